Context: an optimization exercise on an open-source flow, tuned for small area. The choices shown serve that exercise and are no tape-out recipe.
At most, simulation tests tie the RTL to the original design; equivalence was not proved.
Order is by start time. A run may have started before the one above it ended, and the first run may already hold edits.
Not every run is shown, and edits may drop behaviour that the tests do not exercise.
The RTL of runs 6 to 9, 17 and 18 was laid out without a check of its function.

[run.sh]
#!/bin/bash
# synth_recipe.tcl (not shown) runs the flow's synth.tcl, then flattens the netlist and writes it again
# the make line also repeats each setting of config.mk as NAME=value (left out here)
make -C /OpenROAD-flow-scripts/flow DESIGN_CONFIG=/design/flow/config.mk WORK_HOME=/design/flow/orfs CLKGATE_MAP_FILE= SYNTH_SCRIPT=/design/flow/synth_recipe.tcl finish
[config.mk]
export PLATFORM = sky130hd
export DESIGN_NAME = UartLink
export DESIGN_NICKNAME = UartLink
export VERILOG_FILES = /design/flow/design.v
export SDC_FILE = /design/flow/constraint.sdc
export NUM_CORES = 4
export LEC_CHECK = 0
export CAP_MARGIN = 20
export CORE_MARGIN = 2
export CORE_UTILIZATION = 40
export SLEW_MARGIN = 20
[constraint.sdc]
create_clock -name core_clock -period 10.0 [get_ports {clock}]
set_input_delay 2.0000 -clock core_clock [delete_from_list [all_inputs] [get_ports {clock}]]
set_output_delay 2.0000 -clock core_clock [all_outputs]
set_load 0.01 [all_outputs]
[design.v]
`timescale 1ns / 1ps
module ControlModule(
    input logic clock, reset, RX_i,
    output logic done,
    output logic [7:0] UART_DATA
    );
    logic [7:0] o_data;
    logic bit_in;
    logic [13:0] clk_counter; 
    logic counter_en, counter_clear; 
    counters SAMPLE_CLK_COUNTER(clock, reset, counter_en, counter_clear, clk_counter);  
    logic [13:0] bit_counter; 
    logic bit_en, bit_clear; 
    counters BIT_COUNTER(clock, reset, bit_en, bit_clear, bit_counter);  
    logic [7:0] data_buf;
    logic [7:0] sreg;
    logic clear_sreg;
    logic RX_1,RX;
    always_ff @(posedge clock, posedge reset) begin
        if (reset) begin
            RX<=1;
            RX_1<=1;
        end
        else begin
            RX<=RX_1;
            RX_1<=RX_i;
        end
    end
    assign bit_in=RX;
    assign UART_DATA=sreg;
    enum logic [2:0] {IDLE, START_B, DATA, END_B, CLEANUP} state, nextState;
        always_ff @(posedge clock or posedge reset) begin 
             if(reset) begin
                 state <= IDLE;
                 sreg  <= 8'd0;
             end else begin
                 state <= nextState;
                 if (clear_sreg==1'b1)
                    sreg<= 8'd0;
                 else
                    sreg  <= sreg | data_buf;
             end
         end 
         always_comb begin
             counter_clear = 1;  
             counter_en = 0;     
             bit_en = 0;   
             bit_clear = 1;
             data_buf=8'd0;
             clear_sreg=1'b0;
             done=0;
             nextState=state;
             case (state)
                 IDLE: begin
                     done = 0;
                     counter_clear = 0; 
                     counter_en = 0;     
                     bit_en = 0; 
                     bit_clear = 1; 
                     clear_sreg=1'b1;
                     if (bit_in == 0) begin
                         nextState = START_B;
                         counter_clear=1;
                     end 
                     else begin 
                         nextState = IDLE; 
                         counter_en = 1; 
                     end 
                 end 
                 START_B: begin 
                     counter_en = 1;  
                     counter_clear = 0; 
                     if (clk_counter == 14'd434)
                     begin
                         if (bit_in == 0) begin  
                              nextState = DATA; 
                         end 
                         else     
                             nextState = START_B;  
                     end 
                     else 
                     begin
                         counter_en = 1; 
                         counter_clear = 0;
                         nextState = START_B;  
                     end 
                 end 
                 DATA: begin 
                     counter_en = 1; 
                     counter_clear = 0; 
                     bit_clear = 0; 
                     bit_en = 0;
                    if (clk_counter == 14'd434) begin
                         bit_en=1;
                         data_buf[bit_counter] = bit_in;
                     end
                     else if (clk_counter == 14'd868) 
                     begin
                         counter_clear = 1;
                        if (bit_counter <= 7) 
                            nextState = DATA;
                        else
                            nextState=END_B;           
                     end 
                     else 
                         nextState = DATA; 
                 end 
                 END_B: begin
                     counter_en = 1; 
                     counter_clear = 0; 
                     if (clk_counter < 14'd868)
                     begin
                         counter_en = 1;
                         nextState = END_B;   
                     end  
                     else 
                     begin
                         counter_en = 0; 
                         counter_clear = 1;  
                         done = 1; 
                         nextState = CLEANUP; 
                     end 
                 end 
                 CLEANUP: begin 
                     done = 0; 
                     nextState = IDLE; 
                 end 
             endcase
         end 
endmodule
module counters(
   input  logic clock,
   input  logic reset,
   input  logic clock_en, clear,
   output logic[13:0] count);
   always_ff @(posedge clock or posedge reset) begin : proc_count
      if(reset) begin
         count <= 0;
      end 
      else begin
         if(clear) begin
            count <= 0;
         end
         else if(clock_en) begin
            count <= count + 1;
         end
      end
   end
endmodule: counters
`timescale 1ns / 1ps
module UARTTOMEM(
    input logic clock, reset, UART_DONE, DONE_TRANSMITTING,
    input logic [7:0] UART_DATA,
    output logic DONE_WRITING,
    output logic [191:0] dataToA,
    output logic [10:0] addrA,
    output logic weA
    );
    localparam logic [10:0] ROUND_PACKETS = 11'd8;  
    logic [5:0] writePos;
    logic clearWritePos, incWritePos, clearAddrACount, incAddrACount;
    VarCount #(.WIDTH(6), .INC_AMT(1)) posCounter (clock ,reset, incWritePos, clearWritePos, writePos);
    VarCount #(.WIDTH(11), .INC_AMT(1)) addrCounter (clock, reset, incAddrACount, clearAddrACount, addrA);
    enum logic [1:0] {INIT,WRITING, DONE} currentState, nextState;
    logic [191:0] fullPackReg;
    logic shiftFullPack;
    assign dataToA={UART_DATA,fullPackReg[191:8]};
    always_ff @(posedge clock, posedge reset) begin
        if (reset) begin
            currentState <= INIT;
            fullPackReg  <= 192'd0;
        end
        else begin
            currentState <= nextState;
            if (shiftFullPack)
                fullPackReg<=dataToA;
        end
    end
    always_comb begin
        incWritePos=1'b0;
        incAddrACount=1'b0;
        clearWritePos=1'b0;
        clearAddrACount=1'b0;
        weA=1'd0;
        DONE_WRITING=1'b0;
        shiftFullPack=1'b0;
        nextState=currentState;
        unique case(currentState)
            INIT: begin
                clearWritePos=1'b1;
                clearAddrACount=1'b1;
                nextState=WRITING;
            end
            WRITING: begin
                nextState=WRITING;
                if (UART_DONE) begin
                    incWritePos=1'b1;
                    shiftFullPack=1'b1;
                    if (writePos==6'd23) begin
                        clearWritePos=1'b1;
                        incAddrACount=1'b1;
                        weA=1'b1;
                    end
                end
                if (addrA>=ROUND_PACKETS) begin
                    nextState=DONE;
                    clearAddrACount=1'b1;
                    clearWritePos=1'b1;
                    DONE_WRITING=1'b1;
                end
            end
            DONE: begin
                nextState=DONE;
                if (DONE_TRANSMITTING)
                    nextState=INIT;
            end
        endcase
    end
endmodule
module VarCount #(parameter WIDTH=10, parameter DEFAULT_VAL=0, parameter INC_AMT=1)(
   input  logic clock,
   input  logic reset,
   input  logic clock_en, clear,
   output logic [WIDTH-1:0] count);
   always_ff @(posedge clock or posedge reset) begin : proc_count
      if(reset) begin
         count <= DEFAULT_VAL;
      end 
      else begin
         if(clear) begin
            count <= {WIDTH{1'b0}};
         end
         else if(clock_en) begin
            count <= count + INC_AMT;
         end
      end
   end
endmodule: VarCount
`timescale 1ns / 1ps
module MEMTOUART(
    input logic clock, reset, ROUND_DONE,
    input logic UART_DONE,
    input logic [191:0] dataFromMEM,
    output logic UART_START,
    output logic [7:0] dataToUART,
    output logic [10:0] addrtoMEM,
    output logic memSel,
    output logic DONE_TRANSMITTING
    );
    localparam logic [10:0] ROUND_PACKETS = 11'd8;  
    logic [5:0] writePos;
    logic clearWritePos, incWritePos, clearAddrACount, incAddrACount;
    VarCount #(.WIDTH(6), .INC_AMT(1)) posCounter (clock ,reset, incWritePos, clearWritePos, writePos);
    VarCount #(.WIDTH(11), .INC_AMT(1)) addrCounter (clock, reset, incAddrACount, clearAddrACount, addrtoMEM);
    enum logic [2:0] {INIT,WRITING, HOLD, HOLD1,HOLD2} currentState, nextState;
    logic [191:0] fullPackReg;
    logic shiftFullPack; 
    logic readReg;
    assign dataToUART=fullPackReg[7:0];
    always_ff @(posedge clock, posedge reset) begin
        if (reset) begin
            currentState <= INIT;
            fullPackReg  <= 192'd0;
        end
        else begin
            currentState <= nextState;
            if (shiftFullPack)
                fullPackReg<={8'd0, fullPackReg[191:8]};
            else if (readReg)
                fullPackReg<=dataFromMEM;
        end
    end
    always_comb begin
        incWritePos=1'b0;
        incAddrACount=1'b0;
        clearWritePos=1'b0;
        clearAddrACount=1'b0;
        shiftFullPack=1'b0;
        memSel=1'b0;
        readReg=1'b0;
        UART_START=1'b0;
        DONE_TRANSMITTING=0;
        nextState=currentState;
        unique case(currentState)
            INIT: begin
                clearWritePos=1'b1;
                clearAddrACount=1'b1;
                nextState=INIT;
                if (ROUND_DONE) begin
                    nextState=HOLD;
                    memSel=1'b1;
                end
            end
            HOLD: begin
                memSel=1'b1;
                nextState=HOLD1;
            end
            HOLD1: begin
                memSel=1'b1;
                nextState=HOLD2;
                readReg=1'b1;
            end
            HOLD2: begin
                memSel=1'b1;
                UART_START=1'b1;
                nextState=WRITING;
                shiftFullPack=1'b1;
                incAddrACount=1'b1;
            end
            WRITING: begin
                nextState=WRITING;
                memSel=1'b1;
                if (UART_DONE) begin
                    incWritePos=1'b1;
                    if (writePos!=6'd23) begin
                        shiftFullPack=1'b1;
                        UART_START=1'b1;
                    end
                    if (writePos==6'd23) begin
                        clearWritePos=1'b1;
                        nextState=HOLD;
                        if (addrtoMEM>=ROUND_PACKETS) begin
                            nextState=INIT;
                            DONE_TRANSMITTING=1;
                            clearAddrACount=1'b1;
                            clearWritePos=1'b1;
                        end
                    end
                end
            end
        endcase
    end
endmodule
`timescale 1ns / 1ps
module ControlTransmiter 
	(input logic clk, rst, rdy_in, 
		input logic [7:0] data_in,
		output logic active_o, 
		output logic bit_o,
		output logic done_o); 
    logic [18:0] clk_counter; 
    logic counter_en, counter_clear; 
    counterd SAMPLE_CLK_COUNTER(clk, rst, counter_en, counter_clear, clk_counter);  
    logic [18:0] bit_counter; 
    logic bit_en, bit_clear; 
    counterd BIT_COUNTER(clk, rst, bit_en, bit_clear, bit_counter);  
    logic [7:0] data_buf; 
    logic active_out, bit_out, done; 
    logic reg_en, reg_clear; 
    registerd #(8) STORE_DATA(clk, reg_en, rst, reg_clear, data_in, data_buf);
    enum logic [2:0] {IDLE, START_B, DATA, END_B, CLEANUP} state, nextState;
		always_ff @(posedge clk or posedge  rst) begin 
		 	if(rst) begin
		 		state <= IDLE;
		 	end else begin
		 		state <= nextState;
		 	end
		 end 
		 always_comb begin
 			counter_clear = 0; 
 			counter_en = 0; 	
 			bit_en = 0; 
 			bit_clear = 0; 
 			active_out = 0;
      reg_en=0;
      reg_clear=0;
            done=0;
            bit_out=1;
            nextState=state;
		 	case (state)
		 		IDLE: begin
		 			bit_out = 1; 
		 			done = 0;
		 			counter_en = 0; 	
		 			bit_en = 0; 
		 			bit_clear = 1; 
		 			if (rdy_in) begin
		 				active_out = 1; 
		 				reg_en = 1;     
		 				nextState = START_B; 
		 			end 
		 	        else 
		 	        	nextState = IDLE; 
		 		end 
		 		START_B: begin 
		 			bit_out = 0; 
		 			counter_en = 1; 
		 			if (clk_counter < 19'd868)
		 			begin
		 				nextState = START_B;  
		 			end 
		 			else 
		 			begin
		 				counter_en = 0; 
		 				counter_clear = 1;
		 				nextState = DATA;  
		 			end 
		 		end 
		 		DATA: begin 
		 		    bit_out = data_buf[bit_counter];
		 			counter_en = 1;
		 			counter_clear = 0; 
		 			bit_clear = 0; 
		 			bit_en = 0;  
					if (clk_counter == 19'd868)
		 			begin			
		 				bit_en = 1; 
		 				counter_clear = 1; 
						if (bit_counter < 7) 
							nextState = DATA;  
						else
							nextState = END_B;    		 			 
		 			end 
		 			else 
		 				nextState = DATA; 
		 		end 
		 		END_B: begin
		 			bit_out = 1;
		 			counter_en = 1; 
		 			if (clk_counter < 19'd868)
		 			begin
 		 				nextState = END_B;   
		 			end  
		 			else 
		 			begin
		 				counter_en = 0; 
		 				counter_clear = 1;  
		 				nextState = CLEANUP; 
		 				active_out = 0; 
		 			end 
		 		end 
		 		CLEANUP: begin 
		 			bit_out = 1; 
		 			done = 1; 
		 			nextState = IDLE; 
          if (rdy_in) begin
            reg_en=1'b1;
            nextState=START_B;
            counter_clear=1;
            bit_clear=1;
          end
		 		end 
		 	endcase
		 end 
		 assign bit_o = bit_out; 
		 assign done_o = done; 
		 assign active_o = active_out; 
endmodule: ControlTransmiter  
module registerd
   #(parameter                      WIDTH=0,
     parameter logic [WIDTH-1:0]    RESET_VAL='b0)
    (input  logic               clk, en, rst, clear,
     input  logic [WIDTH-1:0]   D,
     output logic [WIDTH-1:0]   Q);
     always_ff @(posedge clk, posedge  rst) begin
         if (rst)
             Q <= RESET_VAL;
         else if (clear)
             Q <= RESET_VAL;
         else if (en)
             Q <= D;
     end
endmodule:registerd
module counterd(
   input  logic clock,
   input  logic reset,
   input  logic clock_en, clear,
   output logic[18:0] count);
   always_ff @(posedge clock or posedge reset) begin : proc_count
      if(reset) begin
         count <= 0;
      end 
      else begin
         if(clear) begin
            count <= 0;
         end
         else if(clock_en) begin
            count <= count + 1;
         end
      end
   end
endmodule: counterd
`timescale 1ns / 1ps
module UartLink(
    input  logic         clock,
    input  logic         reset,
    input  logic         RX,
    input  logic         ROUND_DONE,
    input  logic [191:0] dataFromMEM,
    output logic         TX,
    output logic         DONE_WRITING,
    output logic [191:0] dataToA,
    output logic [10:0]  addrA,
    output logic         weA,
    output logic [10:0]  addrtoMEM,
    output logic         memSel,
    output logic         DONE_TRANSMITTING
    );
    logic       UART_DONE;
    logic [7:0] UART_DATA;
    logic       TX_START, TX_DONE, TX_ACTIVE;
    logic [7:0] TX_DATA;
    ControlModule CM(clock, reset, RX, UART_DONE, UART_DATA);
    UARTTOMEM UM(clock, reset, UART_DONE, DONE_TRANSMITTING,
                 UART_DATA, DONE_WRITING, dataToA, addrA, weA);
    MEMTOUART MU(clock, reset, ROUND_DONE, TX_DONE, dataFromMEM,
                 TX_START, TX_DATA, addrtoMEM, memSel, DONE_TRANSMITTING);
    ControlTransmiter CT(clock, reset, TX_START, TX_DATA, TX_ACTIVE, TX, TX_DONE);
endmodule
==> results of run 1 <==
## state kept, by name (all words and copies together) (netlist names)
signal                       flops
CM.BIT_COUNTER.count            14
CM.RX                            1
CM.RX_1                          1
CM.SAMPLE_CLK_COUNTER.count     14
CM.sreg                          8
CM.state                         3
CT.BIT_COUNTER.count            19
CT.SAMPLE_CLK_COUNTER.count     19
CT.STORE_DATA.Q                  8
CT.state                         3
MU.addrCounter.count            11
MU.currentState                  3
MU.fullPackReg                 192
MU.posCounter.count              6
UM.addrCounter.count            11
UM.currentState                  2
UM.fullPackReg                 184
UM.posCounter.count              6
## how the worst max path moves through the flow
stage	startpoint	endpoint	cells after the start
CTS	CT.state[1]	DONE_TRANSMITTING	4
floorplan	reset	CM.BIT_COUNTER.count[0]	1
global route	CT.state[2]	DONE_TRANSMITTING	4
detailed placement	ROUND_DONE	memSel	3
global placement	ROUND_DONE	memSel	3
finish	CT.state[1]	DONE_TRANSMITTING	4
## logic make-up after synthesis
family | after synthesis | synth area share
compound gates | 152 | 0.04219
flops | 505 | 0.5402
xor+xnor | 54 | 0.02021
mux | 393 | 0.1894
fa+ha+maj | 17 | 0.009090
simple gates | 907 | 0.1682
buf+inv | 158 | 0.03075
## layer usage
layer | vias up | wire length (µm) | global-route usage
met5 | - | 0 | 0
met4 | 0 | 1900 | 0.06756
met3 | 115 | 2619 | 0.03405
met2 | 358 | 29630 | 0.3316
met1 | 8289 | 25990 | 0.2602
li1 | 8204 | - | -
## worst max-delay path, delay by kind of cell (launching register included)
family	cells	cell delay (ns)
simple gates	3	1.61
flops	1	0.46
buf+inv	1	0.67
## through the flow
stage	hold WS, ns	setup slack [ns]	instance area, µm²
after detailed placement	0.3490	4.876	28150
after CTS	0.3574	4.606	30100
after global placement	0.3474	4.873	28140
final	0.3563	4.665	30110
after floorplan	0.3452	1.147	23400
after global routing	0.3580	4.536	30100
## cell type report
| cell class | count | share of cell area |
|---|---|---|
| Antenna cell | 4 | 0.0003325 |
| Clock buffer | 81 | 0.05469 |
| Clock inverter | 19 | 0.01002 |
| Inverter | 43 | 0.005486 |
| Multi-Input combinational cell | 1523 | 0.3351 |
| Sequential cell | 505 | 0.4198 |
| Tap cell | 765 | 0.03179 |
| Timing Repair Buffer | 428 | 0.1428 |
## Yosys cell counts (5+ instances only)
cell type  number  share of area
xnor2_1        30          0.011
nor2b_1         8         0.0021
a211oi_1       19         0.0061
mux2_2        370           0.18
a2111oi_0       5         0.0019
clkbuf_1       66          0.011
buf_2          35         0.0075
or4_1          18         0.0058
nand2_1       629           0.10
nand4_1        28         0.0075
inv_1          43         0.0069
buf_6          11         0.0053
o31ai_1        15         0.0048
nand3_1        34         0.0073
dfrtp_1       503           0.54
a31oi_1         5         0.0013
ha_1           17         0.0091
or3_1          22         0.0059
nor2_1         76          0.012
mux2i_1        13         0.0056
xor2_1         24         0.0090
mux2_1          8         0.0039
a21oi_1        38         0.0081
nor4_1         18         0.0048
o21ai_0        36         0.0077
and3_1          9         0.0024
nor3_1         28         0.0060
## layout by cell type, fill, tap and decap left out, types with 15 or more instances in the layout
| master | count |
|---|---|
| or4_1 | 18 |
| nor4_1 | 18 |
| o31ai_1 | 15 |
| xnor2_1 | 30 |
| mux2_2 | 370 |
| nand4_1 | 28 |
| clkbuf_16 | 57 |
| nor2_1 | 76 |
| inv_1 | 42 |
| nand3_1 | 34 |
| ha_1 | 17 |
| or3_1 | 22 |
| nand2_1 | 629 |
| o21ai_0 | 36 |
| dfrtp_1 | 503 |
| clkdlybuf4s50_1 | 414 |
| nor3_1 | 27 |
| a211oi_1 | 19 |
| a21oi_1 | 36 |
| xor2_1 | 24 |
==> impl_metrics.csv, run 1 <==
group,metric,value,unit
setup_path,critPathSlowestCell,"clkdlybuf4s50_1",
layout,drive_gt1_frac,0.1908,
setup_path,regToRegSetupSlack,5.99,ns
timing,worst_slew_pin_slew,1.034,ns
logic_synthesis,avgSynthCellArea,10.70,µm²
global_route,grt_overflow,0,
floorplanning,die_h,245.9,µm
global_route,first_global_vias,17380,
logic_synthesis,ys_ff_latch,505,
timing,slew_viol_final,0,
route,drc,0,
setup_path,slowest_delay,0.67,ns
floorplanning,die-area,0.06045,mm²
clock_tree,clkSinkCount,505,
clock_tree,cts_hold_buf,0,
layout,fin_util,0.5208,
timing,slew_headroom,0.2912,
floorplanning,die_w,245.9,µm
floorplanning,initial_utilization,0.4048,
timing,setup_viol,0,
place,io_buffers,414,
clock_tree,cts_resized,0,
clock_tree,clock_path_buffers,3,
route,via_count,16966,
setup_path,arrival,3.33,ns
timing,rsz0062_at_grt,"no",
floorplanning,rows,88,
timing,fin_crit_sh,0.5335,
route,ant_nets,0,
timing,fin_crit,5.335,ns
timing,setup_tns,0,ns
setup_path,worst-path-max-fanout,8,
setup_path,worst-setup-path-type,"reg2out",
clock_tree,cts_setup_buffers,0,
clock_tree,htreeDepth,2,
floorplanning,coreArea,0.05781,mm²
layout,fillCellCount,5174,
clock_tree,cts_buffers,56,
logic_synthesis,ys_async_sr_fraction,1.000,
hold_path,min_to,"CM.RX",
logic_synthesis,netlist-cell-type-count,69,
logic_synthesis,synth_warnings,9,
place,dp.cells,3264,
global_route,grt_pass1_wl,96260,µm
timing,hold_viol_final,0,
route,drt_iter0_drc,1066,
status,status,"no timing/DRC/antenna violations",
setup_path,endpoint_kind,"output port",
layout,layout.cells.non_filler,3368,
global_route,grt_max_degree,164,
setup_path,worstRegToRegCells,7,
global_route,antenna_found_initial,7,
route,avgViaCountPerCell,5.037,
route,routed_wl,60130,µm
hold_path,hp-class,"reg2reg",
floorplanning,ios,415,
layout,multiInputGateArea,0.01009,mm²
hold_path,hold_start,"CM.RX_1",
setup_path,start_kind,"register",
layout,regArea,0.01264,mm²
logic_synthesis,synth_cells,2186,
clock_tree,cts_root_buffer,"clkbuf_16",
setup_path,path_cells,"or3b_2, or3_1, nor3b_2, clkdlybuf4s50_1",
timing,finClkSkew,0.02047,ns
layout,syn_to_final_growth,28.67,%
flow_run,maxCapViolCount,0,
hold_path,min_path_cells,0,
logic_synthesis,synth_ff_type,"dfrtp_1",
timing,max_freq,187.5,MHz
global_route,grt.total_usage,0.1983,
clock_tree,path_clk_slew,0.06,ns
clock_tree,clock_latency,0.60,ns
setup_path,r2r_start,"MU.posCounter.count[0]",
place,dp_hpwl,40840,µm
route,drt_pre_antenna_iters,5,
logic_synthesis,synth_area,0.02340,mm²
setup_path,crit_required,8.00,ns
clock_tree,cts_tree,"built",
setup_path,worstReg2RegEnd,"MU.fullPackReg[34]",
place,gp_congestion,0.8308,
logic_synthesis,yosysSeqAreaShare,0.5402,
route,routedWlPerCell,17.85,µm
logic_synthesis,synth_enable_flop_cells,0,
layout,fin_nets,2770,
Power of run 1 is not shown: the default activity estimate is doubtful for this run.
==> inputs of run 2 (changes only) <==
==> design.v (replaced) <==
`timescale 1ns / 1ps
module UartLink(
    input  logic         clock,
    input  logic         reset,
    input  logic         RX,
    input  logic         ROUND_DONE,
    input  logic [191:0] dataFromMEM,
    output logic         TX,
    output logic         DONE_WRITING,
    output logic [191:0] dataToA,
    output logic [10:0]  addrA,
    output logic         weA,
    output logic [10:0]  addrtoMEM,
    output logic         memSel,
    output logic         DONE_TRANSMITTING
    );
    localparam logic [1:0] IDLE = 2'd0, START = 2'd1, DATA = 2'd2, STOP = 2'd3;
    logic [191:0] ring;
    logic [7:0]   ph;       
    logic [7:0]   idx;      
    logic [9:0]   timer;    
    logic [2:0]   pkt;      
    logic [1:0]   cs;       
    logic         txm;      
    logic         waitm;    
    logic         txq, dtq;
    wire tc  = txm ? (timer == 10'd868) : (timer == 10'd867);
    wire win = (timer[9:8] == 2'b01) && !(timer[7] & timer[6]);
    wire m   = !txm && win && (ph == idx);
    wire ins = m && (cs == DATA);
    assign weA = m && (cs == STOP) && (idx == 8'd0);
    assign DONE_WRITING = weA && (pkt == 3'd7);
    wire [7:0] txbyte = dataFromMEM[{idx[7:3], 3'b000} +: 8];
    wire       txbit  = txbyte[idx[2:0]];
    always_ff @(posedge clock)
        ring <= {ins ? RX : ring[0], ring[191:1]};
    always_ff @(posedge clock or posedge reset) begin
        if (reset) begin
            ph    <= 8'd0;
            idx   <= 8'd0;
            timer <= 10'd0;
            pkt   <= 3'd0;
            cs    <= IDLE;
            txm   <= 1'b0;
            waitm <= 1'b0;
            txq   <= 1'b1;
            dtq   <= 1'b0;
        end else begin
            ph  <= (ph == 8'd191) ? 8'd0 : ph + 8'd1;
            dtq <= txm && (cs == IDLE);
            txq <= !(txm && (cs == START || (cs == DATA && !txbit)));
            if (cs == IDLE || tc) timer <= 10'd0;
            else                  timer <= timer + 10'd1;
            case (cs)
                IDLE: begin
                    if (txm)
                        txm <= 1'b0;
                    else if (waitm) begin
                        if (ROUND_DONE) begin
                            waitm <= 1'b0;
                            txm   <= 1'b1;
                            cs    <= START;
                        end
                    end else if (!RX)
                        cs <= START;
                end
                START: if (tc) cs <= DATA;
                DATA: if (tc) begin
                    idx <= (idx == 8'd191) ? 8'd0 : idx + 8'd1;
                    if (idx[2:0] == 3'd7) cs <= STOP;
                end
                STOP: if (tc) begin
                    cs <= IDLE;
                    if (txm) begin
                        if (idx == 8'd0) pkt <= pkt + 3'd1;
                        if (!(idx == 8'd0 && pkt == 3'd7)) cs <= START;
                    end
                end
            endcase
            if (weA) begin
                pkt <= pkt + 3'd1;
                if (pkt == 3'd7) begin
                    waitm <= 1'b1;
                    cs    <= IDLE;
                end
            end
        end
    end
    assign dataToA           = ring;
    assign addrA             = {8'd0, pkt};
    assign addrtoMEM         = {8'd0, pkt};
    assign memSel            = txm;
    assign TX                = txq;
    assign DONE_TRANSMITTING = dtq;
endmodule
==> run 2 against run 1 <==
Net effect: first-iteration DRC count is 82% lower; worst hold slack worse by 0.0098 ns; via count is 64% lower; wire length is 59% lower; cell count is 63% lower; synthesized cell count is 74% lower; clock skew hardly changed; critical path depth is 1 higher; die area is 66% lower.
==> impl_metrics.csv, run 2 <==
group,metric,value,unit
logic_synthesis,ys_ff_latch,227,
setup_path,cpMostUsedCell,"and3_1",
layout,fin_nets,1175,
route,avgViaCountPerCell,4.847,
setup_path,critPathSlowestCell,"dfrtp_1",
timing,worst_slew_pin_slew,0.8669,ns
floorplanning,initial_utilization,0.4102,
timing,setup_viol,0,
route,drt_iter0_drc,191,
floorplanning,die_w,143.0,µm
logic_synthesis,ys_top_cells_by_area,"dfxtp_1, dfrtp_1, mux4_2",
clock_tree,clkSinkCount,227,
setup_path,arrival,3.11,ns
floorplanning,ios,415,
clock_tree,cts_buffers,22,
logic_synthesis,synth_enable_flop_cells,0,
timing,fin_crit,5.111,ns
route,routedWlPerCell,19.81,µm
route,routed_wl,24690,µm
layout,layout_common_cells,"clkdlybuf4s50_1, dfxtp_1, nor2_1, dfrtp_1, mux2i_1",
place,gp_congestion,0.9601,
setup_path,worstRegToRegCells,7,
floorplanning,die_h,143.0,µm
hold_path,hp-class,"reg2reg",
setup_path,slowest_delay,0.68,ns
global_route,antenna_found_initial,0,
clock_tree,cts_hold_buf,0,
clock_tree,cts_resized,0,
route,ant_nets,0,
clock_tree,clock_path_buffers,3,
floorplanning,rows,50,
route,via_count,6039,
logic_synthesis,avgSynthCellArea,13.39,µm²
hold_path,min_path_cells,0,
layout,drive_gt1_frac,0.07606,
logic_synthesis,synth_ff_type,"dfxtp_1",
global_route,grt_overflow,0,
logic_synthesis,synth_top_area_frac,0.4976,
global_route,grt.total_usage,0.2348,
logic_synthesis,synth.top_cells.by_count,"dfxtp_1, dfrtp_1, nor2_1",
timing,slew_viol_final,0,
logic_synthesis,yosysSeqAreaShare,0.6111,
clock_tree,path_clk_slew,0.06,ns
logic_synthesis,synth_cells,577,
setup_path,worst-path-max-fanout,25,
status,status,"no timing/DRC/antenna violations",
hold_path,hold_start,"ring[79]",
logic_synthesis,yosysMostFrequentCell,"dfxtp_1",
timing,finClkSkew,0.02070,ns
route,drt_pre_antenna_iters,4,
setup_path,worst-setup-path-type,"reg2out",
layout,layout_commonest_cell,"clkdlybuf4s50_1",
layout,antenna_cells,0,
timing,setup_tns,0,ns
hold_path,min_to,"ring[78]",
layout,largest_reg_flops,192,
logic_synthesis,synth_warnings,1,
route,drc,0,
logic_synthesis,yosys.area.top_type,"dfxtp_1",
logic_synthesis,netlist-cell-type-count,62,
clock_tree,cts_setup_buffers,0,
setup_path,worstReg2RegEnd,"txq",
timing,max_freq,195.7,MHz
logic_synthesis,ys_async_sr_fraction,0.1542,
timing,fin_crit_sh,0.5111,
clock_tree,cts_root_buffer,"clkbuf_16",
place,place_ws,5.396,ns
timing,rsz0062_at_grt,"no",
setup_path,crit_family,"simple AND/OR/NAND/NOR gates",
global_route,first_global_vias,6522,
timing,slew_headroom,0.4215,
setup_path,crit_required,8.00,ns
global_route,grt_max_degree,54,
setup_path,start_kind,"register",
layout,syn_to_final_growth,61.79,%
layout,top_regs,"ring (192), timer (10)",
logic_synthesis,synth_area,0.007725,mm²
global_route,grt_pass1_wl,36950,µm
setup_path,path_cells,"or3_2, and4bb_2, and3_1, and3_1, clkdlybuf4s50_1",
layout,fillCellCount,1409,
setup_path,r2r_start,"idx[3]",
clock_tree,cts_tree,"built",
timing,hold_viol_final,0,
clock_tree,clock_latency,0.50,ns
setup_path,endpoint_kind,"output port",
flow_run,maxCapViolCount,0,
place,io_buffers,398,
layout,top_register,"ring",
clock_tree,htreeDepth,1,
place,dp_hpwl,19160,µm
setup_path,regToRegSetupSlack,7.17,ns
floorplanning,coreArea,0.01883,mm²
timing,setup_slack,4.889,ns
floorplanning,die-area,0.02044,mm²
setup_path,worst-path-buf-inv,1,
==> run 2: worst max path at each step <==
stage	startpoint	endpoint	slack [ns]	cells past startpoint
final	idx[6]	DONE_WRITING	4.89	5
after global routing	idx[6]	DONE_WRITING	4.75	5
after CTS	idx[6]	DONE_WRITING	4.89	5
after detailed placement	idx[6]	DONE_WRITING	5.40	5
after global placement	idx[6]	DONE_WRITING	5.48	5
after floorplan	idx[3]	DONE_WRITING	6.31	5
==> run 2: through the flow <==
stage	hold WS [ns]	instance area, µm²	utilization	std cells
2_1_floorplan	0.3817	7781	-	592
6_report	0.3464	12500	0.6637	1246
3_5_place_dp	0.3355	11780	0.6256	1208
4_1_cts	0.3473	12500	0.6637	1246
3_3_place_gp	0.3353	11780	0.6256	1208
5_1_grt	0.3470	12500	0.6637	1246
==> run 2: area by class of cell <==
| type | instances | area [µm²] | share of cell area |
|---|---|---|---|
| clock inverters | 7 | 92.59 | 0.007408 |
| repair buffers | 402 | 4014 | 0.3212 |
| inverters | 8 | 30.03 | 0.002403 |
| well taps | 260 | 325.3 | 0.02603 |
| flip-flops and latches | 227 | 4723 | 0.3779 |
| clock buffers | 31 | 624.3 | 0.04996 |
| multi-input cells | 311 | 2689 | 0.2151 |
==> run 2: cell families after synthesis <==
logic type / share of synthesized area
flip-flops: 0.6111
AND/OR/NAND/NOR: 0.09314
multiplexers: 0.1552
AO/OA/AOI/OAI: 0.05345
buffers and inverters: 0.04811
XOR/XNOR: 0.02721
adder cells (fa/ha/maj): 0.01134
other: 0.0004854
==> run 2: per-layer routing <==
metal	track usage	up-vias	part of all wire	routed length [µm]
met5	0	-	0	0
met4	0.06462	0	0.024	601
met3	0.07646	39	0.086	2115
met2	0.4034	247	0.49	12150
met1	0.2827	2913	0.40	9822
li1	-	2840	-	-
Power of run 2 is not shown: the default activity estimate is doubtful for this run.
==> inputs of run 3 (changes only) <==
==> flow/run.sh (new file) <==
#!/bin/bash
# Standard ORFS layout (standard.sh), with the port buffers that
# buffer_ports inserts made from the smallest buffer cell.
set -o pipefail
bash standard.sh 'BUFFER_PORTS_ARGS=-buffer_cell sky130_fd_sc_hd__buf_1' finish > flow.log 2>&1
==> standard.sh (new file) <==
#!/bin/bash
# synth_recipe.tcl (not shown) runs the flow's synth.tcl, then flattens the netlist and writes it again
# the make line also repeats each setting of config.mk as NAME=value (left out here)
make -C /OpenROAD-flow-scripts/flow DESIGN_CONFIG=/design/flow/config.mk WORK_HOME=/design/flow/orfs CLKGATE_MAP_FILE= SYNTH_SCRIPT=/design/flow/synth_recipe.tcl "${@:-finish}"
--- a/config.mk
+++ b/config.mk
@@ -5,7 +5,9 @@
 export SDC_FILE = /design/flow/constraint.sdc
 export NUM_CORES = 4
 export LEC_CHECK = 0
+export ABC_AREA = 1
 export CAP_MARGIN = 20
 export CORE_MARGIN = 2
 export CORE_UTILIZATION = 40
+export CTS_BUF_LIST = sky130_fd_sc_hd__clkbuf_2 sky130_fd_sc_hd__clkbuf_4
 export SLEW_MARGIN = 20
removed: run.sh
==> run 3 against run 2 <==
Net effect: still clean on timing, DRC and antenna; register-to-register slack lost 0.06 ns; global-route usage shrank 1.6 points; wire length shrank 0.85%; cell count grew 40%; worst hold slack lost 0.035 ns; sequential cell count is the same; synthesized cell count grew 75%; first-iteration DRC count grew 35%; via count grew 29%; critical path type unchanged; highest routed layer unchanged.
==> impl_metrics.csv, run 3 <==
group,metric,value,unit
route,ant_nets,0,
clock_tree,path_clk_slew,0.07,ns
route,routedWlPerCell,14.08,µm
logic_synthesis,yosysMostFrequentCell,"nand2_1",
floorplanning,initial_utilization,0.4082,
place,gp_congestion,0.9003,
timing,setup_tns,0,ns
status,status,"no timing/DRC/antenna violations",
clock_tree,clock_latency,0.64,ns
setup_path,arrival,3.26,ns
floorplanning,rows,52,
logic_synthesis,synth_fa_ha_area_frac,0.01060,
logic_synthesis,ys_async_sr_fraction,0.1542,
logic_synthesis,netlist-cell-type-count,36,
layout,fin_area,0.01057,mm²
setup_path,worstReg2RegEnd,"txq",
logic_synthesis,synth_cells,1008,
logic_synthesis,synth_area,0.008259,mm²
timing,finClkSkew,0.05495,ns
place,io_buffers,398,
floorplanning,coreArea,0.02023,mm²
floorplanning,die-area,0.02181,mm²
timing,slew_viol_final,0,
logic_synthesis,synth_warnings,1,
place,placed_cell_area,0.009802,mm²
hold_path,hp-class,"reg2reg",
clock_tree,cts_setup_buffers,0,
route,via_count,7765,
layout,largest_reg_flops,192,
timing,fin_crit_sh,0.5265,
layout,top_register,"ring",
place,dp_hpwl,18320,µm
flow_run,maxCapViolCount,0,
setup_path,endpoint_kind,"output port",
logic_synthesis,synth_enable_flop_cells,0,
logic_synthesis,synth-compound-area-share,0.04621,
timing,fin_crit,5.265,ns
global_route,antenna_found_initial,1,
route,drc,0,
logic_synthesis,synth.top_cells.by_count,"nand2_1, dfxtp_1, inv_1",
timing,setup_viol,0,
timing,worst_slew_pin_slew,1.049,ns
floorplanning,die_w,147.7,µm
layout,layout_common_cells,"buf_1, nand2_1, dfxtp_1",
setup_path,worst-path-max-fanout,23,
layout,drive_gt1_frac,0.08174,
logic_synthesis,yosysSeqAreaShare,0.5716,
logic_synthesis,yosys.area.top_type,"dfxtp_1",
floorplanning,die_h,147.7,µm
layout,syn_to_final_growth,27.97,%
hold_path,min_to,"ring[170]",
logic_synthesis,synth_ff_type,"dfxtp_1",
setup_path,worst-setup-path-type,"reg2out",
clock_tree,cts_root_buffer,"clkbuf_4",
floorplanning,ios,415,
global_route,grt_pass1_wl,38250,µm
global_route,grt.total_usage,0.2186,
timing,max_freq,189.9,MHz
logic_synthesis,synth_xor_area_frac,0.006363,
setup_path,start_kind,"register",
layout,layout_commonest_cell,"buf_1",
clock_tree,htreeDepth,2,
route,avgViaCountPerCell,4.465,
layout,fillCellCount,2076,
global_route,first_global_vias,7652,
timing,rsz0062_at_grt,"no",
clock_tree,cts_buffers,54,
logic_synthesis,synth_top_area_frac,0.4654,
layout,fin_nets,1627,
logic_synthesis,synth-simple-area-share,0.2606,
logic_synthesis,ys_top_cells_by_area,"dfxtp_1, nand2_1, dfrtp_1",
logic_synthesis,synth_top_family_by_area,"simple AND/OR/NAND/NOR gates",
timing,hold_viol_final,0,
timing,slew_headroom,0.3007,
setup_path,regToRegSetupSlack,7.11,ns
clock_tree,cts_resized,0,
clock_tree,cts_tree,"built",
global_route,grt_overflow,0,
route,drt_iter0_drc,258,
logic_synthesis,avgSynthCellArea,8.194,µm²
hold_path,min_path_cells,0,
logic_synthesis,synthMuxAreaShare,0,
clock_tree,cts_hold_buf,0,
route,routed_wl,24480,µm
setup_path,r2r_start,"idx[3]",
layout,top_regs,"ring (192), timer (10)",
setup_path,worstRegToRegCells,13,
logic_synthesis,ys_ff_latch,227,
clock_tree,clkSinkCount,227,
setup_path,crit_required,8.00,ns
hold_path,hold_start,"ring[171]",
clock_tree,clock_path_buffers,3,
global_route,grt_max_degree,107,
route,drt_pre_antenna_iters,5,
run 3: cell count changes in the layout (fill, tap and decap cells not counted), moves of 22 or more:
cell             change
clkdlybuf4s50_1    -398
nor2_1              +61
nand3_1             +88
nand2_1            +265
clkbuf_16           -22
o21ai_0             +24
mux2i_1             -29
clkbuf_4            +86
inv_1              +113
buf_1              +398
run 3: how the worst max path moves through the flow:
stage	to	startpoint
3_5_place_dp	DONE_WRITING	idx[5]
4_1_cts	DONE_WRITING	idx[5]
3_3_place_gp	DONE_WRITING	idx[5]
2_1_floorplan	DONE_WRITING	idx[3]
5_1_grt	DONE_WRITING	idx[5]
6_report	DONE_WRITING	idx[5]
run 3: area by class of cell:
type / instances / area, µm² / area share
antenna: 1 / 2.502 / 0.0002368
clock buffer: 86 / 645.6 / 0.06109
clock inverter: 14 / 118.9 / 0.01125
inverter: 129 / 484.2 / 0.04581
multi-input combinational: 610 / 2734 / 0.2587
sequential: 227 / 4722 / 0.4468
tap: 270 / 337.8 / 0.03196
timing repair buffer: 402 / 1524 / 0.1442
run 3: kinds of logic after synthesis:
logic type	after synthesis
simple gates	515
flops	227
buf+inv	186
compound gates	66
fa+ha+maj	7
xor+xnor	6
other cells	1
run 3: critical path, stage by stage, from the launching register on:
cell      delay (ns)
dfrtp_1         0.75
inv_1           0.54
a211oi_1        0.33
nand2_1         0.07
nor3_1          0.35
nand3_2         0.19
inv_2           0.11
nand2_2         0.08
inv_1           0.06
buf_1           0.15
run 3: metrics by stage:
step | std cells | util | hold WS (ns) | worst slack, ns
finish | 1739 | 0.5223 | 0.3110 | 4.735
global route | 1739 | 0.5223 | 0.3035 | 4.370
CTS | 1738 | 0.5222 | 0.3011 | 4.638
detailed placement | 1638 | 0.4844 | 0.3344 | 5.373
global placement | 1638 | 0.4844 | 0.3298 | 5.487
floorplan | 1023 | - | 0.3817 | 6.497
run 3: routing by layer:
metal,part of all wire,GRT usage,wire [µm],up-vias
met5,0,0,0,-
met4,0.025,0.07788,615,0
met3,0.085,0.06975,2083,49
met2,0.48,0.3721,11730,309
met1,0.41,0.2602,10050,3461
li1,-,-,-,3946
Power of run 3 is not shown: the default activity estimate is doubtful for this run.
==> inputs of run 4 (changes only) <==
--- a/design.v
+++ b/design.v
@@ -23,8 +23,8 @@
     logic [1:0]   cs;       
     logic         txm;      
     logic         waitm;    
-    logic         txq, dtq;
-    wire tc  = txm ? (timer == 10'd868) : (timer == 10'd867);
+    logic         txq;
+    wire tc  = timer[9] & timer[8] & timer[6] & timer[5] & timer[2];
     wire win = (timer[9:8] == 2'b01) && !(timer[7] & timer[6]);
     wire m   = !txm && win && (ph == idx);
     wire ins = m && (cs == DATA);
@@ -32,29 +32,29 @@
     assign DONE_WRITING = weA && (pkt == 3'd7);
     wire [7:0] txbyte = dataFromMEM[{idx[7:3], 3'b000} +: 8];
     wire       txbit  = txbyte[idx[2:0]];
+    assign DONE_TRANSMITTING = txm && (cs == IDLE) && timer[0];
     always_ff @(posedge clock)
         ring <= {ins ? RX : ring[0], ring[191:1]};
+    always_ff @(posedge clock)
+        if ((cs == IDLE && !txm) || tc) timer <= 10'd0;
+        else                            timer <= timer + 10'd1;
     always_ff @(posedge clock or posedge reset) begin
         if (reset) begin
             ph    <= 8'd0;
             idx   <= 8'd0;
-            timer <= 10'd0;
             pkt   <= 3'd0;
             cs    <= IDLE;
             txm   <= 1'b0;
             waitm <= 1'b0;
             txq   <= 1'b1;
-            dtq   <= 1'b0;
         end else begin
-            ph  <= (ph == 8'd191) ? 8'd0 : ph + 8'd1;
-            dtq <= txm && (cs == IDLE);
+            ph  <= (ph[7] & (&ph[5:0])) ? 8'd0 : ph + 8'd1;
             txq <= !(txm && (cs == START || (cs == DATA && !txbit)));
-            if (cs == IDLE || tc) timer <= 10'd0;
-            else                  timer <= timer + 10'd1;
             case (cs)
                 IDLE: begin
-                    if (txm)
-                        txm <= 1'b0;
+                    if (txm) begin
+                        if (timer[0]) txm <= 1'b0;
+                    end
                     else if (waitm) begin
                         if (ROUND_DONE) begin
                             waitm <= 1'b0;
@@ -66,7 +66,7 @@
                 end
                 START: if (tc) cs <= DATA;
                 DATA: if (tc) begin
-                    idx <= (idx == 8'd191) ? 8'd0 : idx + 8'd1;
+                    idx <= (idx[7] & (&idx[5:0])) ? 8'd0 : idx + 8'd1;
                     if (idx[2:0] == 3'd7) cs <= STOP;
                 end
                 STOP: if (tc) begin
@@ -87,9 +87,8 @@
         end
     end
     assign dataToA           = ring;
-    assign addrA             = {8'd0, pkt};
-    assign addrtoMEM         = {8'd0, pkt};
+    assign addrA             = {{8{txm}}, pkt};
+    assign addrtoMEM         = {{8{waitm}}, pkt};
     assign memSel            = txm;
     assign TX                = txq;
-    assign DONE_TRANSMITTING = dtq;
 endmodule
==> flow/run.sh (replaced) <==
#!/bin/bash
# Standard ORFS layout (standard.sh) with two changes:
#  - buffer_ports makes every port buffer from the smallest buffer cell;
#  - CTS uses small clock buffers, larger sink clusters and no dummy loads.
set -o pipefail
bash standard.sh \
  'BUFFER_PORTS_ARGS=-buffer_cell sky130_fd_sc_hd__buf_1' \
  'CTS_ARGS=-sink_clustering_enable -repair_clock_nets -dont_use_dummy_load -buf_list {sky130_fd_sc_hd__clkbuf_4 sky130_fd_sc_hd__clkbuf_8} -sink_clustering_size 14 -sink_clustering_max_diameter 50' \
  finish > flow.log 2>&1
==> config.mk (replaced) <==
export PLATFORM = sky130hd
export DESIGN_NAME = UartLink
export DESIGN_NICKNAME = UartLink
export VERILOG_FILES = /design/flow/design.v
export SDC_FILE = /design/flow/constraint.sdc
export NUM_CORES = 4
export LEC_CHECK = 0
export CAP_MARGIN = 20
export CORE_MARGIN = 2
export CORE_UTILIZATION = 25
export SLEW_MARGIN = 20
==> run 4 against run 3 <==
Net effect: still clean; synthesized area down 10%; utilization down 20 points; synthesized cell count down 45%; critical path depth down 4; non-clock buffer count up 17; global-route usage down 9.7 points; clock skew up 0.0061 ns; worst hold slack worse by 0.0085 ns; via count down 26%; first-iteration DRC count down 9.3%; cell count down 23%; critical path type unchanged; highest routed layer unchanged.
==> impl_metrics.csv, run 4 <==
group,metric,value,unit
logic_synthesis,yosysMostFrequentCell,"dfxtp_1",
clock_tree,cts_setup_buffers,0,
place,dp_hpwl,16150,µm
global_route,antenna_found_initial,0,
clock_tree,clock_path_buffers,3,
timing,fin_crit,4.629,ns
floorplanning,initial_utilization,0.2519,
timing,setup_viol,0,
route,routed_wl,20780,µm
route,drt_iter0_drc,234,
timing,max_freq,216.0,MHz
floorplanning,coreArea,0.02940,mm²
clock_tree,cts_hold_buf,0,
setup_path,arrival,2.63,ns
layout,fin_area,0.009575,mm²
logic_synthesis,yosysSeqAreaShare,0.6272,
setup_path,endpoint_kind,"output port",
setup_path,worst-path-max-fanout,19,
setup_path,crit_required,8.00,ns
timing,slew_headroom,0.3891,
clock_tree,cts_resized,0,
clock_tree,cts_root_buffer,"clkbuf_8",
layout,layout_common_cells,"buf_1, dfxtp_1, mux4_2",
floorplanning,rows,63,
flow_run,maxCapViolCount,0,
route,via_count,5756,
layout,top_register,"ring",
layout,fin_nets,1153,
setup_path,worstRegToRegCells,6,
clock_tree,htreeDepth,1,
logic_synthesis,synth_top_area_frac,0.5459,
clock_tree,cts_buffers,25,
logic_synthesis,synth_warnings,1,
global_route,grt.total_usage,0.1220,
global_route,met3_usage,0.03768,
status,status,"no timing/DRC/antenna violations",
setup_path,regToRegSetupSlack,6.64,ns
timing,setup_tns,0,ns
timing,whs,0.3024,ns
logic_synthesis,synth_area,0.007407,mm²
logic_synthesis,avgSynthCellArea,13.44,µm²
setup_path,worst-setup-path-type,"reg2out",
floorplanning,die_w,176.1,µm
route,avgViaCountPerCell,4.302,
route,drt_pre_antenna_iters,4,
hold_path,hp-class,"reg2reg",
timing,finClkSkew,0.06101,ns
logic_synthesis,ys_ff_latch,226,
timing,fin_crit_sh,0.4629,
setup_path,r2r_start,"idx[3]",
logic_synthesis,synth_cells,551,
floorplanning,die_h,176.1,µm
logic_synthesis,synth_enable_flop_cells,0,
logic_synthesis,synth_ff_type,"dfxtp_1",
layout,antenna_cells,0,
place,gp_congestion,0.7515,
timing,slew_viol_final,0,
logic_synthesis,yosys.area.top_type,"dfxtp_1",
clock_tree,clkSinkCount,226,
floorplanning,die-area,0.03102,mm²
timing,rsz0062_at_grt,"no",
setup_path,start_kind,"register",
logic_synthesis,synth.top_cells.by_count,"dfxtp_1, mux4_2, nand2_1",
timing,worst_slew_pin_slew,0.9143,ns
layout,fin_util,0.3257,
clock_tree,clock_latency,0.56,ns
logic_synthesis,ys_top_cells_by_area,"dfxtp_1, mux4_2, dfrtp_1",
logic_synthesis,netlist-cell-type-count,51,
place,placed_cell_area,0.009204,mm²
timing,hold_viol_final,0,
global_route,grt_max_degree,46,
layout,drive_gt1_frac,0.08650,
global_route,grt_overflow,0,
global_route,first_global_vias,5701,
clock_tree,cts_tree,"built",
layout,largest_reg_flops,192,
global_route,grtUsageMet1,0.1522,
route,routedWlPerCell,15.53,µm
layout,top_regs,"ring (192), timer (10)",
clock_tree,path_clk_slew,0.08,ns
layout,syn_to_final_growth,29.27,%
place,io_buffers,414,
route,ant_nets,0,
setup_path,critPathCapture,"DONE_WRITING",
global_route,grt_use_met2,0.2049,
global_route,grt_pass1_wl,30050,µm
route,drc,0,
setup_path,critPathLaunch,"idx[0]",
layout,layout_commonest_cell,"buf_1",
logic_synthesis,ys_async_sr_fraction,0.1062,
global_route,top_usage_layer,"met2",
floorplanning,ios,415,
setup_path,worstReg2RegEnd,"txq",
-- run 4: cell types whose count changed in the layout (fill, tap and decap cells not counted), sizes merged, moves of 44 or more --
cell | before | now
clkbuf | 86 | 25
inv | 130 | 7
mux4 | 0 | 44
nand3 | 104 | 21
nor2 | 95 | 27
nand2 | 294 | 32
-- run 4: worst max-delay path, stage by stage (launching register included) --
cell,delay (ns)
dfrtp_1,0.77
xnor2_1,0.20
nand4_1,0.14
a2111oi_2,0.56
and3_1,0.29
buf_1,0.18
-- run 4: kinds of logic after synthesis --
| family | after synthesis | synth area share |
|---|---|---|
| mux | 64 | 0.1627 |
| simple gates | 126 | 0.08379 |
| buf+inv | 55 | 0.04172 |
| compound gates | 49 | 0.04442 |
| fa+ha+maj | 7 | 0.01182 |
| flops | 226 | 0.6272 |
| xor+xnor | 24 | 0.02838 |
-- run 4: cell type report --
| class | instances | area [µm²] |
|---|---|---|
| Multi-Input combinational cell | 270 | 2452 |
| Clock buffer | 25 | 344.1 |
| Sequential cell | 226 | 4649 |
| Tap cell | 390 | 488.0 |
| Fill cell | 3020 | 19830 |
| Inverter | 8 | 30.03 |
| Timing Repair Buffer | 419 | 1612 |
-- run 4: how the worst min path moves through the flow --
stage,from,end,cells after the start
2_1_floorplan,ring[1],ring[0],0
3_5_place_dp,ring[128],ring[127],0
6_report,ring[9],ring[8],0
3_3_place_gp,ring[32],ring[31],0
5_1_grt,ring[9],ring[8],0
4_1_cts,ring[9],ring[8],0
-- run 4: per-layer routing --
| layer | vias to the layer above | part of all wire |
|---|---|---|
| met1 | 2719 | 0.41 |
| met3 | 26 | 0.097 |
| li1 | 2721 | - |
| met5 | - | 0 |
| met2 | 290 | 0.47 |
| met4 | 0 | 0.020 |
-- run 4: per-stage QoR --
step | worst slack (ns) | std cells
finish | 5.371 | 1338
global route | 5.125 | 1338
CTS | 5.322 | 1337
detailed placement | 5.861 | 1312
global placement | 5.902 | 1312
floorplan | 6.183 | 551
Power of run 4 is not shown: the default activity estimate is doubtful for this run.
==> inputs of run 5 (changes only) <==
==> flow/run.sh (replaced) <==
#!/bin/bash
# Standard ORFS layout (standard.sh) with two changes:
#  - buffer_ports makes every port buffer from the smallest buffer cell;
#  - CTS uses small clock buffers, larger sink clusters and no dummy loads.
set -o pipefail
bash standard.sh \
  'BUFFER_PORTS_ARGS=-buffer_cell sky130_fd_sc_hd__buf_1' \
  'CTS_ARGS=-sink_clustering_enable -repair_clock_nets -dont_use_dummy_load -buf_list {sky130_fd_sc_hd__clkbuf_4 sky130_fd_sc_hd__clkbuf_8} -sink_clustering_size 20 -sink_clustering_max_diameter 60' \
  finish > flow.log 2>&1
==> run 5 against run 4 <==
Net effect: synthesized cell count did not move; critical path depth is the same; non-clock buffer count stayed put; critical path type unchanged.
==> impl_metrics.csv, run 5 <==
group,metric,value,unit
status,status,"no timing/DRC/antenna violations",
route,drc,0,
floorplanning,coreArea,0.02940,mm²
route,avgViaCountPerCell,4.252,
clock_tree,cts_buffers,19,
logic_synthesis,ys_ff_latch,226,
global_route,grt_pass1_wl,29770,µm
layout,top_register,"ring",
logic_synthesis,netlist-cell-type-count,51,
logic_synthesis,synth_area,0.007407,mm²
global_route,first_global_vias,5596,
timing,rsz0062_at_grt,"no",
setup_path,path_cells,"xnor2_1, nand4_1, a2111oi_2, and3_1, buf_1",
logic_synthesis,avgSynthCellArea,13.44,µm²
place,placed_cell_area,0.009204,mm²
global_route,grt.total_usage,0.1212,
timing,setup_viol,0,
setup_path,crit_required,8.00,ns
logic_synthesis,synth_warnings,1,
layout,fillCellCount,3032,
setup_path,critPathSlowestCell,"dfrtp_1",
setup_path,worst-setup-path-type,"reg2out",
logic_synthesis,synth_cells,551,
flow_run,maxCapViolCount,0,
setup_path,worst-path-max-fanout,19,
clock_tree,clkSinkCount,226,
floorplanning,die_h,176.1,µm
timing,finClkSkew,0.05706,ns
floorplanning,die_w,176.1,µm
layout,multiInputGateArea,0.002452,mm²
layout,layout_common_cells,"buf_1, dfxtp_1, mux4_2",
logic_synthesis,synth_top_area_frac,0.5459,
setup_path,endpoint_kind,"output port",
timing,fin_crit_sh,0.4587,
place,dp.cells,1312,
timing,slew_headroom,0.3977,
logic_synthesis,ys_top_cells_by_area,"dfxtp_1, mux4_2, dfrtp_1",
route,via_count,5663,
layout,layout_commonest_cell,"buf_1",
clock_tree,cts_root_buffer,"clkbuf_8",
logic_synthesis,synth.top_cells.by_count,"dfxtp_1, mux4_2, nand2_1",
logic_synthesis,synth_enable_flop_cells,0,
timing,slew_viol_final,0,
route,routed_wl,20690,µm
timing,max_freq,218.0,MHz
hold_path,hp-class,"reg2reg",
floorplanning,ios,415,
route,routedWlPerCell,15.53,µm
layout,antenna_cells,0,
layout,regArea,0.004649,mm²
place,dp_hpwl,16150,µm
logic_synthesis,yosysSeqAreaShare,0.6272,
timing,fin_crit,4.587,ns
timing,worst_slew_pin_slew,0.9016,ns
floorplanning,initial_utilization,0.2519,
clock_tree,path_clk_slew,0.11,ns
logic_synthesis,yosys.area.top_type,"dfxtp_1",
logic_synthesis,synth_ff_type,"dfxtp_1",
layout,fin_nets,1147,
route,drt_iter0_drc,248,
layout,largest_reg_flops,192,
route,ant_nets,0,
clock_tree,cts_setup_buffers,0,
logic_synthesis,yosysMostFrequentCell,"dfxtp_1",
setup_path,arrival,2.59,ns
clock_tree,cts_resized,0,
place,gp_congestion,0.7515,
setup_path,start_kind,"register",
route,drt_pre_antenna_iters,4,
layout,fin_util,0.3229,
global_route,grt_max_degree,46,
floorplanning,rows,63,
layout,top_regs,"ring (192), timer (10)",
global_route,grt_overflow,0,
logic_synthesis,ys_async_sr_fraction,0.1062,
timing,setup_tns,0,ns
layout,syn_to_final_growth,28.16,%
global_route,antenna_found_initial,0,
clock_tree,cts_hold_buf,0,
layout,layout.cells.non_filler,1332,
layout,fin_area,0.009493,mm²
setup_path,slowest_delay,0.77,ns
clock_tree,clock_path_buffers,3,
clock_tree,htreeDepth,1,
timing,hold_viol_final,0,
clock_tree,clock_latency,0.51,ns
place,io_buffers,414,
floorplanning,die-area,0.03102,mm²
layout,drive_gt1_frac,0.08068,
clock_tree,cts_tree,"built",
-- run 5: kinds of logic after synthesis --
logic type / Yosys count / share of synthesized area
buf+inv: 55 / 0.04172
mux: 64 / 0.1627
simple gates: 126 / 0.08379
xor+xnor: 24 / 0.02838
compound gates: 49 / 0.04442
flops: 226 / 0.6272
fa+ha+maj: 7 / 0.01182
-- run 5: stage by stage --
stage | hold WS, ns | setup WS (ns)
finish | 0.3136 | 5.413
CTS | 0.3114 | 5.360
global route | 0.3114 | 5.160
floorplan | 0.3817 | 6.183
detailed placement | 0.3341 | 5.861
global placement | 0.3339 | 5.902
-- run 5: worst max-delay path: cells and delay by family, from the launching register on --
family / cells / cell delay, ns
flip-flops: 1 / 0.77
AO/OA/AOI/OAI: 1 / 0.56
AND/OR/NAND/NOR: 2 / 0.43
XOR/XNOR: 1 / 0.20
buffers and inverters: 1 / 0.18
-- run 5: area by class of cell --
type / instances / share of cell area
clock buffer: 19 / 0.02755
inverter: 8 / 0.003163
multi-input combinational: 270 / 0.2583
sequential: 226 / 0.4898
tap: 390 / 0.05140
timing repair buffer: 419 / 0.1698
-- run 5: per-layer routing --
layer  share of wire  wire [µm]  vias up  track usage
li1                -          -     2707            -
met1            0.41       8527     2639       0.1512
met2            0.47       9758      292       0.2051
met3           0.096       1990       25      0.03575
met4           0.020        413        0      0.03099
met5               0          0        -            0
-- run 5: path summary, 6_finish.rpt --
kind                                end  slack, ns  startpoint  cells after the start
setup / recovery           DONE_WRITING       5.41      idx[0]                      5
hold / removal                 ring[51]       0.31    ring[52]                      0
setup reg to reg                    txq       6.63      idx[3]                      6
hold reg to reg                ring[51]       0.31    ring[52]                      0
max in group asynchronous           txq       8.08       reset                      3
min in group asynchronous         waitm       1.43       reset                      2
Power of run 5 is not shown: the default activity estimate is doubtful for this run.
==> inputs of run 6 (changes only) <==
--- a/design.v
+++ b/design.v
@@ -16,7 +16,7 @@
     );
     localparam logic [1:0] IDLE = 2'd0, START = 2'd1, DATA = 2'd2, STOP = 2'd3;
     logic [191:0] ring;
-    logic [7:0]   ph;       
+    logic [7:0]   c;        
     logic [7:0]   idx;      
     logic [9:0]   timer;    
     logic [2:0]   pkt;      
@@ -26,7 +26,8 @@
     logic         txq;
     wire tc  = timer[9] & timer[8] & timer[6] & timer[5] & timer[2];
     wire win = (timer[9:8] == 2'b01) && !(timer[7] & timer[6]);
-    wire m   = !txm && win && (ph == idx);
+    wire cz  = (c == 8'd0);
+    wire m   = !txm && win && cz;
     wire ins = m && (cs == DATA);
     assign weA = m && (cs == STOP) && (idx == 8'd0);
     assign DONE_WRITING = weA && (pkt == 3'd7);
@@ -40,7 +41,7 @@
         else                            timer <= timer + 10'd1;
     always_ff @(posedge clock or posedge reset) begin
         if (reset) begin
-            ph    <= 8'd0;
+            c     <= 8'd0;
             idx   <= 8'd0;
             pkt   <= 3'd0;
             cs    <= IDLE;
@@ -48,7 +49,7 @@
             waitm <= 1'b0;
             txq   <= 1'b1;
         end else begin
-            ph  <= (ph[7] & (&ph[5:0])) ? 8'd0 : ph + 8'd1;
+            if (!(cs == DATA && tc)) c <= cz ? 8'd191 : c - 8'd1;
             txq <= !(txm && (cs == START || (cs == DATA && !txbit)));
             case (cs)
                 IDLE: begin
==> flow/run.sh (replaced) <==
#!/bin/bash
# The standard layout (standard.sh, ORFS) with these changes:
#  - synthesis is the standard flow's (synth_recipe.tcl) except that ABC maps the logic
#    with flow/abc_area.script, an area-oriented script;
#  - buffer_ports makes every port buffer from the smallest buffer cell;
#  - CTS uses small clock buffers, larger sink clusters and no dummy loads.
# Each tool's output is in flow.log and in ORFS's logs under orfs/logs.
set -o pipefail
here=$(pwd)
{
  head -n 1 synth_recipe.tcl
  cat <<EOT
proc abc {args} {
  set i [lsearch -exact \$args -script]
  if {\$i >= 0} { lset args [expr {\$i + 1}] $here/flow/abc_area.script }
  yosys abc {*}\$args
}
EOT
  tail -n +2 synth_recipe.tcl
} > my_synth.tcl
bash standard.sh \
  "SYNTH_SCRIPT=$here/my_synth.tcl" \
  'BUFFER_PORTS_ARGS=-buffer_cell sky130_fd_sc_hd__buf_1' \
  'CTS_ARGS=-sink_clustering_enable -repair_clock_nets -dont_use_dummy_load -buf_list {sky130_fd_sc_hd__clkbuf_4 sky130_fd_sc_hd__clkbuf_8} -sink_clustering_size 20 -sink_clustering_max_diameter 60' \
  finish > flow.log 2>&1
==> flow/abc_area.script (new file) <==
strash
dc2
dch -f
&get -n
&nf -p -a
&put
&get -n
&st
&dch -f
&nf -p -a
&put
topo
stime -c
==> run 6 against run 5 <==
Net effect: first-iteration DRC count fell by 29%; worst hold slack improved by 0.0093 ns; sequential cell count is the same; non-clock buffer count fell by 1; critical endpoint unchanged; global-route usage is 2.2 points higher; count of clock-buffer cells in the layout shrank 2; wire length grew 11%; sequential share of layout area is 1.9 points higher; highest routed layer unchanged; register-to-register slack got worse by 0.30 ns; cell count grew 0.98%; worst setup slack got worse by 0.077 ns.
==> impl_metrics.csv, run 6 <==
group,metric,value,unit
clock_tree,cts_tree,"built",
logic_synthesis,ys_top_cells_by_area,"dfxtp_1, dfrtp_1, mux4_2",
timing,slew_headroom,0.3126,
route,routedWlPerCell,17.11,µm
layout,largest_reg_flops,192,
clock_tree,cts_root_buffer,"clkbuf_8",
setup_path,slowest_delay,0.75,ns
place,dp.cells,1327,
logic_synthesis,yosysSeqAreaShare,0.6664,
clock_tree,path_clk_slew,0.11,ns
clock_tree,cts_resized,0,
clock_tree,cts_setup_buffers,0,
floorplanning,die_w,171.0,µm
layout,layout_common_cells,"buf_1, dfxtp_1, nor2_1",
place,io_buffers,414,
setup_path,endpoint_kind,"output port",
clock_tree,htreeDepth,1,
global_route,grt_overflow,0,
flow_run,maxCapViolCount,0,
timing,finClkSkew,0.07671,ns
timing,worst_slew_pin_slew,1.031,ns
logic_synthesis,ys_async_sr_fraction,0.1062,
layout,top_register,"ring",
setup_path,arrival,2.66,ns
clock_tree,cts_buffers,17,
logic_synthesis,synth_cells,551,
logic_synthesis,synth_top_area_frac,0.5800,
floorplanning,coreArea,0.02763,mm²
route,via_count,5911,
timing,hold_viol_final,0,
global_route,grt.total_usage,0.1428,
place,placed_cell_area,0.008880,mm²
timing,rsz0062_at_grt,"no",
setup_path,path_cells,"or2_0, nor2_1, nand4_1, nor3_1, and2_0, buf_1",
route,drc,0,
logic_synthesis,yosysMostFrequentCell,"dfxtp_1",
setup_path,worst-setup-path-type,"reg2out",
timing,fin_crit_sh,0.4664,
clock_tree,clock_latency,0.51,ns
logic_synthesis,synth_warnings,1,
floorplanning,die-area,0.02924,mm²
clock_tree,cts_hold_buf,0,
layout,layout.cells.non_filler,1345,
place,gp_congestion,0.7723,
global_route,grt_max_degree,45,
logic_synthesis,synth_enable_flop_cells,0,
layout,layout_commonest_cell,"buf_1",
setup_path,worst-path-buf-inv,1,
global_route,grt_pass1_wl,31660,µm
layout,fin_nets,1172,
logic_synthesis,yosys.area.top_type,"dfxtp_1",
floorplanning,ios,415,
route,drt_iter0_drc,175,
global_route,first_global_vias,5637,
timing,slew_viol_final,0,
status,status,"no timing/DRC/antenna violations",
hold_path,hp-class,"reg2reg",
logic_synthesis,synth_ff_type,"dfxtp_1",
route,avgViaCountPerCell,4.395,
timing,max_freq,214.4,MHz
clock_tree,clock_path_buffers,3,
place,dp_hpwl,17780,µm
layout,top_regs,"ring (192), timer (10)",
floorplanning,rows,61,
route,ant_nets,0,
setup_path,crit_family,"simple AND/OR/NAND/NOR gates",
setup_path,start_kind,"register",
timing,fin_crit,4.664,ns
clock_tree,clkSinkCount,226,
setup_path,crit_required,8.00,ns
setup_path,worst-path-max-fanout,42,
timing,setup_viol,0,
setup_path,critPathSlowestCell,"dfrtp_2",
floorplanning,initial_utilization,0.2523,
floorplanning,die_h,171.0,µm
layout,drive_gt1_frac,0.04240,
layout,fin_area,0.009141,mm²
layout,antenna_cells,0,
logic_synthesis,synth.top_cells.by_count,"dfxtp_1, nor2_1, o21ai_0",
route,drt_pre_antenna_iters,4,
logic_synthesis,ys_ff_latch,226,
logic_synthesis,synth_area,0.006972,mm²
logic_synthesis,avgSynthCellArea,12.65,µm²
layout,syn_to_final_growth,31.12,%
logic_synthesis,netlist-cell-type-count,47,
route,routed_wl,23020,µm
global_route,antenna_found_initial,1,
timing,setup_tns,0,ns
## run 6: worst paths after layout
path | end | start | cells past startpoint | slack [ns]
min in group asynchronous | waitm | reset | 2 | 1.42
setup / recovery | DONE_WRITING | idx[3] | 6 | 5.34
max in group asynchronous | txq | reset | 3 | 8.12
setup reg to reg | txq | idx[3] | 8 | 6.33
hold reg to reg | ring[146] | ring[147] | 0 | 0.32
hold / removal | ring[146] | ring[147] | 0 | 0.32
## run 6: logic make-up after synthesis
kind of cell	after synthesis	synth area share
buffers and inverters	27	0.02477
AND/OR/NAND/NOR	134	0.09512
AO/OA/AOI/OAI	115	0.1093
XOR/XNOR	9	0.01131
flip-flops	226	0.6664
multiplexers	33	0.08058
adder cells (fa/ha/maj)	7	0.01256
## run 6: worst reg2reg max path, cell delays in order, from the launching register on
cell     delay (ns)
dfrtp_2        1.02
nand2_1        0.75
o21ai_0        0.44
nor3_1         0.11
o32a_1         0.35
mux4_2         0.47
o211a_1        0.23
nor3_1         0.16
o21ai_0        0.09
## run 6: metal layers
metal	up-vias	GRT usage	wire length (µm)	share of wire
li1	2828	-	-	-
met1	2707	0.1580	8616	0.37
met2	337	0.2537	11190	0.49
met3	39	0.04210	2343	0.10
met4	0	0.06153	865	0.038
met5	-	0	0	0
## run 6: cell type report
cell class | instances | area [µm²]
multi-input combinational | 298 | 2153
timing repair buffer | 418 | 1604
tap | 378 | 473.0
inverter | 8 | 30.03
sequential | 226 | 4647
clock buffer | 17 | 234.0
fill | 2892 | 18490
## run 6: metrics by stage
stage,hold slack [ns],setup WS (ns),util
2_1_floorplan,0.3817,5.387,-
3_3_place_gp,0.3331,5.783,0.3214
3_5_place_dp,0.3334,5.754,0.3214
4_1_cts,0.3293,5.264,0.3299
5_1_grt,0.3341,5.084,0.3309
6_report,0.3228,5.336,0.3309
Power of run 6 is not shown: the default activity estimate is doubtful for this run.
==> inputs of run 7 (changes only) <==
--- a/flow/run.sh
+++ b/flow/run.sh
@@ -21,5 +21,5 @@
 bash standard.sh \
   "SYNTH_SCRIPT=$here/my_synth.tcl" \
   'BUFFER_PORTS_ARGS=-buffer_cell sky130_fd_sc_hd__buf_1' \
-  'CTS_ARGS=-sink_clustering_enable -repair_clock_nets -dont_use_dummy_load -buf_list {sky130_fd_sc_hd__clkbuf_4 sky130_fd_sc_hd__clkbuf_8} -sink_clustering_size 20 -sink_clustering_max_diameter 60' \
+  'CTS_ARGS=-sink_clustering_enable -repair_clock_nets -dont_use_dummy_load -buf_list {sky130_fd_sc_hd__clkbuf_2 sky130_fd_sc_hd__clkbuf_4} -sink_clustering_size 10 -sink_clustering_max_diameter 35' \
   finish > flow.log 2>&1
==> run 7 against run 6 <==
Net effect: non-clock buffer count did not move; design area barely moved; worst setup slack got worse by 0.12 ns; worst hold slack got worse by 0.058 ns; die area did not move.
==> impl_metrics.csv, run 7 <==
group,metric,value,unit
status,status,"no timing/DRC/antenna violations",
setup_path,worstRegToRegCells,8,
logic_synthesis,ys_async_sr_fraction,0.1062,
layout,syn_to_final_growth,31.07,%
route,drt_iter0_drc,173,
layout,fin_nets,1185,
clock_tree,cts_root_buffer,"clkbuf_4",
layout,regArea,0.004647,mm²
setup_path,regToRegSetupSlack,6.39,ns
logic_synthesis,synth_top_area_frac,0.5800,
timing,setup_viol,0,
clock_tree,cts_buffers,30,
floorplanning,rows,61,
logic_synthesis,yosysSeqAreaShare,0.6664,
hold_path,min_to,"ring[140]",
route,ant_nets,0,
timing,hold_viol_final,0,
route,routed_wl,23200,µm
clock_tree,cts_hold_buf,0,
setup_path,worst-path-buf-inv,1,
setup_path,worstReg2RegEnd,"txq",
place,dp_hpwl,17780,µm
layout,layout_common_cells,"buf_1, dfxtp_1, nor2_1",
hold_path,min_path_cells,0,
global_route,grt_overflow,0,
logic_synthesis,yosys.area.top_type,"dfxtp_1",
logic_synthesis,synth_ff_type,"dfxtp_1",
clock_tree,htreeDepth,1,
route,drt_pre_antenna_iters,5,
setup_path,worst-setup-path-type,"reg2out",
floorplanning,die_h,171.0,µm
layout,fillCellCount,2894,
layout,largest_reg_flops,192,
global_route,grt.total_usage,0.1434,
layout,top_regs,"ring (192), timer (10)",
flow_run,maxCapViolCount,0,
place,io_buffers,414,
logic_synthesis,synth_cells,551,
setup_path,crit_required,8.00,ns
setup_path,critPathSlowestCell,"dfrtp_2",
global_route,antenna_found_initial,2,
logic_synthesis,yosysMostFrequentCell,"dfxtp_1",
clock_tree,cts_resized,0,
logic_synthesis,avgSynthCellArea,12.65,µm²
logic_synthesis,ys_top_cells_by_area,"dfxtp_1, dfrtp_1, mux4_2",
route,avgViaCountPerCell,4.425,
hold_path,hp-class,"reg2reg",
layout,top_register,"ring",
clock_tree,cts_tree,"built",
setup_path,start_kind,"register",
route,routedWlPerCell,17.06,µm
layout,drive_gt1_frac,0.05510,
floorplanning,die_w,171.0,µm
setup_path,crit_family,"simple AND/OR/NAND/NOR gates",
global_route,first_global_vias,5759,
clock_tree,clkSinkCount,226,
timing,rsz0062_at_grt,"no",
timing,setup_tns,0,ns
logic_synthesis,synth_enable_flop_cells,0,
timing,finClkSkew,0.1586,ns
logic_synthesis,ys_ff_latch,226,
setup_path,path_cells,"or2_0, nor2_1, nand4_1, nor3_1, and2_0, buf_1",
clock_tree,clock_latency,0.68,ns
floorplanning,initial_utilization,0.2523,
floorplanning,ios,415,
logic_synthesis,synth_warnings,1,
clock_tree,cts_setup_buffers,0,
timing,worst_slew_pin_slew,1.038,ns
clock_tree,path_clk_slew,0.10,ns
timing,max_freq,209.2,MHz
route,via_count,6018,
floorplanning,coreArea,0.02763,mm²
global_route,grt_pass1_wl,31900,µm
setup_path,worst-path-max-fanout,42,
logic_synthesis,synth_area,0.006972,mm²
logic_synthesis,synth.top_cells.by_count,"dfxtp_1, nor2_1, o21ai_0",
setup_path,endpoint_kind,"output port",
layout,multiInputGateArea,0.002153,mm²
timing,fin_crit,4.781,ns
logic_synthesis,netlist-cell-type-count,47,
global_route,grt_max_degree,45,
route,drc,0,
setup_path,arrival,2.78,ns
timing,slew_viol_final,0,
layout,layout_commonest_cell,"buf_1",
timing,slew_headroom,0.3080,
place,gp_congestion,0.7723,
setup_path,slowest_delay,0.76,ns
clock_tree,clock_path_buffers,3,
timing,fin_crit_sh,0.4781,
setup_path,r2r_start,"idx[3]",
hold_path,hold_start,"ring[141]",
floorplanning,die-area,0.02924,mm²
run 7: cell count changes in the layout (fill, tap and decap cells not counted), sizes merged:
cell / previous run / this run
diode: 0 / 2
clkbuf: 17 / 30
run 7: per-layer routing:
metal  part of all wire  global-route usage  routed length [µm]
met3              0.098             0.04441                2268
met5                  0                   0                   0
met1               0.38              0.1568                8850
met2               0.48              0.2533               11180
met4              0.039             0.06632                 897
run 7: cells by family after synthesis:
| family | share of synthesized area |
|---|---|
| AO/OA/AOI/OAI | 0.1093 |
| XOR/XNOR | 0.01131 |
| adder cells (fa/ha/maj) | 0.01256 |
| buffers and inverters | 0.02477 |
| flip-flops | 0.6664 |
| multiplexers | 0.08058 |
| AND/OR/NAND/NOR | 0.09512 |
run 7: final cells by class:
type / count / area share
sequential: 226 / 0.5086
multi-input combinational: 298 / 0.2357
timing repair buffer: 418 / 0.1755
tap: 378 / 0.05176
clock buffer: 30 / 0.02465
inverter: 8 / 0.003286
antenna: 2 / 0.0005477
run 7: how the worst max path moves through the flow:
stage	cells past startpoint	endpoint	from	slack, ns
after floorplan	5	DONE_WRITING	idx[3]	5.39
after global placement	6	DONE_WRITING	idx[3]	5.78
final	6	DONE_WRITING	idx[3]	5.22
after detailed placement	6	DONE_WRITING	idx[3]	5.75
after CTS	6	DONE_WRITING	idx[3]	5.12
after global routing	6	DONE_WRITING	idx[3]	4.93
run 7: worst register-to-register path, stage by stage, from the launching register on:
cell     delay (ns)
dfrtp_2        1.03
nand2_1        0.75
o21ai_0        0.44
nor3_1         0.11
o32a_1         0.35
mux4_2         0.47
o211a_1        0.23
nor3_1         0.16
o21ai_0        0.09
run 7: stage by stage:
step	util	hold WS [ns]	std cells	area [µm²]	worst slack [ns]
finish	0.3307	0.2653	1360	9138	5.219
CTS	0.3295	0.2439	1357	9105	5.121
global placement	0.3214	0.3331	1327	8880	5.783
global route	0.3307	0.2742	1360	9138	4.934
floorplan	-	0.3817	551	6972	5.387
detailed placement	0.3214	0.3334	1327	8880	5.754
Power of run 7 is not shown: the default activity estimate is doubtful for this run.
==> inputs of run 8 (changes only) <==
--- a/flow/run.sh
+++ b/flow/run.sh
@@ -21,5 +21,5 @@
 bash standard.sh \
   "SYNTH_SCRIPT=$here/my_synth.tcl" \
   'BUFFER_PORTS_ARGS=-buffer_cell sky130_fd_sc_hd__buf_1' \
-  'CTS_ARGS=-sink_clustering_enable -repair_clock_nets -dont_use_dummy_load -buf_list {sky130_fd_sc_hd__clkbuf_2 sky130_fd_sc_hd__clkbuf_4} -sink_clustering_size 10 -sink_clustering_max_diameter 35' \
+  'CTS_ARGS=-sink_clustering_enable -repair_clock_nets -dont_use_dummy_load -buf_list {sky130_fd_sc_hd__clkbuf_4} -sink_clustering_size 12 -sink_clustering_max_diameter 40' \
   finish > flow.log 2>&1
==> run 8 against run 7 <==
Net effect: global-route usage grew 0.11 points; critical path depth is the same; worst setup slack lost 0.069 ns; worst hold slack gained 0.015 ns; highest routed layer is now met5; wire length is essentially flat; first-iteration DRC count shrank 4.0%; die area is the same; largest cell class unchanged; non-clock buffer count is the same; synthesized area is the same; count of clock-buffer cells in the layout shrank 1; cell count shrank 0.15%.
==> impl_metrics.csv, run 8 <==
group,metric,value,unit
flow_run,maxCapViolCount,0,
floorplanning,die-area,0.02924,mm²
layout,syn_to_final_growth,30.92,%
layout,top_register,"ring",
setup_path,start_kind,"register",
timing,hold_viol_final,0,
timing,setup_tns,0,ns
layout,drive_gt1_frac,0.05414,
hold_path,hp-class,"reg2reg",
floorplanning,initial_utilization,0.2523,
status,status,"no timing/DRC/antenna violations",
setup_path,worstRegToRegCells,8,
setup_path,r2r_start,"idx[3]",
floorplanning,coreArea,0.02763,mm²
floorplanning,die_h,171.0,µm
clock_tree,cts_resized,0,
clock_tree,cts_hold_buf,0,
global_route,grt_overflow,0,
route,routed_wl,23200,µm
clock_tree,path_clk_slew,0.11,ns
setup_path,critPathCapture,"DONE_WRITING",
route,routedWlPerCell,17.08,µm
place,dp.cells,1327,
floorplanning,die_w,171.0,µm
logic_synthesis,synth_enable_flop_cells,0,
route,drc,0,
floorplanning,ios,415,
layout,top_regs,"ring (192), timer (10)",
setup_path,worst-path-max-fanout,42,
clock_tree,cts_setup_buffers,0,
clock_tree,cts_root_buffer,"clkbuf_4",
clock_tree,clock_path_buffers,3,
timing,fin_crit,4.850,ns
logic_synthesis,synth_area,0.006972,mm²
clock_tree,cts_buffers,29,
logic_synthesis,synth_warnings,1,
setup_path,critPathLaunch,"idx[3]",
setup_path,worst-setup-path-type,"reg2out",
logic_synthesis,synth.top_cells.by_count,"dfxtp_1, nor2_1, o21ai_0",
timing,fin_crit_sh,0.4850,
timing,finClkSkew,0.1089,ns
place,dp_hpwl,17780,µm
logic_synthesis,yosysMostFrequentCell,"dfxtp_1",
logic_synthesis,avgSynthCellArea,12.65,µm²
setup_path,worstReg2RegEnd,"txq",
timing,slew_viol_final,0,
global_route,first_global_vias,5758,
global_route,antenna_found_initial,3,
clock_tree,clock_latency,0.67,ns
clock_tree,clkSinkCount,226,
place,placed_cell_area,0.008880,mm²
layout,layout_common_cells,"buf_1, dfxtp_1, nor2_1",
global_route,grt.total_usage,0.1445,
logic_synthesis,synth_top_area_frac,0.5800,
logic_synthesis,ys_ff_latch,226,
global_route,grt_pass1_wl,32080,µm
timing,worst_slew_pin_slew,1.041,ns
logic_synthesis,synth_ff_type,"dfxtp_1",
clock_tree,htreeDepth,1,
place,io_buffers,414,
timing,slew_headroom,0.3062,
logic_synthesis,yosysSeqAreaShare,0.6664,
layout,multiInputGateArea,0.002153,mm²
logic_synthesis,netlist-cell-type-count,47,
setup_path,endpoint_kind,"output port",
global_route,grt_max_degree,45,
route,drt_iter0_drc,166,
timing,max_freq,206.2,MHz
logic_synthesis,yosys.area.top_type,"dfxtp_1",
logic_synthesis,ys_async_sr_fraction,0.1062,
layout,layout_commonest_cell,"buf_1",
route,ant_nets,0,
route,avgViaCountPerCell,4.440,
layout,layout.cells.non_filler,1358,
clock_tree,cts_tree,"built",
timing,rsz0062_at_grt,"no",
layout,regArea,0.004647,mm²
logic_synthesis,synth_cells,551,
route,via_count,6029,
place,gp_congestion,0.7723,
setup_path,crit_required,8.00,ns
setup_path,regToRegSetupSlack,6.35,ns
layout,largest_reg_flops,192,
layout,fin_nets,1184,
floorplanning,rows,61,
timing,setup_viol,0,
route,drt_pre_antenna_iters,4,
logic_synthesis,ys_top_cells_by_area,"dfxtp_1, dfrtp_1, mux4_2",
layout,fin_area,0.009128,mm²
layout,fillCellCount,2890,
setup_path,arrival,2.85,ns
==> run 8: cell count changes in the layout (fill, tap and decap cells not counted) <==
cell,before,now
clkbuf_4,30,29
diode_2,2,1
==> run 8: kinds of logic after synthesis <==
family / share of synthesized area
DFF: 0.6664
adders and majority gates: 0.01256
AOI/OAI and AO/OA: 0.1093
xor gates and xnor gates: 0.01131
muxes: 0.08058
and+or+nand+nor: 0.09512
buffers and inverters: 0.02477
==> run 8: cell type report <==
class	instances	share of cell area
inverter	8	0.003290
antenna	1	0.0002742
clock buffer	29	0.02385
timing repair buffer	418	0.1757
multi-input combinational	298	0.2359
tap	378	0.05182
sequential	226	0.5091
==> run 8: stage by stage <==
stage                     hold WS, ns    util  setup slack, ns
after detailed placement       0.3334  0.3214            5.754
after global routing           0.2716  0.3304            4.871
after CTS                      0.2790  0.3293            5.055
after floorplan                0.3817       -            5.387
after global placement         0.3331  0.3214            5.783
final                          0.2804  0.3304            5.150
==> run 8: how the worst min path moves through the flow <==
stage / startpoint / end / slack, ns / depth (start not counted)
floorplan: ring[1] / ring[0] / 0.38 / 0
global placement: ring[67] / ring[66] / 0.33 / 0
detailed placement: ring[131] / ring[130] / 0.33 / 0
CTS: ring[150] / ring[149] / 0.28 / 0
global route: ring[150] / ring[149] / 0.27 / 0
finish: ring[150] / ring[149] / 0.28 / 0
==> run 8: critical path, cell delays in order (launching register included) <==
cell	delay (ns)
dfrtp_2	0.76
or2_0	0.37
nor2_1	0.09
nand4_1	0.21
nor3_1	0.32
and2_0	0.28
buf_1	0.21
==> run 8: per-layer routing <==
layer	track usage	routed length (µm)	share of wire	up-vias
li1	-	-	-	2862
met1	0.1578	8637	0.37	2760
met2	0.2535	11170	0.48	349
met3	0.04418	2339	0.10	56
met4	0.07185	1034	0.045	2
met5	0	16	0.00069	-
Power of run 8 is not shown: the default activity estimate is doubtful for this run.
==> inputs of run 9 (changes only) <==
--- a/design.v
+++ b/design.v
@@ -31,17 +31,25 @@
     wire ins = m && (cs == DATA);
     assign weA = m && (cs == STOP) && (idx == 8'd0);
     assign DONE_WRITING = weA && (pkt == 3'd7);
-    wire [7:0] txbyte = dataFromMEM[{idx[7:3], 3'b000} +: 8];
-    wire       txbit  = txbyte[idx[2:0]];
+    logic [7:0] bsel; logic [23:0] bbit;
+    always_comb begin
+        bsel = 8'd0; bsel[idx[2:0]] = 1'b1;
+        for (int i = 0; i < 24; i++) begin
+            bbit[i] = 1'b0;
+            for (int j = 0; j < 8; j++) bbit[i] = bbit[i] | (dataFromMEM[8*i+j] & bsel[j]);
+        end
+    end
+    wire txbit = bbit[idx[7:3]];
     assign DONE_TRANSMITTING = txm && (cs == IDLE) && timer[0];
     always_ff @(posedge clock)
         ring <= {ins ? RX : ring[0], ring[191:1]};
+    always_ff @(posedge clock)
+        if (!(cs == DATA && tc)) c <= cz ? 8'd191 : c - 8'd1;
     always_ff @(posedge clock)
         if ((cs == IDLE && !txm) || tc) timer <= 10'd0;
         else                            timer <= timer + 10'd1;
     always_ff @(posedge clock or posedge reset) begin
         if (reset) begin
-            c     <= 8'd0;
             idx   <= 8'd0;
             pkt   <= 3'd0;
             cs    <= IDLE;
@@ -49,7 +57,6 @@
             waitm <= 1'b0;
             txq   <= 1'b1;
         end else begin
-            if (!(cs == DATA && tc)) c <= cz ? 8'd191 : c - 8'd1;
             txq <= !(txm && (cs == START || (cs == DATA && !txbit)));
             case (cs)
                 IDLE: begin
==> flow/abc_area.script (replaced) <==
strash
&get -n
&deepsyn -T 15
&put
&get -n
&nf -p -a
&put
topo
stime -c
==> run 9 against run 8 <==
Net effect: wire length down 0.12%; count of clock-buffer cells in the layout is 1 lower; global-route usage up 1.0 points; critical path type unchanged; worst hold slack better by 0.011 ns; non-clock buffer count is 6 higher; critical endpoint unchanged; highest routed layer is now met4.
==> impl_metrics.csv, run 9 <==
group,metric,value,unit
logic_synthesis,synth_top_area_frac,0.6047,
setup_path,endpoint_kind,"output port",
setup_path,critPathSlowestCell,"a2111oi_0",
clock_tree,cts_resized,0,
route,routedWlPerCell,18.13,µm
timing,rsz0062_at_grt,"no",
clock_tree,cts_hold_buf,0,
timing,hold_viol_final,0,
layout,top_register,"ring",
clock_tree,clock_path_buffers,3,
clock_tree,cts_setup_buffers,0,
setup_path,crit_required,8.00,ns
floorplanning,ios,415,
timing,fin_crit_sh,0.5492,
logic_synthesis,yosys.area.top_type,"dfxtp_1",
route,drc,0,
layout,largest_reg_flops,192,
hold_path,hold_start,"ring[57]",
place,io_buffers,414,
layout,top_regs,"ring (192), timer (10)",
setup_path,start_kind,"register",
setup_path,slowest_delay,0.50,ns
logic_synthesis,synth.top_cells.by_count,"dfxtp_1, a22oi_1, a222oi_1",
timing,finClkSkew,0.06776,ns
floorplanning,die_h,167.6,µm
place,dp_hpwl,17980,µm
logic_synthesis,ys_async_sr_fraction,0.07080,
route,avgViaCountPerCell,4.609,
timing,slew_headroom,0.5511,
floorplanning,die-area,0.02807,mm²
floorplanning,rows,59,
setup_path,r2r_start,"idx[0]",
logic_synthesis,avgSynthCellArea,13.11,µm²
route,routed_wl,23170,µm
setup_path,arrival,3.49,ns
timing,slew_viol_final,0,
status,status,"no timing/DRC/antenna violations",
logic_synthesis,ys_top_cells_by_area,"dfxtp_1, dfrtp_1, a22oi_1",
setup_path,path_cells,"clkinv_1, ha_1, nand2b_1, or4_1, or3_1, a2111oi_0, and4_1, and2_0, buf_1",
logic_synthesis,ys_ff_latch,226,
timing,setup_viol,0,
route,drt_pre_antenna_iters,8,
timing,fin_crit,5.492,ns
clock_tree,clkSinkCount,226,
floorplanning,coreArea,0.02613,mm²
route,drt_iter0_drc,344,
clock_tree,clock_latency,0.63,ns
logic_synthesis,synth_area,0.006688,mm²
layout,syn_to_final_growth,31.84,%
setup_path,worst-path-max-fanout,5,
floorplanning,die_w,167.6,µm
clock_tree,cts_buffers,28,
route,via_count,5890,
clock_tree,htreeDepth,1,
clock_tree,cts_tree,"built",
logic_synthesis,yosysSeqAreaShare,0.7007,
global_route,grt_max_degree,29,
logic_synthesis,synth_cells,510,
layout,drive_gt1_frac,0.04560,
logic_synthesis,synth_ff_type,"dfxtp_1",
clock_tree,cts_root_buffer,"clkbuf_4",
timing,max_freq,182.1,MHz
timing,worst_slew_pin_slew,0.6718,ns
logic_synthesis,netlist-cell-type-count,42,
layout,layout_common_cells,"buf_1, dfxtp_1, a22oi_1",
setup_path,critPathLaunch,"c[0]",
layout,fin_nets,1151,
layout,antenna_cells,0,
timing,setup_tns,0,ns
place,gp_congestion,0.8006,
clock_tree,path_clk_slew,0.12,ns
global_route,antenna_found_initial,1,
layout,layout_commonest_cell,"buf_1",
global_route,grt.total_usage,0.1548,
floorplanning,initial_utilization,0.2559,
global_route,grt_pass1_wl,33780,µm
logic_synthesis,synth_warnings,1,
global_route,first_global_vias,6025,
logic_synthesis,synth_enable_flop_cells,8,
logic_synthesis,yosysMostFrequentCell,"dfxtp_1",
global_route,grt_overflow,0,
flow_run,maxCapViolCount,0,
route,ant_nets,0,
hold_path,hp-class,"reg2reg",
setup_path,worst-setup-path-type,"reg2out",
## run 9: routing by layer
metal  global-route usage  routed length [µm]
met1               0.1603                8509
met2               0.2903               11690
met3              0.05152                2274
met4              0.05595                 695
met5                    0                   0
## run 9: worst paths after layout
path                                end  slack (ns)  cells past startpoint
setup / recovery           DONE_WRITING        4.51                      9
hold / removal                 ring[56]        0.29                      0
setup reg to reg                    txq        6.40                     10
hold reg to reg                ring[56]        0.29                      0
max in group asynchronous           txq        8.31                      2
min in group asynchronous         cs[1]        1.32                      2
## run 9: layout make-up
class | count | area, µm²
fillers | 2778 | 17320
multi-input cells | 258 | 1847
repair buffers | 424 | 1629
well taps | 335 | 419.2
clock buffers | 28 | 210.2
flip-flops and latches | 226 | 4686
inverters | 7 | 26.28
## run 9: cell families after synthesis
group	synth area share
mux	0.008232
flops	0.7007
fa+ha+maj	0.01871
buf+inv	0.02526
compound gates	0.1609
xor+xnor	0.01179
simple gates	0.07446
## run 9: per-stage QoR
step | hold slack, ns | area [µm²] | setup WS [ns] | util | std cells
2_1_floorplan | 0.3817 | 6688 | 5.510 | - | 510
3_3_place_gp | 0.3329 | 8607 | 5.206 | 0.3294 | 1250
3_5_place_dp | 0.3329 | 8607 | 5.153 | 0.3294 | 1250
4_1_cts | 0.2851 | 8817 | 4.385 | 0.3374 | 1278
5_1_grt | 0.2785 | 8817 | 4.127 | 0.3374 | 1278
6_report | 0.2910 | 8817 | 4.508 | 0.3374 | 1278
## run 9: critical path: cells and delay by family (launching register included)
| kind | cells | cell delay [ns] |
|---|---|---|
| AND/OR/NAND/NOR | 5 | 1.48 |
| flip-flops | 1 | 0.44 |
| buffers and inverters | 2 | 0.27 |
| AO/OA/AOI/OAI | 1 | 0.50 |
| adder cells (fa/ha/maj) | 1 | 0.18 |
Power of run 9 is not shown: the default activity estimate is doubtful for this run.
==> inputs of run 10 (changes only) <==
--- a/design.v
+++ b/design.v
@@ -24,12 +24,11 @@
     logic         txm;      
     logic         waitm;    
     logic         txq;
-    wire tc  = timer[9] & timer[8] & timer[6] & timer[5] & timer[2];
-    wire win = (timer[9:8] == 2'b01) && !(timer[7] & timer[6]);
-    wire cz  = (c == 8'd0);
-    wire m   = !txm && win && cz;
-    wire ins = m && (cs == DATA);
-    assign weA = m && (cs == STOP) && (idx == 8'd0);
+    wire tc   = timer[9] & timer[8] & timer[6] & timer[5] & timer[2];
+    wire cz   = (c == 8'd0);
+    wire wrap = idx[7] & (&idx[5:0]);           
+    wire ins  = !txm && (cs == DATA) && cz && !(timer[9] & timer[8] & timer[6]);
+    assign weA = !txm && (cs == STOP) && cz;
     assign DONE_WRITING = weA && (pkt == 3'd7);
     logic [7:0] bsel; logic [23:0] bbit;
     always_comb begin
@@ -43,8 +42,9 @@
     assign DONE_TRANSMITTING = txm && (cs == IDLE) && timer[0];
     always_ff @(posedge clock)
         ring <= {ins ? RX : ring[0], ring[191:1]};
+    wire cdec = !(cs == DATA && tc);
     always_ff @(posedge clock)
-        if (!(cs == DATA && tc)) c <= cz ? 8'd191 : c - 8'd1;
+        c <= (cz && cdec) ? 8'd191 : c - {7'd0, cdec};
     always_ff @(posedge clock)
         if ((cs == IDLE && !txm) || tc) timer <= 10'd0;
         else                            timer <= timer + 10'd1;
@@ -74,14 +74,16 @@
                 end
                 START: if (tc) cs <= DATA;
                 DATA: if (tc) begin
-                    idx <= (idx[7] & (&idx[5:0])) ? 8'd0 : idx + 8'd1;
-                    if (idx[2:0] == 3'd7) cs <= STOP;
+                    idx <= wrap ? 8'd0 : idx + 8'd1;
+                    if (idx[2:0] == 3'd7) cs <= (txm || wrap) ? STOP : IDLE;
                 end
-                STOP: if (tc) begin
-                    cs <= IDLE;
-                    if (txm) begin
-                        if (idx == 8'd0) pkt <= pkt + 3'd1;
-                        if (!(idx == 8'd0 && pkt == 3'd7)) cs <= START;
+                STOP: if (!txm) begin
+                    if (cz) cs <= IDLE;
+                end else if (tc) begin
+                    cs <= START;
+                    if (idx == 8'd0) begin
+                        pkt <= pkt + 3'd1;
+                        if (pkt == 3'd7) cs <= IDLE;
                     end
                 end
             endcase
--- a/config.mk
+++ b/config.mk
@@ -5,7 +5,7 @@
 export SDC_FILE = /design/flow/constraint.sdc
 export NUM_CORES = 4
 export LEC_CHECK = 0
-export CAP_MARGIN = 20
+export CAP_MARGIN = 0
 export CORE_MARGIN = 2
-export CORE_UTILIZATION = 25
-export SLEW_MARGIN = 20
+export CORE_UTILIZATION = 20
+export SLEW_MARGIN = 0
==> run 10 against run 9 <==
Net effect: still clean; worst hold slack better by 0.013 ns; count of clock-buffer cells in the layout up 1; die area up 24%; sequential share of layout area down 1.6 points; clock skew up 0.0081 ns; critical path depth down 3; first-iteration DRC count down 4.1%; fmax up 29%; highest routed layer is now met5.
==> impl_metrics.csv, run 10 <==
group,metric,value,unit
clock_tree,cts_setup_buffers,0,
layout,layout_common_cells,"buf_1, dfxtp_1, a22oi_1",
logic_synthesis,synth_warnings,1,
route,via_count,6079,
place,dp_hpwl,18480,µm
route,ant_nets,0,
setup_path,worst-setup-path-type,"reg2out",
timing,finClkSkew,0.07582,ns
flow_run,maxCapViolCount,0,
setup_path,regToRegSetupSlack,6.91,ns
global_route,grt_pass1_wl,35310,µm
layout,syn_to_final_growth,34.12,%
timing,setup_tns,0,ns
clock_tree,cts_hold_buf,0,
place,gp_congestion,0.9104,
logic_synthesis,synth_top_area_frac,0.6305,
timing,worst_slew_pin_slew,0.7253,ns
floorplanning,die-area,0.03481,mm²
layout,fillCellCount,3523,
floorplanning,die_w,186.6,µm
timing,fin_crit,4.264,ns
place,io_buffers,414,
clock_tree,cts_resized,0,
layout,drive_gt1_frac,0.04493,
floorplanning,rows,66,
logic_synthesis,yosys.area.top_type,"dfxtp_1",
clock_tree,cts_root_buffer,"clkbuf_4",
clock_tree,cts_buffers,29,
logic_synthesis,avgSynthCellArea,12.72,µm²
logic_synthesis,ys_ff_latch,226,
route,drt_pre_antenna_iters,5,
logic_synthesis,synth_area,0.006668,mm²
timing,whs,0.3039,ns
timing,slew_headroom,0.5135,
setup_path,r2r_start,"idx[0]",
layout,layout_commonest_cell,"buf_1",
hold_path,hp-class,"reg2reg",
timing,rsz0062_at_grt,"no",
global_route,grt_overflow,0,
logic_synthesis,ys_async_sr_fraction,0.07080,
logic_synthesis,synth_ff_type,"dfxtp_1",
layout,fin_util,0.2735,
clock_tree,htreeDepth,1,
clock_tree,clock_latency,0.65,ns
setup_path,critPathCapture,"DONE_WRITING",
floorplanning,die_h,186.6,µm
logic_synthesis,synth_enable_flop_cells,0,
route,routedWlPerCell,16.95,µm
setup_path,worstRegToRegCells,11,
setup_path,endpoint_kind,"output port",
clock_tree,path_clk_slew,0.11,ns
global_route,antenna_found_initial,1,
global_route,grt.total_usage,0.1286,
layout,top_register,"ring",
timing,setup_viol,0,
route,drt_iter0_drc,330,
timing,max_freq,234.5,MHz
floorplanning,ios,415,
logic_synthesis,synth_cells,524,
logic_synthesis,netlist-cell-type-count,41,
clock_tree,cts_tree,"built",
clock_tree,clkSinkCount,226,
layout,multiInputGateArea,0.001916,mm²
setup_path,start_kind,"register",
setup_path,worstReg2RegEnd,"txq",
layout,fin_nets,1165,
layout,layout.cells.non_filler,1400,
global_route,grt_max_degree,25,
timing,slew_viol_final,0,
floorplanning,initial_utilization,0.2039,
setup_path,path_cells,"nor4_1, nand3_1, or2_0, nor2_1, and2_0, buf_1",
setup_path,critPathSlowestCell,"dfxtp_1",
global_route,first_global_vias,6333,
setup_path,worst-path-max-fanout,5,
setup_path,arrival,2.26,ns
timing,fin_crit_sh,0.4264,
route,drc,0,
status,status,"no timing/DRC/antenna violations",
layout,largest_reg_flops,192,
layout,top_regs,"ring (192), timer (10)",
place,dp.cells,1370,
route,routed_wl,23740,µm
floorplanning,coreArea,0.03270,mm²
clock_tree,clock_path_buffers,3,
route,avgViaCountPerCell,4.342,
logic_synthesis,yosysSeqAreaShare,0.6907,
setup_path,crit_required,8.00,ns
setup_path,slowest_delay,0.37,ns
timing,hold_viol_final,0,
logic_synthesis,synth.top_cells.by_count,"dfxtp_1, a22oi_1, a222oi_1",
hold_path,hold_start,"ring[84]",
logic_synthesis,yosysMostFrequentCell,"dfxtp_1",
logic_synthesis,ys_top_cells_by_area,"dfxtp_1, dfrtp_1, a22oi_1",
layout,regArea,0.004606,mm²
setup_path,critPathLaunch,"c[3]",
run 10: changes by cell type in the layout (fill, tap and decap cells not counted), moves of 3 or more:
| cell | before | now |
|---|---|---|
| a21oi_1 | 24 | 18 |
| a31oi_1 | 3 | 6 |
| a41oi_1 | 11 | 6 |
| dfxtp_1 | 202 | 210 |
| edfxtp_1 | 8 | 0 |
| nand2_1 | 19 | 22 |
| nand2b_1 | 4 | 8 |
| nand3_1 | 5 | 9 |
| nand4_1 | 15 | 22 |
| nor2b_2 | 3 | 0 |
| xnor2_1 | 3 | 8 |
| xor2_1 | 6 | 2 |
run 10: worst min path at each step:
stage | endpoint | slack [ns] | depth (start not counted)
final | ring[83] | 0.30 | 0
after global routing | ring[9] | 0.31 | 0
after CTS | ring[9] | 0.31 | 0
after detailed placement | ring[93] | 0.33 | 0
after global placement | ring[37] | 0.33 | 0
after floorplan | ring[0] | 0.38 | 0
run 10: kinds of logic after synthesis:
logic type / synth area share
and+or+nand+nor: 0.09589
buffers and inverters: 0.02533
xor gates and xnor gates: 0.01314
muxes: 0.009945
adders and majority gates: 0.01877
DFF: 0.6907
AOI/OAI and AO/OA: 0.1462
run 10: critical path, delay by kind of cell (launching register included):
| kind | cells | cell delay, ns |
|---|---|---|
| flip-flops | 1 | 0.37 |
| buffers and inverters | 1 | 0.17 |
| AND/OR/NAND/NOR | 5 | 1.08 |
run 10: cell type report:
class / instances / share of cell area
Multi-Input combinational cell: 272 / 0.2142
Tap cell: 442 / 0.06184
Timing Repair Buffer: 423 / 0.1813
Inverter: 7 / 0.002938
Clock buffer: 29 / 0.02435
Sequential cell: 226 / 0.5150
Antenna cell: 1 / 0.0002798
run 10: stage by stage:
stage,instance area [µm²],setup slack [ns]
floorplan,6668,6.203
global placement,8722,6.429
detailed placement,8722,6.397
CTS,8940,5.621
global route,8940,5.501
finish,8942,5.736
run 10: metal layers:
layer  GRT usage  part of all wire  wire [µm]
met1      0.1311              0.36       8486
met4     0.04487             0.037        883
met5           0           0.00076         18
met2      0.2404              0.50      11800
met3     0.04702              0.11       2550
Power of run 10 is not shown: the default activity estimate is doubtful for this run.
==> inputs of run 11 (changes only) <==
--- a/config.mk
+++ b/config.mk
@@ -5,7 +5,7 @@
 export SDC_FILE = /design/flow/constraint.sdc
 export NUM_CORES = 4
 export LEC_CHECK = 0
-export CAP_MARGIN = 0
+export CAP_MARGIN = 20
 export CORE_MARGIN = 2
 export CORE_UTILIZATION = 20
-export SLEW_MARGIN = 0
+export SLEW_MARGIN = 20
==> run 11 against run 10 <==
Net effect: sequential share of layout area unchanged; via count unchanged; worst setup slack did not move; non-clock buffer count unchanged; count of clock-buffer cells in the layout stayed put; synthesized area unchanged; critical path depth is the same.
==> impl_metrics.csv, run 11 <==
group,metric,value,unit
logic_synthesis,synth.top_cells.by_count,"dfxtp_1, a22oi_1, a222oi_1",
setup_path,critPathLaunch,"c[3]",
setup_path,worstReg2RegEnd,"txq",
place,io_buffers,414,
route,drt_pre_antenna_iters,5,
floorplanning,rows,66,
setup_path,start_kind,"register",
route,avgViaCountPerCell,4.342,
route,drc,0,
floorplanning,die_w,186.6,µm
timing,setup_viol,0,
timing,slew_viol_final,0,
place,dp_hpwl,18480,µm
layout,drive_gt1_frac,0.04493,
layout,fillCellCount,3523,
hold_path,hold_start,"ring[84]",
setup_path,worstRegToRegCells,11,
layout,fin_area,0.008942,mm²
status,status,"no timing/DRC/antenna violations",
clock_tree,path_clk_slew,0.11,ns
place,placed_cell_area,0.008722,mm²
timing,hold_viol_final,0,
clock_tree,cts_root_buffer,"clkbuf_4",
global_route,grt_max_degree,25,
logic_synthesis,ys_ff_latch,226,
timing,max_freq,234.5,MHz
floorplanning,die_h,186.6,µm
global_route,grt_overflow,0,
layout,syn_to_final_growth,34.12,%
layout,top_regs,"ring (192), timer (10)",
place,dp.cells,1370,
place,gp_congestion,0.9104,
setup_path,endpoint_kind,"output port",
clock_tree,cts_hold_buf,0,
clock_tree,htreeDepth,1,
layout,layout.cells.non_filler,1400,
clock_tree,cts_setup_buffers,0,
timing,finClkSkew,0.07582,ns
logic_synthesis,synth_top_area_frac,0.6305,
logic_synthesis,synth_warnings,1,
setup_path,regToRegSetupSlack,6.91,ns
layout,largest_reg_flops,192,
route,routedWlPerCell,16.95,µm
clock_tree,clock_latency,0.65,ns
floorplanning,die-area,0.03481,mm²
global_route,first_global_vias,6333,
global_route,grt_pass1_wl,35310,µm
logic_synthesis,avgSynthCellArea,12.72,µm²
timing,slew_headroom,0.5135,
logic_synthesis,ys_top_cells_by_area,"dfxtp_1, dfrtp_1, a22oi_1",
timing,rsz0062_at_grt,"no",
hold_path,min_path_cells,0,
global_route,grt.total_usage,0.1286,
global_route,antenna_found_initial,1,
floorplanning,ios,415,
logic_synthesis,yosysMostFrequentCell,"dfxtp_1",
logic_synthesis,yosys.area.top_type,"dfxtp_1",
timing,setup_tns,0,ns
clock_tree,cts_buffers,29,
flow_run,maxCapViolCount,0,
setup_path,arrival,2.26,ns
logic_synthesis,synth_ff_type,"dfxtp_1",
timing,fin_crit,4.264,ns
layout,layout_common_cells,"buf_1, dfxtp_1, a22oi_1",
logic_synthesis,synth_cells,524,
setup_path,crit_required,8.00,ns
clock_tree,clock_path_buffers,3,
layout,fin_nets,1165,
setup_path,r2r_start,"idx[0]",
floorplanning,initial_utilization,0.2039,
route,ant_nets,0,
route,via_count,6079,
clock_tree,cts_tree,"built",
clock_tree,clkSinkCount,226,
layout,top_register,"ring",
setup_path,worst-path-max-fanout,5,
hold_path,min_to,"ring[83]",
logic_synthesis,netlist-cell-type-count,41,
layout,layout_commonest_cell,"buf_1",
logic_synthesis,yosysSeqAreaShare,0.6907,
setup_path,worst-setup-path-type,"reg2out",
hold_path,hp-class,"reg2reg",
logic_synthesis,ys_async_sr_fraction,0.07080,
timing,fin_crit_sh,0.4264,
route,routed_wl,23740,µm
clock_tree,cts_resized,0,
route,drt_iter0_drc,330,
logic_synthesis,synth_enable_flop_cells,0,
logic_synthesis,synth_area,0.006668,mm²
floorplanning,coreArea,0.03270,mm²
timing,worst_slew_pin_slew,0.7253,ns
-- run 11: worst max-delay path by stage --
stage                   endpoint  slack (ns)  cells past startpoint
floorplan                    txq        6.20                     10
global placement    DONE_WRITING        6.43                      6
detailed placement  DONE_WRITING        6.40                      6
CTS                 DONE_WRITING        5.62                      6
global route        DONE_WRITING        5.50                      6
finish              DONE_WRITING        5.74                      6
-- run 11: logic make-up after synthesis --
family / share of synthesized area
AOI/OAI and AO/OA: 0.1462
DFF: 0.6907
and+or+nand+nor: 0.09589
xor gates and xnor gates: 0.01314
muxes: 0.009945
adders and majority gates: 0.01877
buffers and inverters: 0.02533
-- run 11: cell type report --
class / instances / area, µm² / share of cell area
timing repair buffer: 423 / 1622 / 0.1813
sequential: 226 / 4606 / 0.5150
multi-input combinational: 272 / 1916 / 0.2142
tap: 442 / 553.0 / 0.06184
clock buffer: 29 / 217.7 / 0.02435
antenna: 1 / 2.502 / 0.0002798
inverter: 7 / 26.28 / 0.002938
-- run 11: worst max-delay path, stage by stage (launching register included) --
cell,delay [ns]
dfxtp_1,0.37
nor4_1,0.28
nand3_1,0.11
or2_0,0.26
nor2_1,0.23
and2_0,0.20
buf_1,0.17
-- run 11: routing by layer --
layer,global-route usage,up-vias,share of wire
li1,-,2824,-
met1,0.1311,2806,0.36
met2,0.2404,385,0.50
met3,0.04702,62,0.11
met4,0.04487,2,0.037
met5,0,-,0.00076
-- run 11: per-stage QoR --
stage               utilization  hold WS, ns  setup WS (ns)
detailed placement       0.2667       0.3336          6.397
finish                   0.2735       0.3039          5.736
global placement         0.2667       0.3320          6.429
CTS                      0.2734       0.3084          5.621
floorplan                     -       0.3817          6.203
global route             0.2734       0.3132          5.501
Power of run 11 is not shown: the default activity estimate is doubtful for this run.
==> inputs of run 12 (changes only) <==
--- a/config.mk
+++ b/config.mk
@@ -8,4 +8,5 @@
 export CAP_MARGIN = 20
 export CORE_MARGIN = 2
 export CORE_UTILIZATION = 20
+export PLACE_DENSITY = 0.8
 export SLEW_MARGIN = 20
==> run 12 against run 11 <==
Net effect: first-iteration DRC count grew 20%; synthesized cell count unchanged; global-route usage rose by 0.71 points; cell count shrank 0.21%; still clean on timing, DRC and antenna; non-clock buffer count fell by 2; utilization fell by 0.069 points; largest cell class unchanged; critical path depth stayed put; sequential share of layout area up 0.13 points.
==> impl_metrics.csv, run 12 <==
group,metric,value,unit
status,status,"no timing/DRC/antenna violations",
layout,fin_nets,1162,
timing,rsz0062_at_grt,"no",
route,routed_wl,24730,µm
clock_tree,cts_resized,0,
logic_synthesis,avgSynthCellArea,12.72,µm²
timing,max_freq,234.3,MHz
clock_tree,clock_path_buffers,3,
logic_synthesis,synth.top_cells.by_count,"dfxtp_1, a22oi_1, a222oi_1",
layout,fin_util,0.2728,
layout,top_regs,"ring (192), timer (10)",
clock_tree,htreeDepth,1,
timing,fin_crit_sh,0.4268,
logic_synthesis,synth-simple-area-share,0.09589,
logic_synthesis,ys_top_cells_by_area,"dfxtp_1, dfrtp_1, a22oi_1",
global_route,grt_pass1_wl,36430,µm
setup_path,worst-path-max-fanout,5,
floorplanning,die_w,186.6,µm
timing,finClkSkew,0.09765,ns
clock_tree,cts_buffers,28,
place,gp_congestion,0.9005,
setup_path,path_cells,"nor4_1, nand3_1, or2_0, nor2_1, and2_0, buf_1",
floorplanning,die_h,186.6,µm
logic_synthesis,synth_area,0.006668,mm²
clock_tree,cts_setup_buffers,0,
global_route,first_global_vias,6453,
clock_tree,cts_hold_buf,0,
setup_path,start_kind,"register",
timing,slew_headroom,0.2799,
route,avgViaCountPerCell,4.391,
logic_synthesis,synth-compound-area-share,0.1462,
route,drt_iter0_drc,395,
clock_tree,cts_tree,"built",
layout,fin_area,0.008920,mm²
layout,syn_to_final_growth,33.78,%
logic_synthesis,yosysMostFrequentCell,"dfxtp_1",
timing,fin_crit,4.268,ns
setup_path,slowest_delay,0.36,ns
hold_path,hp-class,"reg2reg",
timing,setup_tns,0,ns
logic_synthesis,synth_warnings,1,
place,io_buffers,414,
route,drt_pre_antenna_iters,5,
clock_tree,path_clk_slew,0.11,ns
layout,layout_common_cells,"buf_1, dfxtp_1, a22oi_1",
floorplanning,initial_utilization,0.2039,
logic_synthesis,netlist-cell-type-count,41,
logic_synthesis,ys_async_sr_fraction,0.07080,
logic_synthesis,ys_ff_latch,226,
timing,hold_viol_final,0,
global_route,grt.total_usage,0.1356,
floorplanning,die-area,0.03481,mm²
layout,fillCellCount,3431,
logic_synthesis,synth_top_area_frac,0.6305,
setup_path,worst-setup-path-type,"reg2out",
logic_synthesis,synth_top_family_by_area,"compound AO/OA/AOI/OAI gates",
clock_tree,cts_root_buffer,"clkbuf_4",
logic_synthesis,synth_fa_ha_area_frac,0.01877,
logic_synthesis,synth_cells,524,
route,ant_nets,0,
place,placed_cell_area,0.008707,mm²
logic_synthesis,synth_xor_area_frac,0.01314,
logic_synthesis,yosys.area.top_type,"dfxtp_1",
clock_tree,clock_latency,0.72,ns
setup_path,crit_required,8.00,ns
floorplanning,coreArea,0.03270,mm²
clock_tree,clkSinkCount,226,
timing,setup_viol,0,
logic_synthesis,synthMuxAreaShare,0.009946,
layout,drive_gt1_frac,0.04193,
global_route,grt_overflow,0,
layout,top_register,"ring",
global_route,grt_max_degree,29,
timing,slew_viol_final,0,
route,via_count,6134,
place,dp_hpwl,19010,µm
setup_path,arrival,2.27,ns
timing,worst_slew_pin_slew,1.080,ns
floorplanning,rows,66,
floorplanning,ios,415,
layout,largest_reg_flops,192,
logic_synthesis,synth_ff_type,"dfxtp_1",
route,drc,0,
global_route,antenna_found_initial,1,
setup_path,endpoint_kind,"output port",
layout,layout_commonest_cell,"buf_1",
setup_path,critPathSlowestCell,"dfxtp_1",
route,routedWlPerCell,17.70,µm
flow_run,maxCapViolCount,0,
logic_synthesis,yosysSeqAreaShare,0.6907,
logic_synthesis,synth_enable_flop_cells,0,
run 12: changes by cell type in the layout (fill, tap and decap cells not counted):
cell	previous run	this run
clkbuf_4	29	28
and2_1	0	4
buf_4	9	7
and2_0	6	2
run 12: layout make-up:
| class | count | area [µm²] | share of cell area |
|---|---|---|---|
| multi-input combinational | 272 | 1916 | 0.2148 |
| sequential | 226 | 4606 | 0.5163 |
| inverter | 7 | 26.28 | 0.002946 |
| tap | 442 | 553.0 | 0.06200 |
| timing repair buffer | 421 | 1607 | 0.1801 |
| antenna | 1 | 2.502 | 0.0002805 |
| clock buffer | 28 | 210.2 | 0.02357 |
run 12: worst max-delay path: cells and delay by family, from the launching register on:
kind,cells,cell delay (ns)
buf+inv,1,0.17
flops,1,0.36
simple gates,5,1.05
run 12: per-stage QoR:
| step | hold WS, ns | worst slack [ns] | instances |
|---|---|---|---|
| after floorplan | 0.3817 | 6.203 | 524 |
| after global placement | 0.3330 | 6.441 | 1368 |
| after detailed placement | 0.3350 | 6.464 | 1368 |
| after CTS | 0.2934 | 5.644 | 1396 |
| after global routing | 0.2867 | 5.430 | 1397 |
| final | 0.2895 | 5.732 | 1397 |
run 12: cell families after synthesis:
kind of cell / Yosys count
buffers and inverters: 26
DFF: 226
xor gates and xnor gates: 10
adders and majority gates: 10
and+or+nand+nor: 118
AOI/OAI and AO/OA: 128
muxes: 6
run 12: final timing paths:
path | slack (ns) | endpoint | from | depth (start not counted)
max | 5.73 | DONE_WRITING | c[3] | 6
min | 0.29 | ring[158] | ring[159] | 0
max reg2reg | 6.46 | txq | idx[0] | 10
min reg2reg | 0.29 | ring[158] | ring[159] | 0
max in group asynchronous | 8.26 | txq | reset | 2
min in group asynchronous | 1.28 | txm | reset | 2
run 12: per-layer routing:
| metal | up-vias | routed length [µm] | part of all wire | track usage |
|---|---|---|---|---|
| li1 | 2817 | - | - | - |
| met1 | 2843 | 8462 | 0.34 | 0.1269 |
| met2 | 415 | 12890 | 0.52 | 0.2651 |
| met3 | 59 | 2474 | 0.10 | 0.04382 |
| met4 | 0 | 898 | 0.036 | 0.06197 |
| met5 | - | 0 | 0 | 0 |
Power of run 12 is not shown: the default activity estimate is doubtful for this run.
==> inputs of run 13 (changes only) <==
--- a/design.v
+++ b/design.v
@@ -24,10 +24,12 @@
     logic         txm;      
     logic         waitm;    
     logic         txq;
-    wire tc   = timer[9] & timer[8] & timer[6] & timer[5] & timer[2];
+    localparam logic [9:0] TSTART = 10'd5;
+    wire tc   = (timer[4:0] == 5'd0) && (timer[7:6] == 2'd0) &&
+                (txm ? !timer[8] : !timer[5]);
     wire cz   = (c == 8'd0);
     wire wrap = idx[7] & (&idx[5:0]);           
-    wire ins  = !txm && (cs == DATA) && cz && !(timer[9] & timer[8] & timer[6]);
+    wire ins  = !txm && (cs == DATA) && cz && !tc;
     assign weA = !txm && (cs == STOP) && cz;
     assign DONE_WRITING = weA && (pkt == 3'd7);
     logic [7:0] bsel; logic [23:0] bbit;
@@ -39,15 +41,15 @@
         end
     end
     wire txbit = bbit[idx[7:3]];
-    assign DONE_TRANSMITTING = txm && (cs == IDLE) && timer[0];
+    assign DONE_TRANSMITTING = txm && (cs == IDLE) && timer[1];
     always_ff @(posedge clock)
         ring <= {ins ? RX : ring[0], ring[191:1]};
     wire cdec = !(cs == DATA && tc);
     always_ff @(posedge clock)
         c <= (cz && cdec) ? 8'd191 : c - {7'd0, cdec};
     always_ff @(posedge clock)
-        if ((cs == IDLE && !txm) || tc) timer <= 10'd0;
-        else                            timer <= timer + 10'd1;
+        if ((cs == IDLE && !txm) || tc) timer <= TSTART;
+        else                            timer <= {timer[8:0], timer[9] ^ timer[6]};
     always_ff @(posedge clock or posedge reset) begin
         if (reset) begin
             idx   <= 8'd0;
@@ -61,7 +63,7 @@
             case (cs)
                 IDLE: begin
                     if (txm) begin
-                        if (timer[0]) txm <= 1'b0;
+                        if (timer[1]) txm <= 1'b0;
                     end
                     else if (waitm) begin
                         if (ROUND_DONE) begin
--- a/config.mk
+++ b/config.mk
@@ -8,5 +8,4 @@
 export CAP_MARGIN = 20
 export CORE_MARGIN = 2
 export CORE_UTILIZATION = 20
-export PLACE_DENSITY = 0.8
 export SLEW_MARGIN = 20
==> run 13 against run 12 <==
Net effect: critical path depth down 1; first-iteration DRC count down 32%; utilization down 0.050 points; register-to-register slack better by 0.11 ns; synthesized cell count down 2.9%; global-route usage down 1.7 points; sequential cell count unchanged; cell count down 1.0%; wire length down 9.0%; non-clock buffer count up 2; highest routed layer unchanged.
==> impl_metrics.csv, run 13 <==
group,metric,value,unit
status,status,"no timing/DRC/antenna violations",
clock_tree,clock_latency,0.70,ns
global_route,grt_overflow,0,
setup_path,crit_required,8.00,ns
setup_path,slowest_delay,0.36,ns
logic_synthesis,synth_warnings,1,
setup_path,worst-path-buf-inv,1,
logic_synthesis,yosys.area.top_type,"dfxtp_1",
global_route,grt_pass1_wl,31240,µm
hold_path,min_to,"ring[180]",
clock_tree,cts_resized,0,
flow_run,maxCapViolCount,0,
floorplanning,initial_utilization,0.2027,
timing,hold_viol_final,0,
logic_synthesis,synth_area,0.006596,mm²
global_route,grt.total_usage,0.1188,
route,ant_nets,0,
floorplanning,die-area,0.03445,mm²
logic_synthesis,synth_enable_flop_cells,0,
setup_path,worst-path-max-fanout,4,
timing,fin_crit,4.151,ns
layout,layout_commonest_cell,"buf_1",
setup_path,critPathSlowestCell,"nor4_1",
timing,setup_viol,0,
timing,slew_headroom,0.5669,
timing,finClkSkew,0.07458,ns
place,dp_hpwl,17380,µm
clock_tree,cts_tree,"built",
floorplanning,ios,415,
place,io_buffers,414,
clock_tree,htreeDepth,1,
timing,setup_tns,0,ns
layout,antenna_cells,0,
layout,layout.cells.non_filler,1383,
timing,rsz0062_at_grt,"no",
hold_path,hold_start,"ring[181]",
timing,whs,0.2828,ns
clock_tree,cts_buffers,28,
setup_path,path_cells,"nor4_1, nand2_1, nor3_1, and2_0, buf_1",
floorplanning,die_w,185.6,µm
floorplanning,rows,66,
logic_synthesis,synth_ff_type,"dfxtp_1",
setup_path,arrival,2.15,ns
route,drt_iter0_drc,270,
layout,top_regs,"ring (192), timer (10)",
route,drc,0,
layout,top_register,"ring",
logic_synthesis,yosysSeqAreaShare,0.6982,
layout,fin_nets,1149,
setup_path,start_kind,"register",
logic_synthesis,synth_top_area_frac,0.6373,
global_route,first_global_vias,5781,
timing,worst_slew_pin_slew,0.6456,ns
layout,syn_to_final_growth,34.29,%
logic_synthesis,synth_cells,509,
setup_path,cp_num_cells,5,
setup_path,worst-setup-path-type,"reg2out",
logic_synthesis,yosysMostFrequentCell,"dfxtp_1",
layout,drive_gt1_frac,0.04676,
clock_tree,cts_hold_buf,0,
clock_tree,path_clk_slew,0.12,ns
logic_synthesis,ys_top_cells_by_area,"dfxtp_1, dfrtp_1, a22oi_1",
place,dp.cells,1355,
global_route,grt_max_degree,25,
route,routedWlPerCell,16.27,µm
setup_path,worstReg2RegEnd,"txq",
layout,fillCellCount,3503,
layout,largest_reg_flops,192,
clock_tree,clkSinkCount,226,
clock_tree,cts_root_buffer,"clkbuf_4",
setup_path,regToRegSetupSlack,6.57,ns
hold_path,min_path_cells,0,
route,avgViaCountPerCell,4.315,
setup_path,worstRegToRegCells,12,
place,gp_congestion,0.7711,
setup_path,r2r_start,"idx[0]",
logic_synthesis,ys_async_sr_fraction,0.07080,
setup_path,endpoint_kind,"output port",
route,via_count,5968,
clock_tree,cts_setup_buffers,0,
logic_synthesis,synth.top_cells.by_count,"dfxtp_1, a22oi_1, a222oi_1, nand4_1, nand2_1",
route,drt_pre_antenna_iters,6,
logic_synthesis,avgSynthCellArea,12.96,µm²
hold_path,hp-class,"reg2reg",
logic_synthesis,ys_ff_latch,226,
floorplanning,die_h,185.6,µm
timing,slew_viol_final,0,
timing,fin_crit_sh,0.4151,
logic_synthesis,netlist-cell-type-count,43,
timing,max_freq,240.9,MHz
route,routed_wl,22500,µm
global_route,antenna_found_initial,0,
setup_path,crit_family,"simple AND/OR/NAND/NOR gates",
floorplanning,coreArea,0.03254,mm²
layout,layout_common_cells,"buf_1, dfxtp_1, a22oi_1",
clock_tree,clock_path_buffers,3,
-- run 13: cell types whose count changed after synthesis, moves of 3 or more --
cell / before / now
and3_1: 9 / 5
nor2b_1: 2 / 9
a41oi_1: 6 / 1
a22o_1: 1 / 7
a221oi_1: 0 / 6
and2_0: 6 / 9
a21boi_0: 12 / 7
a31oi_1: 6 / 2
nor3_1: 8 / 4
a22oi_1: 49 / 36
and4_1: 3 / 0
nand2b_1: 8 / 5
o31ai_1: 0 / 4
nor2_1: 16 / 11
-- run 13: cell families (layout without fill, tap and decap cells) --
group,after synthesis,count (layout),share of synthesized area
AO/OA/AOI/OAI,121,121,0.1413
adder cells (fa/ha/maj),10,10,0.01897
XOR/XNOR,9,9,0.01195
multiplexers,6,6,0.01176
AND/OR/NAND/NOR,112,112,0.09275
flip-flops,226,226,0.6982
buffers and inverters,25,457,0.02504
-- run 13: stage by stage --
stage               instance area, µm²    util  setup slack [ns]
floorplan                         6596       -             5.631
global placement                  8648  0.2658             6.307
detailed placement                8648  0.2658             6.286
CTS                               8859  0.2723             5.697
global route                      8859  0.2723             5.456
finish                            8859  0.2723             5.849
-- run 13: worst max path at each step --
stage	start	endpoint
floorplan	idx[0]	txq
global placement	dataFromMEM[5]	txq
detailed placement	dataFromMEM[28]	txq
CTS	c[2]	DONE_WRITING
global route	c[4]	DONE_WRITING
finish	c[2]	DONE_WRITING
-- run 13: worst register-to-register path, stage by stage (launching register included) --
cell	delay, ns
dfrtp_1	0.54
clkinv_1	0.17
ha_1	0.25
xnor2_1	0.47
nor4b_2	0.30
buf_4	0.36
a21boi_0	0.17
nand4_1	0.10
nand2_1	0.07
mux4_2	0.50
o21ai_0	0.17
a31oi_1	0.09
o21ai_0	0.16
-- run 13: area by class of cell --
type / count / area [µm²] / share of cell area
tap: 442 / 553.0 / 0.06243
clock buffer: 28 / 210.2 / 0.02373
sequential: 226 / 4606 / 0.5199
inverter: 6 / 22.52 / 0.002542
timing repair buffer: 423 / 1622 / 0.1831
multi-input combinational: 258 / 1846 / 0.2083
-- run 13: layer usage --
metal  track usage  vias to the layer above  share of wire
li1              -                     2764              -
met1        0.1179                     2758           0.36
met2        0.2219                      388           0.49
met3       0.04148                       58           0.11
met4       0.05323                        0          0.040
met5             0                        -              0
Power of run 13 is not shown: the default activity estimate is doubtful for this run.
==> inputs of run 14 (changes only) <==
--- a/config.mk
+++ b/config.mk
@@ -8,4 +8,5 @@
 export CAP_MARGIN = 20
 export CORE_MARGIN = 2
 export CORE_UTILIZATION = 20
+export PLACE_DENSITY = 0.7
 export SLEW_MARGIN = 20
==> run 14 against run 13 <==
Net effect: sequential share of layout area about the same; count of clock-buffer cells in the layout down 1; worst setup slack better by 0.028 ns; utilization about the same; register-to-register slack worse by 0.12 ns; global-route usage down 0.35 points; critical endpoint unchanged; first-iteration DRC count up 34%; clock skew up 0.019 ns.
==> impl_metrics.csv, run 14 <==
group,metric,value,unit
clock_tree,cts_hold_buf,0,
logic_synthesis,avgSynthCellArea,12.96,µm²
timing,fin_crit,4.124,ns
global_route,grt_overflow,0,
route,avgViaCountPerCell,4.337,
global_route,grt_max_degree,25,
logic_synthesis,ys_top_cells_by_area,"dfxtp_1, dfrtp_1, a22oi_1",
setup_path,worst-setup-path-type,"reg2out",
setup_path,path_cells,"nor4_1, nand2_1, nor3_1, and2_0, buf_1",
route,via_count,6002,
place,dp_hpwl,17360,µm
logic_synthesis,synth_top_area_frac,0.6373,
logic_synthesis,synth_warnings,1,
clock_tree,cts_buffers,27,
timing,setup_viol,0,
logic_synthesis,synth.top_cells.by_count,"dfxtp_1, a22oi_1, a222oi_1, nand4_1, nand2_1",
floorplanning,initial_utilization,0.2027,
logic_synthesis,synth_enable_flop_cells,0,
clock_tree,cts_setup_buffers,0,
layout,largest_reg_flops,192,
hold_path,hold_start,"ring[139]",
timing,rsz0062_at_grt,"no",
place,io_buffers,414,
clock_tree,htreeDepth,1,
floorplanning,die_h,185.6,µm
clock_tree,cts_root_buffer,"clkbuf_4",
clock_tree,clock_path_buffers,3,
clock_tree,clock_latency,0.68,ns
timing,finClkSkew,0.09327,ns
layout,top_register,"ring",
clock_tree,cts_tree,"built",
setup_path,start_kind,"register",
timing,max_freq,242.5,MHz
logic_synthesis,ys_async_sr_fraction,0.07080,
timing,fin_crit_sh,0.4124,
clock_tree,clkSinkCount,226,
floorplanning,die_w,185.6,µm
global_route,antenna_found_initial,1,
logic_synthesis,yosys.area.top_type,"dfxtp_1",
logic_synthesis,synth_cells,509,
layout,drive_gt1_frac,0.04574,
setup_path,crit_required,8.00,ns
clock_tree,cts_resized,0,
flow_run,maxCapViolCount,0,
status,status,"no timing/DRC/antenna violations",
logic_synthesis,synth_area,0.006596,mm²
setup_path,slowest_delay,0.38,ns
timing,worst_slew_pin_slew,0.6810,ns
timing,setup_tns,0,ns
floorplanning,coreArea,0.03254,mm²
layout,syn_to_final_growth,34.26,%
layout,fin_util,0.2722,
timing,slew_viol_final,0,
setup_path,critPathSlowestCell,"nor4_1",
route,drt_pre_antenna_iters,6,
route,ant_nets,0,
setup_path,arrival,2.12,ns
hold_path,hp-class,"reg2reg",
logic_synthesis,yosysMostFrequentCell,"dfxtp_1",
layout,fin_nets,1148,
global_route,first_global_vias,5830,
floorplanning,die-area,0.03445,mm²
route,drc,0,
place,gp_congestion,0.8046,
setup_path,r2r_start,"idx[0]",
logic_synthesis,synth_ff_type,"dfxtp_1",
route,drt_iter0_drc,362,
clock_tree,path_clk_slew,0.11,ns
setup_path,endpoint_kind,"output port",
logic_synthesis,ys_ff_latch,226,
setup_path,worst-path-max-fanout,4,
layout,layout_common_cells,"buf_1, dfxtp_1, a22oi_1",
layout,top_regs,"ring (192), timer (10)",
route,routedWlPerCell,16.15,µm
setup_path,critPathLaunch,"c[2]",
floorplanning,rows,66,
timing,slew_headroom,0.5460,
logic_synthesis,netlist-cell-type-count,43,
layout,layout_commonest_cell,"buf_1",
logic_synthesis,yosysSeqAreaShare,0.6982,
global_route,grt_pass1_wl,30630,µm
global_route,grt.total_usage,0.1153,
route,routed_wl,22350,µm
timing,hold_viol_final,0,
floorplanning,ios,415,
-- run 14: cell counts after synthesis --
Identical to the previous run, type by type.
-- run 14: final timing paths --
kind,end,slack (ns),cells after the start
worst max register to register,txq,6.45,12
worst min-delay path,ring[138],0.27,0
max in group asynchronous,txq,8.31,2
worst min register to register,ring[138],0.27,0
min in group asynchronous,pkt[0],1.27,2
worst max-delay path,DONE_WRITING,5.88,5
-- run 14: cell families (layout without fill, tap and decap cells) --
| kind of cell | after synthesis | in the layout | synth area share |
|---|---|---|---|
| compound gates | 121 | 121 | 0.1413 |
| xor+xnor | 9 | 9 | 0.01195 |
| fa+ha+maj | 10 | 10 | 0.01897 |
| buf+inv | 25 | 456 | 0.02504 |
| flops | 226 | 226 | 0.6982 |
| mux | 6 | 6 | 0.01176 |
| other cells | 0 | 2 | 0 |
| simple gates | 112 | 112 | 0.09275 |
-- run 14: cell type report --
class                      instances  area, µm²
inverter                           6      22.52
timing repair buffer             423       1622
multi-input combinational        258       1846
sequential                       226       4606
clock buffer                      27      202.7
tap                              442      553.0
fill                            3453      23680
antenna                            2      5.005
-- run 14: through the flow --
step                      instances  hold slack, ns  setup WS (ns)  instance area (µm²)
after floorplan                 509          0.3817          5.631                 6596
after global placement         1355          0.3312          6.124                 8648
after detailed placement       1355          0.3362          6.099                 8648
after CTS                      1382          0.2711          5.762                 8851
after global routing           1382          0.2758          5.596                 8851
final                          1384          0.2694          5.877                 8856
-- run 14: metal layers --
metal	GRT usage	routed length [µm]	vias up
met5	0	0	-
met4	0.03969	651	0
met3	0.03541	2442	57
met2	0.2227	10840	415
met1	0.1162	8415	2775
li1	-	-	2755
-- run 14: critical path, delay by kind of cell (launching register included) --
family,cells,cell delay [ns]
simple gates,4,0.97
flops,1,0.34
buf+inv,1,0.16
Power of run 14 is not shown: the default activity estimate is doubtful for this run.
==> inputs of run 15 (changes only) <==
--- a/design.v
+++ b/design.v
@@ -50,10 +50,18 @@
     always_ff @(posedge clock)
         if ((cs == IDLE && !txm) || tc) timer <= TSTART;
         else                            timer <= {timer[8:0], timer[9] ^ timer[6]};
+    wire idx_inc = (cs == DATA) && tc;
+    wire pkt_inc = weA || (txm && (cs == STOP) && tc && (idx == 8'd0));
+    always_ff @(posedge clock or posedge reset)
+        if (reset) begin
+            idx <= 8'd0;
+            pkt <= 3'd0;
+        end else begin
+            idx <= (idx_inc && wrap) ? 8'd0 : idx + {7'd0, idx_inc};
+            pkt <= pkt + {2'd0, pkt_inc};
+        end
     always_ff @(posedge clock or posedge reset) begin
         if (reset) begin
-            idx   <= 8'd0;
-            pkt   <= 3'd0;
             cs    <= IDLE;
             txm   <= 1'b0;
             waitm <= 1'b0;
@@ -76,21 +84,16 @@
                 end
                 START: if (tc) cs <= DATA;
                 DATA: if (tc) begin
-                    idx <= wrap ? 8'd0 : idx + 8'd1;
                     if (idx[2:0] == 3'd7) cs <= (txm || wrap) ? STOP : IDLE;
                 end
                 STOP: if (!txm) begin
                     if (cz) cs <= IDLE;
                 end else if (tc) begin
                     cs <= START;
-                    if (idx == 8'd0) begin
-                        pkt <= pkt + 3'd1;
-                        if (pkt == 3'd7) cs <= IDLE;
-                    end
+                    if (idx == 8'd0 && pkt == 3'd7) cs <= IDLE;
                 end
             endcase
             if (weA) begin
-                pkt <= pkt + 3'd1;
                 if (pkt == 3'd7) begin
                     waitm <= 1'b1;
                     cs    <= IDLE;
==> run 15 against run 14 <==
Net effect: critical path type unchanged; via count down 0.93%; first-iteration DRC count increased by 24%; global-route usage up 0.60 points; still clean on timing, DRC and antenna; synthesized area fell by 0.42%.
==> impl_metrics.csv, run 15 <==
group,metric,value,unit
status,status,"no timing/DRC/antenna violations",
setup_path,start_kind,"register",
clock_tree,clock_latency,0.66,ns
layout,top_register,"ring",
layout,layout_commonest_cell,"buf_1",
logic_synthesis,synth-compound-area-share,0.1436,
clock_tree,cts_tree,"built",
place,dp_hpwl,17820,µm
place,dp.cells,1356,
global_route,grt_pass1_wl,31550,µm
clock_tree,htreeDepth,1,
layout,syn_to_final_growth,34.13,%
logic_synthesis,synth_cells,511,
floorplanning,rows,66,
timing,finClkSkew,0.08568,ns
clock_tree,cts_setup_buffers,0,
logic_synthesis,ys_ff_latch,226,
logic_synthesis,ys_async_sr_fraction,0.07080,
layout,multiInputGateArea,0.001814,mm²
global_route,grt_overflow,0,
route,drt_pre_antenna_iters,7,
global_route,grt_max_degree,30,
logic_synthesis,netlist-cell-type-count,44,
clock_tree,cts_root_buffer,"clkbuf_4",
layout,fin_area,0.008811,mm²
floorplanning,die-area,0.03431,mm²
timing,setup_slack,5.769,ns
timing,worst_slew_pin_slew,1.065,ns
logic_synthesis,synth_xor_area_frac,0.01467,
global_route,grt.total_usage,0.1214,
setup_path,worst-path-max-fanout,4,
timing,fin_crit_sh,0.4231,
logic_synthesis,synth_fa_ha_area_frac,0.01905,
layout,layout.cells.non_filler,1383,
route,drt_iter0_drc,450,
layout,regArea,0.004606,mm²
logic_synthesis,synth_enable_flop_cells,0,
route,routed_wl,23200,µm
timing,hold_viol_final,0,
logic_synthesis,synth.top_cells.by_count,"dfxtp_1, a22oi_1, a222oi_1",
place,io_buffers,414,
layout,fin_nets,1148,
logic_synthesis,yosysMostFrequentCell,"dfxtp_1",
logic_synthesis,synth_warnings,1,
setup_path,arrival,2.23,ns
logic_synthesis,avgSynthCellArea,12.85,µm²
flow_run,maxCapViolCount,0,
logic_synthesis,yosys.area.top_type,"dfxtp_1",
logic_synthesis,synth_top_area_frac,0.6400,
setup_path,crit_required,8.00,ns
place,placed_cell_area,0.008613,mm²
route,ant_nets,0,
timing,setup_viol,0,
logic_synthesis,ys_top_cells_by_area,"dfxtp_1, dfrtp_1, a22oi_1",
timing,slew_headroom,0.2897,
clock_tree,cts_resized,0,
global_route,first_global_vias,5690,
layout,largest_reg_flops,192,
clock_tree,cts_buffers,26,
route,drc,0,
route,routedWlPerCell,16.77,µm
logic_synthesis,synth-simple-area-share,0.09257,
logic_synthesis,synth_ff_type,"dfxtp_1",
logic_synthesis,synthMuxAreaShare,0.003238,
route,via_count,5946,
place,place_ws,6.049,ns
timing,setup_tns,0,ns
clock_tree,path_clk_slew,0.11,ns
clock_tree,clock_path_buffers,3,
setup_path,regToRegSetupSlack,6.42,ns
place,gp_congestion,0.8032,
logic_synthesis,synth_area,0.006569,mm²
layout,fillCellCount,3476,
timing,max_freq,236.4,MHz
timing,fin_crit,4.231,ns
global_route,antenna_found_initial,2,
floorplanning,coreArea,0.03245,mm²
floorplanning,die_w,185.2,µm
logic_synthesis,yosysSeqAreaShare,0.7011,
logic_synthesis,synth_top_family_by_area,"compound AO/OA/AOI/OAI gates",
timing,slew_viol_final,0,
route,avgViaCountPerCell,4.299,
timing,rsz0062_at_grt,"no",
layout,drive_gt1_frac,0.04255,
hold_path,hp-class,"reg2reg",
setup_path,endpoint_kind,"output port",
clock_tree,clkSinkCount,226,
floorplanning,initial_utilization,0.2024,
layout,top_regs,"ring (192), timer (10)",
clock_tree,cts_hold_buf,0,
setup_path,worst-setup-path-type,"reg2out",
floorplanning,die_h,185.2,µm
layout,layout_common_cells,"buf_1, dfxtp_1, a22oi_1",
floorplanning,ios,415,
==> run 15: layout make-up <==
class / count / area share
timing repair buffer: 422 / 0.1832
clock buffer: 26 / 0.02215
tap: 442 / 0.06277
sequential: 226 / 0.5227
inverter: 7 / 0.002982
multi-input combinational: 259 / 0.2059
antenna: 1 / 0.0002840
==> run 15: path summary, 6_finish.rpt <==
| kind | start | end | cells after the start |
|---|---|---|---|
| worst max-delay path | c[4] | DONE_WRITING | 4 |
| min in group asynchronous | reset | pkt[1] | 2 |
| worst min register to register | ring[13] | ring[12] | 0 |
| worst max register to register | idx[1] | txq | 12 |
| max in group asynchronous | reset | txq | 2 |
| worst min-delay path | ring[13] | ring[12] | 0 |
==> run 15: through the flow <==
stage               utilization  hold WS, ns
floorplan                     -       0.3817
global placement         0.2654       0.3335
CTS                      0.2714       0.3115
finish                   0.2715       0.3179
global route             0.2715       0.3080
detailed placement       0.2654       0.3329
==> run 15: worst max-delay path: stages (launching register included) <==
cell and delay (ns):
dfxtp_1 0.36, nor4_1 0.53, nand3_1 0.35, nor2_1 0.18, buf_1 0.16
==> run 15: cell families (layout without fill, tap and decap cells) <==
kind of cell / Yosys count / in the layout
other: 0 / 1
xor gates and xnor gates: 11 / 11
buffers and inverters: 26 / 455
muxes: 2 / 2
AOI/OAI and AO/OA: 123 / 123
and+or+nand+nor: 113 / 113
adders and majority gates: 10 / 10
DFF: 226 / 226
==> run 15: metal layers <==
metal / up-vias / global-route usage / part of all wire
li1: 2755 / - / -
met1: 2748 / 0.1206 / 0.36
met2: 388 / 0.2355 / 0.50
met3: 53 / 0.03834 / 0.11
met4: 2 / 0.04063 / 0.031
met5: - / 0 / 0.00056
Power of run 15 is not shown: the default activity estimate is doubtful for this run.
==> inputs of run 16 (changes only) <==
--- a/flow/run.sh
+++ b/flow/run.sh
@@ -21,5 +21,5 @@
 bash standard.sh \
   "SYNTH_SCRIPT=$here/my_synth.tcl" \
   'BUFFER_PORTS_ARGS=-buffer_cell sky130_fd_sc_hd__buf_1' \
-  'CTS_ARGS=-sink_clustering_enable -repair_clock_nets -dont_use_dummy_load -buf_list {sky130_fd_sc_hd__clkbuf_4} -sink_clustering_size 12 -sink_clustering_max_diameter 40' \
+  'CTS_ARGS=-sink_clustering_enable -repair_clock_nets -dont_use_dummy_load -buf_list {sky130_fd_sc_hd__clkbuf_4} -sink_clustering_size 11 -sink_clustering_max_diameter 35' \
   finish > flow.log 2>&1
--- a/config.mk
+++ b/config.mk
@@ -8,5 +8,5 @@
 export CAP_MARGIN = 20
 export CORE_MARGIN = 2
 export CORE_UTILIZATION = 20
-export PLACE_DENSITY = 0.7
+export PLACE_DENSITY = 0.8
 export SLEW_MARGIN = 20
==> run 16 against run 15 <==
Net effect: sequential cell count unchanged; non-clock buffer count down 1; worst hold slack worse by 0.036 ns; critical endpoint unchanged; synthesized area unchanged; first-iteration DRC count down 3.3%; still clean; global-route usage up 0.95 points; clock skew up 0.015 ns; critical path type unchanged; fmax up 0.43%; wire length up 4.4%; via count up 3.3%.
==> impl_metrics.csv, run 16 <==
group,metric,value,unit
status,status,"no timing/DRC/antenna violations",
clock_tree,clock_path_buffers,3,
clock_tree,cts_hold_buf,0,
clock_tree,htreeDepth,2,
hold_path,hp-class,"reg2reg",
logic_synthesis,synth_warnings,1,
layout,multiInputGateArea,0.001814,mm²
logic_synthesis,ys_top_cells_by_area,"dfxtp_1, dfrtp_1, a22oi_1",
setup_path,start_kind,"register",
global_route,first_global_vias,6061,
route,via_count,6140,
clock_tree,clkSinkCount,226,
layout,layout_commonest_cell,"buf_1",
global_route,grt.total_usage,0.1309,
timing,setup_tns,0,ns
logic_synthesis,synth_enable_flop_cells,0,
route,routed_wl,24210,µm
route,drt_pre_antenna_iters,5,
logic_synthesis,synth.top_cells.by_count,"dfxtp_1, a22oi_1, a222oi_1",
timing,rsz0062_at_grt,"no",
logic_synthesis,netlist-cell-type-count,44,
logic_synthesis,ys_ff_latch,226,
setup_path,path_cells,"nor4_1, nand3_1, nor2_1, buf_1",
floorplanning,ios,415,
logic_synthesis,synth_top_area_frac,0.6400,
global_route,grt_max_degree,30,
timing,fin_crit,4.213,ns
layout,regArea,0.004607,mm²
flow_run,maxCapViolCount,0,
clock_tree,clock_latency,0.64,ns
floorplanning,coreArea,0.03245,mm²
logic_synthesis,yosys.area.top_type,"dfxtp_1",
clock_tree,cts_tree,"built",
setup_path,critPathSlowestCell,"nor4_1",
timing,worst_slew_pin_slew,1.150,ns
setup_path,worst-path-buf-inv,1,
logic_synthesis,synthMuxAreaShare,0.003238,
logic_synthesis,synth_fa_ha_area_frac,0.01905,
setup_path,crit_required,8.00,ns
timing,max_freq,237.4,MHz
timing,setup_viol,0,
layout,drive_gt1_frac,0.05069,
global_route,grt_overflow,0,
route,routedWlPerCell,17.38,µm
logic_synthesis,synth-compound-area-share,0.1436,
setup_path,slowest_delay,0.53,ns
timing,slew_viol_final,0,
layout,syn_to_final_growth,35.07,%
floorplanning,die_w,185.2,µm
setup_path,worst-path-max-fanout,4,
logic_synthesis,avgSynthCellArea,12.85,µm²
logic_synthesis,synth_cells,511,
route,avgViaCountPerCell,4.408,
layout,largest_reg_flops,192,
timing,hold_viol_final,0,
logic_synthesis,yosysSeqAreaShare,0.7011,
place,io_buffers,414,
route,drt_iter0_drc,435,
global_route,grt_pass1_wl,33350,µm
logic_synthesis,synth_xor_area_frac,0.01467,
floorplanning,rows,66,
timing,whs,0.2822,ns
clock_tree,cts_setup_buffers,0,
timing,finClkSkew,0.1007,ns
route,drc,0,
layout,top_regs,"ring (192), timer (10)",
timing,fin_crit_sh,0.4213,
logic_synthesis,yosysMostFrequentCell,"dfxtp_1",
logic_synthesis,ys_async_sr_fraction,0.07080,
clock_tree,cts_buffers,34,
layout,layout_common_cells,"buf_1, dfxtp_1, a22oi_1",
setup_path,worst-setup-path-type,"reg2out",
layout,fillCellCount,3440,
setup_path,endpoint_kind,"output port",
route,ant_nets,0,
logic_synthesis,synth-simple-area-share,0.09257,
clock_tree,cts_root_buffer,"clkbuf_4",
setup_path,arrival,2.21,ns
layout,top_register,"ring",
floorplanning,die_h,185.2,µm
setup_path,crit_family,"simple AND/OR/NAND/NOR gates",
layout,fin_nets,1155,
place,dp_hpwl,18410,µm
floorplanning,initial_utilization,0.2024,
global_route,antenna_found_initial,3,
logic_synthesis,synth_top_family_by_area,"compound AO/OA/AOI/OAI gates",
place,gp_congestion,0.8316,
floorplanning,die-area,0.03431,mm²
logic_synthesis,synth_area,0.006569,mm²
clock_tree,cts_resized,0,
logic_synthesis,synth_ff_type,"dfxtp_1",
clock_tree,path_clk_slew,0.11,ns
timing,slew_headroom,0.2331,
-- run 16: cell counts after synthesis --
No cell type changed its count.
-- run 16: routing by layer --
metal  wire, µm  global-route usage  vias to the layer above
met5          0                   0                        -
met3       2477             0.04385                       60
met4        997             0.06349                        0
met1       8806              0.1281                     2862
li1           -                   -                     2783
met2      11930              0.2452                      435
-- run 16: final timing paths --
kind / from / to / slack, ns / cells past startpoint
max reg2reg: idx[0] / txq / 5.94 / 11
min reg2reg: ring[26] / ring[25] / 0.28 / 0
max in group asynchronous: reset / idx[3] / 8.28 / 2
max: c[1] / DONE_WRITING / 5.79 / 4
min in group asynchronous: reset / idx[2] / 1.37 / 2
min: ring[26] / ring[25] / 0.28 / 0
-- run 16: stage by stage --
step | instances | util | cell area, µm² | setup WS [ns]
floorplan | 511 | - | 6569 | 5.808
global placement | 1355 | 0.2652 | 8606 | 6.196
detailed placement | 1355 | 0.2652 | 8606 | 6.118
CTS | 1389 | 0.2730 | 8861 | 5.643
global route | 1392 | 0.2733 | 8870 | 5.411
finish | 1393 | 0.2734 | 8872 | 5.787
-- run 16: layout make-up --
| type | instances | area share |
|---|---|---|
| inverters | 7 | 0.002962 |
| flip-flops and latches | 226 | 0.5192 |
| well taps | 442 | 0.06233 |
| multi-input cells | 259 | 0.2045 |
| diodes | 4 | 0.001128 |
| clock buffers | 34 | 0.02877 |
| repair buffers | 421 | 0.1811 |
-- run 16: kinds of logic (layout without fill, tap and decap cells) --
group | count (synthesis) | after routing
DFF | 226 | 226
muxes | 2 | 2
and+or+nand+nor | 113 | 113
buffers and inverters | 26 | 462
xor gates and xnor gates | 11 | 11
AOI/OAI and AO/OA | 123 | 123
other | 0 | 4
adders and majority gates | 10 | 10
Power of run 16 is not shown: the default activity estimate is doubtful for this run.
==> inputs of run 17 (changes only) <==
--- a/design.v
+++ b/design.v
@@ -51,7 +51,8 @@
         if ((cs == IDLE && !txm) || tc) timer <= TSTART;
         else                            timer <= {timer[8:0], timer[9] ^ timer[6]};
     wire idx_inc = (cs == DATA) && tc;
-    wire pkt_inc = weA || (txm && (cs == STOP) && tc && (idx == 8'd0));
+    wire wdone   = (idx[7:3] == 5'd0);
+    wire pkt_inc = weA || (txm && (cs == STOP) && tc && wdone);
     always_ff @(posedge clock or posedge reset)
         if (reset) begin
             idx <= 8'd0;
@@ -90,7 +91,7 @@
                     if (cz) cs <= IDLE;
                 end else if (tc) begin
                     cs <= START;
-                    if (idx == 8'd0 && pkt == 3'd7) cs <= IDLE;
+                    if (wdone && pkt == 3'd7) cs <= IDLE;
                 end
             endcase
             if (weA) begin
--- a/flow/run.sh
+++ b/flow/run.sh
@@ -21,5 +21,5 @@
 bash standard.sh \
   "SYNTH_SCRIPT=$here/my_synth.tcl" \
   'BUFFER_PORTS_ARGS=-buffer_cell sky130_fd_sc_hd__buf_1' \
-  'CTS_ARGS=-sink_clustering_enable -repair_clock_nets -dont_use_dummy_load -buf_list {sky130_fd_sc_hd__clkbuf_4} -sink_clustering_size 11 -sink_clustering_max_diameter 35' \
+  'CTS_ARGS=-sink_clustering_enable -repair_clock_nets -dont_use_dummy_load -buf_list {sky130_fd_sc_hd__clkbuf_4} -sink_clustering_size 12 -sink_clustering_max_diameter 40' \
   finish > flow.log 2>&1
--- a/config.mk
+++ b/config.mk
@@ -8,5 +8,5 @@
 export CAP_MARGIN = 20
 export CORE_MARGIN = 2
 export CORE_UTILIZATION = 20
-export PLACE_DENSITY = 0.8
+export PLACE_DENSITY = 0.7
 export SLEW_MARGIN = 20
==> run 17 against run 16 <==
Net effect: worst setup slack got worse by 0.045 ns; via count down 3.9%; still clean on timing, DRC and antenna; count of clock-buffer cells in the layout fell by 6; sequential cell count stayed put; non-clock buffer count rose by 3; first-iteration DRC count fell by 23%; highest routed layer unchanged; cell count is 0.86% lower; register-to-register slack better by 0.75 ns; clock skew is 0.0051 ns lower; fmax is 1.1% lower; design area down 0.65%.
==> impl_metrics.csv, run 17 <==
group,metric,value,unit
status,status,"no timing/DRC/antenna violations",
setup_path,crit_required,8.00,ns
layout,top_register,"ring",
clock_tree,cts_buffers,28,
clock_tree,cts_resized,0,
global_route,grt_overflow,0,
route,routed_wl,23630,µm
layout,fillCellCount,3470,
route,routedWlPerCell,17.11,µm
global_route,top_usage_layer,"met2",
logic_synthesis,ys_ff_latch,226,
layout,top_regs,"ring (192), timer (10)",
setup_path,critPathSlowestCell,"nor3_1",
setup_path,worstReg2RegEnd,"txq",
timing,setup_tns,0,ns
hold_path,min_to,"ring[141]",
setup_path,start_kind,"register",
clock_tree,path_clk_slew,0.11,ns
hold_path,hold_start,"ring[142]",
floorplanning,coreArea,0.03237,mm²
floorplanning,die_w,185.0,µm
layout,syn_to_final_growth,34.47,%
setup_path,path_cells,"nor4_1, nand3_1, or2_0, nor3_1, buf_1",
timing,fin_crit_sh,0.4258,
logic_synthesis,synth_warnings,1,
layout,fin_nets,1146,
logic_synthesis,yosysMostFrequentCell,"dfxtp_1",
clock_tree,clkSinkCount,226,
layout,layout_common_cells,"buf_1, dfxtp_1, a22oi_1",
hold_path,hp-class,"reg2reg",
floorplanning,ios,415,
clock_tree,cts_root_buffer,"clkbuf_4",
logic_synthesis,synth_top_area_frac,0.6413,
clock_tree,clock_latency,0.67,ns
place,placed_cell_area,0.008602,mm²
clock_tree,htreeDepth,1,
clock_tree,cts_tree,"built",
timing,worst_slew_pin_slew,1.032,ns
logic_synthesis,synth_ff_type,"dfxtp_1",
logic_synthesis,avgSynthCellArea,12.98,µm²
flow_run,maxCapViolCount,0,
logic_synthesis,yosysSeqAreaShare,0.7026,
setup_path,worst-path-max-fanout,5,
route,drc,0,
setup_path,critPathLaunch,"c[3]",
setup_path,arrival,2.26,ns
global_route,grtUsageMet1,0.1199,
global_route,met3_usage,0.03972,
global_route,grt_max_degree,30,
floorplanning,rows,66,
floorplanning,die_h,185.0,µm
setup_path,r2r_start,"idx[1]",
setup_path,regToRegSetupSlack,6.69,ns
setup_path,worstRegToRegCells,10,
floorplanning,initial_utilization,0.2025,
layout,largest_reg_flops,192,
global_route,grt.total_usage,0.1247,
route,ant_nets,0,
layout,layout_commonest_cell,"buf_1",
timing,rsz0062_at_grt,"no",
layout,fin_util,0.2723,
clock_tree,cts_hold_buf,0,
hold_path,min_path_cells,0,
timing,max_freq,234.9,MHz
global_route,first_global_vias,5668,
clock_tree,clock_path_buffers,3,
logic_synthesis,synth_cells,505,
global_route,grt_pass1_wl,31970,µm
logic_synthesis,synth_enable_flop_cells,0,
logic_synthesis,netlist-cell-type-count,40,
route,avgViaCountPerCell,4.271,
timing,slew_headroom,0.3123,
place,dp_hpwl,18420,µm
logic_synthesis,ys_top_cells_by_area,"dfxtp_1, dfrtp_1, a22oi_1",
logic_synthesis,synth.top_cells.by_count,"dfxtp_1, a22oi_1, a222oi_1",
timing,finClkSkew,0.09565,ns
global_route,antenna_found_initial,1,
place,dp.cells,1352,
route,drt_iter0_drc,337,
layout,drive_gt1_frac,0.04478,
layout,layout.cells.non_filler,1381,
global_route,grt_use_met2,0.2488,
logic_synthesis,ys_async_sr_fraction,0.07080,
timing,setup_viol,0,
logic_synthesis,yosys.area.top_type,"dfxtp_1",
place,gp_congestion,0.7697,
layout,fin_area,0.008815,mm²
route,via_count,5898,
timing,slew_viol_final,0,
route,drt_pre_antenna_iters,10,
place,io_buffers,414,
timing,fin_crit,4.258,ns
setup_path,slowest_delay,0.38,ns
setup_path,worst-setup-path-type,"reg2out",
timing,hold_viol_final,0,
floorplanning,die-area,0.03424,mm²
logic_synthesis,synth_area,0.006555,mm²
setup_path,endpoint_kind,"output port",
clock_tree,cts_setup_buffers,0,
[run 17: cell type report]
| type | count | area (µm²) | area share |
|---|---|---|---|
| timing repair buffer | 424 | 1629 | 0.1848 |
| tap | 442 | 553.0 | 0.06274 |
| sequential | 226 | 4606 | 0.5225 |
| antenna | 1 | 2.502 | 0.0002839 |
| multi-input combinational | 254 | 1792 | 0.2033 |
| clock buffer | 28 | 210.2 | 0.02385 |
| inverter | 6 | 22.52 | 0.002555 |
[run 17: worst max-delay path by stage]
stage | end | cells after the start
after floorplan | DONE_WRITING | 4
after global placement | txq | 6
after detailed placement | txq | 7
after CTS | DONE_WRITING | 5
after global routing | DONE_WRITING | 5
final | DONE_WRITING | 5
[run 17: routing by layer]
layer  wire length (µm)  share of wire  vias up
met1               8408           0.36     2716
met5                  0              0        -
met4                644          0.027        0
li1                   -              -     2742
met2              12120           0.51      389
met3               2462           0.10       51
[run 17: kinds of logic after synthesis]
kind of cell             after synthesis  share of synthesized area
multiplexers                           2                   0.003245
flip-flops                           226                     0.7026
adder cells (fa/ha/maj)               10                    0.01909
AND/OR/NAND/NOR                      110                    0.08952
buffers and inverters                 25                    0.02520
XOR/XNOR                              11                    0.01470
AO/OA/AOI/OAI                        121                     0.1456
[run 17: stage by stage]
stage / setup slack, ns / hold WS, ns
floorplan: 6.669 / 0.3817
global placement: 6.408 / 0.3316
detailed placement: 6.363 / 0.3340
CTS: 5.657 / 0.2399
global route: 5.519 / 0.2724
finish: 5.742 / 0.2763
[run 17: critical path, delay by kind of cell (launching register included)]
family	cells	cell delay, ns
and+or+nand+nor	4	1.07
buffers and inverters	1	0.20
DFF	1	0.35
Power of run 17 is not shown: the default activity estimate is doubtful for this run.
==> inputs of run 18 (changes only) <==
--- a/config.mk
+++ b/config.mk
@@ -8,5 +8,6 @@
 export CAP_MARGIN = 20
 export CORE_MARGIN = 2
 export CORE_UTILIZATION = 20
+export GPL_TIMING_DRIVEN = 0
 export PLACE_DENSITY = 0.7
 export SLEW_MARGIN = 20
==> run 18 against run 17 <==
Net effect: synthesized cell count did not move; sequential share of layout area decreased by 0.97 points; cell count is 1.1% higher; wire length fell by 1.6%; global-route usage fell by 0.27 points; clock skew rose by 0.00059 ns; count of clock-buffer cells in the layout increased by 1; worst setup slack better by 0.010 ns; sequential cell count stayed put; worst hold slack improved by 0.0045 ns; fmax rose by 0.24%; register-to-register slack got worse by 0.35 ns; critical path type unchanged; highest routed layer is now met5.
==> impl_metrics.csv, run 18 <==
group,metric,value,unit
floorplanning,die_h,185.0,µm
setup_path,start_kind,"register",
route,routed_wl,23260,µm
floorplanning,rows,66,
timing,fin_crit_sh,0.4248,
floorplanning,coreArea,0.03237,mm²
global_route,antenna_found_initial,1,
global_route,top_usage_layer,"met2",
timing,rsz0062_at_grt,"no",
route,ant_nets,0,
clock_tree,path_clk_slew,0.11,ns
logic_synthesis,ys_async_sr_fraction,0.07080,
layout,antenna_cells,0,
floorplanning,die-area,0.03424,mm²
route,drt_iter0_drc,335,
setup_path,endpoint_kind,"output port",
logic_synthesis,synth_ff_type,"dfxtp_1",
global_route,grt_overflow,0,
timing,slew_headroom,0.2304,
logic_synthesis,netlist-cell-type-count,40,
logic_synthesis,ys_top_cells_by_area,"dfxtp_1, dfrtp_1, a22oi_1",
layout,layout_common_cells,"buf_1, dfxtp_1, a22oi_1",
timing,worst_slew_pin_slew,1.154,ns
setup_path,regToRegSetupSlack,6.34,ns
logic_synthesis,synth_enable_flop_cells,0,
floorplanning,ios,415,
setup_path,path_cells,"nor4_1, nand3_1, or2_0, nor3_1, buf_1",
place,place_ws,6.034,ns
global_route,met3_usage,0.03205,
clock_tree,clock_path_buffers,3,
logic_synthesis,synth.top_cells.by_count,"dfxtp_1, a22oi_1, a222oi_1",
setup_path,critPathSlowestCell,"nor3_1",
route,drt_pre_antenna_iters,6,
clock_tree,cts_tree,"built",
route,avgViaCountPerCell,4.265,
setup_path,arrival,2.25,ns
floorplanning,die_w,185.0,µm
global_route,first_global_vias,5743,
route,drc,0,
route,routedWlPerCell,16.66,µm
global_route,grt_pass1_wl,31530,µm
clock_tree,htreeDepth,1,
logic_synthesis,yosysMostFrequentCell,"dfxtp_1",
timing,hold_viol_final,0,
timing,max_freq,235.4,MHz
flow_run,maxCapViolCount,0,
status,status,"no timing/DRC/antenna violations",
timing,finClkSkew,0.09624,ns
layout,layout_commonest_cell,"buf_1",
clock_tree,cts_buffers,29,
logic_synthesis,synth_warnings,1,
layout,top_regs,"ring (192), timer (10)",
layout,top_register,"ring",
logic_synthesis,synth_cells,505,
timing,slew_viol_final,0,
layout,largest_reg_flops,192,
timing,whs,0.2808,ns
logic_synthesis,avgSynthCellArea,12.98,µm²
timing,setup_viol,0,
global_route,grt.total_usage,0.1220,
setup_path,worst-path-max-fanout,5,
place,dp_hpwl,18350,µm
global_route,grt_use_met2,0.2403,
logic_synthesis,synth_top_area_frac,0.6413,
layout,drive_gt1_frac,0.06184,
clock_tree,clkSinkCount,226,
clock_tree,cts_hold_buf,0,
place,gp_congestion,0.7664,
logic_synthesis,synth_area,0.006555,mm²
clock_tree,clock_latency,0.67,ns
setup_path,slowest_delay,0.37,ns
setup_path,crit_required,8.00,ns
global_route,grtUsageMet1,0.1229,
global_route,grt_max_degree,30,
logic_synthesis,yosysSeqAreaShare,0.7026,
route,via_count,5954,
timing,setup_slack,5.752,ns
clock_tree,cts_root_buffer,"clkbuf_4",
logic_synthesis,ys_ff_latch,226,
layout,syn_to_final_growth,37.01,%
floorplanning,initial_utilization,0.2025,
place,io_buffers,414,
setup_path,worst-setup-path-type,"reg2out",
timing,setup_tns,0,ns
layout,fillCellCount,3425,
clock_tree,cts_resized,0,
layout,fin_nets,1162,
hold_path,hp-class,"reg2reg",
timing,fin_crit,4.248,ns
clock_tree,cts_setup_buffers,0,
logic_synthesis,yosys.area.top_type,"dfxtp_1",
run 18: final timing paths:
| check | end | depth (start not counted) | from |
|---|---|---|---|
| min | ring[16] | 0 | ring[17] |
| min in group asynchronous | idx[0] | 2 | reset |
| max in group asynchronous | pkt[0] | 2 | reset |
| min reg2reg | ring[16] | 0 | ring[17] |
| max reg2reg | txq | 10 | idx[1] |
| max | DONE_WRITING | 5 | c[3] |
run 18: area by class of cell:
class / instances / area [µm²] / area share
well taps: 442 / 553.0 / 0.06158
flip-flops and latches: 226 / 4606 / 0.5128
multi-input cells: 254 / 1803 / 0.2008
clock buffers: 29 / 217.7 / 0.02424
repair buffers: 420 / 1637 / 0.1822
plain buffers: 19 / 142.6 / 0.01588
inverters: 6 / 22.52 / 0.002508
run 18: logic make-up after synthesis:
group                      synth area share
AOI/OAI and AO/OA                    0.1456
adders and majority gates           0.01909
buffers and inverters               0.02520
DFF                                  0.7026
muxes                              0.003245
xor gates and xnor gates            0.01470
and+or+nand+nor                     0.08952
run 18: worst max-delay path, delay by kind of cell, from the launching register on:
family | cells | cell delay, ns
and+or+nand+nor | 4 | 1.08
DFF | 1 | 0.34
buffers and inverters | 1 | 0.20
run 18: per-layer routing:
layer | up-vias | share of wire
met5 | - | 0.00047
met2 | 394 | 0.51
met4 | 2 | 0.027
met3 | 53 | 0.093
met1 | 2730 | 0.37
li1 | 2775 | -
run 18: stage by stage:
stage | util | instances | instance area, µm²
detailed placement | 0.2704 | 1366 | 8752
global route | 0.2774 | 1396 | 8981
floorplan | - | 505 | 6555
global placement | 0.2676 | 1361 | 8662
finish | 0.2774 | 1396 | 8981
CTS | 0.2771 | 1395 | 8970
Power of run 18 is not shown: the default activity estimate is doubtful for this run.

==> afterwards: timing with drivers on the ports <==
The results above use ideal ports. As a check the final layouts listed here were re-extracted and re-timed, cells and wires unchanged. Step 1, drivers: a clkbuf_16 drives clock and a buf_2 each remaining input, both assumed. Step 2 adds t to the input delays and takes it off the output delays; t is the mean of the earliest and latest rising clock arrival at the registers after step 1. Input paths then give back, and output paths get back, about the clock's delay inside the block. Three values: ideal, step 1, step 2; two values: the first two.
| run | t (ns) | setup WS [ns] | pins driven straight from the clock port |
|---|---|---|---|
| run 1 | 0.649 | 4.665 / 4.603 / 4.850 | 1 |
| run 2 | 0.542 | 4.889 / 4.842 / 5.384 | 1 |
| run 3 | 0.655 | 4.735 / 4.692 / 5.347 | 1 |
| run 4 | 0.553 | 5.371 / 5.331 / 5.884 | 1 |
| run 5 | 0.535 | 5.413 / 5.371 / 5.906 | 1 |
| run 6 | 0.512 | 5.336 / 5.297 / 5.809 | 1 |
| run 7 | 0.652 | 5.219 / 5.171 / 5.824 | 1 |
| run 8 | 0.667 | 5.150 / 5.104 / 5.771 | 1 |
| run 9 | 0.635 | 4.508 / 4.477 / 5.112 | 1 |
| run 10 | 0.662 | 5.736 / 5.702 / 6.364 | 1 |
| run 11 | 0.662 | 5.736 / 5.702 / 6.364 | 1 |
| run 12 | 0.711 | 5.732 / 5.686 / 6.396 | 1 |
| run 13 | 0.675 | 5.849 / 5.814 / 6.260 | 1 |
| run 14 | 0.647 | 5.876 / 5.845 / 6.251 | 1 |
| run 15 | 0.657 | 5.769 / 5.737 / 6.079 | 1 |
| run 16 | 0.613 | 5.787 / 5.753 / 5.944 | 1 |
| run 17 | 0.635 | 5.742 / 5.709 / 6.345 | 1 |
| run 18 | 0.638 | 5.752 / 5.720 / 6.118 | 1 |
After both steps every run listed still meets setup and hold.
